This design comes from an exercise in tuning for small area, a short achievable clock period and few clock cycles per item on the open sky130 flow, not from production work.
Where RTL was checked, it was by simulation tests only, not by an equivalence proof against the original.
Runs are listed by start time; runs that overlapped did not see each other's results, and the first one shown may already differ from the original design.
Not every run is shown, and edits may drop behaviour that the tests do not exercise.
For runs 1 to 3, only the layout was checked, not whether the RTL still works.

--- flow/config.mk ---
export PLATFORM = sky130hd
export DESIGN_NAME = sha_256
export DESIGN_NICKNAME = sha_256
export VERILOG_FILES = /design/flow/design.v
export SDC_FILE = /design/flow/constraint.sdc
export NUM_CORES = 8
export LEC_CHECK = 0
export ABC_CLOCK_PERIOD_IN_PS = 54000
export CAP_MARGIN = 40
export CORE_MARGIN = 2
export CORE_UTILIZATION = 30
export PLACE_DENSITY = 0.45
export SETUP_SLACK_MARGIN = 0.5
export SLEW_MARGIN = 40
--- flow/constraint.sdc ---
create_clock -name core_clock -period 64.0 [get_ports {clk}]
set_input_delay 12.8000 -clock core_clock [delete_from_list [all_inputs] [get_ports {clk}]]
set_output_delay 12.8000 -clock core_clock [all_outputs]
set_load 0.01 [all_outputs]
--- flow/design.v ---
module sha_256 #(parameter input_width = 24) (clk, rst, in_valid, in_ready, data_in, out_valid, digest);
input clk;
input rst;
input in_valid;
output in_ready;
input [input_width-1:0] data_in;
output out_valid;
output [255:0] digest;
reg [3:0] j;         
reg first_q;          
reg rdy_q;            
reg run_q;            
reg nxt_q;            
reg ov_q;
reg [31:0] a_q, b_q, c_q, d_q, e_q, f_q, g_q, h_q;
reg [31:0] w0_q;
reg [31:0] w1_q;
reg [31:0] w2_q;
reg [31:0] w3_q;
reg [31:0] w4_q;
reg [31:0] w5_q;
reg [31:0] w6_q;
reg [31:0] w7_q;
reg [31:0] w8_q;
reg [31:0] w9_q;
reg [31:0] w10_q;
reg [31:0] w11_q;
reg [31:0] w12_q;
reg [31:0] w13_q;
reg [31:0] w14_q;
reg [31:0] w15_q;
assign in_ready = rdy_q;
assign out_valid = ov_q;
assign digest = {a_q, b_q, c_q, d_q, e_q, f_q, g_q, h_q};
wire acc = in_valid & rdy_q;
wire last = (j == 4'd15);
reg [3:0] j_nx;
always @(*) begin
    if (j == 4'd12) j_nx = (run_q | acc) ? 4'd13 : 4'd12;
    else if (j == 4'd15) j_nx = nxt_q ? 4'd0 : 4'd12;
    else j_nx = j + 4'd1;
end
always @(posedge clk) begin
    if (rst) begin
        j <= 4'd12; first_q <= 1'b0; rdy_q <= 1'b1; run_q <= 1'b0; nxt_q <= 1'b0; ov_q <= 1'b0;
    end else begin
        j <= j_nx;
        first_q <= (j_nx == 4'd0);
        rdy_q <= (j_nx == 4'd12);
        if (j == 4'd12) nxt_q <= acc; else if (last) nxt_q <= 1'b0;
        if (last) run_q <= nxt_q;
        ov_q <= last & run_q;
    end
end
wire jd0 = (j == 4'd0);
wire jd1 = (j == 4'd1);
wire jd2 = (j == 4'd2);
wire jd3 = (j == 4'd3);
wire jd4 = (j == 4'd4);
wire jd5 = (j == 4'd5);
wire jd6 = (j == 4'd6);
wire jd7 = (j == 4'd7);
wire jd8 = (j == 4'd8);
wire jd9 = (j == 4'd9);
wire jd10 = (j == 4'd10);
wire jd11 = (j == 4'd11);
wire jd12 = (j == 4'd12);
wire jd13 = (j == 4'd13);
wire jd14 = (j == 4'd14);
wire jd15 = (j == 4'd15);
wire [31:0] k0 = ({32{jd0}} & 32'h428a2f98) | ({32{jd1}} & 32'h3956c25b) | ({32{jd2}} & 32'hd807aa98) | ({32{jd3}} & 32'h72be5d74) | ({32{jd4}} & 32'he49b69c1) | ({32{jd5}} & 32'h2de92c6f) | ({32{jd6}} & 32'h983e5152) | ({32{jd7}} & 32'hc6e00bf3) | ({32{jd8}} & 32'h27b70a85) | ({32{jd9}} & 32'h650a7354) | ({32{jd10}} & 32'ha2bfe8a1) | ({32{jd11}} & 32'hd192e819) | ({32{jd12}} & 32'h19a4c116) | ({32{jd13}} & 32'h391c0cb3) | ({32{jd14}} & 32'h748f82ee) | ({32{jd15}} & 32'h90befffa);
wire [31:0] k1 = ({32{jd0}} & 32'h71374491) | ({32{jd1}} & 32'h59f111f1) | ({32{jd2}} & 32'h12835b01) | ({32{jd3}} & 32'h80deb1fe) | ({32{jd4}} & 32'hefbe4786) | ({32{jd5}} & 32'h4a7484aa) | ({32{jd6}} & 32'ha831c66d) | ({32{jd7}} & 32'hd5a79147) | ({32{jd8}} & 32'h2e1b2138) | ({32{jd9}} & 32'h766a0abb) | ({32{jd10}} & 32'ha81a664b) | ({32{jd11}} & 32'hd6990624) | ({32{jd12}} & 32'h1e376c08) | ({32{jd13}} & 32'h4ed8aa4a) | ({32{jd14}} & 32'h78a5636f) | ({32{jd15}} & 32'ha4506ceb);
wire [31:0] k2 = ({32{jd0}} & 32'hb5c0fbcf) | ({32{jd1}} & 32'h923f82a4) | ({32{jd2}} & 32'h243185be) | ({32{jd3}} & 32'h9bdc06a7) | ({32{jd4}} & 32'h0fc19dc6) | ({32{jd5}} & 32'h5cb0a9dc) | ({32{jd6}} & 32'hb00327c8) | ({32{jd7}} & 32'h06ca6351) | ({32{jd8}} & 32'h4d2c6dfc) | ({32{jd9}} & 32'h81c2c92e) | ({32{jd10}} & 32'hc24b8b70) | ({32{jd11}} & 32'hf40e3585) | ({32{jd12}} & 32'h2748774c) | ({32{jd13}} & 32'h5b9cca4f) | ({32{jd14}} & 32'h84c87814) | ({32{jd15}} & 32'hbef9a3f7);
wire [31:0] k3 = ({32{jd0}} & 32'he9b5dba5) | ({32{jd1}} & 32'hab1c5ed5) | ({32{jd2}} & 32'h550c7dc3) | ({32{jd3}} & 32'hc19bf174) | ({32{jd4}} & 32'h240ca1cc) | ({32{jd5}} & 32'h76f988da) | ({32{jd6}} & 32'hbf597fc7) | ({32{jd7}} & 32'h14292967) | ({32{jd8}} & 32'h53380d13) | ({32{jd9}} & 32'h92722c85) | ({32{jd10}} & 32'hc76c51a3) | ({32{jd11}} & 32'h106aa070) | ({32{jd12}} & 32'h34b0bcb5) | ({32{jd13}} & 32'h682e6ff3) | ({32{jd14}} & 32'h8cc70208) | ({32{jd15}} & 32'h307b5f59);
wire [31:0] a0 = first_q ? 32'h6a09e667 : a_q;
wire [31:0] b0 = first_q ? 32'hbb67ae85 : b_q;
wire [31:0] c0 = first_q ? 32'h3c6ef372 : c_q;
wire [31:0] d0 = first_q ? 32'ha54ff53a : d_q;
wire [31:0] e0 = first_q ? 32'h510e527f : e_q;
wire [31:0] f0 = first_q ? 32'h9b05688c : f_q;
wire [31:0] g0 = first_q ? 32'h1f83d9ab : g_q;
wire [31:0] h0 = first_q ? 32'h5be0cd19 : h_q;
wire [31:0] x0_s = h0 ^ w0_q ^ k0;
wire [31:0] x0_m = (h0 & w0_q) | (k0 & (h0 | w0_q));
wire [31:0] x0_c = {x0_m[30:0], 1'b0};
wire [31:0] S1_0 = ({e0[5:0], e0[31:6]} ^ {e0[10:0], e0[31:11]} ^ {e0[24:0], e0[31:25]});
wire [31:0] ch0 = (e0 & f0) | (~e0 & g0);
wire [31:0] S0_0 = ({a0[1:0], a0[31:2]} ^ {a0[12:0], a0[31:13]} ^ {a0[21:0], a0[31:22]});
wire [31:0] mj0 = (b0 & c0) | (a0 & (b0 | c0));
wire [31:0] y0_s = S1_0 ^ ch0 ^ x0_s;
wire [31:0] y0_m = (S1_0 & ch0) | (x0_s & (S1_0 | ch0));
wire [31:0] y0_c = {y0_m[30:0], 1'b0};
wire [31:0] t0_s = y0_s ^ y0_c ^ x0_c;
wire [31:0] t0_m = (y0_s & y0_c) | (x0_c & (y0_s | y0_c));
wire [31:0] t0_c = {t0_m[30:0], 1'b0};
wire [31:0] e0p_s = t0_s ^ t0_c ^ d0;
wire [31:0] e0p_m = (t0_s & t0_c) | (d0 & (t0_s | t0_c));
wire [31:0] e0p_c = {e0p_m[30:0], 1'b0};
wire [31:0] e1;
wire [31:0] ae0_p0 = e0p_s ^ e0p_c;
wire [31:0] ae0_g0 = e0p_s & e0p_c;
wire ae0_n1_g = ae0_g0[1] | (ae0_p0[1] & ae0_g0[0]);
wire ae0_n2_g = ae0_g0[3] | (ae0_p0[3] & ae0_g0[2]);
wire ae0_n2_p = ae0_p0[3] & ae0_p0[2];
wire ae0_n3_g = ae0_g0[5] | (ae0_p0[5] & ae0_g0[4]);
wire ae0_n3_p = ae0_p0[5] & ae0_p0[4];
wire ae0_n4_g = ae0_g0[7] | (ae0_p0[7] & ae0_g0[6]);
wire ae0_n4_p = ae0_p0[7] & ae0_p0[6];
wire ae0_n5_g = ae0_g0[9] | (ae0_p0[9] & ae0_g0[8]);
wire ae0_n5_p = ae0_p0[9] & ae0_p0[8];
wire ae0_n6_g = ae0_g0[11] | (ae0_p0[11] & ae0_g0[10]);
wire ae0_n6_p = ae0_p0[11] & ae0_p0[10];
wire ae0_n7_g = ae0_g0[13] | (ae0_p0[13] & ae0_g0[12]);
wire ae0_n7_p = ae0_p0[13] & ae0_p0[12];
wire ae0_n8_g = ae0_g0[15] | (ae0_p0[15] & ae0_g0[14]);
wire ae0_n8_p = ae0_p0[15] & ae0_p0[14];
wire ae0_n9_g = ae0_g0[17] | (ae0_p0[17] & ae0_g0[16]);
wire ae0_n9_p = ae0_p0[17] & ae0_p0[16];
wire ae0_n10_g = ae0_g0[19] | (ae0_p0[19] & ae0_g0[18]);
wire ae0_n10_p = ae0_p0[19] & ae0_p0[18];
wire ae0_n11_g = ae0_g0[21] | (ae0_p0[21] & ae0_g0[20]);
wire ae0_n11_p = ae0_p0[21] & ae0_p0[20];
wire ae0_n12_g = ae0_g0[23] | (ae0_p0[23] & ae0_g0[22]);
wire ae0_n12_p = ae0_p0[23] & ae0_p0[22];
wire ae0_n13_g = ae0_g0[25] | (ae0_p0[25] & ae0_g0[24]);
wire ae0_n13_p = ae0_p0[25] & ae0_p0[24];
wire ae0_n14_g = ae0_g0[27] | (ae0_p0[27] & ae0_g0[26]);
wire ae0_n14_p = ae0_p0[27] & ae0_p0[26];
wire ae0_n15_g = ae0_g0[29] | (ae0_p0[29] & ae0_g0[28]);
wire ae0_n15_p = ae0_p0[29] & ae0_p0[28];
wire ae0_n16_g = ae0_g0[31] | (ae0_p0[31] & ae0_g0[30]);
wire ae0_n16_p = ae0_p0[31] & ae0_p0[30];
wire ae0_n17_g = ae0_g0[2] | (ae0_p0[2] & ae0_n1_g);
wire ae0_n18_g = ae0_n2_g | (ae0_n2_p & ae0_n1_g);
wire ae0_n19_g = ae0_g0[6] | (ae0_p0[6] & ae0_n3_g);
wire ae0_n19_p = ae0_p0[6] & ae0_n3_p;
wire ae0_n20_g = ae0_n4_g | (ae0_n4_p & ae0_n3_g);
wire ae0_n20_p = ae0_n4_p & ae0_n3_p;
wire ae0_n21_g = ae0_g0[10] | (ae0_p0[10] & ae0_n5_g);
wire ae0_n21_p = ae0_p0[10] & ae0_n5_p;
wire ae0_n22_g = ae0_n6_g | (ae0_n6_p & ae0_n5_g);
wire ae0_n22_p = ae0_n6_p & ae0_n5_p;
wire ae0_n23_g = ae0_g0[14] | (ae0_p0[14] & ae0_n7_g);
wire ae0_n23_p = ae0_p0[14] & ae0_n7_p;
wire ae0_n24_g = ae0_n8_g | (ae0_n8_p & ae0_n7_g);
wire ae0_n24_p = ae0_n8_p & ae0_n7_p;
wire ae0_n25_g = ae0_g0[18] | (ae0_p0[18] & ae0_n9_g);
wire ae0_n25_p = ae0_p0[18] & ae0_n9_p;
wire ae0_n26_g = ae0_n10_g | (ae0_n10_p & ae0_n9_g);
wire ae0_n26_p = ae0_n10_p & ae0_n9_p;
wire ae0_n27_g = ae0_g0[22] | (ae0_p0[22] & ae0_n11_g);
wire ae0_n27_p = ae0_p0[22] & ae0_n11_p;
wire ae0_n28_g = ae0_n12_g | (ae0_n12_p & ae0_n11_g);
wire ae0_n28_p = ae0_n12_p & ae0_n11_p;
wire ae0_n29_g = ae0_g0[26] | (ae0_p0[26] & ae0_n13_g);
wire ae0_n29_p = ae0_p0[26] & ae0_n13_p;
wire ae0_n30_g = ae0_n14_g | (ae0_n14_p & ae0_n13_g);
wire ae0_n30_p = ae0_n14_p & ae0_n13_p;
wire ae0_n31_g = ae0_g0[30] | (ae0_p0[30] & ae0_n15_g);
wire ae0_n31_p = ae0_p0[30] & ae0_n15_p;
wire ae0_n32_g = ae0_n16_g | (ae0_n16_p & ae0_n15_g);
wire ae0_n32_p = ae0_n16_p & ae0_n15_p;
wire ae0_n33_g = ae0_g0[4] | (ae0_p0[4] & ae0_n18_g);
wire ae0_n34_g = ae0_n3_g | (ae0_n3_p & ae0_n18_g);
wire ae0_n35_g = ae0_n19_g | (ae0_n19_p & ae0_n18_g);
wire ae0_n36_g = ae0_n20_g | (ae0_n20_p & ae0_n18_g);
wire ae0_n37_g = ae0_g0[12] | (ae0_p0[12] & ae0_n22_g);
wire ae0_n37_p = ae0_p0[12] & ae0_n22_p;
wire ae0_n38_g = ae0_n7_g | (ae0_n7_p & ae0_n22_g);
wire ae0_n38_p = ae0_n7_p & ae0_n22_p;
wire ae0_n39_g = ae0_n23_g | (ae0_n23_p & ae0_n22_g);
wire ae0_n39_p = ae0_n23_p & ae0_n22_p;
wire ae0_n40_g = ae0_n24_g | (ae0_n24_p & ae0_n22_g);
wire ae0_n40_p = ae0_n24_p & ae0_n22_p;
wire ae0_n41_g = ae0_g0[20] | (ae0_p0[20] & ae0_n26_g);
wire ae0_n41_p = ae0_p0[20] & ae0_n26_p;
wire ae0_n42_g = ae0_n11_g | (ae0_n11_p & ae0_n26_g);
wire ae0_n42_p = ae0_n11_p & ae0_n26_p;
wire ae0_n43_g = ae0_n27_g | (ae0_n27_p & ae0_n26_g);
wire ae0_n43_p = ae0_n27_p & ae0_n26_p;
wire ae0_n44_g = ae0_n28_g | (ae0_n28_p & ae0_n26_g);
wire ae0_n44_p = ae0_n28_p & ae0_n26_p;
wire ae0_n45_g = ae0_g0[28] | (ae0_p0[28] & ae0_n30_g);
wire ae0_n45_p = ae0_p0[28] & ae0_n30_p;
wire ae0_n46_g = ae0_n15_g | (ae0_n15_p & ae0_n30_g);
wire ae0_n46_p = ae0_n15_p & ae0_n30_p;
wire ae0_n47_g = ae0_n31_g | (ae0_n31_p & ae0_n30_g);
wire ae0_n47_p = ae0_n31_p & ae0_n30_p;
wire ae0_n48_g = ae0_n32_g | (ae0_n32_p & ae0_n30_g);
wire ae0_n48_p = ae0_n32_p & ae0_n30_p;
wire ae0_n49_g = ae0_g0[8] | (ae0_p0[8] & ae0_n36_g);
wire ae0_n50_g = ae0_n5_g | (ae0_n5_p & ae0_n36_g);
wire ae0_n51_g = ae0_n21_g | (ae0_n21_p & ae0_n36_g);
wire ae0_n52_g = ae0_n22_g | (ae0_n22_p & ae0_n36_g);
wire ae0_n53_g = ae0_n37_g | (ae0_n37_p & ae0_n36_g);
wire ae0_n54_g = ae0_n38_g | (ae0_n38_p & ae0_n36_g);
wire ae0_n55_g = ae0_n39_g | (ae0_n39_p & ae0_n36_g);
wire ae0_n56_g = ae0_n40_g | (ae0_n40_p & ae0_n36_g);
wire ae0_n57_g = ae0_g0[24] | (ae0_p0[24] & ae0_n44_g);
wire ae0_n57_p = ae0_p0[24] & ae0_n44_p;
wire ae0_n58_g = ae0_n13_g | (ae0_n13_p & ae0_n44_g);
wire ae0_n58_p = ae0_n13_p & ae0_n44_p;
wire ae0_n59_g = ae0_n29_g | (ae0_n29_p & ae0_n44_g);
wire ae0_n59_p = ae0_n29_p & ae0_n44_p;
wire ae0_n60_g = ae0_n30_g | (ae0_n30_p & ae0_n44_g);
wire ae0_n60_p = ae0_n30_p & ae0_n44_p;
wire ae0_n61_g = ae0_n45_g | (ae0_n45_p & ae0_n44_g);
wire ae0_n61_p = ae0_n45_p & ae0_n44_p;
wire ae0_n62_g = ae0_n46_g | (ae0_n46_p & ae0_n44_g);
wire ae0_n62_p = ae0_n46_p & ae0_n44_p;
wire ae0_n63_g = ae0_n47_g | (ae0_n47_p & ae0_n44_g);
wire ae0_n63_p = ae0_n47_p & ae0_n44_p;
wire ae0_n64_g = ae0_n48_g | (ae0_n48_p & ae0_n44_g);
wire ae0_n64_p = ae0_n48_p & ae0_n44_p;
wire ae0_n65_g = ae0_g0[16] | (ae0_p0[16] & ae0_n56_g);
wire ae0_n66_g = ae0_n9_g | (ae0_n9_p & ae0_n56_g);
wire ae0_n67_g = ae0_n25_g | (ae0_n25_p & ae0_n56_g);
wire ae0_n68_g = ae0_n26_g | (ae0_n26_p & ae0_n56_g);
wire ae0_n69_g = ae0_n41_g | (ae0_n41_p & ae0_n56_g);
wire ae0_n70_g = ae0_n42_g | (ae0_n42_p & ae0_n56_g);
wire ae0_n71_g = ae0_n43_g | (ae0_n43_p & ae0_n56_g);
wire ae0_n72_g = ae0_n44_g | (ae0_n44_p & ae0_n56_g);
wire ae0_n73_g = ae0_n57_g | (ae0_n57_p & ae0_n56_g);
wire ae0_n74_g = ae0_n58_g | (ae0_n58_p & ae0_n56_g);
wire ae0_n75_g = ae0_n59_g | (ae0_n59_p & ae0_n56_g);
wire ae0_n76_g = ae0_n60_g | (ae0_n60_p & ae0_n56_g);
wire ae0_n77_g = ae0_n61_g | (ae0_n61_p & ae0_n56_g);
wire ae0_n78_g = ae0_n62_g | (ae0_n62_p & ae0_n56_g);
wire ae0_n79_g = ae0_n63_g | (ae0_n63_p & ae0_n56_g);
wire ae0_n80_g = ae0_n64_g | (ae0_n64_p & ae0_n56_g);
wire [31:0] ae0_c = {ae0_n79_g, ae0_n78_g, ae0_n77_g, ae0_n76_g, ae0_n75_g, ae0_n74_g, ae0_n73_g, ae0_n72_g, ae0_n71_g, ae0_n70_g, ae0_n69_g, ae0_n68_g, ae0_n67_g, ae0_n66_g, ae0_n65_g, ae0_n56_g, ae0_n55_g, ae0_n54_g, ae0_n53_g, ae0_n52_g, ae0_n51_g, ae0_n50_g, ae0_n49_g, ae0_n36_g, ae0_n35_g, ae0_n34_g, ae0_n33_g, ae0_n18_g, ae0_n17_g, ae0_n1_g, ae0_g0[0], 1'b0};
assign e1 = ae0_p0 ^ ae0_c;
wire [31:0] u0_s = t0_s ^ t0_c ^ mj0;
wire [31:0] u0_m = (t0_s & t0_c) | (mj0 & (t0_s | t0_c));
wire [31:0] u0_c = {u0_m[30:0], 1'b0};
wire [31:0] v0_s = u0_s ^ u0_c ^ S0_0;
wire [31:0] v0_m = (u0_s & u0_c) | (S0_0 & (u0_s | u0_c));
wire [31:0] v0_c = {v0_m[30:0], 1'b0};
wire [31:0] a1;
wire [31:0] aa0_p0 = v0_s ^ v0_c;
wire [31:0] aa0_g0 = v0_s & v0_c;
wire aa0_n1_g = aa0_g0[1] | (aa0_p0[1] & aa0_g0[0]);
wire aa0_n2_g = aa0_g0[3] | (aa0_p0[3] & aa0_g0[2]);
wire aa0_n2_p = aa0_p0[3] & aa0_p0[2];
wire aa0_n3_g = aa0_g0[5] | (aa0_p0[5] & aa0_g0[4]);
wire aa0_n3_p = aa0_p0[5] & aa0_p0[4];
wire aa0_n4_g = aa0_g0[7] | (aa0_p0[7] & aa0_g0[6]);
wire aa0_n4_p = aa0_p0[7] & aa0_p0[6];
wire aa0_n5_g = aa0_g0[9] | (aa0_p0[9] & aa0_g0[8]);
wire aa0_n5_p = aa0_p0[9] & aa0_p0[8];
wire aa0_n6_g = aa0_g0[11] | (aa0_p0[11] & aa0_g0[10]);
wire aa0_n6_p = aa0_p0[11] & aa0_p0[10];
wire aa0_n7_g = aa0_g0[13] | (aa0_p0[13] & aa0_g0[12]);
wire aa0_n7_p = aa0_p0[13] & aa0_p0[12];
wire aa0_n8_g = aa0_g0[15] | (aa0_p0[15] & aa0_g0[14]);
wire aa0_n8_p = aa0_p0[15] & aa0_p0[14];
wire aa0_n9_g = aa0_g0[17] | (aa0_p0[17] & aa0_g0[16]);
wire aa0_n9_p = aa0_p0[17] & aa0_p0[16];
wire aa0_n10_g = aa0_g0[19] | (aa0_p0[19] & aa0_g0[18]);
wire aa0_n10_p = aa0_p0[19] & aa0_p0[18];
wire aa0_n11_g = aa0_g0[21] | (aa0_p0[21] & aa0_g0[20]);
wire aa0_n11_p = aa0_p0[21] & aa0_p0[20];
wire aa0_n12_g = aa0_g0[23] | (aa0_p0[23] & aa0_g0[22]);
wire aa0_n12_p = aa0_p0[23] & aa0_p0[22];
wire aa0_n13_g = aa0_g0[25] | (aa0_p0[25] & aa0_g0[24]);
wire aa0_n13_p = aa0_p0[25] & aa0_p0[24];
wire aa0_n14_g = aa0_g0[27] | (aa0_p0[27] & aa0_g0[26]);
wire aa0_n14_p = aa0_p0[27] & aa0_p0[26];
wire aa0_n15_g = aa0_g0[29] | (aa0_p0[29] & aa0_g0[28]);
wire aa0_n15_p = aa0_p0[29] & aa0_p0[28];
wire aa0_n16_g = aa0_g0[31] | (aa0_p0[31] & aa0_g0[30]);
wire aa0_n16_p = aa0_p0[31] & aa0_p0[30];
wire aa0_n17_g = aa0_g0[2] | (aa0_p0[2] & aa0_n1_g);
wire aa0_n18_g = aa0_n2_g | (aa0_n2_p & aa0_n1_g);
wire aa0_n19_g = aa0_g0[6] | (aa0_p0[6] & aa0_n3_g);
wire aa0_n19_p = aa0_p0[6] & aa0_n3_p;
wire aa0_n20_g = aa0_n4_g | (aa0_n4_p & aa0_n3_g);
wire aa0_n20_p = aa0_n4_p & aa0_n3_p;
wire aa0_n21_g = aa0_g0[10] | (aa0_p0[10] & aa0_n5_g);
wire aa0_n21_p = aa0_p0[10] & aa0_n5_p;
wire aa0_n22_g = aa0_n6_g | (aa0_n6_p & aa0_n5_g);
wire aa0_n22_p = aa0_n6_p & aa0_n5_p;
wire aa0_n23_g = aa0_g0[14] | (aa0_p0[14] & aa0_n7_g);
wire aa0_n23_p = aa0_p0[14] & aa0_n7_p;
wire aa0_n24_g = aa0_n8_g | (aa0_n8_p & aa0_n7_g);
wire aa0_n24_p = aa0_n8_p & aa0_n7_p;
wire aa0_n25_g = aa0_g0[18] | (aa0_p0[18] & aa0_n9_g);
wire aa0_n25_p = aa0_p0[18] & aa0_n9_p;
wire aa0_n26_g = aa0_n10_g | (aa0_n10_p & aa0_n9_g);
wire aa0_n26_p = aa0_n10_p & aa0_n9_p;
wire aa0_n27_g = aa0_g0[22] | (aa0_p0[22] & aa0_n11_g);
wire aa0_n27_p = aa0_p0[22] & aa0_n11_p;
wire aa0_n28_g = aa0_n12_g | (aa0_n12_p & aa0_n11_g);
wire aa0_n28_p = aa0_n12_p & aa0_n11_p;
wire aa0_n29_g = aa0_g0[26] | (aa0_p0[26] & aa0_n13_g);
wire aa0_n29_p = aa0_p0[26] & aa0_n13_p;
wire aa0_n30_g = aa0_n14_g | (aa0_n14_p & aa0_n13_g);
wire aa0_n30_p = aa0_n14_p & aa0_n13_p;
wire aa0_n31_g = aa0_g0[30] | (aa0_p0[30] & aa0_n15_g);
wire aa0_n31_p = aa0_p0[30] & aa0_n15_p;
wire aa0_n32_g = aa0_n16_g | (aa0_n16_p & aa0_n15_g);
wire aa0_n32_p = aa0_n16_p & aa0_n15_p;
wire aa0_n33_g = aa0_g0[4] | (aa0_p0[4] & aa0_n18_g);
wire aa0_n34_g = aa0_n3_g | (aa0_n3_p & aa0_n18_g);
wire aa0_n35_g = aa0_n19_g | (aa0_n19_p & aa0_n18_g);
wire aa0_n36_g = aa0_n20_g | (aa0_n20_p & aa0_n18_g);
wire aa0_n37_g = aa0_g0[12] | (aa0_p0[12] & aa0_n22_g);
wire aa0_n37_p = aa0_p0[12] & aa0_n22_p;
wire aa0_n38_g = aa0_n7_g | (aa0_n7_p & aa0_n22_g);
wire aa0_n38_p = aa0_n7_p & aa0_n22_p;
wire aa0_n39_g = aa0_n23_g | (aa0_n23_p & aa0_n22_g);
wire aa0_n39_p = aa0_n23_p & aa0_n22_p;
wire aa0_n40_g = aa0_n24_g | (aa0_n24_p & aa0_n22_g);
wire aa0_n40_p = aa0_n24_p & aa0_n22_p;
wire aa0_n41_g = aa0_g0[20] | (aa0_p0[20] & aa0_n26_g);
wire aa0_n41_p = aa0_p0[20] & aa0_n26_p;
wire aa0_n42_g = aa0_n11_g | (aa0_n11_p & aa0_n26_g);
wire aa0_n42_p = aa0_n11_p & aa0_n26_p;
wire aa0_n43_g = aa0_n27_g | (aa0_n27_p & aa0_n26_g);
wire aa0_n43_p = aa0_n27_p & aa0_n26_p;
wire aa0_n44_g = aa0_n28_g | (aa0_n28_p & aa0_n26_g);
wire aa0_n44_p = aa0_n28_p & aa0_n26_p;
wire aa0_n45_g = aa0_g0[28] | (aa0_p0[28] & aa0_n30_g);
wire aa0_n45_p = aa0_p0[28] & aa0_n30_p;
wire aa0_n46_g = aa0_n15_g | (aa0_n15_p & aa0_n30_g);
wire aa0_n46_p = aa0_n15_p & aa0_n30_p;
wire aa0_n47_g = aa0_n31_g | (aa0_n31_p & aa0_n30_g);
wire aa0_n47_p = aa0_n31_p & aa0_n30_p;
wire aa0_n48_g = aa0_n32_g | (aa0_n32_p & aa0_n30_g);
wire aa0_n48_p = aa0_n32_p & aa0_n30_p;
wire aa0_n49_g = aa0_g0[8] | (aa0_p0[8] & aa0_n36_g);
wire aa0_n50_g = aa0_n5_g | (aa0_n5_p & aa0_n36_g);
wire aa0_n51_g = aa0_n21_g | (aa0_n21_p & aa0_n36_g);
wire aa0_n52_g = aa0_n22_g | (aa0_n22_p & aa0_n36_g);
wire aa0_n53_g = aa0_n37_g | (aa0_n37_p & aa0_n36_g);
wire aa0_n54_g = aa0_n38_g | (aa0_n38_p & aa0_n36_g);
wire aa0_n55_g = aa0_n39_g | (aa0_n39_p & aa0_n36_g);
wire aa0_n56_g = aa0_n40_g | (aa0_n40_p & aa0_n36_g);
wire aa0_n57_g = aa0_g0[24] | (aa0_p0[24] & aa0_n44_g);
wire aa0_n57_p = aa0_p0[24] & aa0_n44_p;
wire aa0_n58_g = aa0_n13_g | (aa0_n13_p & aa0_n44_g);
wire aa0_n58_p = aa0_n13_p & aa0_n44_p;
wire aa0_n59_g = aa0_n29_g | (aa0_n29_p & aa0_n44_g);
wire aa0_n59_p = aa0_n29_p & aa0_n44_p;
wire aa0_n60_g = aa0_n30_g | (aa0_n30_p & aa0_n44_g);
wire aa0_n60_p = aa0_n30_p & aa0_n44_p;
wire aa0_n61_g = aa0_n45_g | (aa0_n45_p & aa0_n44_g);
wire aa0_n61_p = aa0_n45_p & aa0_n44_p;
wire aa0_n62_g = aa0_n46_g | (aa0_n46_p & aa0_n44_g);
wire aa0_n62_p = aa0_n46_p & aa0_n44_p;
wire aa0_n63_g = aa0_n47_g | (aa0_n47_p & aa0_n44_g);
wire aa0_n63_p = aa0_n47_p & aa0_n44_p;
wire aa0_n64_g = aa0_n48_g | (aa0_n48_p & aa0_n44_g);
wire aa0_n64_p = aa0_n48_p & aa0_n44_p;
wire aa0_n65_g = aa0_g0[16] | (aa0_p0[16] & aa0_n56_g);
wire aa0_n66_g = aa0_n9_g | (aa0_n9_p & aa0_n56_g);
wire aa0_n67_g = aa0_n25_g | (aa0_n25_p & aa0_n56_g);
wire aa0_n68_g = aa0_n26_g | (aa0_n26_p & aa0_n56_g);
wire aa0_n69_g = aa0_n41_g | (aa0_n41_p & aa0_n56_g);
wire aa0_n70_g = aa0_n42_g | (aa0_n42_p & aa0_n56_g);
wire aa0_n71_g = aa0_n43_g | (aa0_n43_p & aa0_n56_g);
wire aa0_n72_g = aa0_n44_g | (aa0_n44_p & aa0_n56_g);
wire aa0_n73_g = aa0_n57_g | (aa0_n57_p & aa0_n56_g);
wire aa0_n74_g = aa0_n58_g | (aa0_n58_p & aa0_n56_g);
wire aa0_n75_g = aa0_n59_g | (aa0_n59_p & aa0_n56_g);
wire aa0_n76_g = aa0_n60_g | (aa0_n60_p & aa0_n56_g);
wire aa0_n77_g = aa0_n61_g | (aa0_n61_p & aa0_n56_g);
wire aa0_n78_g = aa0_n62_g | (aa0_n62_p & aa0_n56_g);
wire aa0_n79_g = aa0_n63_g | (aa0_n63_p & aa0_n56_g);
wire aa0_n80_g = aa0_n64_g | (aa0_n64_p & aa0_n56_g);
wire [31:0] aa0_c = {aa0_n79_g, aa0_n78_g, aa0_n77_g, aa0_n76_g, aa0_n75_g, aa0_n74_g, aa0_n73_g, aa0_n72_g, aa0_n71_g, aa0_n70_g, aa0_n69_g, aa0_n68_g, aa0_n67_g, aa0_n66_g, aa0_n65_g, aa0_n56_g, aa0_n55_g, aa0_n54_g, aa0_n53_g, aa0_n52_g, aa0_n51_g, aa0_n50_g, aa0_n49_g, aa0_n36_g, aa0_n35_g, aa0_n34_g, aa0_n33_g, aa0_n18_g, aa0_n17_g, aa0_n1_g, aa0_g0[0], 1'b0};
assign a1 = aa0_p0 ^ aa0_c;
wire [31:0] x1_s = g0 ^ w1_q ^ k1;
wire [31:0] x1_m = (g0 & w1_q) | (k1 & (g0 | w1_q));
wire [31:0] x1_c = {x1_m[30:0], 1'b0};
wire [31:0] S1_1 = ({e1[5:0], e1[31:6]} ^ {e1[10:0], e1[31:11]} ^ {e1[24:0], e1[31:25]});
wire [31:0] ch1 = (e1 & e0) | (~e1 & f0);
wire [31:0] S0_1 = ({a1[1:0], a1[31:2]} ^ {a1[12:0], a1[31:13]} ^ {a1[21:0], a1[31:22]});
wire [31:0] mj1 = (a0 & b0) | (a1 & (a0 | b0));
wire [31:0] xa1;
wire [31:0] xa1_p0 = x1_s ^ x1_c;
wire [31:0] xa1_g0 = x1_s & x1_c;
wire xa1_n1_g = xa1_g0[1] | (xa1_p0[1] & xa1_g0[0]);
wire xa1_n2_g = xa1_g0[3] | (xa1_p0[3] & xa1_g0[2]);
wire xa1_n2_p = xa1_p0[3] & xa1_p0[2];
wire xa1_n3_g = xa1_g0[5] | (xa1_p0[5] & xa1_g0[4]);
wire xa1_n3_p = xa1_p0[5] & xa1_p0[4];
wire xa1_n4_g = xa1_g0[7] | (xa1_p0[7] & xa1_g0[6]);
wire xa1_n4_p = xa1_p0[7] & xa1_p0[6];
wire xa1_n5_g = xa1_g0[9] | (xa1_p0[9] & xa1_g0[8]);
wire xa1_n5_p = xa1_p0[9] & xa1_p0[8];
wire xa1_n6_g = xa1_g0[11] | (xa1_p0[11] & xa1_g0[10]);
wire xa1_n6_p = xa1_p0[11] & xa1_p0[10];
wire xa1_n7_g = xa1_g0[13] | (xa1_p0[13] & xa1_g0[12]);
wire xa1_n7_p = xa1_p0[13] & xa1_p0[12];
wire xa1_n8_g = xa1_g0[15] | (xa1_p0[15] & xa1_g0[14]);
wire xa1_n8_p = xa1_p0[15] & xa1_p0[14];
wire xa1_n9_g = xa1_g0[17] | (xa1_p0[17] & xa1_g0[16]);
wire xa1_n9_p = xa1_p0[17] & xa1_p0[16];
wire xa1_n10_g = xa1_g0[19] | (xa1_p0[19] & xa1_g0[18]);
wire xa1_n10_p = xa1_p0[19] & xa1_p0[18];
wire xa1_n11_g = xa1_g0[21] | (xa1_p0[21] & xa1_g0[20]);
wire xa1_n11_p = xa1_p0[21] & xa1_p0[20];
wire xa1_n12_g = xa1_g0[23] | (xa1_p0[23] & xa1_g0[22]);
wire xa1_n12_p = xa1_p0[23] & xa1_p0[22];
wire xa1_n13_g = xa1_g0[25] | (xa1_p0[25] & xa1_g0[24]);
wire xa1_n13_p = xa1_p0[25] & xa1_p0[24];
wire xa1_n14_g = xa1_g0[27] | (xa1_p0[27] & xa1_g0[26]);
wire xa1_n14_p = xa1_p0[27] & xa1_p0[26];
wire xa1_n15_g = xa1_g0[29] | (xa1_p0[29] & xa1_g0[28]);
wire xa1_n15_p = xa1_p0[29] & xa1_p0[28];
wire xa1_n16_g = xa1_g0[31] | (xa1_p0[31] & xa1_g0[30]);
wire xa1_n16_p = xa1_p0[31] & xa1_p0[30];
wire xa1_n17_g = xa1_g0[2] | (xa1_p0[2] & xa1_n1_g);
wire xa1_n18_g = xa1_n2_g | (xa1_n2_p & xa1_n1_g);
wire xa1_n19_g = xa1_g0[6] | (xa1_p0[6] & xa1_n3_g);
wire xa1_n19_p = xa1_p0[6] & xa1_n3_p;
wire xa1_n20_g = xa1_n4_g | (xa1_n4_p & xa1_n3_g);
wire xa1_n20_p = xa1_n4_p & xa1_n3_p;
wire xa1_n21_g = xa1_g0[10] | (xa1_p0[10] & xa1_n5_g);
wire xa1_n21_p = xa1_p0[10] & xa1_n5_p;
wire xa1_n22_g = xa1_n6_g | (xa1_n6_p & xa1_n5_g);
wire xa1_n22_p = xa1_n6_p & xa1_n5_p;
wire xa1_n23_g = xa1_g0[14] | (xa1_p0[14] & xa1_n7_g);
wire xa1_n23_p = xa1_p0[14] & xa1_n7_p;
wire xa1_n24_g = xa1_n8_g | (xa1_n8_p & xa1_n7_g);
wire xa1_n24_p = xa1_n8_p & xa1_n7_p;
wire xa1_n25_g = xa1_g0[18] | (xa1_p0[18] & xa1_n9_g);
wire xa1_n25_p = xa1_p0[18] & xa1_n9_p;
wire xa1_n26_g = xa1_n10_g | (xa1_n10_p & xa1_n9_g);
wire xa1_n26_p = xa1_n10_p & xa1_n9_p;
wire xa1_n27_g = xa1_g0[22] | (xa1_p0[22] & xa1_n11_g);
wire xa1_n27_p = xa1_p0[22] & xa1_n11_p;
wire xa1_n28_g = xa1_n12_g | (xa1_n12_p & xa1_n11_g);
wire xa1_n28_p = xa1_n12_p & xa1_n11_p;
wire xa1_n29_g = xa1_g0[26] | (xa1_p0[26] & xa1_n13_g);
wire xa1_n29_p = xa1_p0[26] & xa1_n13_p;
wire xa1_n30_g = xa1_n14_g | (xa1_n14_p & xa1_n13_g);
wire xa1_n30_p = xa1_n14_p & xa1_n13_p;
wire xa1_n31_g = xa1_g0[30] | (xa1_p0[30] & xa1_n15_g);
wire xa1_n31_p = xa1_p0[30] & xa1_n15_p;
wire xa1_n32_g = xa1_n16_g | (xa1_n16_p & xa1_n15_g);
wire xa1_n32_p = xa1_n16_p & xa1_n15_p;
wire xa1_n33_g = xa1_g0[4] | (xa1_p0[4] & xa1_n18_g);
wire xa1_n34_g = xa1_n3_g | (xa1_n3_p & xa1_n18_g);
wire xa1_n35_g = xa1_n19_g | (xa1_n19_p & xa1_n18_g);
wire xa1_n36_g = xa1_n20_g | (xa1_n20_p & xa1_n18_g);
wire xa1_n37_g = xa1_g0[12] | (xa1_p0[12] & xa1_n22_g);
wire xa1_n37_p = xa1_p0[12] & xa1_n22_p;
wire xa1_n38_g = xa1_n7_g | (xa1_n7_p & xa1_n22_g);
wire xa1_n38_p = xa1_n7_p & xa1_n22_p;
wire xa1_n39_g = xa1_n23_g | (xa1_n23_p & xa1_n22_g);
wire xa1_n39_p = xa1_n23_p & xa1_n22_p;
wire xa1_n40_g = xa1_n24_g | (xa1_n24_p & xa1_n22_g);
wire xa1_n40_p = xa1_n24_p & xa1_n22_p;
wire xa1_n41_g = xa1_g0[20] | (xa1_p0[20] & xa1_n26_g);
wire xa1_n41_p = xa1_p0[20] & xa1_n26_p;
wire xa1_n42_g = xa1_n11_g | (xa1_n11_p & xa1_n26_g);
wire xa1_n42_p = xa1_n11_p & xa1_n26_p;
wire xa1_n43_g = xa1_n27_g | (xa1_n27_p & xa1_n26_g);
wire xa1_n43_p = xa1_n27_p & xa1_n26_p;
wire xa1_n44_g = xa1_n28_g | (xa1_n28_p & xa1_n26_g);
wire xa1_n44_p = xa1_n28_p & xa1_n26_p;
wire xa1_n45_g = xa1_g0[28] | (xa1_p0[28] & xa1_n30_g);
wire xa1_n45_p = xa1_p0[28] & xa1_n30_p;
wire xa1_n46_g = xa1_n15_g | (xa1_n15_p & xa1_n30_g);
wire xa1_n46_p = xa1_n15_p & xa1_n30_p;
wire xa1_n47_g = xa1_n31_g | (xa1_n31_p & xa1_n30_g);
wire xa1_n47_p = xa1_n31_p & xa1_n30_p;
wire xa1_n48_g = xa1_n32_g | (xa1_n32_p & xa1_n30_g);
wire xa1_n48_p = xa1_n32_p & xa1_n30_p;
wire xa1_n49_g = xa1_g0[8] | (xa1_p0[8] & xa1_n36_g);
wire xa1_n50_g = xa1_n5_g | (xa1_n5_p & xa1_n36_g);
wire xa1_n51_g = xa1_n21_g | (xa1_n21_p & xa1_n36_g);
wire xa1_n52_g = xa1_n22_g | (xa1_n22_p & xa1_n36_g);
wire xa1_n53_g = xa1_n37_g | (xa1_n37_p & xa1_n36_g);
wire xa1_n54_g = xa1_n38_g | (xa1_n38_p & xa1_n36_g);
wire xa1_n55_g = xa1_n39_g | (xa1_n39_p & xa1_n36_g);
wire xa1_n56_g = xa1_n40_g | (xa1_n40_p & xa1_n36_g);
wire xa1_n57_g = xa1_g0[24] | (xa1_p0[24] & xa1_n44_g);
wire xa1_n57_p = xa1_p0[24] & xa1_n44_p;
wire xa1_n58_g = xa1_n13_g | (xa1_n13_p & xa1_n44_g);
wire xa1_n58_p = xa1_n13_p & xa1_n44_p;
wire xa1_n59_g = xa1_n29_g | (xa1_n29_p & xa1_n44_g);
wire xa1_n59_p = xa1_n29_p & xa1_n44_p;
wire xa1_n60_g = xa1_n30_g | (xa1_n30_p & xa1_n44_g);
wire xa1_n60_p = xa1_n30_p & xa1_n44_p;
wire xa1_n61_g = xa1_n45_g | (xa1_n45_p & xa1_n44_g);
wire xa1_n61_p = xa1_n45_p & xa1_n44_p;
wire xa1_n62_g = xa1_n46_g | (xa1_n46_p & xa1_n44_g);
wire xa1_n62_p = xa1_n46_p & xa1_n44_p;
wire xa1_n63_g = xa1_n47_g | (xa1_n47_p & xa1_n44_g);
wire xa1_n63_p = xa1_n47_p & xa1_n44_p;
wire xa1_n64_g = xa1_n48_g | (xa1_n48_p & xa1_n44_g);
wire xa1_n64_p = xa1_n48_p & xa1_n44_p;
wire xa1_n65_g = xa1_g0[16] | (xa1_p0[16] & xa1_n56_g);
wire xa1_n66_g = xa1_n9_g | (xa1_n9_p & xa1_n56_g);
wire xa1_n67_g = xa1_n25_g | (xa1_n25_p & xa1_n56_g);
wire xa1_n68_g = xa1_n26_g | (xa1_n26_p & xa1_n56_g);
wire xa1_n69_g = xa1_n41_g | (xa1_n41_p & xa1_n56_g);
wire xa1_n70_g = xa1_n42_g | (xa1_n42_p & xa1_n56_g);
wire xa1_n71_g = xa1_n43_g | (xa1_n43_p & xa1_n56_g);
wire xa1_n72_g = xa1_n44_g | (xa1_n44_p & xa1_n56_g);
wire xa1_n73_g = xa1_n57_g | (xa1_n57_p & xa1_n56_g);
wire xa1_n74_g = xa1_n58_g | (xa1_n58_p & xa1_n56_g);
wire xa1_n75_g = xa1_n59_g | (xa1_n59_p & xa1_n56_g);
wire xa1_n76_g = xa1_n60_g | (xa1_n60_p & xa1_n56_g);
wire xa1_n77_g = xa1_n61_g | (xa1_n61_p & xa1_n56_g);
wire xa1_n78_g = xa1_n62_g | (xa1_n62_p & xa1_n56_g);
wire xa1_n79_g = xa1_n63_g | (xa1_n63_p & xa1_n56_g);
wire xa1_n80_g = xa1_n64_g | (xa1_n64_p & xa1_n56_g);
wire [31:0] xa1_c = {xa1_n79_g, xa1_n78_g, xa1_n77_g, xa1_n76_g, xa1_n75_g, xa1_n74_g, xa1_n73_g, xa1_n72_g, xa1_n71_g, xa1_n70_g, xa1_n69_g, xa1_n68_g, xa1_n67_g, xa1_n66_g, xa1_n65_g, xa1_n56_g, xa1_n55_g, xa1_n54_g, xa1_n53_g, xa1_n52_g, xa1_n51_g, xa1_n50_g, xa1_n49_g, xa1_n36_g, xa1_n35_g, xa1_n34_g, xa1_n33_g, xa1_n18_g, xa1_n17_g, xa1_n1_g, xa1_g0[0], 1'b0};
assign xa1 = xa1_p0 ^ xa1_c;
wire [31:0] t1_s = S1_1 ^ ch1 ^ xa1;
wire [31:0] t1_m = (S1_1 & ch1) | (xa1 & (S1_1 | ch1));
wire [31:0] t1_c = {t1_m[30:0], 1'b0};
wire [31:0] e1p_s = t1_s ^ t1_c ^ c0;
wire [31:0] e1p_m = (t1_s & t1_c) | (c0 & (t1_s | t1_c));
wire [31:0] e1p_c = {e1p_m[30:0], 1'b0};
wire [31:0] e2;
wire [31:0] ae1_p0 = e1p_s ^ e1p_c;
wire [31:0] ae1_g0 = e1p_s & e1p_c;
wire ae1_n1_g = ae1_g0[1] | (ae1_p0[1] & ae1_g0[0]);
wire ae1_n2_g = ae1_g0[3] | (ae1_p0[3] & ae1_g0[2]);
wire ae1_n2_p = ae1_p0[3] & ae1_p0[2];
wire ae1_n3_g = ae1_g0[5] | (ae1_p0[5] & ae1_g0[4]);
wire ae1_n3_p = ae1_p0[5] & ae1_p0[4];
wire ae1_n4_g = ae1_g0[7] | (ae1_p0[7] & ae1_g0[6]);
wire ae1_n4_p = ae1_p0[7] & ae1_p0[6];
wire ae1_n5_g = ae1_g0[9] | (ae1_p0[9] & ae1_g0[8]);
wire ae1_n5_p = ae1_p0[9] & ae1_p0[8];
wire ae1_n6_g = ae1_g0[11] | (ae1_p0[11] & ae1_g0[10]);
wire ae1_n6_p = ae1_p0[11] & ae1_p0[10];
wire ae1_n7_g = ae1_g0[13] | (ae1_p0[13] & ae1_g0[12]);
wire ae1_n7_p = ae1_p0[13] & ae1_p0[12];
wire ae1_n8_g = ae1_g0[15] | (ae1_p0[15] & ae1_g0[14]);
wire ae1_n8_p = ae1_p0[15] & ae1_p0[14];
wire ae1_n9_g = ae1_g0[17] | (ae1_p0[17] & ae1_g0[16]);
wire ae1_n9_p = ae1_p0[17] & ae1_p0[16];
wire ae1_n10_g = ae1_g0[19] | (ae1_p0[19] & ae1_g0[18]);
wire ae1_n10_p = ae1_p0[19] & ae1_p0[18];
wire ae1_n11_g = ae1_g0[21] | (ae1_p0[21] & ae1_g0[20]);
wire ae1_n11_p = ae1_p0[21] & ae1_p0[20];
wire ae1_n12_g = ae1_g0[23] | (ae1_p0[23] & ae1_g0[22]);
wire ae1_n12_p = ae1_p0[23] & ae1_p0[22];
wire ae1_n13_g = ae1_g0[25] | (ae1_p0[25] & ae1_g0[24]);
wire ae1_n13_p = ae1_p0[25] & ae1_p0[24];
wire ae1_n14_g = ae1_g0[27] | (ae1_p0[27] & ae1_g0[26]);
wire ae1_n14_p = ae1_p0[27] & ae1_p0[26];
wire ae1_n15_g = ae1_g0[29] | (ae1_p0[29] & ae1_g0[28]);
wire ae1_n15_p = ae1_p0[29] & ae1_p0[28];
wire ae1_n16_g = ae1_g0[31] | (ae1_p0[31] & ae1_g0[30]);
wire ae1_n16_p = ae1_p0[31] & ae1_p0[30];
wire ae1_n17_g = ae1_g0[2] | (ae1_p0[2] & ae1_n1_g);
wire ae1_n18_g = ae1_n2_g | (ae1_n2_p & ae1_n1_g);
wire ae1_n19_g = ae1_g0[6] | (ae1_p0[6] & ae1_n3_g);
wire ae1_n19_p = ae1_p0[6] & ae1_n3_p;
wire ae1_n20_g = ae1_n4_g | (ae1_n4_p & ae1_n3_g);
wire ae1_n20_p = ae1_n4_p & ae1_n3_p;
wire ae1_n21_g = ae1_g0[10] | (ae1_p0[10] & ae1_n5_g);
wire ae1_n21_p = ae1_p0[10] & ae1_n5_p;
wire ae1_n22_g = ae1_n6_g | (ae1_n6_p & ae1_n5_g);
wire ae1_n22_p = ae1_n6_p & ae1_n5_p;
wire ae1_n23_g = ae1_g0[14] | (ae1_p0[14] & ae1_n7_g);
wire ae1_n23_p = ae1_p0[14] & ae1_n7_p;
wire ae1_n24_g = ae1_n8_g | (ae1_n8_p & ae1_n7_g);
wire ae1_n24_p = ae1_n8_p & ae1_n7_p;
wire ae1_n25_g = ae1_g0[18] | (ae1_p0[18] & ae1_n9_g);
wire ae1_n25_p = ae1_p0[18] & ae1_n9_p;
wire ae1_n26_g = ae1_n10_g | (ae1_n10_p & ae1_n9_g);
wire ae1_n26_p = ae1_n10_p & ae1_n9_p;
wire ae1_n27_g = ae1_g0[22] | (ae1_p0[22] & ae1_n11_g);
wire ae1_n27_p = ae1_p0[22] & ae1_n11_p;
wire ae1_n28_g = ae1_n12_g | (ae1_n12_p & ae1_n11_g);
wire ae1_n28_p = ae1_n12_p & ae1_n11_p;
wire ae1_n29_g = ae1_g0[26] | (ae1_p0[26] & ae1_n13_g);
wire ae1_n29_p = ae1_p0[26] & ae1_n13_p;
wire ae1_n30_g = ae1_n14_g | (ae1_n14_p & ae1_n13_g);
wire ae1_n30_p = ae1_n14_p & ae1_n13_p;
wire ae1_n31_g = ae1_g0[30] | (ae1_p0[30] & ae1_n15_g);
wire ae1_n31_p = ae1_p0[30] & ae1_n15_p;
wire ae1_n32_g = ae1_n16_g | (ae1_n16_p & ae1_n15_g);
wire ae1_n32_p = ae1_n16_p & ae1_n15_p;
wire ae1_n33_g = ae1_g0[4] | (ae1_p0[4] & ae1_n18_g);
wire ae1_n34_g = ae1_n3_g | (ae1_n3_p & ae1_n18_g);
wire ae1_n35_g = ae1_n19_g | (ae1_n19_p & ae1_n18_g);
wire ae1_n36_g = ae1_n20_g | (ae1_n20_p & ae1_n18_g);
wire ae1_n37_g = ae1_g0[12] | (ae1_p0[12] & ae1_n22_g);
wire ae1_n37_p = ae1_p0[12] & ae1_n22_p;
wire ae1_n38_g = ae1_n7_g | (ae1_n7_p & ae1_n22_g);
wire ae1_n38_p = ae1_n7_p & ae1_n22_p;
wire ae1_n39_g = ae1_n23_g | (ae1_n23_p & ae1_n22_g);
wire ae1_n39_p = ae1_n23_p & ae1_n22_p;
wire ae1_n40_g = ae1_n24_g | (ae1_n24_p & ae1_n22_g);
wire ae1_n40_p = ae1_n24_p & ae1_n22_p;
wire ae1_n41_g = ae1_g0[20] | (ae1_p0[20] & ae1_n26_g);
wire ae1_n41_p = ae1_p0[20] & ae1_n26_p;
wire ae1_n42_g = ae1_n11_g | (ae1_n11_p & ae1_n26_g);
wire ae1_n42_p = ae1_n11_p & ae1_n26_p;
wire ae1_n43_g = ae1_n27_g | (ae1_n27_p & ae1_n26_g);
wire ae1_n43_p = ae1_n27_p & ae1_n26_p;
wire ae1_n44_g = ae1_n28_g | (ae1_n28_p & ae1_n26_g);
wire ae1_n44_p = ae1_n28_p & ae1_n26_p;
wire ae1_n45_g = ae1_g0[28] | (ae1_p0[28] & ae1_n30_g);
wire ae1_n45_p = ae1_p0[28] & ae1_n30_p;
wire ae1_n46_g = ae1_n15_g | (ae1_n15_p & ae1_n30_g);
wire ae1_n46_p = ae1_n15_p & ae1_n30_p;
wire ae1_n47_g = ae1_n31_g | (ae1_n31_p & ae1_n30_g);
wire ae1_n47_p = ae1_n31_p & ae1_n30_p;
wire ae1_n48_g = ae1_n32_g | (ae1_n32_p & ae1_n30_g);
wire ae1_n48_p = ae1_n32_p & ae1_n30_p;
wire ae1_n49_g = ae1_g0[8] | (ae1_p0[8] & ae1_n36_g);
wire ae1_n50_g = ae1_n5_g | (ae1_n5_p & ae1_n36_g);
wire ae1_n51_g = ae1_n21_g | (ae1_n21_p & ae1_n36_g);
wire ae1_n52_g = ae1_n22_g | (ae1_n22_p & ae1_n36_g);
wire ae1_n53_g = ae1_n37_g | (ae1_n37_p & ae1_n36_g);
wire ae1_n54_g = ae1_n38_g | (ae1_n38_p & ae1_n36_g);
wire ae1_n55_g = ae1_n39_g | (ae1_n39_p & ae1_n36_g);
wire ae1_n56_g = ae1_n40_g | (ae1_n40_p & ae1_n36_g);
wire ae1_n57_g = ae1_g0[24] | (ae1_p0[24] & ae1_n44_g);
wire ae1_n57_p = ae1_p0[24] & ae1_n44_p;
wire ae1_n58_g = ae1_n13_g | (ae1_n13_p & ae1_n44_g);
wire ae1_n58_p = ae1_n13_p & ae1_n44_p;
wire ae1_n59_g = ae1_n29_g | (ae1_n29_p & ae1_n44_g);
wire ae1_n59_p = ae1_n29_p & ae1_n44_p;
wire ae1_n60_g = ae1_n30_g | (ae1_n30_p & ae1_n44_g);
wire ae1_n60_p = ae1_n30_p & ae1_n44_p;
wire ae1_n61_g = ae1_n45_g | (ae1_n45_p & ae1_n44_g);
wire ae1_n61_p = ae1_n45_p & ae1_n44_p;
wire ae1_n62_g = ae1_n46_g | (ae1_n46_p & ae1_n44_g);
wire ae1_n62_p = ae1_n46_p & ae1_n44_p;
wire ae1_n63_g = ae1_n47_g | (ae1_n47_p & ae1_n44_g);
wire ae1_n63_p = ae1_n47_p & ae1_n44_p;
wire ae1_n64_g = ae1_n48_g | (ae1_n48_p & ae1_n44_g);
wire ae1_n64_p = ae1_n48_p & ae1_n44_p;
wire ae1_n65_g = ae1_g0[16] | (ae1_p0[16] & ae1_n56_g);
wire ae1_n66_g = ae1_n9_g | (ae1_n9_p & ae1_n56_g);
wire ae1_n67_g = ae1_n25_g | (ae1_n25_p & ae1_n56_g);
wire ae1_n68_g = ae1_n26_g | (ae1_n26_p & ae1_n56_g);
wire ae1_n69_g = ae1_n41_g | (ae1_n41_p & ae1_n56_g);
wire ae1_n70_g = ae1_n42_g | (ae1_n42_p & ae1_n56_g);
wire ae1_n71_g = ae1_n43_g | (ae1_n43_p & ae1_n56_g);
wire ae1_n72_g = ae1_n44_g | (ae1_n44_p & ae1_n56_g);
wire ae1_n73_g = ae1_n57_g | (ae1_n57_p & ae1_n56_g);
wire ae1_n74_g = ae1_n58_g | (ae1_n58_p & ae1_n56_g);
wire ae1_n75_g = ae1_n59_g | (ae1_n59_p & ae1_n56_g);
wire ae1_n76_g = ae1_n60_g | (ae1_n60_p & ae1_n56_g);
wire ae1_n77_g = ae1_n61_g | (ae1_n61_p & ae1_n56_g);
wire ae1_n78_g = ae1_n62_g | (ae1_n62_p & ae1_n56_g);
wire ae1_n79_g = ae1_n63_g | (ae1_n63_p & ae1_n56_g);
wire ae1_n80_g = ae1_n64_g | (ae1_n64_p & ae1_n56_g);
wire [31:0] ae1_c = {ae1_n79_g, ae1_n78_g, ae1_n77_g, ae1_n76_g, ae1_n75_g, ae1_n74_g, ae1_n73_g, ae1_n72_g, ae1_n71_g, ae1_n70_g, ae1_n69_g, ae1_n68_g, ae1_n67_g, ae1_n66_g, ae1_n65_g, ae1_n56_g, ae1_n55_g, ae1_n54_g, ae1_n53_g, ae1_n52_g, ae1_n51_g, ae1_n50_g, ae1_n49_g, ae1_n36_g, ae1_n35_g, ae1_n34_g, ae1_n33_g, ae1_n18_g, ae1_n17_g, ae1_n1_g, ae1_g0[0], 1'b0};
assign e2 = ae1_p0 ^ ae1_c;
wire [31:0] u1_s = t1_s ^ t1_c ^ mj1;
wire [31:0] u1_m = (t1_s & t1_c) | (mj1 & (t1_s | t1_c));
wire [31:0] u1_c = {u1_m[30:0], 1'b0};
wire [31:0] v1_s = u1_s ^ u1_c ^ S0_1;
wire [31:0] v1_m = (u1_s & u1_c) | (S0_1 & (u1_s | u1_c));
wire [31:0] v1_c = {v1_m[30:0], 1'b0};
wire [31:0] a2;
wire [31:0] aa1_p0 = v1_s ^ v1_c;
wire [31:0] aa1_g0 = v1_s & v1_c;
wire aa1_n1_g = aa1_g0[1] | (aa1_p0[1] & aa1_g0[0]);
wire aa1_n2_g = aa1_g0[3] | (aa1_p0[3] & aa1_g0[2]);
wire aa1_n2_p = aa1_p0[3] & aa1_p0[2];
wire aa1_n3_g = aa1_g0[5] | (aa1_p0[5] & aa1_g0[4]);
wire aa1_n3_p = aa1_p0[5] & aa1_p0[4];
wire aa1_n4_g = aa1_g0[7] | (aa1_p0[7] & aa1_g0[6]);
wire aa1_n4_p = aa1_p0[7] & aa1_p0[6];
wire aa1_n5_g = aa1_g0[9] | (aa1_p0[9] & aa1_g0[8]);
wire aa1_n5_p = aa1_p0[9] & aa1_p0[8];
wire aa1_n6_g = aa1_g0[11] | (aa1_p0[11] & aa1_g0[10]);
wire aa1_n6_p = aa1_p0[11] & aa1_p0[10];
wire aa1_n7_g = aa1_g0[13] | (aa1_p0[13] & aa1_g0[12]);
wire aa1_n7_p = aa1_p0[13] & aa1_p0[12];
wire aa1_n8_g = aa1_g0[15] | (aa1_p0[15] & aa1_g0[14]);
wire aa1_n8_p = aa1_p0[15] & aa1_p0[14];
wire aa1_n9_g = aa1_g0[17] | (aa1_p0[17] & aa1_g0[16]);
wire aa1_n9_p = aa1_p0[17] & aa1_p0[16];
wire aa1_n10_g = aa1_g0[19] | (aa1_p0[19] & aa1_g0[18]);
wire aa1_n10_p = aa1_p0[19] & aa1_p0[18];
wire aa1_n11_g = aa1_g0[21] | (aa1_p0[21] & aa1_g0[20]);
wire aa1_n11_p = aa1_p0[21] & aa1_p0[20];
wire aa1_n12_g = aa1_g0[23] | (aa1_p0[23] & aa1_g0[22]);
wire aa1_n12_p = aa1_p0[23] & aa1_p0[22];
wire aa1_n13_g = aa1_g0[25] | (aa1_p0[25] & aa1_g0[24]);
wire aa1_n13_p = aa1_p0[25] & aa1_p0[24];
wire aa1_n14_g = aa1_g0[27] | (aa1_p0[27] & aa1_g0[26]);
wire aa1_n14_p = aa1_p0[27] & aa1_p0[26];
wire aa1_n15_g = aa1_g0[29] | (aa1_p0[29] & aa1_g0[28]);
wire aa1_n15_p = aa1_p0[29] & aa1_p0[28];
wire aa1_n16_g = aa1_g0[31] | (aa1_p0[31] & aa1_g0[30]);
wire aa1_n16_p = aa1_p0[31] & aa1_p0[30];
wire aa1_n17_g = aa1_g0[2] | (aa1_p0[2] & aa1_n1_g);
wire aa1_n18_g = aa1_n2_g | (aa1_n2_p & aa1_n1_g);
wire aa1_n19_g = aa1_g0[6] | (aa1_p0[6] & aa1_n3_g);
wire aa1_n19_p = aa1_p0[6] & aa1_n3_p;
wire aa1_n20_g = aa1_n4_g | (aa1_n4_p & aa1_n3_g);
wire aa1_n20_p = aa1_n4_p & aa1_n3_p;
wire aa1_n21_g = aa1_g0[10] | (aa1_p0[10] & aa1_n5_g);
wire aa1_n21_p = aa1_p0[10] & aa1_n5_p;
wire aa1_n22_g = aa1_n6_g | (aa1_n6_p & aa1_n5_g);
wire aa1_n22_p = aa1_n6_p & aa1_n5_p;
wire aa1_n23_g = aa1_g0[14] | (aa1_p0[14] & aa1_n7_g);
wire aa1_n23_p = aa1_p0[14] & aa1_n7_p;
wire aa1_n24_g = aa1_n8_g | (aa1_n8_p & aa1_n7_g);
wire aa1_n24_p = aa1_n8_p & aa1_n7_p;
wire aa1_n25_g = aa1_g0[18] | (aa1_p0[18] & aa1_n9_g);
wire aa1_n25_p = aa1_p0[18] & aa1_n9_p;
wire aa1_n26_g = aa1_n10_g | (aa1_n10_p & aa1_n9_g);
wire aa1_n26_p = aa1_n10_p & aa1_n9_p;
wire aa1_n27_g = aa1_g0[22] | (aa1_p0[22] & aa1_n11_g);
wire aa1_n27_p = aa1_p0[22] & aa1_n11_p;
wire aa1_n28_g = aa1_n12_g | (aa1_n12_p & aa1_n11_g);
wire aa1_n28_p = aa1_n12_p & aa1_n11_p;
wire aa1_n29_g = aa1_g0[26] | (aa1_p0[26] & aa1_n13_g);
wire aa1_n29_p = aa1_p0[26] & aa1_n13_p;
wire aa1_n30_g = aa1_n14_g | (aa1_n14_p & aa1_n13_g);
wire aa1_n30_p = aa1_n14_p & aa1_n13_p;
wire aa1_n31_g = aa1_g0[30] | (aa1_p0[30] & aa1_n15_g);
wire aa1_n31_p = aa1_p0[30] & aa1_n15_p;
wire aa1_n32_g = aa1_n16_g | (aa1_n16_p & aa1_n15_g);
wire aa1_n32_p = aa1_n16_p & aa1_n15_p;
wire aa1_n33_g = aa1_g0[4] | (aa1_p0[4] & aa1_n18_g);
wire aa1_n34_g = aa1_n3_g | (aa1_n3_p & aa1_n18_g);
wire aa1_n35_g = aa1_n19_g | (aa1_n19_p & aa1_n18_g);
wire aa1_n36_g = aa1_n20_g | (aa1_n20_p & aa1_n18_g);
wire aa1_n37_g = aa1_g0[12] | (aa1_p0[12] & aa1_n22_g);
wire aa1_n37_p = aa1_p0[12] & aa1_n22_p;
wire aa1_n38_g = aa1_n7_g | (aa1_n7_p & aa1_n22_g);
wire aa1_n38_p = aa1_n7_p & aa1_n22_p;
wire aa1_n39_g = aa1_n23_g | (aa1_n23_p & aa1_n22_g);
wire aa1_n39_p = aa1_n23_p & aa1_n22_p;
wire aa1_n40_g = aa1_n24_g | (aa1_n24_p & aa1_n22_g);
wire aa1_n40_p = aa1_n24_p & aa1_n22_p;
wire aa1_n41_g = aa1_g0[20] | (aa1_p0[20] & aa1_n26_g);
wire aa1_n41_p = aa1_p0[20] & aa1_n26_p;
wire aa1_n42_g = aa1_n11_g | (aa1_n11_p & aa1_n26_g);
wire aa1_n42_p = aa1_n11_p & aa1_n26_p;
wire aa1_n43_g = aa1_n27_g | (aa1_n27_p & aa1_n26_g);
wire aa1_n43_p = aa1_n27_p & aa1_n26_p;
wire aa1_n44_g = aa1_n28_g | (aa1_n28_p & aa1_n26_g);
wire aa1_n44_p = aa1_n28_p & aa1_n26_p;
wire aa1_n45_g = aa1_g0[28] | (aa1_p0[28] & aa1_n30_g);
wire aa1_n45_p = aa1_p0[28] & aa1_n30_p;
wire aa1_n46_g = aa1_n15_g | (aa1_n15_p & aa1_n30_g);
wire aa1_n46_p = aa1_n15_p & aa1_n30_p;
wire aa1_n47_g = aa1_n31_g | (aa1_n31_p & aa1_n30_g);
wire aa1_n47_p = aa1_n31_p & aa1_n30_p;
wire aa1_n48_g = aa1_n32_g | (aa1_n32_p & aa1_n30_g);
wire aa1_n48_p = aa1_n32_p & aa1_n30_p;
wire aa1_n49_g = aa1_g0[8] | (aa1_p0[8] & aa1_n36_g);
wire aa1_n50_g = aa1_n5_g | (aa1_n5_p & aa1_n36_g);
wire aa1_n51_g = aa1_n21_g | (aa1_n21_p & aa1_n36_g);
wire aa1_n52_g = aa1_n22_g | (aa1_n22_p & aa1_n36_g);
wire aa1_n53_g = aa1_n37_g | (aa1_n37_p & aa1_n36_g);
wire aa1_n54_g = aa1_n38_g | (aa1_n38_p & aa1_n36_g);
wire aa1_n55_g = aa1_n39_g | (aa1_n39_p & aa1_n36_g);
wire aa1_n56_g = aa1_n40_g | (aa1_n40_p & aa1_n36_g);
wire aa1_n57_g = aa1_g0[24] | (aa1_p0[24] & aa1_n44_g);
wire aa1_n57_p = aa1_p0[24] & aa1_n44_p;
wire aa1_n58_g = aa1_n13_g | (aa1_n13_p & aa1_n44_g);
wire aa1_n58_p = aa1_n13_p & aa1_n44_p;
wire aa1_n59_g = aa1_n29_g | (aa1_n29_p & aa1_n44_g);
wire aa1_n59_p = aa1_n29_p & aa1_n44_p;
wire aa1_n60_g = aa1_n30_g | (aa1_n30_p & aa1_n44_g);
wire aa1_n60_p = aa1_n30_p & aa1_n44_p;
wire aa1_n61_g = aa1_n45_g | (aa1_n45_p & aa1_n44_g);
wire aa1_n61_p = aa1_n45_p & aa1_n44_p;
wire aa1_n62_g = aa1_n46_g | (aa1_n46_p & aa1_n44_g);
wire aa1_n62_p = aa1_n46_p & aa1_n44_p;
wire aa1_n63_g = aa1_n47_g | (aa1_n47_p & aa1_n44_g);
wire aa1_n63_p = aa1_n47_p & aa1_n44_p;
wire aa1_n64_g = aa1_n48_g | (aa1_n48_p & aa1_n44_g);
wire aa1_n64_p = aa1_n48_p & aa1_n44_p;
wire aa1_n65_g = aa1_g0[16] | (aa1_p0[16] & aa1_n56_g);
wire aa1_n66_g = aa1_n9_g | (aa1_n9_p & aa1_n56_g);
wire aa1_n67_g = aa1_n25_g | (aa1_n25_p & aa1_n56_g);
wire aa1_n68_g = aa1_n26_g | (aa1_n26_p & aa1_n56_g);
wire aa1_n69_g = aa1_n41_g | (aa1_n41_p & aa1_n56_g);
wire aa1_n70_g = aa1_n42_g | (aa1_n42_p & aa1_n56_g);
wire aa1_n71_g = aa1_n43_g | (aa1_n43_p & aa1_n56_g);
wire aa1_n72_g = aa1_n44_g | (aa1_n44_p & aa1_n56_g);
wire aa1_n73_g = aa1_n57_g | (aa1_n57_p & aa1_n56_g);
wire aa1_n74_g = aa1_n58_g | (aa1_n58_p & aa1_n56_g);
wire aa1_n75_g = aa1_n59_g | (aa1_n59_p & aa1_n56_g);
wire aa1_n76_g = aa1_n60_g | (aa1_n60_p & aa1_n56_g);
wire aa1_n77_g = aa1_n61_g | (aa1_n61_p & aa1_n56_g);
wire aa1_n78_g = aa1_n62_g | (aa1_n62_p & aa1_n56_g);
wire aa1_n79_g = aa1_n63_g | (aa1_n63_p & aa1_n56_g);
wire aa1_n80_g = aa1_n64_g | (aa1_n64_p & aa1_n56_g);
wire [31:0] aa1_c = {aa1_n79_g, aa1_n78_g, aa1_n77_g, aa1_n76_g, aa1_n75_g, aa1_n74_g, aa1_n73_g, aa1_n72_g, aa1_n71_g, aa1_n70_g, aa1_n69_g, aa1_n68_g, aa1_n67_g, aa1_n66_g, aa1_n65_g, aa1_n56_g, aa1_n55_g, aa1_n54_g, aa1_n53_g, aa1_n52_g, aa1_n51_g, aa1_n50_g, aa1_n49_g, aa1_n36_g, aa1_n35_g, aa1_n34_g, aa1_n33_g, aa1_n18_g, aa1_n17_g, aa1_n1_g, aa1_g0[0], 1'b0};
assign a2 = aa1_p0 ^ aa1_c;
wire [31:0] x2_s = f0 ^ w2_q ^ k2;
wire [31:0] x2_m = (f0 & w2_q) | (k2 & (f0 | w2_q));
wire [31:0] x2_c = {x2_m[30:0], 1'b0};
wire [31:0] S1_2 = ({e2[5:0], e2[31:6]} ^ {e2[10:0], e2[31:11]} ^ {e2[24:0], e2[31:25]});
wire [31:0] ch2 = (e2 & e1) | (~e2 & e0);
wire [31:0] S0_2 = ({a2[1:0], a2[31:2]} ^ {a2[12:0], a2[31:13]} ^ {a2[21:0], a2[31:22]});
wire [31:0] mj2 = (a1 & a0) | (a2 & (a1 | a0));
wire [31:0] xa2;
wire [31:0] xa2_p0 = x2_s ^ x2_c;
wire [31:0] xa2_g0 = x2_s & x2_c;
wire xa2_n1_g = xa2_g0[1] | (xa2_p0[1] & xa2_g0[0]);
wire xa2_n2_g = xa2_g0[3] | (xa2_p0[3] & xa2_g0[2]);
wire xa2_n2_p = xa2_p0[3] & xa2_p0[2];
wire xa2_n3_g = xa2_g0[5] | (xa2_p0[5] & xa2_g0[4]);
wire xa2_n3_p = xa2_p0[5] & xa2_p0[4];
wire xa2_n4_g = xa2_g0[7] | (xa2_p0[7] & xa2_g0[6]);
wire xa2_n4_p = xa2_p0[7] & xa2_p0[6];
wire xa2_n5_g = xa2_g0[9] | (xa2_p0[9] & xa2_g0[8]);
wire xa2_n5_p = xa2_p0[9] & xa2_p0[8];
wire xa2_n6_g = xa2_g0[11] | (xa2_p0[11] & xa2_g0[10]);
wire xa2_n6_p = xa2_p0[11] & xa2_p0[10];
wire xa2_n7_g = xa2_g0[13] | (xa2_p0[13] & xa2_g0[12]);
wire xa2_n7_p = xa2_p0[13] & xa2_p0[12];
wire xa2_n8_g = xa2_g0[15] | (xa2_p0[15] & xa2_g0[14]);
wire xa2_n8_p = xa2_p0[15] & xa2_p0[14];
wire xa2_n9_g = xa2_g0[17] | (xa2_p0[17] & xa2_g0[16]);
wire xa2_n9_p = xa2_p0[17] & xa2_p0[16];
wire xa2_n10_g = xa2_g0[19] | (xa2_p0[19] & xa2_g0[18]);
wire xa2_n10_p = xa2_p0[19] & xa2_p0[18];
wire xa2_n11_g = xa2_g0[21] | (xa2_p0[21] & xa2_g0[20]);
wire xa2_n11_p = xa2_p0[21] & xa2_p0[20];
wire xa2_n12_g = xa2_g0[23] | (xa2_p0[23] & xa2_g0[22]);
wire xa2_n12_p = xa2_p0[23] & xa2_p0[22];
wire xa2_n13_g = xa2_g0[25] | (xa2_p0[25] & xa2_g0[24]);
wire xa2_n13_p = xa2_p0[25] & xa2_p0[24];
wire xa2_n14_g = xa2_g0[27] | (xa2_p0[27] & xa2_g0[26]);
wire xa2_n14_p = xa2_p0[27] & xa2_p0[26];
wire xa2_n15_g = xa2_g0[29] | (xa2_p0[29] & xa2_g0[28]);
wire xa2_n15_p = xa2_p0[29] & xa2_p0[28];
wire xa2_n16_g = xa2_g0[31] | (xa2_p0[31] & xa2_g0[30]);
wire xa2_n16_p = xa2_p0[31] & xa2_p0[30];
wire xa2_n17_g = xa2_g0[2] | (xa2_p0[2] & xa2_n1_g);
wire xa2_n18_g = xa2_n2_g | (xa2_n2_p & xa2_n1_g);
wire xa2_n19_g = xa2_g0[6] | (xa2_p0[6] & xa2_n3_g);
wire xa2_n19_p = xa2_p0[6] & xa2_n3_p;
wire xa2_n20_g = xa2_n4_g | (xa2_n4_p & xa2_n3_g);
wire xa2_n20_p = xa2_n4_p & xa2_n3_p;
wire xa2_n21_g = xa2_g0[10] | (xa2_p0[10] & xa2_n5_g);
wire xa2_n21_p = xa2_p0[10] & xa2_n5_p;
wire xa2_n22_g = xa2_n6_g | (xa2_n6_p & xa2_n5_g);
wire xa2_n22_p = xa2_n6_p & xa2_n5_p;
wire xa2_n23_g = xa2_g0[14] | (xa2_p0[14] & xa2_n7_g);
wire xa2_n23_p = xa2_p0[14] & xa2_n7_p;
wire xa2_n24_g = xa2_n8_g | (xa2_n8_p & xa2_n7_g);
wire xa2_n24_p = xa2_n8_p & xa2_n7_p;
wire xa2_n25_g = xa2_g0[18] | (xa2_p0[18] & xa2_n9_g);
wire xa2_n25_p = xa2_p0[18] & xa2_n9_p;
wire xa2_n26_g = xa2_n10_g | (xa2_n10_p & xa2_n9_g);
wire xa2_n26_p = xa2_n10_p & xa2_n9_p;
wire xa2_n27_g = xa2_g0[22] | (xa2_p0[22] & xa2_n11_g);
wire xa2_n27_p = xa2_p0[22] & xa2_n11_p;
wire xa2_n28_g = xa2_n12_g | (xa2_n12_p & xa2_n11_g);
wire xa2_n28_p = xa2_n12_p & xa2_n11_p;
wire xa2_n29_g = xa2_g0[26] | (xa2_p0[26] & xa2_n13_g);
wire xa2_n29_p = xa2_p0[26] & xa2_n13_p;
wire xa2_n30_g = xa2_n14_g | (xa2_n14_p & xa2_n13_g);
wire xa2_n30_p = xa2_n14_p & xa2_n13_p;
wire xa2_n31_g = xa2_g0[30] | (xa2_p0[30] & xa2_n15_g);
wire xa2_n31_p = xa2_p0[30] & xa2_n15_p;
wire xa2_n32_g = xa2_n16_g | (xa2_n16_p & xa2_n15_g);
wire xa2_n32_p = xa2_n16_p & xa2_n15_p;
wire xa2_n33_g = xa2_g0[4] | (xa2_p0[4] & xa2_n18_g);
wire xa2_n34_g = xa2_n3_g | (xa2_n3_p & xa2_n18_g);
wire xa2_n35_g = xa2_n19_g | (xa2_n19_p & xa2_n18_g);
wire xa2_n36_g = xa2_n20_g | (xa2_n20_p & xa2_n18_g);
wire xa2_n37_g = xa2_g0[12] | (xa2_p0[12] & xa2_n22_g);
wire xa2_n37_p = xa2_p0[12] & xa2_n22_p;
wire xa2_n38_g = xa2_n7_g | (xa2_n7_p & xa2_n22_g);
wire xa2_n38_p = xa2_n7_p & xa2_n22_p;
wire xa2_n39_g = xa2_n23_g | (xa2_n23_p & xa2_n22_g);
wire xa2_n39_p = xa2_n23_p & xa2_n22_p;
wire xa2_n40_g = xa2_n24_g | (xa2_n24_p & xa2_n22_g);
wire xa2_n40_p = xa2_n24_p & xa2_n22_p;
wire xa2_n41_g = xa2_g0[20] | (xa2_p0[20] & xa2_n26_g);
wire xa2_n41_p = xa2_p0[20] & xa2_n26_p;
wire xa2_n42_g = xa2_n11_g | (xa2_n11_p & xa2_n26_g);
wire xa2_n42_p = xa2_n11_p & xa2_n26_p;
wire xa2_n43_g = xa2_n27_g | (xa2_n27_p & xa2_n26_g);
wire xa2_n43_p = xa2_n27_p & xa2_n26_p;
wire xa2_n44_g = xa2_n28_g | (xa2_n28_p & xa2_n26_g);
wire xa2_n44_p = xa2_n28_p & xa2_n26_p;
wire xa2_n45_g = xa2_g0[28] | (xa2_p0[28] & xa2_n30_g);
wire xa2_n45_p = xa2_p0[28] & xa2_n30_p;
wire xa2_n46_g = xa2_n15_g | (xa2_n15_p & xa2_n30_g);
wire xa2_n46_p = xa2_n15_p & xa2_n30_p;
wire xa2_n47_g = xa2_n31_g | (xa2_n31_p & xa2_n30_g);
wire xa2_n47_p = xa2_n31_p & xa2_n30_p;
wire xa2_n48_g = xa2_n32_g | (xa2_n32_p & xa2_n30_g);
wire xa2_n48_p = xa2_n32_p & xa2_n30_p;
wire xa2_n49_g = xa2_g0[8] | (xa2_p0[8] & xa2_n36_g);
wire xa2_n50_g = xa2_n5_g | (xa2_n5_p & xa2_n36_g);
wire xa2_n51_g = xa2_n21_g | (xa2_n21_p & xa2_n36_g);
wire xa2_n52_g = xa2_n22_g | (xa2_n22_p & xa2_n36_g);
wire xa2_n53_g = xa2_n37_g | (xa2_n37_p & xa2_n36_g);
wire xa2_n54_g = xa2_n38_g | (xa2_n38_p & xa2_n36_g);
wire xa2_n55_g = xa2_n39_g | (xa2_n39_p & xa2_n36_g);
wire xa2_n56_g = xa2_n40_g | (xa2_n40_p & xa2_n36_g);
wire xa2_n57_g = xa2_g0[24] | (xa2_p0[24] & xa2_n44_g);
wire xa2_n57_p = xa2_p0[24] & xa2_n44_p;
wire xa2_n58_g = xa2_n13_g | (xa2_n13_p & xa2_n44_g);
wire xa2_n58_p = xa2_n13_p & xa2_n44_p;
wire xa2_n59_g = xa2_n29_g | (xa2_n29_p & xa2_n44_g);
wire xa2_n59_p = xa2_n29_p & xa2_n44_p;
wire xa2_n60_g = xa2_n30_g | (xa2_n30_p & xa2_n44_g);
wire xa2_n60_p = xa2_n30_p & xa2_n44_p;
wire xa2_n61_g = xa2_n45_g | (xa2_n45_p & xa2_n44_g);
wire xa2_n61_p = xa2_n45_p & xa2_n44_p;
wire xa2_n62_g = xa2_n46_g | (xa2_n46_p & xa2_n44_g);
wire xa2_n62_p = xa2_n46_p & xa2_n44_p;
wire xa2_n63_g = xa2_n47_g | (xa2_n47_p & xa2_n44_g);
wire xa2_n63_p = xa2_n47_p & xa2_n44_p;
wire xa2_n64_g = xa2_n48_g | (xa2_n48_p & xa2_n44_g);
wire xa2_n64_p = xa2_n48_p & xa2_n44_p;
wire xa2_n65_g = xa2_g0[16] | (xa2_p0[16] & xa2_n56_g);
wire xa2_n66_g = xa2_n9_g | (xa2_n9_p & xa2_n56_g);
wire xa2_n67_g = xa2_n25_g | (xa2_n25_p & xa2_n56_g);
wire xa2_n68_g = xa2_n26_g | (xa2_n26_p & xa2_n56_g);
wire xa2_n69_g = xa2_n41_g | (xa2_n41_p & xa2_n56_g);
wire xa2_n70_g = xa2_n42_g | (xa2_n42_p & xa2_n56_g);
wire xa2_n71_g = xa2_n43_g | (xa2_n43_p & xa2_n56_g);
wire xa2_n72_g = xa2_n44_g | (xa2_n44_p & xa2_n56_g);
wire xa2_n73_g = xa2_n57_g | (xa2_n57_p & xa2_n56_g);
wire xa2_n74_g = xa2_n58_g | (xa2_n58_p & xa2_n56_g);
wire xa2_n75_g = xa2_n59_g | (xa2_n59_p & xa2_n56_g);
wire xa2_n76_g = xa2_n60_g | (xa2_n60_p & xa2_n56_g);
wire xa2_n77_g = xa2_n61_g | (xa2_n61_p & xa2_n56_g);
wire xa2_n78_g = xa2_n62_g | (xa2_n62_p & xa2_n56_g);
wire xa2_n79_g = xa2_n63_g | (xa2_n63_p & xa2_n56_g);
wire xa2_n80_g = xa2_n64_g | (xa2_n64_p & xa2_n56_g);
wire [31:0] xa2_c = {xa2_n79_g, xa2_n78_g, xa2_n77_g, xa2_n76_g, xa2_n75_g, xa2_n74_g, xa2_n73_g, xa2_n72_g, xa2_n71_g, xa2_n70_g, xa2_n69_g, xa2_n68_g, xa2_n67_g, xa2_n66_g, xa2_n65_g, xa2_n56_g, xa2_n55_g, xa2_n54_g, xa2_n53_g, xa2_n52_g, xa2_n51_g, xa2_n50_g, xa2_n49_g, xa2_n36_g, xa2_n35_g, xa2_n34_g, xa2_n33_g, xa2_n18_g, xa2_n17_g, xa2_n1_g, xa2_g0[0], 1'b0};
assign xa2 = xa2_p0 ^ xa2_c;
wire [31:0] t2_s = S1_2 ^ ch2 ^ xa2;
wire [31:0] t2_m = (S1_2 & ch2) | (xa2 & (S1_2 | ch2));
wire [31:0] t2_c = {t2_m[30:0], 1'b0};
wire [31:0] e2p_s = t2_s ^ t2_c ^ b0;
wire [31:0] e2p_m = (t2_s & t2_c) | (b0 & (t2_s | t2_c));
wire [31:0] e2p_c = {e2p_m[30:0], 1'b0};
wire [31:0] e3;
wire [31:0] ae2_p0 = e2p_s ^ e2p_c;
wire [31:0] ae2_g0 = e2p_s & e2p_c;
wire ae2_n1_g = ae2_g0[1] | (ae2_p0[1] & ae2_g0[0]);
wire ae2_n2_g = ae2_g0[3] | (ae2_p0[3] & ae2_g0[2]);
wire ae2_n2_p = ae2_p0[3] & ae2_p0[2];
wire ae2_n3_g = ae2_g0[5] | (ae2_p0[5] & ae2_g0[4]);
wire ae2_n3_p = ae2_p0[5] & ae2_p0[4];
wire ae2_n4_g = ae2_g0[7] | (ae2_p0[7] & ae2_g0[6]);
wire ae2_n4_p = ae2_p0[7] & ae2_p0[6];
wire ae2_n5_g = ae2_g0[9] | (ae2_p0[9] & ae2_g0[8]);
wire ae2_n5_p = ae2_p0[9] & ae2_p0[8];
wire ae2_n6_g = ae2_g0[11] | (ae2_p0[11] & ae2_g0[10]);
wire ae2_n6_p = ae2_p0[11] & ae2_p0[10];
wire ae2_n7_g = ae2_g0[13] | (ae2_p0[13] & ae2_g0[12]);
wire ae2_n7_p = ae2_p0[13] & ae2_p0[12];
wire ae2_n8_g = ae2_g0[15] | (ae2_p0[15] & ae2_g0[14]);
wire ae2_n8_p = ae2_p0[15] & ae2_p0[14];
wire ae2_n9_g = ae2_g0[17] | (ae2_p0[17] & ae2_g0[16]);
wire ae2_n9_p = ae2_p0[17] & ae2_p0[16];
wire ae2_n10_g = ae2_g0[19] | (ae2_p0[19] & ae2_g0[18]);
wire ae2_n10_p = ae2_p0[19] & ae2_p0[18];
wire ae2_n11_g = ae2_g0[21] | (ae2_p0[21] & ae2_g0[20]);
wire ae2_n11_p = ae2_p0[21] & ae2_p0[20];
wire ae2_n12_g = ae2_g0[23] | (ae2_p0[23] & ae2_g0[22]);
wire ae2_n12_p = ae2_p0[23] & ae2_p0[22];
wire ae2_n13_g = ae2_g0[25] | (ae2_p0[25] & ae2_g0[24]);
wire ae2_n13_p = ae2_p0[25] & ae2_p0[24];
wire ae2_n14_g = ae2_g0[27] | (ae2_p0[27] & ae2_g0[26]);
wire ae2_n14_p = ae2_p0[27] & ae2_p0[26];
wire ae2_n15_g = ae2_g0[29] | (ae2_p0[29] & ae2_g0[28]);
wire ae2_n15_p = ae2_p0[29] & ae2_p0[28];
wire ae2_n16_g = ae2_g0[31] | (ae2_p0[31] & ae2_g0[30]);
wire ae2_n16_p = ae2_p0[31] & ae2_p0[30];
wire ae2_n17_g = ae2_g0[2] | (ae2_p0[2] & ae2_n1_g);
wire ae2_n18_g = ae2_n2_g | (ae2_n2_p & ae2_n1_g);
wire ae2_n19_g = ae2_g0[6] | (ae2_p0[6] & ae2_n3_g);
wire ae2_n19_p = ae2_p0[6] & ae2_n3_p;
wire ae2_n20_g = ae2_n4_g | (ae2_n4_p & ae2_n3_g);
wire ae2_n20_p = ae2_n4_p & ae2_n3_p;
wire ae2_n21_g = ae2_g0[10] | (ae2_p0[10] & ae2_n5_g);
wire ae2_n21_p = ae2_p0[10] & ae2_n5_p;
wire ae2_n22_g = ae2_n6_g | (ae2_n6_p & ae2_n5_g);
wire ae2_n22_p = ae2_n6_p & ae2_n5_p;
wire ae2_n23_g = ae2_g0[14] | (ae2_p0[14] & ae2_n7_g);
wire ae2_n23_p = ae2_p0[14] & ae2_n7_p;
wire ae2_n24_g = ae2_n8_g | (ae2_n8_p & ae2_n7_g);
wire ae2_n24_p = ae2_n8_p & ae2_n7_p;
wire ae2_n25_g = ae2_g0[18] | (ae2_p0[18] & ae2_n9_g);
wire ae2_n25_p = ae2_p0[18] & ae2_n9_p;
wire ae2_n26_g = ae2_n10_g | (ae2_n10_p & ae2_n9_g);
wire ae2_n26_p = ae2_n10_p & ae2_n9_p;
wire ae2_n27_g = ae2_g0[22] | (ae2_p0[22] & ae2_n11_g);
wire ae2_n27_p = ae2_p0[22] & ae2_n11_p;
wire ae2_n28_g = ae2_n12_g | (ae2_n12_p & ae2_n11_g);
wire ae2_n28_p = ae2_n12_p & ae2_n11_p;
wire ae2_n29_g = ae2_g0[26] | (ae2_p0[26] & ae2_n13_g);
wire ae2_n29_p = ae2_p0[26] & ae2_n13_p;
wire ae2_n30_g = ae2_n14_g | (ae2_n14_p & ae2_n13_g);
wire ae2_n30_p = ae2_n14_p & ae2_n13_p;
wire ae2_n31_g = ae2_g0[30] | (ae2_p0[30] & ae2_n15_g);
wire ae2_n31_p = ae2_p0[30] & ae2_n15_p;
wire ae2_n32_g = ae2_n16_g | (ae2_n16_p & ae2_n15_g);
wire ae2_n32_p = ae2_n16_p & ae2_n15_p;
wire ae2_n33_g = ae2_g0[4] | (ae2_p0[4] & ae2_n18_g);
wire ae2_n34_g = ae2_n3_g | (ae2_n3_p & ae2_n18_g);
wire ae2_n35_g = ae2_n19_g | (ae2_n19_p & ae2_n18_g);
wire ae2_n36_g = ae2_n20_g | (ae2_n20_p & ae2_n18_g);
wire ae2_n37_g = ae2_g0[12] | (ae2_p0[12] & ae2_n22_g);
wire ae2_n37_p = ae2_p0[12] & ae2_n22_p;
wire ae2_n38_g = ae2_n7_g | (ae2_n7_p & ae2_n22_g);
wire ae2_n38_p = ae2_n7_p & ae2_n22_p;
wire ae2_n39_g = ae2_n23_g | (ae2_n23_p & ae2_n22_g);
wire ae2_n39_p = ae2_n23_p & ae2_n22_p;
wire ae2_n40_g = ae2_n24_g | (ae2_n24_p & ae2_n22_g);
wire ae2_n40_p = ae2_n24_p & ae2_n22_p;
wire ae2_n41_g = ae2_g0[20] | (ae2_p0[20] & ae2_n26_g);
wire ae2_n41_p = ae2_p0[20] & ae2_n26_p;
wire ae2_n42_g = ae2_n11_g | (ae2_n11_p & ae2_n26_g);
wire ae2_n42_p = ae2_n11_p & ae2_n26_p;
wire ae2_n43_g = ae2_n27_g | (ae2_n27_p & ae2_n26_g);
wire ae2_n43_p = ae2_n27_p & ae2_n26_p;
wire ae2_n44_g = ae2_n28_g | (ae2_n28_p & ae2_n26_g);
wire ae2_n44_p = ae2_n28_p & ae2_n26_p;
wire ae2_n45_g = ae2_g0[28] | (ae2_p0[28] & ae2_n30_g);
wire ae2_n45_p = ae2_p0[28] & ae2_n30_p;
wire ae2_n46_g = ae2_n15_g | (ae2_n15_p & ae2_n30_g);
wire ae2_n46_p = ae2_n15_p & ae2_n30_p;
wire ae2_n47_g = ae2_n31_g | (ae2_n31_p & ae2_n30_g);
wire ae2_n47_p = ae2_n31_p & ae2_n30_p;
wire ae2_n48_g = ae2_n32_g | (ae2_n32_p & ae2_n30_g);
wire ae2_n48_p = ae2_n32_p & ae2_n30_p;
wire ae2_n49_g = ae2_g0[8] | (ae2_p0[8] & ae2_n36_g);
wire ae2_n50_g = ae2_n5_g | (ae2_n5_p & ae2_n36_g);
wire ae2_n51_g = ae2_n21_g | (ae2_n21_p & ae2_n36_g);
wire ae2_n52_g = ae2_n22_g | (ae2_n22_p & ae2_n36_g);
wire ae2_n53_g = ae2_n37_g | (ae2_n37_p & ae2_n36_g);
wire ae2_n54_g = ae2_n38_g | (ae2_n38_p & ae2_n36_g);
wire ae2_n55_g = ae2_n39_g | (ae2_n39_p & ae2_n36_g);
wire ae2_n56_g = ae2_n40_g | (ae2_n40_p & ae2_n36_g);
wire ae2_n57_g = ae2_g0[24] | (ae2_p0[24] & ae2_n44_g);
wire ae2_n57_p = ae2_p0[24] & ae2_n44_p;
wire ae2_n58_g = ae2_n13_g | (ae2_n13_p & ae2_n44_g);
wire ae2_n58_p = ae2_n13_p & ae2_n44_p;
wire ae2_n59_g = ae2_n29_g | (ae2_n29_p & ae2_n44_g);
wire ae2_n59_p = ae2_n29_p & ae2_n44_p;
wire ae2_n60_g = ae2_n30_g | (ae2_n30_p & ae2_n44_g);
wire ae2_n60_p = ae2_n30_p & ae2_n44_p;
wire ae2_n61_g = ae2_n45_g | (ae2_n45_p & ae2_n44_g);
wire ae2_n61_p = ae2_n45_p & ae2_n44_p;
wire ae2_n62_g = ae2_n46_g | (ae2_n46_p & ae2_n44_g);
wire ae2_n62_p = ae2_n46_p & ae2_n44_p;
wire ae2_n63_g = ae2_n47_g | (ae2_n47_p & ae2_n44_g);
wire ae2_n63_p = ae2_n47_p & ae2_n44_p;
wire ae2_n64_g = ae2_n48_g | (ae2_n48_p & ae2_n44_g);
wire ae2_n64_p = ae2_n48_p & ae2_n44_p;
wire ae2_n65_g = ae2_g0[16] | (ae2_p0[16] & ae2_n56_g);
wire ae2_n66_g = ae2_n9_g | (ae2_n9_p & ae2_n56_g);
wire ae2_n67_g = ae2_n25_g | (ae2_n25_p & ae2_n56_g);
wire ae2_n68_g = ae2_n26_g | (ae2_n26_p & ae2_n56_g);
wire ae2_n69_g = ae2_n41_g | (ae2_n41_p & ae2_n56_g);
wire ae2_n70_g = ae2_n42_g | (ae2_n42_p & ae2_n56_g);
wire ae2_n71_g = ae2_n43_g | (ae2_n43_p & ae2_n56_g);
wire ae2_n72_g = ae2_n44_g | (ae2_n44_p & ae2_n56_g);
wire ae2_n73_g = ae2_n57_g | (ae2_n57_p & ae2_n56_g);
wire ae2_n74_g = ae2_n58_g | (ae2_n58_p & ae2_n56_g);
wire ae2_n75_g = ae2_n59_g | (ae2_n59_p & ae2_n56_g);
wire ae2_n76_g = ae2_n60_g | (ae2_n60_p & ae2_n56_g);
wire ae2_n77_g = ae2_n61_g | (ae2_n61_p & ae2_n56_g);
wire ae2_n78_g = ae2_n62_g | (ae2_n62_p & ae2_n56_g);
wire ae2_n79_g = ae2_n63_g | (ae2_n63_p & ae2_n56_g);
wire ae2_n80_g = ae2_n64_g | (ae2_n64_p & ae2_n56_g);
wire [31:0] ae2_c = {ae2_n79_g, ae2_n78_g, ae2_n77_g, ae2_n76_g, ae2_n75_g, ae2_n74_g, ae2_n73_g, ae2_n72_g, ae2_n71_g, ae2_n70_g, ae2_n69_g, ae2_n68_g, ae2_n67_g, ae2_n66_g, ae2_n65_g, ae2_n56_g, ae2_n55_g, ae2_n54_g, ae2_n53_g, ae2_n52_g, ae2_n51_g, ae2_n50_g, ae2_n49_g, ae2_n36_g, ae2_n35_g, ae2_n34_g, ae2_n33_g, ae2_n18_g, ae2_n17_g, ae2_n1_g, ae2_g0[0], 1'b0};
assign e3 = ae2_p0 ^ ae2_c;
wire [31:0] u2_s = t2_s ^ t2_c ^ mj2;
wire [31:0] u2_m = (t2_s & t2_c) | (mj2 & (t2_s | t2_c));
wire [31:0] u2_c = {u2_m[30:0], 1'b0};
wire [31:0] v2_s = u2_s ^ u2_c ^ S0_2;
wire [31:0] v2_m = (u2_s & u2_c) | (S0_2 & (u2_s | u2_c));
wire [31:0] v2_c = {v2_m[30:0], 1'b0};
wire [31:0] a3;
wire [31:0] aa2_p0 = v2_s ^ v2_c;
wire [31:0] aa2_g0 = v2_s & v2_c;
wire aa2_n1_g = aa2_g0[1] | (aa2_p0[1] & aa2_g0[0]);
wire aa2_n2_g = aa2_g0[3] | (aa2_p0[3] & aa2_g0[2]);
wire aa2_n2_p = aa2_p0[3] & aa2_p0[2];
wire aa2_n3_g = aa2_g0[5] | (aa2_p0[5] & aa2_g0[4]);
wire aa2_n3_p = aa2_p0[5] & aa2_p0[4];
wire aa2_n4_g = aa2_g0[7] | (aa2_p0[7] & aa2_g0[6]);
wire aa2_n4_p = aa2_p0[7] & aa2_p0[6];
wire aa2_n5_g = aa2_g0[9] | (aa2_p0[9] & aa2_g0[8]);
wire aa2_n5_p = aa2_p0[9] & aa2_p0[8];
wire aa2_n6_g = aa2_g0[11] | (aa2_p0[11] & aa2_g0[10]);
wire aa2_n6_p = aa2_p0[11] & aa2_p0[10];
wire aa2_n7_g = aa2_g0[13] | (aa2_p0[13] & aa2_g0[12]);
wire aa2_n7_p = aa2_p0[13] & aa2_p0[12];
wire aa2_n8_g = aa2_g0[15] | (aa2_p0[15] & aa2_g0[14]);
wire aa2_n8_p = aa2_p0[15] & aa2_p0[14];
wire aa2_n9_g = aa2_g0[17] | (aa2_p0[17] & aa2_g0[16]);
wire aa2_n9_p = aa2_p0[17] & aa2_p0[16];
wire aa2_n10_g = aa2_g0[19] | (aa2_p0[19] & aa2_g0[18]);
wire aa2_n10_p = aa2_p0[19] & aa2_p0[18];
wire aa2_n11_g = aa2_g0[21] | (aa2_p0[21] & aa2_g0[20]);
wire aa2_n11_p = aa2_p0[21] & aa2_p0[20];
wire aa2_n12_g = aa2_g0[23] | (aa2_p0[23] & aa2_g0[22]);
wire aa2_n12_p = aa2_p0[23] & aa2_p0[22];
wire aa2_n13_g = aa2_g0[25] | (aa2_p0[25] & aa2_g0[24]);
wire aa2_n13_p = aa2_p0[25] & aa2_p0[24];
wire aa2_n14_g = aa2_g0[27] | (aa2_p0[27] & aa2_g0[26]);
wire aa2_n14_p = aa2_p0[27] & aa2_p0[26];
wire aa2_n15_g = aa2_g0[29] | (aa2_p0[29] & aa2_g0[28]);
wire aa2_n15_p = aa2_p0[29] & aa2_p0[28];
wire aa2_n16_g = aa2_g0[31] | (aa2_p0[31] & aa2_g0[30]);
wire aa2_n16_p = aa2_p0[31] & aa2_p0[30];
wire aa2_n17_g = aa2_g0[2] | (aa2_p0[2] & aa2_n1_g);
wire aa2_n18_g = aa2_n2_g | (aa2_n2_p & aa2_n1_g);
wire aa2_n19_g = aa2_g0[6] | (aa2_p0[6] & aa2_n3_g);
wire aa2_n19_p = aa2_p0[6] & aa2_n3_p;
wire aa2_n20_g = aa2_n4_g | (aa2_n4_p & aa2_n3_g);
wire aa2_n20_p = aa2_n4_p & aa2_n3_p;
wire aa2_n21_g = aa2_g0[10] | (aa2_p0[10] & aa2_n5_g);
wire aa2_n21_p = aa2_p0[10] & aa2_n5_p;
wire aa2_n22_g = aa2_n6_g | (aa2_n6_p & aa2_n5_g);
wire aa2_n22_p = aa2_n6_p & aa2_n5_p;
wire aa2_n23_g = aa2_g0[14] | (aa2_p0[14] & aa2_n7_g);
wire aa2_n23_p = aa2_p0[14] & aa2_n7_p;
wire aa2_n24_g = aa2_n8_g | (aa2_n8_p & aa2_n7_g);
wire aa2_n24_p = aa2_n8_p & aa2_n7_p;
wire aa2_n25_g = aa2_g0[18] | (aa2_p0[18] & aa2_n9_g);
wire aa2_n25_p = aa2_p0[18] & aa2_n9_p;
wire aa2_n26_g = aa2_n10_g | (aa2_n10_p & aa2_n9_g);
wire aa2_n26_p = aa2_n10_p & aa2_n9_p;
wire aa2_n27_g = aa2_g0[22] | (aa2_p0[22] & aa2_n11_g);
wire aa2_n27_p = aa2_p0[22] & aa2_n11_p;
wire aa2_n28_g = aa2_n12_g | (aa2_n12_p & aa2_n11_g);
wire aa2_n28_p = aa2_n12_p & aa2_n11_p;
wire aa2_n29_g = aa2_g0[26] | (aa2_p0[26] & aa2_n13_g);
wire aa2_n29_p = aa2_p0[26] & aa2_n13_p;
wire aa2_n30_g = aa2_n14_g | (aa2_n14_p & aa2_n13_g);
wire aa2_n30_p = aa2_n14_p & aa2_n13_p;
wire aa2_n31_g = aa2_g0[30] | (aa2_p0[30] & aa2_n15_g);
wire aa2_n31_p = aa2_p0[30] & aa2_n15_p;
wire aa2_n32_g = aa2_n16_g | (aa2_n16_p & aa2_n15_g);
wire aa2_n32_p = aa2_n16_p & aa2_n15_p;
wire aa2_n33_g = aa2_g0[4] | (aa2_p0[4] & aa2_n18_g);
wire aa2_n34_g = aa2_n3_g | (aa2_n3_p & aa2_n18_g);
wire aa2_n35_g = aa2_n19_g | (aa2_n19_p & aa2_n18_g);
wire aa2_n36_g = aa2_n20_g | (aa2_n20_p & aa2_n18_g);
wire aa2_n37_g = aa2_g0[12] | (aa2_p0[12] & aa2_n22_g);
wire aa2_n37_p = aa2_p0[12] & aa2_n22_p;
wire aa2_n38_g = aa2_n7_g | (aa2_n7_p & aa2_n22_g);
wire aa2_n38_p = aa2_n7_p & aa2_n22_p;
wire aa2_n39_g = aa2_n23_g | (aa2_n23_p & aa2_n22_g);
wire aa2_n39_p = aa2_n23_p & aa2_n22_p;
wire aa2_n40_g = aa2_n24_g | (aa2_n24_p & aa2_n22_g);
wire aa2_n40_p = aa2_n24_p & aa2_n22_p;
wire aa2_n41_g = aa2_g0[20] | (aa2_p0[20] & aa2_n26_g);
wire aa2_n41_p = aa2_p0[20] & aa2_n26_p;
wire aa2_n42_g = aa2_n11_g | (aa2_n11_p & aa2_n26_g);
wire aa2_n42_p = aa2_n11_p & aa2_n26_p;
wire aa2_n43_g = aa2_n27_g | (aa2_n27_p & aa2_n26_g);
wire aa2_n43_p = aa2_n27_p & aa2_n26_p;
wire aa2_n44_g = aa2_n28_g | (aa2_n28_p & aa2_n26_g);
wire aa2_n44_p = aa2_n28_p & aa2_n26_p;
wire aa2_n45_g = aa2_g0[28] | (aa2_p0[28] & aa2_n30_g);
wire aa2_n45_p = aa2_p0[28] & aa2_n30_p;
wire aa2_n46_g = aa2_n15_g | (aa2_n15_p & aa2_n30_g);
wire aa2_n46_p = aa2_n15_p & aa2_n30_p;
wire aa2_n47_g = aa2_n31_g | (aa2_n31_p & aa2_n30_g);
wire aa2_n47_p = aa2_n31_p & aa2_n30_p;
wire aa2_n48_g = aa2_n32_g | (aa2_n32_p & aa2_n30_g);
wire aa2_n48_p = aa2_n32_p & aa2_n30_p;
wire aa2_n49_g = aa2_g0[8] | (aa2_p0[8] & aa2_n36_g);
wire aa2_n50_g = aa2_n5_g | (aa2_n5_p & aa2_n36_g);
wire aa2_n51_g = aa2_n21_g | (aa2_n21_p & aa2_n36_g);
wire aa2_n52_g = aa2_n22_g | (aa2_n22_p & aa2_n36_g);
wire aa2_n53_g = aa2_n37_g | (aa2_n37_p & aa2_n36_g);
wire aa2_n54_g = aa2_n38_g | (aa2_n38_p & aa2_n36_g);
wire aa2_n55_g = aa2_n39_g | (aa2_n39_p & aa2_n36_g);
wire aa2_n56_g = aa2_n40_g | (aa2_n40_p & aa2_n36_g);
wire aa2_n57_g = aa2_g0[24] | (aa2_p0[24] & aa2_n44_g);
wire aa2_n57_p = aa2_p0[24] & aa2_n44_p;
wire aa2_n58_g = aa2_n13_g | (aa2_n13_p & aa2_n44_g);
wire aa2_n58_p = aa2_n13_p & aa2_n44_p;
wire aa2_n59_g = aa2_n29_g | (aa2_n29_p & aa2_n44_g);
wire aa2_n59_p = aa2_n29_p & aa2_n44_p;
wire aa2_n60_g = aa2_n30_g | (aa2_n30_p & aa2_n44_g);
wire aa2_n60_p = aa2_n30_p & aa2_n44_p;
wire aa2_n61_g = aa2_n45_g | (aa2_n45_p & aa2_n44_g);
wire aa2_n61_p = aa2_n45_p & aa2_n44_p;
wire aa2_n62_g = aa2_n46_g | (aa2_n46_p & aa2_n44_g);
wire aa2_n62_p = aa2_n46_p & aa2_n44_p;
wire aa2_n63_g = aa2_n47_g | (aa2_n47_p & aa2_n44_g);
wire aa2_n63_p = aa2_n47_p & aa2_n44_p;
wire aa2_n64_g = aa2_n48_g | (aa2_n48_p & aa2_n44_g);
wire aa2_n64_p = aa2_n48_p & aa2_n44_p;
wire aa2_n65_g = aa2_g0[16] | (aa2_p0[16] & aa2_n56_g);
wire aa2_n66_g = aa2_n9_g | (aa2_n9_p & aa2_n56_g);
wire aa2_n67_g = aa2_n25_g | (aa2_n25_p & aa2_n56_g);
wire aa2_n68_g = aa2_n26_g | (aa2_n26_p & aa2_n56_g);
wire aa2_n69_g = aa2_n41_g | (aa2_n41_p & aa2_n56_g);
wire aa2_n70_g = aa2_n42_g | (aa2_n42_p & aa2_n56_g);
wire aa2_n71_g = aa2_n43_g | (aa2_n43_p & aa2_n56_g);
wire aa2_n72_g = aa2_n44_g | (aa2_n44_p & aa2_n56_g);
wire aa2_n73_g = aa2_n57_g | (aa2_n57_p & aa2_n56_g);
wire aa2_n74_g = aa2_n58_g | (aa2_n58_p & aa2_n56_g);
wire aa2_n75_g = aa2_n59_g | (aa2_n59_p & aa2_n56_g);
wire aa2_n76_g = aa2_n60_g | (aa2_n60_p & aa2_n56_g);
wire aa2_n77_g = aa2_n61_g | (aa2_n61_p & aa2_n56_g);
wire aa2_n78_g = aa2_n62_g | (aa2_n62_p & aa2_n56_g);
wire aa2_n79_g = aa2_n63_g | (aa2_n63_p & aa2_n56_g);
wire aa2_n80_g = aa2_n64_g | (aa2_n64_p & aa2_n56_g);
wire [31:0] aa2_c = {aa2_n79_g, aa2_n78_g, aa2_n77_g, aa2_n76_g, aa2_n75_g, aa2_n74_g, aa2_n73_g, aa2_n72_g, aa2_n71_g, aa2_n70_g, aa2_n69_g, aa2_n68_g, aa2_n67_g, aa2_n66_g, aa2_n65_g, aa2_n56_g, aa2_n55_g, aa2_n54_g, aa2_n53_g, aa2_n52_g, aa2_n51_g, aa2_n50_g, aa2_n49_g, aa2_n36_g, aa2_n35_g, aa2_n34_g, aa2_n33_g, aa2_n18_g, aa2_n17_g, aa2_n1_g, aa2_g0[0], 1'b0};
assign a3 = aa2_p0 ^ aa2_c;
wire [31:0] x3_s = e0 ^ w3_q ^ k3;
wire [31:0] x3_m = (e0 & w3_q) | (k3 & (e0 | w3_q));
wire [31:0] x3_c = {x3_m[30:0], 1'b0};
wire [31:0] S1_3 = ({e3[5:0], e3[31:6]} ^ {e3[10:0], e3[31:11]} ^ {e3[24:0], e3[31:25]});
wire [31:0] ch3 = (e3 & e2) | (~e3 & e1);
wire [31:0] S0_3 = ({a3[1:0], a3[31:2]} ^ {a3[12:0], a3[31:13]} ^ {a3[21:0], a3[31:22]});
wire [31:0] mj3 = (a2 & a1) | (a3 & (a2 | a1));
wire [31:0] xa3;
wire [31:0] xa3_p0 = x3_s ^ x3_c;
wire [31:0] xa3_g0 = x3_s & x3_c;
wire xa3_n1_g = xa3_g0[1] | (xa3_p0[1] & xa3_g0[0]);
wire xa3_n2_g = xa3_g0[3] | (xa3_p0[3] & xa3_g0[2]);
wire xa3_n2_p = xa3_p0[3] & xa3_p0[2];
wire xa3_n3_g = xa3_g0[5] | (xa3_p0[5] & xa3_g0[4]);
wire xa3_n3_p = xa3_p0[5] & xa3_p0[4];
wire xa3_n4_g = xa3_g0[7] | (xa3_p0[7] & xa3_g0[6]);
wire xa3_n4_p = xa3_p0[7] & xa3_p0[6];
wire xa3_n5_g = xa3_g0[9] | (xa3_p0[9] & xa3_g0[8]);
wire xa3_n5_p = xa3_p0[9] & xa3_p0[8];
wire xa3_n6_g = xa3_g0[11] | (xa3_p0[11] & xa3_g0[10]);
wire xa3_n6_p = xa3_p0[11] & xa3_p0[10];
wire xa3_n7_g = xa3_g0[13] | (xa3_p0[13] & xa3_g0[12]);
wire xa3_n7_p = xa3_p0[13] & xa3_p0[12];
wire xa3_n8_g = xa3_g0[15] | (xa3_p0[15] & xa3_g0[14]);
wire xa3_n8_p = xa3_p0[15] & xa3_p0[14];
wire xa3_n9_g = xa3_g0[17] | (xa3_p0[17] & xa3_g0[16]);
wire xa3_n9_p = xa3_p0[17] & xa3_p0[16];
wire xa3_n10_g = xa3_g0[19] | (xa3_p0[19] & xa3_g0[18]);
wire xa3_n10_p = xa3_p0[19] & xa3_p0[18];
wire xa3_n11_g = xa3_g0[21] | (xa3_p0[21] & xa3_g0[20]);
wire xa3_n11_p = xa3_p0[21] & xa3_p0[20];
wire xa3_n12_g = xa3_g0[23] | (xa3_p0[23] & xa3_g0[22]);
wire xa3_n12_p = xa3_p0[23] & xa3_p0[22];
wire xa3_n13_g = xa3_g0[25] | (xa3_p0[25] & xa3_g0[24]);
wire xa3_n13_p = xa3_p0[25] & xa3_p0[24];
wire xa3_n14_g = xa3_g0[27] | (xa3_p0[27] & xa3_g0[26]);
wire xa3_n14_p = xa3_p0[27] & xa3_p0[26];
wire xa3_n15_g = xa3_g0[29] | (xa3_p0[29] & xa3_g0[28]);
wire xa3_n15_p = xa3_p0[29] & xa3_p0[28];
wire xa3_n16_g = xa3_g0[31] | (xa3_p0[31] & xa3_g0[30]);
wire xa3_n16_p = xa3_p0[31] & xa3_p0[30];
wire xa3_n17_g = xa3_g0[2] | (xa3_p0[2] & xa3_n1_g);
wire xa3_n18_g = xa3_n2_g | (xa3_n2_p & xa3_n1_g);
wire xa3_n19_g = xa3_g0[6] | (xa3_p0[6] & xa3_n3_g);
wire xa3_n19_p = xa3_p0[6] & xa3_n3_p;
wire xa3_n20_g = xa3_n4_g | (xa3_n4_p & xa3_n3_g);
wire xa3_n20_p = xa3_n4_p & xa3_n3_p;
wire xa3_n21_g = xa3_g0[10] | (xa3_p0[10] & xa3_n5_g);
wire xa3_n21_p = xa3_p0[10] & xa3_n5_p;
wire xa3_n22_g = xa3_n6_g | (xa3_n6_p & xa3_n5_g);
wire xa3_n22_p = xa3_n6_p & xa3_n5_p;
wire xa3_n23_g = xa3_g0[14] | (xa3_p0[14] & xa3_n7_g);
wire xa3_n23_p = xa3_p0[14] & xa3_n7_p;
wire xa3_n24_g = xa3_n8_g | (xa3_n8_p & xa3_n7_g);
wire xa3_n24_p = xa3_n8_p & xa3_n7_p;
wire xa3_n25_g = xa3_g0[18] | (xa3_p0[18] & xa3_n9_g);
wire xa3_n25_p = xa3_p0[18] & xa3_n9_p;
wire xa3_n26_g = xa3_n10_g | (xa3_n10_p & xa3_n9_g);
wire xa3_n26_p = xa3_n10_p & xa3_n9_p;
wire xa3_n27_g = xa3_g0[22] | (xa3_p0[22] & xa3_n11_g);
wire xa3_n27_p = xa3_p0[22] & xa3_n11_p;
wire xa3_n28_g = xa3_n12_g | (xa3_n12_p & xa3_n11_g);
wire xa3_n28_p = xa3_n12_p & xa3_n11_p;
wire xa3_n29_g = xa3_g0[26] | (xa3_p0[26] & xa3_n13_g);
wire xa3_n29_p = xa3_p0[26] & xa3_n13_p;
wire xa3_n30_g = xa3_n14_g | (xa3_n14_p & xa3_n13_g);
wire xa3_n30_p = xa3_n14_p & xa3_n13_p;
wire xa3_n31_g = xa3_g0[30] | (xa3_p0[30] & xa3_n15_g);
wire xa3_n31_p = xa3_p0[30] & xa3_n15_p;
wire xa3_n32_g = xa3_n16_g | (xa3_n16_p & xa3_n15_g);
wire xa3_n32_p = xa3_n16_p & xa3_n15_p;
wire xa3_n33_g = xa3_g0[4] | (xa3_p0[4] & xa3_n18_g);
wire xa3_n34_g = xa3_n3_g | (xa3_n3_p & xa3_n18_g);
wire xa3_n35_g = xa3_n19_g | (xa3_n19_p & xa3_n18_g);
wire xa3_n36_g = xa3_n20_g | (xa3_n20_p & xa3_n18_g);
wire xa3_n37_g = xa3_g0[12] | (xa3_p0[12] & xa3_n22_g);
wire xa3_n37_p = xa3_p0[12] & xa3_n22_p;
wire xa3_n38_g = xa3_n7_g | (xa3_n7_p & xa3_n22_g);
wire xa3_n38_p = xa3_n7_p & xa3_n22_p;
wire xa3_n39_g = xa3_n23_g | (xa3_n23_p & xa3_n22_g);
wire xa3_n39_p = xa3_n23_p & xa3_n22_p;
wire xa3_n40_g = xa3_n24_g | (xa3_n24_p & xa3_n22_g);
wire xa3_n40_p = xa3_n24_p & xa3_n22_p;
wire xa3_n41_g = xa3_g0[20] | (xa3_p0[20] & xa3_n26_g);
wire xa3_n41_p = xa3_p0[20] & xa3_n26_p;
wire xa3_n42_g = xa3_n11_g | (xa3_n11_p & xa3_n26_g);
wire xa3_n42_p = xa3_n11_p & xa3_n26_p;
wire xa3_n43_g = xa3_n27_g | (xa3_n27_p & xa3_n26_g);
wire xa3_n43_p = xa3_n27_p & xa3_n26_p;
wire xa3_n44_g = xa3_n28_g | (xa3_n28_p & xa3_n26_g);
wire xa3_n44_p = xa3_n28_p & xa3_n26_p;
wire xa3_n45_g = xa3_g0[28] | (xa3_p0[28] & xa3_n30_g);
wire xa3_n45_p = xa3_p0[28] & xa3_n30_p;
wire xa3_n46_g = xa3_n15_g | (xa3_n15_p & xa3_n30_g);
wire xa3_n46_p = xa3_n15_p & xa3_n30_p;
wire xa3_n47_g = xa3_n31_g | (xa3_n31_p & xa3_n30_g);
wire xa3_n47_p = xa3_n31_p & xa3_n30_p;
wire xa3_n48_g = xa3_n32_g | (xa3_n32_p & xa3_n30_g);
wire xa3_n48_p = xa3_n32_p & xa3_n30_p;
wire xa3_n49_g = xa3_g0[8] | (xa3_p0[8] & xa3_n36_g);
wire xa3_n50_g = xa3_n5_g | (xa3_n5_p & xa3_n36_g);
wire xa3_n51_g = xa3_n21_g | (xa3_n21_p & xa3_n36_g);
wire xa3_n52_g = xa3_n22_g | (xa3_n22_p & xa3_n36_g);
wire xa3_n53_g = xa3_n37_g | (xa3_n37_p & xa3_n36_g);
wire xa3_n54_g = xa3_n38_g | (xa3_n38_p & xa3_n36_g);
wire xa3_n55_g = xa3_n39_g | (xa3_n39_p & xa3_n36_g);
wire xa3_n56_g = xa3_n40_g | (xa3_n40_p & xa3_n36_g);
wire xa3_n57_g = xa3_g0[24] | (xa3_p0[24] & xa3_n44_g);
wire xa3_n57_p = xa3_p0[24] & xa3_n44_p;
wire xa3_n58_g = xa3_n13_g | (xa3_n13_p & xa3_n44_g);
wire xa3_n58_p = xa3_n13_p & xa3_n44_p;
wire xa3_n59_g = xa3_n29_g | (xa3_n29_p & xa3_n44_g);
wire xa3_n59_p = xa3_n29_p & xa3_n44_p;
wire xa3_n60_g = xa3_n30_g | (xa3_n30_p & xa3_n44_g);
wire xa3_n60_p = xa3_n30_p & xa3_n44_p;
wire xa3_n61_g = xa3_n45_g | (xa3_n45_p & xa3_n44_g);
wire xa3_n61_p = xa3_n45_p & xa3_n44_p;
wire xa3_n62_g = xa3_n46_g | (xa3_n46_p & xa3_n44_g);
wire xa3_n62_p = xa3_n46_p & xa3_n44_p;
wire xa3_n63_g = xa3_n47_g | (xa3_n47_p & xa3_n44_g);
wire xa3_n63_p = xa3_n47_p & xa3_n44_p;
wire xa3_n64_g = xa3_n48_g | (xa3_n48_p & xa3_n44_g);
wire xa3_n64_p = xa3_n48_p & xa3_n44_p;
wire xa3_n65_g = xa3_g0[16] | (xa3_p0[16] & xa3_n56_g);
wire xa3_n66_g = xa3_n9_g | (xa3_n9_p & xa3_n56_g);
wire xa3_n67_g = xa3_n25_g | (xa3_n25_p & xa3_n56_g);
wire xa3_n68_g = xa3_n26_g | (xa3_n26_p & xa3_n56_g);
wire xa3_n69_g = xa3_n41_g | (xa3_n41_p & xa3_n56_g);
wire xa3_n70_g = xa3_n42_g | (xa3_n42_p & xa3_n56_g);
wire xa3_n71_g = xa3_n43_g | (xa3_n43_p & xa3_n56_g);
wire xa3_n72_g = xa3_n44_g | (xa3_n44_p & xa3_n56_g);
wire xa3_n73_g = xa3_n57_g | (xa3_n57_p & xa3_n56_g);
wire xa3_n74_g = xa3_n58_g | (xa3_n58_p & xa3_n56_g);
wire xa3_n75_g = xa3_n59_g | (xa3_n59_p & xa3_n56_g);
wire xa3_n76_g = xa3_n60_g | (xa3_n60_p & xa3_n56_g);
wire xa3_n77_g = xa3_n61_g | (xa3_n61_p & xa3_n56_g);
wire xa3_n78_g = xa3_n62_g | (xa3_n62_p & xa3_n56_g);
wire xa3_n79_g = xa3_n63_g | (xa3_n63_p & xa3_n56_g);
wire xa3_n80_g = xa3_n64_g | (xa3_n64_p & xa3_n56_g);
wire [31:0] xa3_c = {xa3_n79_g, xa3_n78_g, xa3_n77_g, xa3_n76_g, xa3_n75_g, xa3_n74_g, xa3_n73_g, xa3_n72_g, xa3_n71_g, xa3_n70_g, xa3_n69_g, xa3_n68_g, xa3_n67_g, xa3_n66_g, xa3_n65_g, xa3_n56_g, xa3_n55_g, xa3_n54_g, xa3_n53_g, xa3_n52_g, xa3_n51_g, xa3_n50_g, xa3_n49_g, xa3_n36_g, xa3_n35_g, xa3_n34_g, xa3_n33_g, xa3_n18_g, xa3_n17_g, xa3_n1_g, xa3_g0[0], 1'b0};
assign xa3 = xa3_p0 ^ xa3_c;
wire [31:0] t3_s = S1_3 ^ ch3 ^ xa3;
wire [31:0] t3_m = (S1_3 & ch3) | (xa3 & (S1_3 | ch3));
wire [31:0] t3_c = {t3_m[30:0], 1'b0};
wire [31:0] dd3 = a0 + (last ? 32'he7046c18 : 32'h0);
wire [31:0] e3p_s = t3_s ^ t3_c ^ dd3;
wire [31:0] e3p_m = (t3_s & t3_c) | (dd3 & (t3_s | t3_c));
wire [31:0] e3p_c = {e3p_m[30:0], 1'b0};
wire [31:0] e4;
wire [31:0] ae3_p0 = e3p_s ^ e3p_c;
wire [31:0] ae3_g0 = e3p_s & e3p_c;
wire ae3_n1_g = ae3_g0[1] | (ae3_p0[1] & ae3_g0[0]);
wire ae3_n2_g = ae3_g0[3] | (ae3_p0[3] & ae3_g0[2]);
wire ae3_n2_p = ae3_p0[3] & ae3_p0[2];
wire ae3_n3_g = ae3_g0[5] | (ae3_p0[5] & ae3_g0[4]);
wire ae3_n3_p = ae3_p0[5] & ae3_p0[4];
wire ae3_n4_g = ae3_g0[7] | (ae3_p0[7] & ae3_g0[6]);
wire ae3_n4_p = ae3_p0[7] & ae3_p0[6];
wire ae3_n5_g = ae3_g0[9] | (ae3_p0[9] & ae3_g0[8]);
wire ae3_n5_p = ae3_p0[9] & ae3_p0[8];
wire ae3_n6_g = ae3_g0[11] | (ae3_p0[11] & ae3_g0[10]);
wire ae3_n6_p = ae3_p0[11] & ae3_p0[10];
wire ae3_n7_g = ae3_g0[13] | (ae3_p0[13] & ae3_g0[12]);
wire ae3_n7_p = ae3_p0[13] & ae3_p0[12];
wire ae3_n8_g = ae3_g0[15] | (ae3_p0[15] & ae3_g0[14]);
wire ae3_n8_p = ae3_p0[15] & ae3_p0[14];
wire ae3_n9_g = ae3_g0[17] | (ae3_p0[17] & ae3_g0[16]);
wire ae3_n9_p = ae3_p0[17] & ae3_p0[16];
wire ae3_n10_g = ae3_g0[19] | (ae3_p0[19] & ae3_g0[18]);
wire ae3_n10_p = ae3_p0[19] & ae3_p0[18];
wire ae3_n11_g = ae3_g0[21] | (ae3_p0[21] & ae3_g0[20]);
wire ae3_n11_p = ae3_p0[21] & ae3_p0[20];
wire ae3_n12_g = ae3_g0[23] | (ae3_p0[23] & ae3_g0[22]);
wire ae3_n12_p = ae3_p0[23] & ae3_p0[22];
wire ae3_n13_g = ae3_g0[25] | (ae3_p0[25] & ae3_g0[24]);
wire ae3_n13_p = ae3_p0[25] & ae3_p0[24];
wire ae3_n14_g = ae3_g0[27] | (ae3_p0[27] & ae3_g0[26]);
wire ae3_n14_p = ae3_p0[27] & ae3_p0[26];
wire ae3_n15_g = ae3_g0[29] | (ae3_p0[29] & ae3_g0[28]);
wire ae3_n15_p = ae3_p0[29] & ae3_p0[28];
wire ae3_n16_g = ae3_g0[31] | (ae3_p0[31] & ae3_g0[30]);
wire ae3_n16_p = ae3_p0[31] & ae3_p0[30];
wire ae3_n17_g = ae3_g0[2] | (ae3_p0[2] & ae3_n1_g);
wire ae3_n18_g = ae3_n2_g | (ae3_n2_p & ae3_n1_g);
wire ae3_n19_g = ae3_g0[6] | (ae3_p0[6] & ae3_n3_g);
wire ae3_n19_p = ae3_p0[6] & ae3_n3_p;
wire ae3_n20_g = ae3_n4_g | (ae3_n4_p & ae3_n3_g);
wire ae3_n20_p = ae3_n4_p & ae3_n3_p;
wire ae3_n21_g = ae3_g0[10] | (ae3_p0[10] & ae3_n5_g);
wire ae3_n21_p = ae3_p0[10] & ae3_n5_p;
wire ae3_n22_g = ae3_n6_g | (ae3_n6_p & ae3_n5_g);
wire ae3_n22_p = ae3_n6_p & ae3_n5_p;
wire ae3_n23_g = ae3_g0[14] | (ae3_p0[14] & ae3_n7_g);
wire ae3_n23_p = ae3_p0[14] & ae3_n7_p;
wire ae3_n24_g = ae3_n8_g | (ae3_n8_p & ae3_n7_g);
wire ae3_n24_p = ae3_n8_p & ae3_n7_p;
wire ae3_n25_g = ae3_g0[18] | (ae3_p0[18] & ae3_n9_g);
wire ae3_n25_p = ae3_p0[18] & ae3_n9_p;
wire ae3_n26_g = ae3_n10_g | (ae3_n10_p & ae3_n9_g);
wire ae3_n26_p = ae3_n10_p & ae3_n9_p;
wire ae3_n27_g = ae3_g0[22] | (ae3_p0[22] & ae3_n11_g);
wire ae3_n27_p = ae3_p0[22] & ae3_n11_p;
wire ae3_n28_g = ae3_n12_g | (ae3_n12_p & ae3_n11_g);
wire ae3_n28_p = ae3_n12_p & ae3_n11_p;
wire ae3_n29_g = ae3_g0[26] | (ae3_p0[26] & ae3_n13_g);
wire ae3_n29_p = ae3_p0[26] & ae3_n13_p;
wire ae3_n30_g = ae3_n14_g | (ae3_n14_p & ae3_n13_g);
wire ae3_n30_p = ae3_n14_p & ae3_n13_p;
wire ae3_n31_g = ae3_g0[30] | (ae3_p0[30] & ae3_n15_g);
wire ae3_n31_p = ae3_p0[30] & ae3_n15_p;
wire ae3_n32_g = ae3_n16_g | (ae3_n16_p & ae3_n15_g);
wire ae3_n32_p = ae3_n16_p & ae3_n15_p;
wire ae3_n33_g = ae3_g0[4] | (ae3_p0[4] & ae3_n18_g);
wire ae3_n34_g = ae3_n3_g | (ae3_n3_p & ae3_n18_g);
wire ae3_n35_g = ae3_n19_g | (ae3_n19_p & ae3_n18_g);
wire ae3_n36_g = ae3_n20_g | (ae3_n20_p & ae3_n18_g);
wire ae3_n37_g = ae3_g0[12] | (ae3_p0[12] & ae3_n22_g);
wire ae3_n37_p = ae3_p0[12] & ae3_n22_p;
wire ae3_n38_g = ae3_n7_g | (ae3_n7_p & ae3_n22_g);
wire ae3_n38_p = ae3_n7_p & ae3_n22_p;
wire ae3_n39_g = ae3_n23_g | (ae3_n23_p & ae3_n22_g);
wire ae3_n39_p = ae3_n23_p & ae3_n22_p;
wire ae3_n40_g = ae3_n24_g | (ae3_n24_p & ae3_n22_g);
wire ae3_n40_p = ae3_n24_p & ae3_n22_p;
wire ae3_n41_g = ae3_g0[20] | (ae3_p0[20] & ae3_n26_g);
wire ae3_n41_p = ae3_p0[20] & ae3_n26_p;
wire ae3_n42_g = ae3_n11_g | (ae3_n11_p & ae3_n26_g);
wire ae3_n42_p = ae3_n11_p & ae3_n26_p;
wire ae3_n43_g = ae3_n27_g | (ae3_n27_p & ae3_n26_g);
wire ae3_n43_p = ae3_n27_p & ae3_n26_p;
wire ae3_n44_g = ae3_n28_g | (ae3_n28_p & ae3_n26_g);
wire ae3_n44_p = ae3_n28_p & ae3_n26_p;
wire ae3_n45_g = ae3_g0[28] | (ae3_p0[28] & ae3_n30_g);
wire ae3_n45_p = ae3_p0[28] & ae3_n30_p;
wire ae3_n46_g = ae3_n15_g | (ae3_n15_p & ae3_n30_g);
wire ae3_n46_p = ae3_n15_p & ae3_n30_p;
wire ae3_n47_g = ae3_n31_g | (ae3_n31_p & ae3_n30_g);
wire ae3_n47_p = ae3_n31_p & ae3_n30_p;
wire ae3_n48_g = ae3_n32_g | (ae3_n32_p & ae3_n30_g);
wire ae3_n48_p = ae3_n32_p & ae3_n30_p;
wire ae3_n49_g = ae3_g0[8] | (ae3_p0[8] & ae3_n36_g);
wire ae3_n50_g = ae3_n5_g | (ae3_n5_p & ae3_n36_g);
wire ae3_n51_g = ae3_n21_g | (ae3_n21_p & ae3_n36_g);
wire ae3_n52_g = ae3_n22_g | (ae3_n22_p & ae3_n36_g);
wire ae3_n53_g = ae3_n37_g | (ae3_n37_p & ae3_n36_g);
wire ae3_n54_g = ae3_n38_g | (ae3_n38_p & ae3_n36_g);
wire ae3_n55_g = ae3_n39_g | (ae3_n39_p & ae3_n36_g);
wire ae3_n56_g = ae3_n40_g | (ae3_n40_p & ae3_n36_g);
wire ae3_n57_g = ae3_g0[24] | (ae3_p0[24] & ae3_n44_g);
wire ae3_n57_p = ae3_p0[24] & ae3_n44_p;
wire ae3_n58_g = ae3_n13_g | (ae3_n13_p & ae3_n44_g);
wire ae3_n58_p = ae3_n13_p & ae3_n44_p;
wire ae3_n59_g = ae3_n29_g | (ae3_n29_p & ae3_n44_g);
wire ae3_n59_p = ae3_n29_p & ae3_n44_p;
wire ae3_n60_g = ae3_n30_g | (ae3_n30_p & ae3_n44_g);
wire ae3_n60_p = ae3_n30_p & ae3_n44_p;
wire ae3_n61_g = ae3_n45_g | (ae3_n45_p & ae3_n44_g);
wire ae3_n61_p = ae3_n45_p & ae3_n44_p;
wire ae3_n62_g = ae3_n46_g | (ae3_n46_p & ae3_n44_g);
wire ae3_n62_p = ae3_n46_p & ae3_n44_p;
wire ae3_n63_g = ae3_n47_g | (ae3_n47_p & ae3_n44_g);
wire ae3_n63_p = ae3_n47_p & ae3_n44_p;
wire ae3_n64_g = ae3_n48_g | (ae3_n48_p & ae3_n44_g);
wire ae3_n64_p = ae3_n48_p & ae3_n44_p;
wire ae3_n65_g = ae3_g0[16] | (ae3_p0[16] & ae3_n56_g);
wire ae3_n66_g = ae3_n9_g | (ae3_n9_p & ae3_n56_g);
wire ae3_n67_g = ae3_n25_g | (ae3_n25_p & ae3_n56_g);
wire ae3_n68_g = ae3_n26_g | (ae3_n26_p & ae3_n56_g);
wire ae3_n69_g = ae3_n41_g | (ae3_n41_p & ae3_n56_g);
wire ae3_n70_g = ae3_n42_g | (ae3_n42_p & ae3_n56_g);
wire ae3_n71_g = ae3_n43_g | (ae3_n43_p & ae3_n56_g);
wire ae3_n72_g = ae3_n44_g | (ae3_n44_p & ae3_n56_g);
wire ae3_n73_g = ae3_n57_g | (ae3_n57_p & ae3_n56_g);
wire ae3_n74_g = ae3_n58_g | (ae3_n58_p & ae3_n56_g);
wire ae3_n75_g = ae3_n59_g | (ae3_n59_p & ae3_n56_g);
wire ae3_n76_g = ae3_n60_g | (ae3_n60_p & ae3_n56_g);
wire ae3_n77_g = ae3_n61_g | (ae3_n61_p & ae3_n56_g);
wire ae3_n78_g = ae3_n62_g | (ae3_n62_p & ae3_n56_g);
wire ae3_n79_g = ae3_n63_g | (ae3_n63_p & ae3_n56_g);
wire ae3_n80_g = ae3_n64_g | (ae3_n64_p & ae3_n56_g);
wire [31:0] ae3_c = {ae3_n79_g, ae3_n78_g, ae3_n77_g, ae3_n76_g, ae3_n75_g, ae3_n74_g, ae3_n73_g, ae3_n72_g, ae3_n71_g, ae3_n70_g, ae3_n69_g, ae3_n68_g, ae3_n67_g, ae3_n66_g, ae3_n65_g, ae3_n56_g, ae3_n55_g, ae3_n54_g, ae3_n53_g, ae3_n52_g, ae3_n51_g, ae3_n50_g, ae3_n49_g, ae3_n36_g, ae3_n35_g, ae3_n34_g, ae3_n33_g, ae3_n18_g, ae3_n17_g, ae3_n1_g, ae3_g0[0], 1'b0};
assign e4 = ae3_p0 ^ ae3_c;
wire [31:0] u3_s = t3_s ^ t3_c ^ mj3;
wire [31:0] u3_m = (t3_s & t3_c) | (mj3 & (t3_s | t3_c));
wire [31:0] u3_c = {u3_m[30:0], 1'b0};
wire [31:0] v3_s = u3_s ^ u3_c ^ S0_3;
wire [31:0] v3_m = (u3_s & u3_c) | (S0_3 & (u3_s | u3_c));
wire [31:0] v3_c = {v3_m[30:0], 1'b0};
wire [31:0] a4;
wire [31:0] aa3_p0 = v3_s ^ v3_c;
wire [31:0] aa3_g0 = v3_s & v3_c;
wire aa3_n1_g = aa3_g0[1] | (aa3_p0[1] & aa3_g0[0]);
wire aa3_n2_g = aa3_g0[3] | (aa3_p0[3] & aa3_g0[2]);
wire aa3_n2_p = aa3_p0[3] & aa3_p0[2];
wire aa3_n3_g = aa3_g0[5] | (aa3_p0[5] & aa3_g0[4]);
wire aa3_n3_p = aa3_p0[5] & aa3_p0[4];
wire aa3_n4_g = aa3_g0[7] | (aa3_p0[7] & aa3_g0[6]);
wire aa3_n4_p = aa3_p0[7] & aa3_p0[6];
wire aa3_n5_g = aa3_g0[9] | (aa3_p0[9] & aa3_g0[8]);
wire aa3_n5_p = aa3_p0[9] & aa3_p0[8];
wire aa3_n6_g = aa3_g0[11] | (aa3_p0[11] & aa3_g0[10]);
wire aa3_n6_p = aa3_p0[11] & aa3_p0[10];
wire aa3_n7_g = aa3_g0[13] | (aa3_p0[13] & aa3_g0[12]);
wire aa3_n7_p = aa3_p0[13] & aa3_p0[12];
wire aa3_n8_g = aa3_g0[15] | (aa3_p0[15] & aa3_g0[14]);
wire aa3_n8_p = aa3_p0[15] & aa3_p0[14];
wire aa3_n9_g = aa3_g0[17] | (aa3_p0[17] & aa3_g0[16]);
wire aa3_n9_p = aa3_p0[17] & aa3_p0[16];
wire aa3_n10_g = aa3_g0[19] | (aa3_p0[19] & aa3_g0[18]);
wire aa3_n10_p = aa3_p0[19] & aa3_p0[18];
wire aa3_n11_g = aa3_g0[21] | (aa3_p0[21] & aa3_g0[20]);
wire aa3_n11_p = aa3_p0[21] & aa3_p0[20];
wire aa3_n12_g = aa3_g0[23] | (aa3_p0[23] & aa3_g0[22]);
wire aa3_n12_p = aa3_p0[23] & aa3_p0[22];
wire aa3_n13_g = aa3_g0[25] | (aa3_p0[25] & aa3_g0[24]);
wire aa3_n13_p = aa3_p0[25] & aa3_p0[24];
wire aa3_n14_g = aa3_g0[27] | (aa3_p0[27] & aa3_g0[26]);
wire aa3_n14_p = aa3_p0[27] & aa3_p0[26];
wire aa3_n15_g = aa3_g0[29] | (aa3_p0[29] & aa3_g0[28]);
wire aa3_n15_p = aa3_p0[29] & aa3_p0[28];
wire aa3_n16_g = aa3_g0[31] | (aa3_p0[31] & aa3_g0[30]);
wire aa3_n16_p = aa3_p0[31] & aa3_p0[30];
wire aa3_n17_g = aa3_g0[2] | (aa3_p0[2] & aa3_n1_g);
wire aa3_n18_g = aa3_n2_g | (aa3_n2_p & aa3_n1_g);
wire aa3_n19_g = aa3_g0[6] | (aa3_p0[6] & aa3_n3_g);
wire aa3_n19_p = aa3_p0[6] & aa3_n3_p;
wire aa3_n20_g = aa3_n4_g | (aa3_n4_p & aa3_n3_g);
wire aa3_n20_p = aa3_n4_p & aa3_n3_p;
wire aa3_n21_g = aa3_g0[10] | (aa3_p0[10] & aa3_n5_g);
wire aa3_n21_p = aa3_p0[10] & aa3_n5_p;
wire aa3_n22_g = aa3_n6_g | (aa3_n6_p & aa3_n5_g);
wire aa3_n22_p = aa3_n6_p & aa3_n5_p;
wire aa3_n23_g = aa3_g0[14] | (aa3_p0[14] & aa3_n7_g);
wire aa3_n23_p = aa3_p0[14] & aa3_n7_p;
wire aa3_n24_g = aa3_n8_g | (aa3_n8_p & aa3_n7_g);
wire aa3_n24_p = aa3_n8_p & aa3_n7_p;
wire aa3_n25_g = aa3_g0[18] | (aa3_p0[18] & aa3_n9_g);
wire aa3_n25_p = aa3_p0[18] & aa3_n9_p;
wire aa3_n26_g = aa3_n10_g | (aa3_n10_p & aa3_n9_g);
wire aa3_n26_p = aa3_n10_p & aa3_n9_p;
wire aa3_n27_g = aa3_g0[22] | (aa3_p0[22] & aa3_n11_g);
wire aa3_n27_p = aa3_p0[22] & aa3_n11_p;
wire aa3_n28_g = aa3_n12_g | (aa3_n12_p & aa3_n11_g);
wire aa3_n28_p = aa3_n12_p & aa3_n11_p;
wire aa3_n29_g = aa3_g0[26] | (aa3_p0[26] & aa3_n13_g);
wire aa3_n29_p = aa3_p0[26] & aa3_n13_p;
wire aa3_n30_g = aa3_n14_g | (aa3_n14_p & aa3_n13_g);
wire aa3_n30_p = aa3_n14_p & aa3_n13_p;
wire aa3_n31_g = aa3_g0[30] | (aa3_p0[30] & aa3_n15_g);
wire aa3_n31_p = aa3_p0[30] & aa3_n15_p;
wire aa3_n32_g = aa3_n16_g | (aa3_n16_p & aa3_n15_g);
wire aa3_n32_p = aa3_n16_p & aa3_n15_p;
wire aa3_n33_g = aa3_g0[4] | (aa3_p0[4] & aa3_n18_g);
wire aa3_n34_g = aa3_n3_g | (aa3_n3_p & aa3_n18_g);
wire aa3_n35_g = aa3_n19_g | (aa3_n19_p & aa3_n18_g);
wire aa3_n36_g = aa3_n20_g | (aa3_n20_p & aa3_n18_g);
wire aa3_n37_g = aa3_g0[12] | (aa3_p0[12] & aa3_n22_g);
wire aa3_n37_p = aa3_p0[12] & aa3_n22_p;
wire aa3_n38_g = aa3_n7_g | (aa3_n7_p & aa3_n22_g);
wire aa3_n38_p = aa3_n7_p & aa3_n22_p;
wire aa3_n39_g = aa3_n23_g | (aa3_n23_p & aa3_n22_g);
wire aa3_n39_p = aa3_n23_p & aa3_n22_p;
wire aa3_n40_g = aa3_n24_g | (aa3_n24_p & aa3_n22_g);
wire aa3_n40_p = aa3_n24_p & aa3_n22_p;
wire aa3_n41_g = aa3_g0[20] | (aa3_p0[20] & aa3_n26_g);
wire aa3_n41_p = aa3_p0[20] & aa3_n26_p;
wire aa3_n42_g = aa3_n11_g | (aa3_n11_p & aa3_n26_g);
wire aa3_n42_p = aa3_n11_p & aa3_n26_p;
wire aa3_n43_g = aa3_n27_g | (aa3_n27_p & aa3_n26_g);
wire aa3_n43_p = aa3_n27_p & aa3_n26_p;
wire aa3_n44_g = aa3_n28_g | (aa3_n28_p & aa3_n26_g);
wire aa3_n44_p = aa3_n28_p & aa3_n26_p;
wire aa3_n45_g = aa3_g0[28] | (aa3_p0[28] & aa3_n30_g);
wire aa3_n45_p = aa3_p0[28] & aa3_n30_p;
wire aa3_n46_g = aa3_n15_g | (aa3_n15_p & aa3_n30_g);
wire aa3_n46_p = aa3_n15_p & aa3_n30_p;
wire aa3_n47_g = aa3_n31_g | (aa3_n31_p & aa3_n30_g);
wire aa3_n47_p = aa3_n31_p & aa3_n30_p;
wire aa3_n48_g = aa3_n32_g | (aa3_n32_p & aa3_n30_g);
wire aa3_n48_p = aa3_n32_p & aa3_n30_p;
wire aa3_n49_g = aa3_g0[8] | (aa3_p0[8] & aa3_n36_g);
wire aa3_n50_g = aa3_n5_g | (aa3_n5_p & aa3_n36_g);
wire aa3_n51_g = aa3_n21_g | (aa3_n21_p & aa3_n36_g);
wire aa3_n52_g = aa3_n22_g | (aa3_n22_p & aa3_n36_g);
wire aa3_n53_g = aa3_n37_g | (aa3_n37_p & aa3_n36_g);
wire aa3_n54_g = aa3_n38_g | (aa3_n38_p & aa3_n36_g);
wire aa3_n55_g = aa3_n39_g | (aa3_n39_p & aa3_n36_g);
wire aa3_n56_g = aa3_n40_g | (aa3_n40_p & aa3_n36_g);
wire aa3_n57_g = aa3_g0[24] | (aa3_p0[24] & aa3_n44_g);
wire aa3_n57_p = aa3_p0[24] & aa3_n44_p;
wire aa3_n58_g = aa3_n13_g | (aa3_n13_p & aa3_n44_g);
wire aa3_n58_p = aa3_n13_p & aa3_n44_p;
wire aa3_n59_g = aa3_n29_g | (aa3_n29_p & aa3_n44_g);
wire aa3_n59_p = aa3_n29_p & aa3_n44_p;
wire aa3_n60_g = aa3_n30_g | (aa3_n30_p & aa3_n44_g);
wire aa3_n60_p = aa3_n30_p & aa3_n44_p;
wire aa3_n61_g = aa3_n45_g | (aa3_n45_p & aa3_n44_g);
wire aa3_n61_p = aa3_n45_p & aa3_n44_p;
wire aa3_n62_g = aa3_n46_g | (aa3_n46_p & aa3_n44_g);
wire aa3_n62_p = aa3_n46_p & aa3_n44_p;
wire aa3_n63_g = aa3_n47_g | (aa3_n47_p & aa3_n44_g);
wire aa3_n63_p = aa3_n47_p & aa3_n44_p;
wire aa3_n64_g = aa3_n48_g | (aa3_n48_p & aa3_n44_g);
wire aa3_n64_p = aa3_n48_p & aa3_n44_p;
wire aa3_n65_g = aa3_g0[16] | (aa3_p0[16] & aa3_n56_g);
wire aa3_n66_g = aa3_n9_g | (aa3_n9_p & aa3_n56_g);
wire aa3_n67_g = aa3_n25_g | (aa3_n25_p & aa3_n56_g);
wire aa3_n68_g = aa3_n26_g | (aa3_n26_p & aa3_n56_g);
wire aa3_n69_g = aa3_n41_g | (aa3_n41_p & aa3_n56_g);
wire aa3_n70_g = aa3_n42_g | (aa3_n42_p & aa3_n56_g);
wire aa3_n71_g = aa3_n43_g | (aa3_n43_p & aa3_n56_g);
wire aa3_n72_g = aa3_n44_g | (aa3_n44_p & aa3_n56_g);
wire aa3_n73_g = aa3_n57_g | (aa3_n57_p & aa3_n56_g);
wire aa3_n74_g = aa3_n58_g | (aa3_n58_p & aa3_n56_g);
wire aa3_n75_g = aa3_n59_g | (aa3_n59_p & aa3_n56_g);
wire aa3_n76_g = aa3_n60_g | (aa3_n60_p & aa3_n56_g);
wire aa3_n77_g = aa3_n61_g | (aa3_n61_p & aa3_n56_g);
wire aa3_n78_g = aa3_n62_g | (aa3_n62_p & aa3_n56_g);
wire aa3_n79_g = aa3_n63_g | (aa3_n63_p & aa3_n56_g);
wire aa3_n80_g = aa3_n64_g | (aa3_n64_p & aa3_n56_g);
wire [31:0] aa3_c = {aa3_n79_g, aa3_n78_g, aa3_n77_g, aa3_n76_g, aa3_n75_g, aa3_n74_g, aa3_n73_g, aa3_n72_g, aa3_n71_g, aa3_n70_g, aa3_n69_g, aa3_n68_g, aa3_n67_g, aa3_n66_g, aa3_n65_g, aa3_n56_g, aa3_n55_g, aa3_n54_g, aa3_n53_g, aa3_n52_g, aa3_n51_g, aa3_n50_g, aa3_n49_g, aa3_n36_g, aa3_n35_g, aa3_n34_g, aa3_n33_g, aa3_n18_g, aa3_n17_g, aa3_n1_g, aa3_g0[0], 1'b0};
assign a4 = aa3_p0 ^ aa3_c;
always @(posedge clk) a_q <= a4;
wire [31:0] b_nx = a3 + (last ? 32'hbb67ae85 : 32'h0);
always @(posedge clk) b_q <= b_nx;
wire [31:0] c_nx = a2 + (last ? 32'h3c6ef372 : 32'h0);
always @(posedge clk) c_q <= c_nx;
wire [31:0] d_nx = a1 + (last ? 32'ha54ff53a : 32'h0);
always @(posedge clk) d_q <= d_nx;
always @(posedge clk) e_q <= e4;
wire [31:0] f_nx = e3 + (last ? 32'h9b05688c : 32'h0);
always @(posedge clk) f_q <= f_nx;
wire [31:0] g_nx = e2 + (last ? 32'h1f83d9ab : 32'h0);
always @(posedge clk) g_q <= g_nx;
wire [31:0] h_nx = e1 + (last ? 32'h5be0cd19 : 32'h0);
always @(posedge clk) h_q <= h_nx;
wire [31:0] sg1_0 = ({w14_q[16:0], w14_q[31:17]} ^ {w14_q[18:0], w14_q[31:19]} ^ (w14_q >> 10));
wire [31:0] sg0_0 = ({w1_q[6:0], w1_q[31:7]} ^ {w1_q[17:0], w1_q[31:18]} ^ (w1_q >> 3));
wire [31:0] q0_s = w0_q ^ w9_q ^ sg0_0;
wire [31:0] q0_m = (w0_q & w9_q) | (sg0_0 & (w0_q | w9_q));
wire [31:0] q0_c = {q0_m[30:0], 1'b0};
wire [31:0] r0_s = q0_s ^ q0_c ^ sg1_0;
wire [31:0] r0_m = (q0_s & q0_c) | (sg1_0 & (q0_s | q0_c));
wire [31:0] r0_c = {r0_m[30:0], 1'b0};
wire [31:0] cw0 = r0_s + r0_c;
reg [31:0] nw0;
always @(*) begin
    case (j)
        4'd0: nw0 = cw0;
        4'd1: nw0 = cw0;
        4'd2: nw0 = cw0;
        4'd3: nw0 = cw0;
        4'd4: nw0 = cw0;
        4'd5: nw0 = cw0;
        4'd6: nw0 = cw0;
        4'd7: nw0 = cw0;
        4'd8: nw0 = cw0;
        4'd9: nw0 = cw0;
        4'd10: nw0 = cw0;
        4'd11: nw0 = cw0;
        4'd12: nw0 = {data_in, 8'h80};
        4'd13: nw0 = 32'h00000000;
        4'd14: nw0 = 32'h00000000;
        4'd15: nw0 = 32'h00000000;
        default: nw0 = 32'h0;
    endcase
end
wire [31:0] sg1_1 = ({w15_q[16:0], w15_q[31:17]} ^ {w15_q[18:0], w15_q[31:19]} ^ (w15_q >> 10));
wire [31:0] sg0_1 = ({w2_q[6:0], w2_q[31:7]} ^ {w2_q[17:0], w2_q[31:18]} ^ (w2_q >> 3));
wire [31:0] q1_s = w1_q ^ w10_q ^ sg0_1;
wire [31:0] q1_m = (w1_q & w10_q) | (sg0_1 & (w1_q | w10_q));
wire [31:0] q1_c = {q1_m[30:0], 1'b0};
wire [31:0] r1_s = q1_s ^ q1_c ^ sg1_1;
wire [31:0] r1_m = (q1_s & q1_c) | (sg1_1 & (q1_s | q1_c));
wire [31:0] r1_c = {r1_m[30:0], 1'b0};
wire [31:0] cw1 = r1_s + r1_c;
reg [31:0] nw1;
always @(*) begin
    case (j)
        4'd0: nw1 = cw1;
        4'd1: nw1 = cw1;
        4'd2: nw1 = cw1;
        4'd3: nw1 = cw1;
        4'd4: nw1 = cw1;
        4'd5: nw1 = cw1;
        4'd6: nw1 = cw1;
        4'd7: nw1 = cw1;
        4'd8: nw1 = cw1;
        4'd9: nw1 = cw1;
        4'd10: nw1 = cw1;
        4'd11: nw1 = cw1;
        4'd12: nw1 = 32'h00000000;
        4'd13: nw1 = 32'h00000000;
        4'd14: nw1 = 32'h00000000;
        4'd15: nw1 = 32'h00000000;
        default: nw1 = 32'h0;
    endcase
end
wire [31:0] sg1_2 = ({nw0[16:0], nw0[31:17]} ^ {nw0[18:0], nw0[31:19]} ^ (nw0 >> 10));
wire [31:0] sg0_2 = ({w3_q[6:0], w3_q[31:7]} ^ {w3_q[17:0], w3_q[31:18]} ^ (w3_q >> 3));
wire [31:0] q2_s = w2_q ^ w11_q ^ sg0_2;
wire [31:0] q2_m = (w2_q & w11_q) | (sg0_2 & (w2_q | w11_q));
wire [31:0] q2_c = {q2_m[30:0], 1'b0};
wire [31:0] r2_s = q2_s ^ q2_c ^ sg1_2;
wire [31:0] r2_m = (q2_s & q2_c) | (sg1_2 & (q2_s | q2_c));
wire [31:0] r2_c = {r2_m[30:0], 1'b0};
wire [31:0] cw2 = r2_s + r2_c;
reg [31:0] nw2;
always @(*) begin
    case (j)
        4'd0: nw2 = cw2;
        4'd1: nw2 = cw2;
        4'd2: nw2 = cw2;
        4'd3: nw2 = cw2;
        4'd4: nw2 = cw2;
        4'd5: nw2 = cw2;
        4'd6: nw2 = cw2;
        4'd7: nw2 = cw2;
        4'd8: nw2 = cw2;
        4'd9: nw2 = cw2;
        4'd10: nw2 = cw2;
        4'd11: nw2 = cw2;
        4'd12: nw2 = 32'h00000000;
        4'd13: nw2 = 32'h00000000;
        4'd14: nw2 = 32'h00000000;
        4'd15: nw2 = 32'h00000000;
        default: nw2 = 32'h0;
    endcase
end
wire [31:0] sg1_3 = ({nw1[16:0], nw1[31:17]} ^ {nw1[18:0], nw1[31:19]} ^ (nw1 >> 10));
wire [31:0] sg0_3 = ({w4_q[6:0], w4_q[31:7]} ^ {w4_q[17:0], w4_q[31:18]} ^ (w4_q >> 3));
wire [31:0] q3_s = w3_q ^ w12_q ^ sg0_3;
wire [31:0] q3_m = (w3_q & w12_q) | (sg0_3 & (w3_q | w12_q));
wire [31:0] q3_c = {q3_m[30:0], 1'b0};
wire [31:0] r3_s = q3_s ^ q3_c ^ sg1_3;
wire [31:0] r3_m = (q3_s & q3_c) | (sg1_3 & (q3_s | q3_c));
wire [31:0] r3_c = {r3_m[30:0], 1'b0};
wire [31:0] cw3 = r3_s + r3_c;
reg [31:0] nw3;
always @(*) begin
    case (j)
        4'd0: nw3 = cw3;
        4'd1: nw3 = cw3;
        4'd2: nw3 = cw3;
        4'd3: nw3 = cw3;
        4'd4: nw3 = cw3;
        4'd5: nw3 = cw3;
        4'd6: nw3 = cw3;
        4'd7: nw3 = cw3;
        4'd8: nw3 = cw3;
        4'd9: nw3 = cw3;
        4'd10: nw3 = cw3;
        4'd11: nw3 = cw3;
        4'd12: nw3 = 32'h00000000;
        4'd13: nw3 = 32'h00000000;
        4'd14: nw3 = 32'h00000000;
        4'd15: nw3 = 32'h00000018;
        default: nw3 = 32'h0;
    endcase
end
always @(posedge clk) begin
    w0_q <= w4_q;
    w1_q <= w5_q;
    w2_q <= w6_q;
    w3_q <= w7_q;
    w4_q <= w8_q;
    w5_q <= w9_q;
    w6_q <= w10_q;
    w7_q <= w11_q;
    w8_q <= w12_q;
    w9_q <= w13_q;
    w10_q <= w14_q;
    w11_q <= w15_q;
    w12_q <= nw0;
    w13_q <= nw1;
    w14_q <= nw2;
    w15_q <= nw3;
end
endmodule
--- flow/run.sh ---
#!/bin/bash
# synth_recipe.tcl (not shown) runs the flow's synth.tcl, then flattens the netlist and writes it again
# the make line also repeats each setting of config.mk as NAME=value (left out here)
make -C /OpenROAD-flow-scripts/flow DESIGN_CONFIG=/design/flow/config.mk WORK_HOME=/design/flow/orfs CLKGATE_MAP_FILE= SYNTH_SCRIPT=/design/flow/synth_recipe.tcl finish
==> results.yml, run 1 <==
yosys:
  synth.avg_cell_area_um2: 9.20
  yosysSeqAreaShare: 0.197
  syn_nets: 10114
  netlist_instances: 8567
  ys_top_cells_by_count: "inv_1, xnor2_1, fa_1"
  synth_seq_cells: 777
  synth_cell_types: 88
  synth_edf_count: 0
  synth-main-ff-cell: "dfxtp_1"
  synthesis.area_um2: 78900
  yosys.area.top_type: "fa_1"
  yosys_warnings: 1
  synth_most_common_cell: "inv_1"
  async_reset_ff_frac: 0
  synth.top_cell.area_share: 0.236
  synth_area_leaders: "fa_1, dfxtp_1, xnor2_1"
floorplan:
  die_h_um: 517
  dieWidth_um: 517
  dieArea_um2: 267000
  core_area_um2: 262000
  initial_utilization: 0.301
  rows: 188
  boundaryPins: 285
clock_network:
  clkTransAtPathRegs_ns: 0.07
  cts_root_buf: "clkbuf_16"
  cts_hold_buf: 0
  cts.sinks: 777
  h-tree-depth: 3
  cts_resized: 0
  cts_buffer_depth: 3
  cts_buffers: 98
  cts_setup_buffers: 0
  clk_latency_ns: 0.84
  cts_tree: "done"
route:
  drc: 0
  dr.pass1.iters: 8
  drt-total-wl_mm: 487
  vias_per_cell: 5.15
  detail-route-antenna-nets: 0
  via_count: 65321
  drtIter0Drc: 6633
  post_drt_wl_per_cell_um: 38.5
finish:
  syn_to_final_growth_pct: 16.5
  final_nets: 10595
  drive_above_1_share: 0.0786
sta:
  hold_viol_final: 0
  min_period_ns: 23.05
  clock.fmax_mhz: 43.4
  period_share: 0.360
  tightest_slew_ns: 1.01
  hold_ws_ns: 0.287
  finalMaxSlewViolations: 0
  relSlewSlack: 0.327
  rsz0062_at_grt: "false"
  setup_viol: 0
  fin_tns_setup_ns: 0
  skew_ns: 0.0785
setup_path:
  crit_slowest_cell: "xnor2_2"
  path_class: "reg -> reg"
  cp.required_ns: 64.75
  cpMostUsedCell: "fa_1"
  r2r_slack_ns: 40.95
  path_max_fanout: 39
  cp-start-kind: "flop"
  crit_arrival_ns: 23.80
  critPathMaxStageDelay_ns: 0.67
  end_kind: "flop"
global_route:
  grt_max_degree: 62
  grt_first_pass_wirelength_mm: 627
  grt-ovfl-total: 0
  grt_pass1_vias: 64919
  grt_use_total: 0.360
  antenna_found_initial: 43
status:
  outcome: "timing/DRC/antenna clean"
worst_hold_path:
  hold_path.class: "reg -> reg"
placed_design:
  place.gp.congestion: 1.06
  port_buffers: 284
  place_hpwl_mm: 425
flow_run:
  drv_cap: 0
## through the flow
| step | cells | setup slack, ns | instance area [um^2] | utilization |
|---|---|---|---|---|
| 2_1_floorplan | 8567 | 44.62 | 78900 | - |
| 3_3_place_gp | 12463 | 41.19 | 87800 | 0.335 |
| 3_5_place_dp | 12463 | 41.23 | 88000 | 0.336 |
| 4_1_cts | 12647 | 41.17 | 91700 | 0.350 |
| 5_1_grt | 12657 | 39.96 | 91800 | 0.351 |
| 6_report | 12675 | 40.95 | 91800 | 0.351 |
## area by class of cell
cell class              count  area [um^2]
fillers                 27033       170000
well taps                3515         4400
flip-flops and latches    777        15600
repair buffers            589         5140
multi-input cells        6120        57500
clock buffers             123         2690
clock inverters            61         1010
inverters                1462         5490
diodes                     28         70.1
## layer usage
| layer | routed length (um) | up-vias | share of wire | global-route usage |
|---|---|---|---|---|
| met1 | 187000 | 32908 | 0.38 | 0.424 |
| met2 | 219000 | 3174 | 0.45 | 0.571 |
| met5 | 38 | - | 0.000078 | 0 |
| met4 | 53200 | 6 | 0.11 | 0.321 |
| li1 | - | 28131 | - | - |
| met3 | 28100 | 1102 | 0.058 | 0.0502 |
## worst max-delay path: cells and delay by family (launching register included)
family	cells	cell delay, ns
flip-flops	1	0.39
adder cells (fa/ha/maj)	15	6.78
AND/OR/NAND/NOR	8	1.61
AO/OA/AOI/OAI	31	8.27
XOR/XNOR	11	3.63
buffers and inverters	12	2.22
## placed cells by master, fill, tap and decap left out, types with 17 or more instances in the layout
cell and n:
buf_4 304, nor2_1 556, o21ai_1 28, clkbuf_16 98
or3_1 21, xor2_1 339, a21boi_0 17, nor2b_1 150
o21a_1 83, nor3_1 100, maj3_1 61, o211ai_1 20
and2_1 49, a31o_2 17, diode_2 28, xnor2_2 25
a21oi_1 415, o21ai_0 252, nand2_1 374, nand2b_1 48
nand3_1 77, o21bai_1 68, bufinv_16 18, dfxtp_1 768
and3_1 40, inv_1 1455, mux2_2 36, or2_2 62
o22ai_1 19, clkdlybuf4s50_1 284, a21o_1 150, o31ai_1 19
a31oi_1 53, mux2i_1 43, a211oi_1 32, fa_1 930
ha_1 588, xnor2_1 1197
## final timing paths
check / from / end / cells past startpoint
max: j[0]$_SDFF_PP0_ / a_q[31]$_DFF_P_ / 77
min: w6_q[3]$_DFF_P_ / w2_q[3]$_DFF_P_ / 0
min reg2reg: w6_q[3]$_DFF_P_ / w2_q[3]$_DFF_P_ / 0
max reg2reg: j[0]$_SDFF_PP0_ / a_q[31]$_DFF_P_ / 77
## logic make-up after synthesis
family | share of synthesized area
compound gates | 0.105
xor+xnor | 0.177
fa+ha+maj | 0.338
buf+inv | 0.0795
flops | 0.197
mux | 0.0112
simple gates | 0.0920
Power of run 1 is left out: the tool's default activity adds up to more than one toggle a clock period on the data nets, which glitch-free logic cannot reach.
==> run 2: changes to the inputs <==
--- a/flow/design.v
+++ b/flow/design.v
@@ -1712,3 +1712,3 @@
 end
-wire [31:0] sg1_2 = ({nw0[16:0], nw0[31:17]} ^ {nw0[18:0], nw0[31:19]} ^ (nw0 >> 10));
+wire [31:0] sg1_2 = ({cw0[16:0], cw0[31:17]} ^ {cw0[18:0], cw0[31:19]} ^ (cw0 >> 10));
 wire [31:0] sg0_2 = ({w3_q[6:0], w3_q[31:7]} ^ {w3_q[17:0], w3_q[31:18]} ^ (w3_q >> 3));
@@ -1743,3 +1743,3 @@
 end
-wire [31:0] sg1_3 = ({nw1[16:0], nw1[31:17]} ^ {nw1[18:0], nw1[31:19]} ^ (nw1 >> 10));
+wire [31:0] sg1_3 = ({cw1[16:0], cw1[31:17]} ^ {cw1[18:0], cw1[31:19]} ^ (cw1 >> 10));
 wire [31:0] sg0_3 = ({w4_q[6:0], w4_q[31:7]} ^ {w4_q[17:0], w4_q[31:18]} ^ (w4_q >> 3));
==> flow/flow/run.sh (new file) <==
#!/bin/bash
# The standard layout (standard synthesis unchanged), with the resizer's setup repair
# asked for a larger slack margin so that it works on the long round paths.
set -euo pipefail
bash standard.sh SETUP_SLACK_MARGIN=50 finish > standard_flow.log 2>&1
==> flow/standard.sh (new file) <==
#!/bin/bash
# synth_recipe.tcl (not shown) runs the flow's synth.tcl, then flattens the netlist and writes it again
# the make line also repeats each setting of config.mk as NAME=value (left out here)
make -C /OpenROAD-flow-scripts/flow DESIGN_CONFIG=/design/flow/config.mk WORK_HOME=/design/flow/orfs CLKGATE_MAP_FILE= SYNTH_SCRIPT=/design/flow/synth_recipe.tcl "${@:-finish}"
--- a/flow/config.mk
+++ b/flow/config.mk
@@ -7,8 +7,6 @@
 export LEC_CHECK = 0
-export ABC_CLOCK_PERIOD_IN_PS = 54000
 export CAP_MARGIN = 40
 export CORE_MARGIN = 2
-export CORE_UTILIZATION = 30
-export PLACE_DENSITY = 0.45
-export SETUP_SLACK_MARGIN = 0.5
+export CORE_UTILIZATION = 40
+export PLACE_DENSITY = 0.55
 export SLEW_MARGIN = 40
removed: flow/run.sh
==> results.yml, run 2 <==
status:
  outcome: "timing/DRC/antenna clean"
setup_path:
  cpMostUsedCell: "fa_1"
  end_kind: "flop"
  cp-start-kind: "flop"
  crit_arrival_ns: 20.07
  path_class: "reg -> reg"
  crit_slowest_cell: "a21oi_1"
  critPathMaxStageDelay_ns: 0.87
  path_max_fanout: 10
  cp.required_ns: 64.70
  reg2reg_depth: 75
sta:
  skew_ns: 0.0989
  period_share: 0.303
  rsz0062_at_grt: "true"
  relSlewSlack: 0.241
  setup_viol: 0
  tightest_slew_ns: 1.14
  hold_viol_final: 0
  finalMaxSlewViolations: 0
  min_period_ns: 19.37
  fin_tns_setup_ns: 0
  clock.fmax_mhz: 51.6
floorplan:
  initial_utilization: 0.402
  rows: 164
  die_h_um: 451
  dieArea_um2: 204000
  dieWidth_um: 451
  core_area_um2: 199000
  boundaryPins: 285
yosys:
  synth.top_cell.area_share: 0.233
  synth_most_common_cell: "inv_1"
  muxShareOfSynthArea: 0.0104
  yosys.area.top_type: "fa_1"
  synth_cell_types: 106
  synth_edf_count: 0
  synth_fa_ha_area_frac: 0.332
  async_reset_ff_frac: 0
  yosysSeqAreaShare: 0.194
  synth_seq_cells: 777
  synthSimpleGateAreaFrac: 0.101
  netlist_instances: 8667
  ys_top_cells_by_count: "inv_1, xnor2_1, fa_1"
  synth_top_family_by_area: "adder cells"
  synthesis.area_um2: 80000
  yosys_warnings: 1
  synth-main-ff-cell: "dfxtp_1"
  synth_area_leaders: "fa_1, dfxtp_1, xnor2_1"
  synth_xor_area_frac: 0.174
  syn_nets: 10214
  synth_compound_area_frac: 0.111
  synth.avg_cell_area_um2: 9.23
route:
  drt-total-wl_mm: 497
  vias_per_cell: 5.76
  dr.pass1.iters: 8
  post_drt_wl_per_cell_um: 39.9
  via_count: 71703
  drc: 0
  drtIter0Drc: 8479
  detail-route-antenna-nets: 0
global_route:
  grt-ovfl-total: 0
  antenna_found_initial: 31
  grt_pass1_vias: 69711
  grt_max_degree: 105
  grt_first_pass_wirelength_mm: 642
  grt_use_total: 0.478
worst_hold_path:
  min_path_cells: 0
  hold_path.class: "reg -> reg"
flow_run:
  drv_cap: 0
clock_network:
  clkTransAtPathRegs_ns: 0.06
  cts_hold_buf: 0
  h-tree-depth: 3
  clk_latency_ns: 0.87
  cts_buffer_depth: 3
  cts_root_buf: "clkbuf_16"
  cts_buffers: 97
  cts.sinks: 777
  cts_tree: "done"
finish:
  syn_to_final_growth_pct: 28.4
  final_nets: 11247
  final_common_cell: "inv_1"
  drive_above_1_share: 0.232
  fillCellCount: 18659
  final_cell_mix: "inv_1, xnor2_1, fa_1, buf_4, ha_1"
placed_design:
  port_buffers: 284
  place_hpwl_mm: 400
  place.gp.congestion: 1.11
-- run 2: critical path, delay by kind of cell (launching register included) --
family	cells	cell delay (ns)
fa+ha+maj	16	7.33
buf+inv	17	2.39
flops	1	0.39
simple gates	11	2.17
xor+xnor	4	0.60
compound gates	27	6.35
-- run 2: cells by family after synthesis --
logic type	count (synthesis)
XOR/XNOR	1566
multiplexers	78
flip-flops	777
adder cells (fa/ha/maj)	1572
AND/OR/NAND/NOR	1645
buffers and inverters	1653
AO/OA/AOI/OAI	1376
-- run 2: final timing paths --
check	start	to	slack, ns
setup / recovery	j[1]$_SDFF_PP0_	a_q[31]$_DFF_P_	44.63
setup reg to reg	j[1]$_SDFF_PP0_	a_q[31]$_DFF_P_	44.63
hold / removal	w5_q[16]$_DFF_P_	w1_q[16]$_DFF_P_	0.26
hold reg to reg	w5_q[16]$_DFF_P_	w1_q[16]$_DFF_P_	0.26
-- run 2: layer usage --
| layer | vias up | track usage | wire, um |
|---|---|---|---|
| met5 | - | 0.000710 | 114 |
| met3 | 1880 | 0.119 | 45200 |
| met2 | 4716 | 0.721 | 212000 |
| met1 | 35310 | 0.519 | 168000 |
| met4 | 16 | 0.538 | 72400 |
| li1 | 29781 | - | - |
-- run 2: layout make-up --
type,count,area (um^2),share of cell area
Antenna cell,20,50.0,0.000487
Multi-Input combinational cell,6237,62200,0.606
Sequential cell,777,16300,0.159
Tap cell,2656,3320,0.0324
Timing Repair Buffer,1157,11900,0.116
Clock inverter,54,759,0.00739
Inverter,1430,5420,0.0527
Clock buffer,125,2710,0.0263
-- run 2: metrics by stage --
stage,hold WS [ns],utilization,instances,worst slack [ns],cell area [um^2]
2_1_floorplan,0.310,-,8667,46.06,81000
3_3_place_gp,0.310,0.443,11635,42.77,88200
3_5_place_dp,0.312,0.444,11636,42.53,88500
4_1_cts,0.271,0.501,12245,45.03,99800
5_1_grt,0.282,0.515,12442,44.19,103000
6_report,0.263,0.516,12456,44.63,103000
-- run 2: repair_timing --
item,CTS,global route
setup endpoints to repair,393,375
buffers inserted,421,188
gates resized for setup,2285,407
pin swaps,196,166
gates cloned,9,2
Power of run 2 is left out for the same reason.
==> run 3: changes to the inputs <==
--- a/flow/flow/run.sh
+++ b/flow/flow/run.sh
@@ -4,2 +4,2 @@
 set -euo pipefail
-bash standard.sh SETUP_SLACK_MARGIN=50 finish > standard_flow.log 2>&1
+bash standard.sh SETUP_SLACK_MARGIN=46 finish > standard_flow.log 2>&1
==> results.yml, run 3 <==
yosys:
  netlist_instances: 8667
  synth.top_cell.area_share: 0.233
  synth_cell_types: 106
  yosys.area.top_type: "fa_1"
  ys_top_cells_by_count: "inv_1, xnor2_1, fa_1"
  yosysSeqAreaShare: 0.194
  async_reset_ff_frac: 0
  synth-main-ff-cell: "dfxtp_1"
  synth_area_leaders: "fa_1, dfxtp_1, xnor2_1"
  synth_most_common_cell: "inv_1"
  syn_nets: 10214
  synth_edf_count: 0
  synth.avg_cell_area_um2: 9.23
  synth_seq_cells: 777
  yosys_warnings: 1
  synthesis.area_um2: 80000
setup_path:
  crit_arrival_ns: 19.86
  cpMostUsedCell: "fa_1"
  crit_slowest_cell: "fa_1"
  cp.required_ns: 64.65
  path_class: "reg -> reg"
  r2r-start: "j[2]$_SDFF_PP1_"
  path_max_fanout: 16
  cp-start-kind: "flop"
  end_kind: "flop"
  critPathMaxStageDelay_ns: 0.61
  worstSetupStartpoint: "j[2]$_SDFF_PP1_"
worst_hold_path:
  hold_path.class: "reg -> reg"
  hp-start: "w6_q[21]$_DFF_P_"
placed_design:
  port_buffers: 284
  dp.cells: 11645
  place.gp.congestion: 1.14
  place_hpwl_mm: 382
  post-place-ws_ns: 41.96
global_route:
  grt_pass1_vias: 68255
  grt_use_total: 0.440
  grt-ovfl-total: 0
  grt_max_degree: 66
  antenna_found_initial: 35
  grt_first_pass_wirelength_mm: 598
sta:
  hold_viol_final: 0
  period_share: 0.300
  clock.fmax_mhz: 52.0
  min_period_ns: 19.21
  skew_ns: 0.0931
  fin_tns_setup_ns: 0
  tightest_slew_ns: 0.993
  finalMaxSlewViolations: 0
  setup_viol: 0
  rsz0062_at_grt: "true"
  relSlewSlack: 0.331
  layout_setup_ws_ns: 44.79
route:
  detail-route-antenna-nets: 0
  dr.pass1.iters: 9
  drt-total-wl_mm: 457
  via_count: 69630
  drc: 0
  drtIter0Drc: 8188
  vias_per_cell: 5.78
  post_drt_wl_per_cell_um: 37.9
clock_network:
  cts_root_buf: "clkbuf_16"
  cts_buffer_depth: 3
  clkTransAtPathRegs_ns: 0.07
  h-tree-depth: 3
  clk_latency_ns: 0.85
  cts_tree: "done"
  cts_buffers: 94
  cts_hold_buf: 0
  cts.sinks: 777
floorplan:
  boundaryPins: 285
  dieArea_um2: 204000
  die_h_um: 451
  rows: 164
  core_area_um2: 199000
  initial_utilization: 0.402
  dieWidth_um: 451
finish:
  final_cell_mix: "inv_1, xnor2_1, fa_1, dfxtp_1, ha_1"
  syn_to_final_growth_pct: 19.0
  final_common_cell: "inv_1"
  finalNonFillerCells: 12040
  drive_above_1_share: 0.124
  final_nets: 10818
status:
  outcome: "timing/DRC/antenna clean"
flow_run:
  drv_cap: 0
[run 3: cell families after synthesis]
logic type	synth area share
AO/OA/AOI/OAI	0.111
buffers and inverters	0.0779
flip-flops	0.194
XOR/XNOR	0.174
multiplexers	0.0104
adder cells (fa/ha/maj)	0.332
AND/OR/NAND/NOR	0.101
[run 3: layout make-up]
cell class	instances	area, um^2
fillers	18942	104000
multi-input cells	6237	60700
flip-flops and latches	777	15600
repair buffers	731	6750
inverters	1430	5410
well taps	2656	3320
clock buffers	112	2500
clock inverters	66	868
diodes	31	77.6
[run 3: final timing paths]
| check | endpoint | slack (ns) | depth (start not counted) |
|---|---|---|---|
| setup reg to reg | a_q[31]$_DFF_P_ | 44.79 | 80 |
| hold / removal | w2_q[21]$_DFF_P_ | 0.27 | 0 |
| setup / recovery | a_q[31]$_DFF_P_ | 44.79 | 80 |
| hold reg to reg | w2_q[21]$_DFF_P_ | 0.27 | 0 |
[run 3: stage by stage]
stage | instance area (um^2) | utilization | hold slack, ns
global placement | 87700 | 0.440 | 0.310
floorplan | 80400 | - | 0.310
global route | 95200 | 0.478 | 0.266
CTS | 93600 | 0.470 | 0.271
detailed placement | 88000 | 0.442 | 0.312
finish | 95200 | 0.478 | 0.268
[run 3: layer usage]
layer  vias up  wire (um)  GRT usage
li1      28932          -          -
met1     33938     157000      0.482
met2      4861     191000      0.654
met3      1875      42900      0.122
met4        24      65800      0.489
met5         -        150   0.000473
[run 3: timing repair]
action,CTS,global route
buffers inserted,95,76
resized for setup,247,147
gates cloned,10,4
endpoints found under the setup margin,77,38
pin swaps,105,122
endpoints found under the hold margin,0,0
[run 3: critical path, delay by kind of cell, from the launching register on]
kind / cells / cell delay [ns]
AO/OA/AOI/OAI: 28 / 5.23
XOR/XNOR: 7 / 1.16
adder cells (fa/ha/maj): 15 / 6.74
buffers and inverters: 14 / 2.08
flip-flops: 1 / 0.40
AND/OR/NAND/NOR: 16 / 3.35
Power of run 3 is left out for the same reason.
==> run 4: changes to the inputs <==
--- a/flow/design.v
+++ b/flow/design.v
@@ -82,5 +82,2 @@
 wire [31:0] h0 = first_q ? 32'h5be0cd19 : h_q;
-wire [31:0] x0_s = h0 ^ w0_q ^ k0;
-wire [31:0] x0_m = (h0 & w0_q) | (k0 & (h0 | w0_q));
-wire [31:0] x0_c = {x0_m[30:0], 1'b0};
 wire [31:0] S1_0 = ({e0[5:0], e0[31:6]} ^ {e0[10:0], e0[31:11]} ^ {e0[24:0], e0[31:25]});
@@ -89,7 +86,5 @@
 wire [31:0] mj0 = (b0 & c0) | (a0 & (b0 | c0));
-wire [31:0] y0_s = S1_0 ^ ch0 ^ x0_s;
-wire [31:0] y0_m = (S1_0 & ch0) | (x0_s & (S1_0 | ch0));
-wire [31:0] y0_c = {y0_m[30:0], 1'b0};
-wire [31:0] t0_s = y0_s ^ y0_c ^ x0_c;
-wire [31:0] t0_m = (y0_s & y0_c) | (x0_c & (y0_s | y0_c));
+reg [31:0] x0_q;
+wire [31:0] t0_s = S1_0 ^ ch0 ^ x0_q;
+wire [31:0] t0_m = (S1_0 & ch0) | (x0_q & (S1_0 | ch0));
 wire [31:0] t0_c = {t0_m[30:0], 1'b0};
@@ -1650,2 +1645,9 @@
 always @(posedge clk) h_q <= h_nx;
+wire [31:0] k0n = ({32{jd0}} & 32'h3956c25b) | ({32{jd1}} & 32'hd807aa98) | ({32{jd2}} & 32'h72be5d74) | ({32{jd3}} & 32'he49b69c1) | ({32{jd4}} & 32'h2de92c6f) | ({32{jd5}} & 32'h983e5152) | ({32{jd6}} & 32'hc6e00bf3) | ({32{jd7}} & 32'h27b70a85) | ({32{jd8}} & 32'h650a7354) | ({32{jd9}} & 32'ha2bfe8a1) | ({32{jd10}} & 32'hd192e819) | ({32{jd11}} & 32'h19a4c116) | ({32{jd12}} & 32'h391c0cb3) | ({32{jd13}} & 32'h748f82ee) | ({32{jd14}} & 32'h90befffa) | ({32{jd15}} & 32'h428a2f98);
+wire [31:0] h0n = last ? 32'h5be0cd19 : e1;
+wire [31:0] x0n_s = h0n ^ w4_q ^ k0n;
+wire [31:0] x0n_m = (h0n & w4_q) | (k0n & (h0n | w4_q));
+wire [31:0] x0n_c = {x0n_m[30:0], 1'b0};
+wire [31:0] x0_nx = x0n_s + x0n_c;
+always @(posedge clk) x0_q <= x0_nx;
 wire [31:0] sg1_0 = ({w14_q[16:0], w14_q[31:17]} ^ {w14_q[18:0], w14_q[31:19]} ^ (w14_q >> 10));
==> flow/run.sh (new file) <==
#!/bin/bash
# synth_recipe.tcl (not shown) runs the flow's synth.tcl, then flattens the netlist and writes it again
# the make line also repeats each setting of config.mk as NAME=value (left out here)
make -C /OpenROAD-flow-scripts/flow DESIGN_CONFIG=/design/flow/config.mk WORK_HOME=/design/flow/orfs CLKGATE_MAP_FILE= SYNTH_SCRIPT=/design/flow/synth_recipe.tcl finish
--- a/flow/config.mk
+++ b/flow/config.mk
@@ -7,6 +7,8 @@
 export LEC_CHECK = 0
+export ABC_CLOCK_PERIOD_IN_PS = 54000
 export CAP_MARGIN = 40
 export CORE_MARGIN = 2
-export CORE_UTILIZATION = 40
-export PLACE_DENSITY = 0.55
+export CORE_UTILIZATION = 30
+export PLACE_DENSITY = 0.45
+export SETUP_SLACK_MARGIN = 0.5
 export SLEW_MARGIN = 40
removed: flow/flow/run.sh
removed: flow/standard.sh
==> results.yml, run 4 <==
setup_path:
  path_max_fanout: 70
  cp.required_ns: 64.69
  end_kind: "flop"
  cpMostUsedCell: "xnor2_1"
  critPathMaxStageDelay_ns: 0.73
  reg2reg_depth: 82
  cp-start-kind: "flop"
  crit_arrival_ns: 24.33
  crit_slowest_cell: "dfxtp_4"
  path_class: "reg -> reg"
yosys:
  synthesis.area_um2: 79900
  synth_cell_types: 90
  synth.avg_cell_area_um2: 9.16
  yosys.area.top_type: "fa_1"
  synth_seq_cells: 809
  synth_edf_count: 0
  netlist_instances: 8724
  ys_top_cells_by_count: "inv_1, xnor2_1, fa_1"
  yosysSeqAreaShare: 0.203
  synth_most_common_cell: "inv_1"
  synth-main-ff-cell: "dfxtp_1"
  synth.top_cell.area_share: 0.223
  async_reset_ff_frac: 0
  yosys_warnings: 1
  synth_area_leaders: "fa_1, dfxtp_1, xnor2_1"
  syn_nets: 10283
clock_network:
  cts_hold_buf: 0
  cts_resized: 0
  cts_setup_buffers: 0
  cts_buffer_depth: 3
  clk_latency_ns: 0.86
  h-tree-depth: 3
  clkTransAtPathRegs_ns: 0.07
  cts.sinks: 809
  cts_tree: "done"
  cts_buffers: 100
  cts_root_buf: "clkbuf_16"
finish:
  register_area_um2: 16200
  syn_to_final_growth_pct: 16.7
  multi_input_area_um2: 58100
  fillCellCount: 27426
  final_nets: 10782
  final_cell_mix: "inv_1, xnor2_1, fa_1, dfxtp_1, ha_1"
  drive_above_1_share: 0.0782
  final_common_cell: "inv_1"
route:
  post_drt_wl_per_cell_um: 37.7
  detail-route-antenna-nets: 0
  vias_per_cell: 5.16
  drc: 0
  dr.pass1.iters: 28
  drt-total-wl_mm: 485
  via_count: 66443
  drtIter0Drc: 6559
sta:
  period_share: 0.369
  clock.fmax_mhz: 42.3
  relSlewSlack: 0.349
  skew_ns: 0.0896
  fin_tns_setup_ns: 0
  hold_viol_final: 0
  rsz0062_at_grt: "false"
  finalMaxSlewViolations: 0
  setup_viol: 0
  tightest_slew_ns: 0.974
  min_period_ns: 23.65
placed_design:
  place.gp.congestion: 1.06
  place_hpwl_mm: 420
  port_buffers: 284
status:
  outcome: "timing/DRC/antenna clean"
flow_run:
  drv_cap: 0
floorplan:
  boundaryPins: 285
  rows: 189
  dieWidth_um: 520
  dieArea_um2: 270000
  die_h_um: 520
  core_area_um2: 265000
  initial_utilization: 0.301
worst_hold_path:
  min_path_cells: 0
  hold_path.class: "reg -> reg"
global_route:
  grt_pass1_vias: 66406
  grt_use_total: 0.352
  antenna_found_initial: 26
  grt-ovfl-total: 0
  grt_first_pass_wirelength_mm: 627
  grt_max_degree: 71
-- run 4: path summary, 6_finish.rpt --
kind                       to                  from  slack [ns]
min reg2reg  w9_q[21]$_DFF_P_  w13_q[21]$_SDFF_PP0_        0.27
min          w9_q[21]$_DFF_P_  w13_q[21]$_SDFF_PP0_        0.27
max           a_q[31]$_DFF_P_    first_q$_SDFF_PP0_       40.35
max reg2reg   a_q[31]$_DFF_P_    first_q$_SDFF_PP0_       40.35
-- run 4: cell type report --
type | count | share of cell area
inverters | 1486 | 0.0599
repair buffers | 602 | 0.0563
diodes | 27 | 0.000725
multi-input cells | 6224 | 0.623
clock buffers | 130 | 0.0297
well taps | 3533 | 0.0474
clock inverters | 57 | 0.00899
flip-flops and latches | 809 | 0.174
-- run 4: stage by stage --
step	instances	utilization	cell area, um^2	hold slack (ns)	setup WS (ns)
CTS	12841	0.351	93100	0.255	40.58
detailed placement	12654	0.338	89500	0.312	40.73
global route	12856	0.352	93200	0.266	38.96
global placement	12650	0.336	89100	0.310	40.66
floorplan	8724	-	79900	0.310	43.94
finish	12868	0.352	93200	0.266	40.35
-- run 4: metal layers --
metal,up-vias,track usage,routed length (um)
li1,28638,-,-
met1,33575,0.417,187000
met2,3181,0.560,216000
met3,1045,0.0537,29900
met4,4,0.299,51900
met5,-,0,22
-- run 4: logic make-up (layout without fill, tap and decap cells) --
group,count (synthesis),count (layout),share of synthesized area
buffers and inverters,1691,2275,0.0795
xor gates and xnor gates,1618,1618,0.179
DFF,809,809,0.203
AOI/OAI and AO/OA,1322,1322,0.105
and+or+nand+nor,1616,1616,0.0933
muxes,62,62,0.00836
adders and majority gates,1606,1606,0.333
other,0,27,0
-- run 4: critical path, delay by kind of cell, from the launching register on --
kind                       cells  cell delay [ns]
AOI/OAI and AO/OA             37             9.34
adders and majority gates     13             5.66
xor gates and xnor gates      12             3.26
and+or+nand+nor               11             2.23
buffers and inverters          9             2.13
DFF                            1             0.73
Power of run 4 is left out for the same reason.
==> run 5: changes to the inputs <==
==> flow/flow/run.sh (new file) <==
#!/bin/bash
# The standard layout (standard synthesis unchanged), with the resizer's setup repair
# asked for a larger slack margin so that it works on the long round paths.
set -euo pipefail
bash standard.sh SETUP_SLACK_MARGIN=46 finish > standard_flow.log 2>&1
==> flow/standard.sh (new file) <==
#!/bin/bash
# synth_recipe.tcl (not shown) runs the flow's synth.tcl, then flattens the netlist and writes it again
# the make line also repeats each setting of config.mk as NAME=value (left out here)
make -C /OpenROAD-flow-scripts/flow DESIGN_CONFIG=/design/flow/config.mk WORK_HOME=/design/flow/orfs CLKGATE_MAP_FILE= SYNTH_SCRIPT=/design/flow/synth_recipe.tcl "${@:-finish}"
--- a/flow/config.mk
+++ b/flow/config.mk
@@ -7,8 +7,6 @@
 export LEC_CHECK = 0
-export ABC_CLOCK_PERIOD_IN_PS = 54000
 export CAP_MARGIN = 40
 export CORE_MARGIN = 2
-export CORE_UTILIZATION = 30
-export PLACE_DENSITY = 0.45
-export SETUP_SLACK_MARGIN = 0.5
+export CORE_UTILIZATION = 40
+export PLACE_DENSITY = 0.55
 export SLEW_MARGIN = 40
removed: flow/run.sh
==> results.yml, run 5 <==
status:
  outcome: "timing/DRC/antenna clean"
route:
  via_count: 69664
  drc: 0
  drtIter0Drc: 8850
  vias_per_cell: 5.75
  post_drt_wl_per_cell_um: 40.8
  dr.pass1.iters: 6
  drt-total-wl_mm: 494
  detail-route-antenna-nets: 0
sta:
  tightest_slew_ns: 0.986
  fin_tns_setup_ns: 0
  min_period_ns: 18.98
  hold_viol_final: 0
  skew_ns: 0.0518
  clock.fmax_mhz: 52.7
  setup_viol: 0
  rsz0062_at_grt: "true"
  period_share: 0.297
  hold_ws_ns: 0.309
  finalMaxSlewViolations: 0
  relSlewSlack: 0.324
clock_network:
  cts_hold_buf: 0
  clk_latency_ns: 0.84
  cts_buffer_depth: 3
  cts_buffers: 98
  h-tree-depth: 3
  cts_root_buf: "clkbuf_16"
  clkTransAtPathRegs_ns: 0.08
  cts_tree: "done"
  cts.sinks: 809
yosys:
  synth.avg_cell_area_um2: 9.16
  yosys.area.top_type: "fa_1"
  ys_top_cells_by_count: "inv_1, xnor2_1, fa_1"
  synth_area_leaders: "fa_1, dfxtp_1, xnor2_1"
  synth_xor_area_frac: 0.179
  synth.top_cell.area_share: 0.223
  async_reset_ff_frac: 0
  synth-main-ff-cell: "dfxtp_1"
  netlist_instances: 8724
  syn_nets: 10283
  synth_top_family_by_area: "adder cells"
  yosysSeqAreaShare: 0.203
  yosys_warnings: 1
  synth_fa_ha_area_frac: 0.333
  synth_compound_area_frac: 0.105
  synthesis.area_um2: 79900
  synth_cell_types: 90
  synth_most_common_cell: "inv_1"
  synthSimpleGateAreaFrac: 0.0933
  synth_seq_cells: 809
  muxShareOfSynthArea: 0.00836
  synth_edf_count: 0
floorplan:
  boundaryPins: 285
  core_area_um2: 199000
  initial_utilization: 0.401
  die_h_um: 451
  rows: 164
  dieWidth_um: 451
  dieArea_um2: 203000
finish:
  final_common_cell: "inv_1"
  final_nets: 10907
  final_cell_mix: "inv_1, xnor2_1, fa_1, dfxtp_1, ha_1"
  fillCellCount: 19245
  syn_to_final_growth_pct: 18.8
  drive_above_1_share: 0.111
setup_path:
  path_class: "reg -> reg"
  cp.required_ns: 64.69
  path_max_fanout: 11
  cpMostUsedCell: "fa_1"
  cp-start-kind: "flop"
  end_kind: "flop"
  crit_arrival_ns: 19.67
  critPathMaxStageDelay_ns: 0.78
  crit_slowest_cell: "a211oi_4"
global_route:
  grt_first_pass_wirelength_mm: 641
  grt_pass1_vias: 68081
  grt-ovfl-total: 0
  grt_use_total: 0.479
  antenna_found_initial: 31
  grt_max_degree: 83
worst_hold_path:
  hold_path.class: "reg -> reg"
placed_design:
  place_hpwl_mm: 411
  place.gp.congestion: 1.11
  port_buffers: 284
flow_run:
  drv_cap: 0
run 5: cell count changes in the layout (fill, tap and decap cells not counted), moves of 15 or more:
cell / delta
buf_4: +86
a21oi_1: -27
xnor2_1: -25
ha_1: -22
a21oi_2: +21
nor2_1: -20
buf_6: +18
ha_4: +18
fa_1: -17
fa_2: +17
dfxtp_1: -15
run 5: final cells by class:
type / instances / area [um^2] / share of cell area
repair inverters: 1 / 8.76 / 0.0000922
clock inverters: 52 / 743 / 0.00783
flip-flops and latches: 809 / 16200 / 0.171
diodes: 23 / 57.6 / 0.000606
clock buffers: 130 / 2710 / 0.0286
multi-input cells: 6224 / 59600 / 0.627
well taps: 2656 / 3320 / 0.0350
repair buffers: 728 / 6700 / 0.0706
inverters: 1486 / 5610 / 0.0591
run 5: kinds of logic (layout without fill, tap and decap cells):
| family | after synthesis | in the layout |
|---|---|---|
| xor+xnor | 1618 | 1618 |
| compound gates | 1322 | 1322 |
| flops | 809 | 809 |
| simple gates | 1616 | 1616 |
| fa+ha+maj | 1606 | 1606 |
| other cells | 0 | 23 |
| buf+inv | 1691 | 2397 |
| mux | 62 | 62 |
run 5: path summary, 6_finish.rpt:
| check | start | slack [ns] | cells after the start | to |
|---|---|---|---|---|
| hold / removal | w13_q[14]$_SDFF_PP0_ | 0.31 | 0 | w9_q[14]$_DFF_P_ |
| setup reg to reg | first_q$_SDFF_PP0_ | 45.02 | 78 | a_q[31]$_DFF_P_ |
| setup / recovery | first_q$_SDFF_PP0_ | 45.02 | 78 | a_q[31]$_DFF_P_ |
| hold reg to reg | w13_q[14]$_SDFF_PP0_ | 0.31 | 0 | w9_q[14]$_DFF_P_ |
run 5: timing repair:
item	4_1_cts	5_1_grt
gates cloned	10	0
buffers inserted	91	44
setup endpoints to repair	75	46
pin swaps	106	111
gates resized for setup	200	88
run 5: routing by layer:
layer | global-route usage | wire [um] | vias to the layer above
met1 | 0.545 | 174000 | 34694
met3 | 0.108 | 43000 | 1547
li1 | - | - | 28924
met5 | 0.000237 | 57 | -
met4 | 0.513 | 66900 | 8
met2 | 0.713 | 210000 | 4491
run 5: stage by stage:
| step | util | instances | setup slack [ns] | area (um^2) |
|---|---|---|---|---|
| global placement | 0.442 | 11758 | 41.68 | 88000 |
| detailed placement | 0.445 | 11759 | 41.57 | 88600 |
| global route | 0.477 | 12093 | 44.62 | 94900 |
| floorplan | - | 8724 | 46.00 | 80100 |
| CTS | 0.472 | 12042 | 44.73 | 94000 |
| finish | 0.477 | 12109 | 45.02 | 94900 |
run 5: critical path: cells and delay by family (launching register included):
family,cells,cell delay [ns]
AOI/OAI and AO/OA,28,6.52
xor gates and xnor gates,8,1.42
adders and majority gates,14,6.05
buffers and inverters,15,1.92
DFF,1,0.46
and+or+nand+nor,13,2.40
Power of run 5 is left out for the same reason.

==> afterwards: timing with drivers on the ports <==
No port has a modelled driver above. Below, the same layouts with a new extraction and two added sets of constraints. Step 1: set_driving_cell puts a clkbuf_16 on clk and a buf_2 on each other input, an assumption about the parent block. Step 2 adds t to the input delays and takes it off the output delays; t is the mean of the earliest and latest rising clock arrival at the registers after step 1. Input paths then give back, and output paths get back, about the clock's delay inside the block. Three values: no drivers, after step 1, after step 2; two values: the first two.
run	t, ns	slack for setup (ns)	worst hold slack (ns)	worst setup path after step 2	worst register clock-pin slew, ns
run 1	0.895	40.950 / 40.950 / 40.950	0.287 / 0.287 / 0.287	register to register	0.08 / 0.08
run 2	0.915	44.629 / 44.629 / 44.629	0.263 / 0.263 / 0.263	register to register	0.09 / 0.09
run 3	0.901	44.788 / 44.788 / 44.788	0.268 / 0.268 / 0.268	register to register	0.09 / 0.09
run 4	0.913	40.354 / 40.354 / 40.354	0.266 / 0.266 / 0.266	register to register	0.08 / 0.08
run 5	0.918	45.016 / 45.016 / 45.016	0.309 / 0.309 / 0.309	register to register	0.08 / 0.08
After both steps every run listed still meets setup and hold.
